Source: an optimization exercise on an open RTL-to-GDS flow (aim: small area and a short achievable clock period). Production flows keep margins and buffers that such runs may drop. The RTL was checked by simulation tests, not by an equivalence proof against the original design. Runs are listed by start time; runs that overlapped did not see each other's results, and the first one shown may already differ from the original design. The series may have gaps, and a smaller design here may also do less where the tests do not look. Power and IR drop assume default switching activity.

`flow/design.v`:
```
`timescale 1ns / 1ps
module alu (
    input wire [31:0] operand_a,
    input wire [31:0] operand_b,
    input wire [4:0] alu_op,
    input wire carry_in,
    output reg [31:0] result,
    output reg carry_out,
    output reg zero_flag,
    output reg negative_flag,
    output reg overflow_flag
);
reg [32:0] temp_result;
always @(*) begin
    carry_out = 1'b0;
    overflow_flag = 1'b0;
    temp_result = 33'b0;
    case (alu_op)
        5'b01011: begin
            result = operand_b;
        end
        5'b01101: begin
            result = ~operand_b;
        end
        5'b00100: begin
            temp_result = operand_a + operand_b;
            result = temp_result[31:0];
            carry_out = temp_result[32];
            overflow_flag = (operand_a[31] == operand_b[31]) && (result[31] != operand_a[31]);
        end
        5'b00101: begin
            temp_result = operand_a + operand_b + carry_in;
            result = temp_result[31:0];
            carry_out = temp_result[32];
            overflow_flag = (operand_a[31] == operand_b[31]) && (result[31] != operand_a[31]);
        end
        5'b00010: begin
            temp_result = operand_a - operand_b;
            result = temp_result[31:0];
            carry_out = !temp_result[32];
            overflow_flag = (operand_a[31] != operand_b[31]) && (result[31] != operand_a[31]);
        end
        5'b00110: begin
            temp_result = operand_a - operand_b - !carry_in;
            result = temp_result[31:0];
            carry_out = !temp_result[32];
            overflow_flag = (operand_a[31] != operand_b[31]) && (result[31] != operand_a[31]);
        end
        5'b00011: begin
            temp_result = operand_b - operand_a;
            result = temp_result[31:0];
            carry_out = !temp_result[32];
            overflow_flag = (operand_b[31] != operand_a[31]) && (result[31] != operand_b[31]);
        end
        5'b01111: begin
            result = operand_a * operand_b;
        end
        5'b01110: begin
            result = -operand_a;
        end
        5'b00000: begin
            result = operand_a & operand_b;
        end
        5'b01010: begin
            result = operand_a | operand_b;
        end
        5'b00001: begin
            result = operand_a ^ operand_b;
        end
        5'b01100: begin
            result = operand_a & (~operand_b);
        end
        5'b00111: begin
            result = operand_a & operand_b;
        end
        5'b01000: begin
            temp_result = operand_a - operand_b;
            result = temp_result[31:0];
            carry_out = !temp_result[32];
            overflow_flag = (operand_a[31] != operand_b[31]) && (result[31] != operand_a[31]);
        end
        5'b10000, 5'b10001, 5'b10010, 5'b10011: begin
            result = operand_a + operand_b;  
        end
        5'b01001: begin
            temp_result = operand_a + operand_b;
            result = temp_result[31:0];
            carry_out = temp_result[32];
            overflow_flag = (operand_a[31] == operand_b[31]) && (result[31] != operand_a[31]);
        end
        default: begin
            result = 32'b0;
        end
    endcase
    zero_flag = (result == 32'b0);
    negative_flag = result[31];
end
endmodule
`timescale 1ns / 1ps
module shifter (
    input wire [31:0] data_in,
    input wire [4:0] shift_amount,
    input wire [1:0] shift_type,
    input wire carry_in,
    output reg [31:0] data_out,
    output reg carry_out
);
localparam LSL = 2'b00;
localparam LSR = 2'b01;
localparam ASR = 2'b10;
localparam ROR = 2'b11;
always @(*) begin
    carry_out = carry_in;
    case (shift_type)
        LSL: begin
            if (shift_amount == 0) begin
                data_out = data_in;
            end else if (shift_amount < 32) begin
                data_out = data_in << shift_amount;
                carry_out = data_in[32 - shift_amount];
            end else begin
                data_out = 32'b0;
                carry_out = (shift_amount == 32) ? data_in[0] : 1'b0;
            end
        end
        LSR: begin
            if (shift_amount == 0) begin
                data_out = 32'b0;
                carry_out = data_in[31];
            end else if (shift_amount < 32) begin
                data_out = data_in >> shift_amount;
                carry_out = data_in[shift_amount - 1];
            end else begin
                data_out = 32'b0;
                carry_out = (shift_amount == 32) ? data_in[31] : 1'b0;
            end
        end
        ASR: begin
            if (shift_amount == 0) begin
                data_out = data_in[31] ? 32'hFFFFFFFF : 32'b0;
                carry_out = data_in[31];
            end else if (shift_amount < 32) begin
                if (data_in[31]) begin  
                    data_out = (data_in >> shift_amount) | (~(32'hFFFFFFFF >> shift_amount));
                end else begin  
                    data_out = data_in >> shift_amount;
                end
                carry_out = data_in[shift_amount - 1];
            end else begin
                data_out = data_in[31] ? 32'hFFFFFFFF : 32'b0;
                carry_out = data_in[31];
            end
        end
        ROR: begin
            if (shift_amount == 0) begin
                data_out = {carry_in, data_in[31:1]};
                carry_out = data_in[0];
            end else begin
                data_out = (data_in >> shift_amount) | (data_in << (32 - shift_amount));
                carry_out = data_in[shift_amount - 1];
            end
        end
    endcase
end
endmodule
`timescale 1ns / 1ps
module immediate_extender (
    input wire [11:0] immediate,
    input wire [4:0] rotate,
    output reg [31:0] extended_immediate
);
reg [31:0] temp_immediate;
always @(*) begin
    temp_immediate = {24'b0, immediate[7:0]};
    extended_immediate = (temp_immediate >> (rotate * 2)) | (temp_immediate << (32 - (rotate * 2)));
end
endmodule
`timescale 1ns / 1ps
module instruction_decoder (
    input wire [31:0] instruction,
    output reg [4:0] opcode,
    output reg [3:0] rd, rs1, rs2,
    output reg [11:0] immediate,
    output reg [23:0] branch_offset,
    output reg [4:0] shift_amount,
    output reg [1:0] shift_type,
    output reg immediate_flag,
    output reg write_back_flag,
    output reg [3:0] condition,
    output reg reg_write_en,
    output reg mem_read_en,
    output reg mem_write_en,
    output reg mem_byte_en,
    output reg branch_en,
    output reg link_en,
    output reg flags_update_en
);
always @(*) begin
    opcode = 5'b11111;
    rd = 4'b0000;
    rs1 = 4'b0000;
    rs2 = 4'b0000;
    immediate = 12'b0;
    branch_offset = 24'b0;
    shift_amount = 5'b0;
    shift_type = 2'b0;
    immediate_flag = 1'b0;
    write_back_flag = 1'b0;
    condition = 4'b1110;  
    reg_write_en = 1'b0;
    mem_read_en = 1'b0;
    mem_write_en = 1'b0;
    mem_byte_en = 1'b0;
    branch_en = 1'b0;
    link_en = 1'b0;
    flags_update_en = 1'b0;
    condition = instruction[31:28];
    case (instruction[27:25])
        3'b000: begin  
            opcode = {1'b0, instruction[24:21]};
            rd = instruction[15:12];
            rs1 = instruction[19:16];
            immediate_flag = instruction[25];
            flags_update_en = instruction[20];
            if (instruction[25]) begin  
                immediate = instruction[11:0];
            end else begin  
                rs2 = instruction[3:0];
                shift_amount = instruction[11:7];
                shift_type = instruction[6:5];
            end
            case (instruction[24:21])
                4'b0000: begin  
                    opcode = 5'b00000;
                    reg_write_en = 1'b1;
                end
                4'b0001: begin  
                    opcode = 5'b00001;
                    reg_write_en = 1'b1;
                end
                4'b0010: begin  
                    opcode = 5'b00010;
                    reg_write_en = 1'b1;
                end
                4'b0011: begin  
                    opcode = 5'b00011;
                    reg_write_en = 1'b1;
                end
                4'b0100: begin  
                    opcode = 5'b00100;
                    reg_write_en = 1'b1;
                end
                4'b0101: begin  
                    opcode = 5'b00101;
                    reg_write_en = 1'b1;
                end
                4'b0110: begin  
                    opcode = 5'b00110;
                    reg_write_en = 1'b1;
                end
                4'b1000: begin  
                    opcode = 5'b00111;
                    flags_update_en = 1'b1;
                end
                4'b1001: begin  
                    opcode = 5'b00001;
                    flags_update_en = 1'b1;
                end
                4'b1010: begin  
                    opcode = 5'b01000;
                    flags_update_en = 1'b1;
                end
                4'b1011: begin  
                    opcode = 5'b01001;
                    flags_update_en = 1'b1;
                end
                4'b1100: begin  
                    opcode = 5'b01010;
                    reg_write_en = 1'b1;
                end
                4'b1101: begin  
                    opcode = 5'b01011;
                    reg_write_en = 1'b1;
                end
                4'b1110: begin  
                    opcode = 5'b01100;
                    reg_write_en = 1'b1;
                end
                4'b1111: begin  
                    opcode = 5'b01101;
                    reg_write_en = 1'b1;
                end
            endcase
        end
        3'b001: begin  
            opcode = {1'b0, instruction[24:21]};
            rd = instruction[15:12];
            rs1 = instruction[19:16];
            immediate = instruction[11:0];
            immediate_flag = 1'b1;
            flags_update_en = instruction[20];
            reg_write_en = 1'b1;
        end
        3'b010: begin  
            rd = instruction[15:12];
            rs1 = instruction[19:16];
            immediate = instruction[11:0];
            immediate_flag = 1'b1;
            if (instruction[20]) begin  
                if (instruction[22]) begin  
                    opcode = 5'b10001;
                    mem_byte_en = 1'b1;
                end else begin  
                    opcode = 5'b10000;
                end
                mem_read_en = 1'b1;
                reg_write_en = 1'b1;
            end else begin  
                if (instruction[22]) begin  
                    opcode = 5'b10011;
                    mem_byte_en = 1'b1;
                end else begin  
                    opcode = 5'b10010;
                end
                mem_write_en = 1'b1;
                rs2 = rd;  
            end
        end
        3'b101: begin  
            branch_offset = instruction[23:0];
            branch_en = 1'b1;
            if (instruction[24]) begin  
                opcode = 5'b10101;
                link_en = 1'b1;
                reg_write_en = 1'b1;
            end else begin  
                opcode = 5'b10100;
            end
            case (condition)
                4'b0000: opcode = 5'b10110;
                4'b0001: opcode = 5'b10111;
                default: opcode = 5'b10100;
            endcase
        end
        default: begin
            opcode = 5'b11111;  
        end
    endcase
end
endmodule
`timescale 1ns / 1ps
module condition_checker (
    input wire [3:0] condition,
    input wire zero_flag,
    input wire carry_flag,
    input wire negative_flag,
    input wire overflow_flag,
    output reg condition_met
);
always @(*) begin
    case (condition)
        4'b0000: condition_met = zero_flag;            
        4'b0001: condition_met = ~zero_flag;           
        4'b0010: condition_met = carry_flag;           
        4'b0011: condition_met = ~carry_flag;          
        4'b0100: condition_met = negative_flag;        
        4'b0101: condition_met = ~negative_flag;       
        4'b0110: condition_met = overflow_flag;        
        4'b0111: condition_met = ~overflow_flag;       
        4'b1000: condition_met = carry_flag & ~zero_flag;  
        4'b1001: condition_met = ~carry_flag | zero_flag;  
        4'b1010: condition_met = negative_flag == overflow_flag;  
        4'b1011: condition_met = negative_flag != overflow_flag;  
        4'b1100: condition_met = ~zero_flag & (negative_flag == overflow_flag);  
        4'b1101: condition_met = zero_flag | (negative_flag != overflow_flag);   
        4'b1110: condition_met = 1'b1;                 
        4'b1111: condition_met = 1'b0;                 
    endcase
end
endmodule
`timescale 1ns / 1ps
module branch_calculator (
    input wire [31:0] pc,
    input wire [23:0] branch_offset,
    input wire [4:0] opcode,
    output reg [31:0] branch_target
);
reg [31:0] sign_extended_offset;
always @(*) begin
    sign_extended_offset = {{6{branch_offset[23]}}, branch_offset, 2'b00};
    case (opcode)
        5'b10100, 5'b10101, 5'b10110, 5'b10111: begin
            branch_target = pc + 8 + sign_extended_offset;  
        end
        default: begin
            branch_target = pc + 4;
        end
    endcase
end
endmodule
`timescale 1ns / 1ps
module status_register (
    input wire clk,
    input wire rst,
    input wire update_flags,
    input wire zero_flag,
    input wire carry_flag,
    input wire negative_flag,
    input wire overflow_flag,
    output reg status_zero,
    output reg status_carry,
    output reg status_negative,
    output reg status_overflow
);
always @(posedge clk or posedge rst) begin
    if (rst) begin
        status_zero <= 1'b0;
        status_carry <= 1'b0;
        status_negative <= 1'b0;
        status_overflow <= 1'b0;
    end else if (update_flags) begin
        status_zero <= zero_flag;
        status_carry <= carry_flag;
        status_negative <= negative_flag;
        status_overflow <= overflow_flag;
    end
end
endmodule
`timescale 1ns / 1ps
module forwarding_unit (
    input wire [3:0] ex_rs1,
    input wire [3:0] ex_rs2,
    input wire [3:0] mem_rd,
    input wire [3:0] wb_rd,
    input wire mem_reg_write,
    input wire wb_reg_write,
    output reg [1:0] forward_a,
    output reg [1:0] forward_b
);
always @(*) begin
    forward_a = 2'b00;
    forward_b = 2'b00;
    if (mem_reg_write && (mem_rd != 4'b0000) && (mem_rd == ex_rs1)) begin
        forward_a = 2'b10;
    end
    if (mem_reg_write && (mem_rd != 4'b0000) && (mem_rd == ex_rs2)) begin
        forward_b = 2'b10;
    end
    if (wb_reg_write && (wb_rd != 4'b0000) && 
        !(mem_reg_write && (mem_rd != 4'b0000) && (mem_rd == ex_rs1)) &&
        (wb_rd == ex_rs1)) begin
        forward_a = 2'b01;
    end
    if (wb_reg_write && (wb_rd != 4'b0000) && 
        !(mem_reg_write && (mem_rd != 4'b0000) && (mem_rd == ex_rs2)) &&
        (wb_rd == ex_rs2)) begin
        forward_b = 2'b01;
    end
end
endmodule
`timescale 1ns / 1ps
module hazard_detection (
    input wire [3:0] if_id_rs1,
    input wire [3:0] if_id_rs2,
    input wire [3:0] id_ex_rd,
    input wire id_ex_mem_read,
    input wire branch_taken,
    output reg stall,
    output reg flush
);
always @(*) begin
    stall = 1'b0;
    flush = 1'b0;
    if (id_ex_mem_read && 
        ((id_ex_rd == if_id_rs1) || (id_ex_rd == if_id_rs2))) begin
        stall = 1'b1;
    end
    if (branch_taken) begin
        flush = 1'b1;
    end
end
endmodule
`timescale 1ns / 1ps
module pipeline_registers (
    input wire clk,
    input wire rst,
    input wire stall,
    input wire flush,
    input wire [31:0] if_instruction,
    input wire [31:0] if_pc,
    output reg [31:0] id_instruction,
    output reg [31:0] id_pc,
    input wire [4:0] id_opcode,
    input wire [3:0] id_rd, id_rs1, id_rs2,
    input wire [11:0] id_immediate,
    input wire [23:0] id_branch_offset,
    input wire [4:0] id_shift_amount,
    input wire [1:0] id_shift_type,
    input wire id_immediate_flag,
    input wire id_reg_write_en,
    input wire id_mem_read_en,
    input wire id_mem_write_en,
    input wire id_mem_byte_en,
    input wire id_branch_en,
    input wire id_flags_update_en,
    input wire [3:0] id_condition,
    input wire [31:0] id_reg_data1,
    input wire [31:0] id_reg_data2,
    output reg [4:0] ex_opcode,
    output reg [3:0] ex_rd, ex_rs1, ex_rs2,
    output reg [11:0] ex_immediate,
    output reg [23:0] ex_branch_offset,
    output reg [4:0] ex_shift_amount,
    output reg [1:0] ex_shift_type,
    output reg ex_immediate_flag,
    output reg ex_reg_write_en,
    output reg ex_mem_read_en,
    output reg ex_mem_write_en,
    output reg ex_mem_byte_en,
    output reg ex_branch_en,
    output reg ex_flags_update_en,
    output reg [3:0] ex_condition,
    output reg [31:0] ex_reg_data1,
    output reg [31:0] ex_reg_data2,
    output reg [31:0] ex_pc
);
always @(posedge clk or posedge rst) begin
    if (rst) begin
        id_instruction <= 32'b0;
        id_pc <= 32'b0;
        ex_opcode <= 5'b0;
        ex_rd <= 4'b0;
        ex_rs1 <= 4'b0;
        ex_rs2 <= 4'b0;
        ex_immediate <= 12'b0;
        ex_branch_offset <= 24'b0;
        ex_shift_amount <= 5'b0;
        ex_shift_type <= 2'b0;
        ex_immediate_flag <= 1'b0;
        ex_reg_write_en <= 1'b0;
        ex_mem_read_en <= 1'b0;
        ex_mem_write_en <= 1'b0;
        ex_mem_byte_en <= 1'b0;
        ex_branch_en <= 1'b0;
        ex_flags_update_en <= 1'b0;
        ex_condition <= 4'b0;
        ex_reg_data1 <= 32'b0;
        ex_reg_data2 <= 32'b0;
        ex_pc <= 32'b0;
    end else begin
        if (!stall) begin
            if (flush) begin
                id_instruction <= 32'b0;
                id_pc <= 32'b0;
            end else begin
                id_instruction <= if_instruction;
                id_pc <= if_pc;
            end
        end
        if (flush) begin
            ex_opcode <= 5'b0;
            ex_rd <= 4'b0;
            ex_rs1 <= 4'b0;
            ex_rs2 <= 4'b0;
            ex_immediate <= 12'b0;
            ex_branch_offset <= 24'b0;
            ex_shift_amount <= 5'b0;
            ex_shift_type <= 2'b0;
            ex_immediate_flag <= 1'b0;
            ex_reg_write_en <= 1'b0;
            ex_mem_read_en <= 1'b0;
            ex_mem_write_en <= 1'b0;
            ex_mem_byte_en <= 1'b0;
            ex_branch_en <= 1'b0;
            ex_flags_update_en <= 1'b0;
            ex_condition <= 4'b0;
            ex_reg_data1 <= 32'b0;
            ex_reg_data2 <= 32'b0;
            ex_pc <= 32'b0;
        end else begin
            ex_opcode <= id_opcode;
            ex_rd <= id_rd;
            ex_rs1 <= id_rs1;
            ex_rs2 <= id_rs2;
            ex_immediate <= id_immediate;
            ex_branch_offset <= id_branch_offset;
            ex_shift_amount <= id_shift_amount;
            ex_shift_type <= id_shift_type;
            ex_immediate_flag <= id_immediate_flag;
            ex_reg_write_en <= id_reg_write_en;
            ex_mem_read_en <= id_mem_read_en;
            ex_mem_write_en <= id_mem_write_en;
            ex_mem_byte_en <= id_mem_byte_en;
            ex_branch_en <= id_branch_en;
            ex_flags_update_en <= id_flags_update_en;
            ex_condition <= id_condition;
            ex_reg_data1 <= id_reg_data1;
            ex_reg_data2 <= id_reg_data2;
            ex_pc <= id_pc;
        end
    end
end
endmodule
`timescale 1ns / 1ps
module program_counter (
    input wire clk,
    input wire rst,
    input wire stall,
    input wire branch_taken,
    input wire [31:0] branch_target,
    output reg [31:0] pc
);
always @(posedge clk or posedge rst) begin
    if (rst) begin
        pc <= 32'h00000000;
    end else if (!stall) begin
        if (branch_taken) begin
            pc <= branch_target;
        end else begin
            pc <= pc + 4;
        end
    end
end
endmodule
`timescale 1ns / 1ps
module register_file (
    input wire clk,
    input wire rst,
    input wire [3:0] read_addr1,
    input wire [3:0] read_addr2,
    input wire [3:0] write_addr,
    input wire [31:0] write_data,
    input wire write_enable,
    output reg [31:0] read_data1,
    output reg [31:0] read_data2
);
reg [31:0] registers [0:15];
integer i;
always @(posedge clk or posedge rst) begin
    if (rst) begin
        for (i = 0; i < 16; i = i + 1) begin
            registers[i] <= 32'b0;
        end
        registers[13] <= 32'h00001000;  
        registers[14] <= 32'h00000000;  
        registers[15] <= 32'h00000000;  
    end else if (write_enable && write_addr != 4'b1111) begin
        registers[write_addr] <= write_data;
    end
end
always @(*) begin
    read_data1 = (read_addr1 == 4'b1111) ? 32'b0 : registers[read_addr1];
    read_data2 = (read_addr2 == 4'b1111) ? 32'b0 : registers[read_addr2];
end
endmodule
`timescale 1ns / 1ps
module instruction_memory (
    input wire clk,
    input wire rst,
    input wire [31:0] address,
    input wire [31:0] imem_data,
    output reg [31:0] instruction
);
    always @(posedge clk or posedge rst) begin
        if (rst) begin
            instruction <= 32'hE1A00000;  
        end else begin
            instruction <= imem_data;  
        end
    end
endmodule
`timescale 1ns / 1ps
module data_memory (
    input wire clk,
    input wire rst,
    input wire [31:0] mem_word,
    input wire read_enable,
    input wire byte_enable,
    output reg [31:0] read_data
);
    always @(posedge clk or posedge rst) begin
        if (rst) begin
            read_data <= 32'b0;
        end else begin
            if (read_enable) begin
                if (byte_enable) begin
                    read_data <= {24'b0, mem_word[7:0]};
                end else begin
                    read_data <= mem_word;
                end
            end else begin
                read_data <= 32'b0;
            end
        end
    end
endmodule
module risc_cpu (
    input wire clk,
    input wire rst,
    input wire [31:0] imem_data,
    input wire [31:0] dmem_rdata,
    output wire [31:0] dmem_wdata,
    output wire dmem_we,
    output wire dmem_re,
    output wire dmem_byte,
    output wire [31:0] pc_out,
    output wire [31:0] instruction_out,
    output wire [31:0] alu_result_out,
    output wire [3:0] flags_out
);
wire [31:0] pc, next_pc, branch_target;
wire [31:0] instruction;
wire branch_taken, stall, flush;
wire [4:0] opcode;
wire [3:0] rd, rs1, rs2;
wire [11:0] immediate;
wire [23:0] branch_offset;
wire [4:0] shift_amount;
wire [1:0] shift_type;
wire immediate_flag, write_back_flag;
wire [3:0] condition;
wire reg_write_en, mem_read_en, mem_write_en, mem_byte_en;
wire branch_en, link_en, flags_update_en;
wire [31:0] id_instruction, id_pc;
wire [4:0] ex_opcode;
wire [3:0] ex_rd, ex_rs1, ex_rs2;
wire [11:0] ex_immediate;
wire [23:0] ex_branch_offset;
wire [4:0] ex_shift_amount;
wire [1:0] ex_shift_type;
wire ex_immediate_flag, ex_reg_write_en, ex_mem_read_en, ex_mem_write_en, ex_mem_byte_en;
wire ex_branch_en, ex_flags_update_en;
wire [3:0] ex_condition;
wire [31:0] ex_reg_data1, ex_reg_data2, ex_pc;
wire [31:0] reg_data1, reg_data2, reg_write_data;
wire reg_write_enable;
wire [31:0] alu_operand_a, alu_operand_b, alu_result;
wire alu_carry_out, alu_zero, alu_negative, alu_overflow;
wire [31:0] shifted_data;
wire shift_carry_out;
wire status_zero, status_carry, status_negative, status_overflow;
wire [31:0] mem_read_data;
wire [1:0] forward_a, forward_b;
wire [31:0] forwarded_data_a, forwarded_data_b;
wire condition_met;
wire [31:0] extended_immediate;
assign pc_out = pc;
assign instruction_out = instruction;
assign alu_result_out = alu_result;
assign flags_out = {status_negative, status_zero, status_carry, status_overflow};
program_counter pc_module (
    .clk(clk),
    .rst(rst),
    .stall(stall),
    .branch_taken(branch_taken),
    .branch_target(branch_target),
    .pc(pc)
);
instruction_memory imem (
    .clk(clk),
    .rst(rst),
    .address(pc),
    .imem_data(imem_data),
    .instruction(instruction)
);
instruction_decoder decoder (
    .instruction(id_instruction),
    .opcode(opcode),
    .rd(rd),
    .rs1(rs1),
    .rs2(rs2),
    .immediate(immediate),
    .branch_offset(branch_offset),
    .shift_amount(shift_amount),
    .shift_type(shift_type),
    .immediate_flag(immediate_flag),
    .write_back_flag(write_back_flag),
    .condition(condition),
    .reg_write_en(reg_write_en),
    .mem_read_en(mem_read_en),
    .mem_write_en(mem_write_en),
    .mem_byte_en(mem_byte_en),
    .branch_en(branch_en),
    .link_en(link_en),
    .flags_update_en(flags_update_en)
);
pipeline_registers pipeline_regs (
    .clk(clk),
    .rst(rst),
    .stall(stall),
    .flush(flush),
    .if_instruction(instruction),
    .if_pc(pc),
    .id_instruction(id_instruction),
    .id_pc(id_pc),
    .id_opcode(opcode),
    .id_rd(rd),
    .id_rs1(rs1),
    .id_rs2(rs2),
    .id_immediate(immediate),
    .id_branch_offset(branch_offset),
    .id_shift_amount(shift_amount),
    .id_shift_type(shift_type),
    .id_immediate_flag(immediate_flag),
    .id_reg_write_en(reg_write_en),
    .id_mem_read_en(mem_read_en),
    .id_mem_write_en(mem_write_en),
    .id_mem_byte_en(mem_byte_en),
    .id_branch_en(branch_en),
    .id_flags_update_en(flags_update_en),
    .id_condition(condition),
    .id_reg_data1(reg_data1),
    .id_reg_data2(reg_data2),
    .ex_opcode(ex_opcode),
    .ex_rd(ex_rd),
    .ex_rs1(ex_rs1),
    .ex_rs2(ex_rs2),
    .ex_immediate(ex_immediate),
    .ex_branch_offset(ex_branch_offset),
    .ex_shift_amount(ex_shift_amount),
    .ex_shift_type(ex_shift_type),
    .ex_immediate_flag(ex_immediate_flag),
    .ex_reg_write_en(ex_reg_write_en),
    .ex_mem_read_en(ex_mem_read_en),
    .ex_mem_write_en(ex_mem_write_en),
    .ex_mem_byte_en(ex_mem_byte_en),
    .ex_branch_en(ex_branch_en),
    .ex_flags_update_en(ex_flags_update_en),
    .ex_condition(ex_condition),
    .ex_reg_data1(ex_reg_data1),
    .ex_reg_data2(ex_reg_data2),
    .ex_pc(ex_pc)
);
register_file reg_file (
    .clk(clk),
    .rst(rst),
    .read_addr1(rs1),
    .read_addr2(rs2),
    .write_addr(ex_rd),
    .write_data(reg_write_data),
    .write_enable(ex_reg_write_en && condition_met),
    .read_data1(reg_data1),
    .read_data2(reg_data2)
);
hazard_detection hazard_unit (
    .if_id_rs1(rs1),
    .if_id_rs2(rs2),
    .id_ex_rd(ex_rd),
    .id_ex_mem_read(ex_mem_read_en),
    .branch_taken(branch_taken),
    .stall(stall),
    .flush(flush)
);
forwarding_unit forward_unit (
    .ex_rs1(ex_rs1),
    .ex_rs2(ex_rs2),
    .mem_rd(ex_rd),
    .wb_rd(wb_rd),
    .mem_reg_write(1'b0),
    .wb_reg_write(wb_reg_write),
    .forward_a(forward_a),
    .forward_b(forward_b)
);
reg [3:0] wb_rd;
reg wb_reg_write;
reg [31:0] wb_data;
always @(posedge clk or posedge rst) begin
    if (rst) begin
        wb_rd <= 4'b0;
        wb_reg_write <= 1'b0;
        wb_data <= 32'b0;
    end else begin
        wb_rd <= ex_rd;
        wb_reg_write <= ex_reg_write_en && condition_met && (ex_rd != 4'b1111);
        wb_data <= reg_write_data;
    end
end
assign forwarded_data_a = (forward_a == 2'b01) ? wb_data : ex_reg_data1;
assign forwarded_data_b = (forward_b == 2'b01) ? wb_data : ex_reg_data2;
immediate_extender imm_ext (
    .immediate(ex_immediate),
    .rotate(ex_immediate[11:8]),
    .extended_immediate(extended_immediate)
);
shifter shift_unit (
    .data_in(forwarded_data_b),
    .shift_amount(ex_shift_amount),
    .shift_type(ex_shift_type),
    .carry_in(status_carry),
    .data_out(shifted_data),
    .carry_out(shift_carry_out)
);
assign alu_operand_a = forwarded_data_a;
assign alu_operand_b = ex_immediate_flag ? extended_immediate : shifted_data;
alu alu_unit (
    .operand_a(alu_operand_a),
    .operand_b(alu_operand_b),
    .alu_op(ex_opcode),
    .carry_in(status_carry),
    .result(alu_result),
    .carry_out(alu_carry_out),
    .zero_flag(alu_zero),
    .negative_flag(alu_negative),
    .overflow_flag(alu_overflow)
);
condition_checker cond_check (
    .condition(ex_condition),
    .zero_flag(status_zero),
    .carry_flag(status_carry),
    .negative_flag(status_negative),
    .overflow_flag(status_overflow),
    .condition_met(condition_met)
);
branch_calculator branch_calc (
    .pc(ex_pc),
    .branch_offset(ex_branch_offset),
    .opcode(ex_opcode),
    .branch_target(branch_target)
);
data_memory dmem (
    .clk(clk),
    .rst(rst),
    .mem_word(dmem_rdata),
    .read_enable(ex_mem_read_en && condition_met),
    .byte_enable(ex_mem_byte_en),
    .read_data(mem_read_data)
);
assign dmem_wdata = forwarded_data_b;
assign dmem_we = ex_mem_write_en && condition_met;
assign dmem_re = ex_mem_read_en && condition_met;
assign dmem_byte = ex_mem_byte_en;
status_register status_reg (
    .clk(clk),
    .rst(rst),
    .update_flags(ex_flags_update_en && condition_met),
    .zero_flag(alu_zero),
    .carry_flag(alu_carry_out),
    .negative_flag(alu_negative),
    .overflow_flag(alu_overflow),
    .status_zero(status_zero),
    .status_carry(status_carry),
    .status_negative(status_negative),
    .status_overflow(status_overflow)
);
assign reg_write_data = ex_mem_read_en ? mem_read_data : alu_result;
assign branch_taken = ex_branch_en && condition_met;
endmodule
```
`flow/run.sh`:
```
#!/bin/bash
# synth_recipe.tcl (not shown) runs the flow's synth.tcl, then flattens the netlist and writes it again
# the make line also repeats each setting of config.mk as NAME=value (left out here)
make -C /OpenROAD-flow-scripts/flow DESIGN_CONFIG=/design/flow/config.mk WORK_HOME=/design/flow/orfs CLKGATE_MAP_FILE= SYNTH_SCRIPT=/design/flow/synth_recipe.tcl finish
```
`flow/config.mk`:
```
export PLATFORM = sky130hd
export DESIGN_NAME = risc_cpu
export DESIGN_NICKNAME = risc_cpu
export VERILOG_FILES = /design/flow/design.v
export SDC_FILE = /design/flow/constraint.sdc
export NUM_CORES = 4
export LEC_CHECK = 0
export CAP_MARGIN = 20
export CORE_MARGIN = 2
export CORE_UTILIZATION = 40
export PLACE_DENSITY = 0.6
export SLEW_MARGIN = 20
```
`flow/constraint.sdc`:
```
create_clock -name core_clock -period 17.5 [get_ports {clk}]
set_input_delay 3.5000 -clock core_clock [delete_from_list [all_inputs] [get_ports {clk}]]
set_output_delay 3.5000 -clock core_clock [all_outputs]
set_load 0.01 [all_outputs]
```
==> run notes, run 1 <==
status complete, no violations; CTS buffer count 79; crit path buf inv count 6; Die Area 0.189 sq mm; clock sinks 848; synthesized flop and latch total 848; setup slack, reg-to-reg 3.99 ns; post-route ant nets 0; Crit Path Class reg -> out; Least-Margin Pin Slew 1.31 ns; ys flop type dfrtp_1; RD Place Congestion 1.13; number of enable flip-flop cells after synthesis 0; vias in the first global route 72,800; Setup-failing EPs final 0; setup_tns 0 ns; Post-route DRC 0; crit-path max FO 30; largest net degree at the start of global routing 153; Mapped Area 0.0744 sq mm; Final #Nets 9,332; most frequent cells in the layout nand2_1, dfrtp_1, nor2_1, inv_1, o21ai_0; max_cap viols 0; number of port buffers 200; hold buffers post-CTS 0; most common cell after layout, fill and taps aside nand2_1; largest area contributor in the netlist dfrtp_1; H-tree levels 3; clock latency on the worst-skew pair 0.70 ns; synth warn 17; # IOs 201; Yosys cell types 126; Hold WS 0.451 ns; cell mode on critical path buf_4; clock skew 0.0414 ns; share of cells above drive strength 1 13.4%; CP Data Required Time 14.00 ns; Critical Path Max Stage Delay 0.73 ns; CP Launch Type register; top cells by area, synth dfrtp_1, fa_1, ha_1, nand2_1, mux2_2; clock tree buffer depth 3; standard-cell rows 158; CTS clock-pin slew for the worst setup and hold paths 0.07 ns; fin crit share 98.4%; initial antenna violation count 47; syn avg cell area 8.83 sq um; CP max-delay cell a2111oi_0; final WL 418,000 um; ys async rst share 100%; initial core utilization 40.2%; Core ar. 0.185 sq mm; first drt pass iteration count 7; CTS tree done; headroom to the max-slew limit 12.3%; via count 74,900; DR iter-0 viols 11,200; Layout area overhead 12.6%; cell family with most CP delay simple AND/OR/NAND/NOR gates; Hold Crit Class reg -> reg; Synth Instances 8,421; via/cell ratio 6.75; root buffer cell clkbuf_16; WL per Instance 37.7 um; grt ovf 0; RSZ-0062 raised after global routing false; Crit. End Element output pin; die height 435 um; Final Max Slew Viols 0; crit path DAT 13.72 ns; first-pass GRT wire length 579,000 um; sequential fraction of the synthesis area 28.5%; Final Hold Viols 0; Tmin final 17.22 ns; DP HPWL 301,000 um; FILL cells 18,300; Max Fclk 58.1 MHz; Die W 435 um; setup bufs post-CTS 0; Synth top area share 28.3%; Overall Global Routing Usage 42.8%
## synthesized netlist by cell type, types with 78 or more instances
cell type  number
o21ai_0       487
a22o_1         86
ha_1          321
and2_1        140
xor2_1         78
o22ai_1       150
mux2i_1       138
nor2_1        688
fa_1          412
nand3_1       249
a221oi_1      114
dfrtp_1       841
inv_1         612
xnor2_1       210
a22oi_1       222
a31oi_1        90
a21oi_1       389
nor3_1        137
nand2_1       929
and3_1         82
clkbuf_1      484
mux2_2        300
## worst register-to-register path: cells and delay by family, from the launching register on
| family | cells | cell delay [ns] |
|---|---|---|
| adders and majority gates | 10 | 3.57 |
| AOI/OAI and AO/OA | 13 | 3.36 |
| and+or+nand+nor | 8 | 3.26 |
| buffers and inverters | 8 | 1.50 |
| xor gates and xnor gates | 2 | 0.77 |
| muxes | 1 | 0.54 |
| DFF | 1 | 0.46 |
## final timing paths
path                            cells past startpoint                          to                   start
worst max-delay path                               35          alu_result_out[31]                wb_rd[1]
worst min-delay path                                1      pipeline_regs.ex_pc[5]  pipeline_regs.id_pc[5]
worst max register to register                     42      status_reg.status_zero                wb_rd[1]
worst min register to register                      1      pipeline_regs.ex_pc[5]  pipeline_regs.id_pc[5]
max in group asynchronous                           6  reg_file.registers[14][25]                     rst
min in group asynchronous                           2            pc_module.pc[31]                     rst
## layout make-up
class / count / area (sq um) / area share [%]
multi-input combinational: 6318 / 48800 / 58.3
timing repair buffer: 625 / 5270 / 6.30
clock buffer: 104 / 2280 / 2.73
tap: 2480 / 3100 / 3.71
clock inverter: 38 / 497 / 0.593
antenna: 14 / 35.0 / 0.0418
sequential: 848 / 21200 / 25.4
inverter: 661 / 2490 / 2.97
## sequential cells by signal, summed over array words and instances, names as in the netlist, 12 cells and up
| signal | cells |
|---|---|
| pipeline_regs.ex_pc | 32 |
| pipeline_regs.id_instruction | 32 |
| pipeline_regs.ex_reg_data2 | 32 |
| wb_data | 32 |
| reg_file.registers | 480 |
| pipeline_regs.id_pc | 32 |
| dmem.read_data | 32 |
| imem.instruction | 32 |
| pipeline_regs.ex_reg_data1 | 32 |
| pipeline_regs.ex_immediate | 12 |
| pipeline_regs.ex_branch_offset | 24 |
| pc_module.pc | 32 |
## metrics by stage
| step | utilization, % | area, sq um | worst slack [ns] | std cells |
|---|---|---|---|---|
| after global routing | 45.2 | 83700 | 0.0224 | 11100 |
| after floorplan | - | 74400 | 2.30 | 8421 |
| final | 45.3 | 83700 | 0.278 | 11100 |
| after global placement | 43.7 | 80800 | 1.15 | 10900 |
| after CTS | 45.2 | 83600 | 0.299 | 11100 |
| after detailed placement | 43.7 | 80800 | 1.08 | 10900 |
## timing repair
action | CTS | global route
endpoints found under the setup margin | 0 | 5
endpoints found under the hold margin | 0 | 0
gates resized for setup | 0 | 6
## metal layers
layer,track usage (%),routed length [um],vias to the layer above
met5,0,570,-
met4,29.7,35800,50
met3,12.9,49700,1608
met2,61.6,173000,5472
met1,54.9,159000,37500
li1,-,-,30200
## cell families (layout without fill, tap and decap cells)
logic type / Yosys count / count (layout) / synth area share [%]
xor gates and xnor gates: 296 / 296 / 3.63
AOI/OAI and AO/OA: 2207 / 2207 / 20.4
buffers and inverters: 1255 / 1428 / 6.59
adders and majority gates: 733 / 733 / 16.5
and+or+nand+nor: 2573 / 2573 / 15.9
other: 0 / 14 / 0
muxes: 509 / 509 / 8.43
DFF: 848 / 848 / 28.5
Power of run 1 is not shown: the default activity estimate is doubtful for this run.
==> inputs of run 2 (changes only) <==
==> flow/design.v (replaced) <==
module risc_cpu (
    input wire clk,
    input wire rst,
    input wire [31:0] imem_data,
    input wire [31:0] dmem_rdata,
    output wire [31:0] dmem_wdata,
    output wire dmem_we,
    output wire dmem_re,
    output wire dmem_byte,
    output wire [31:0] pc_out,
    output wire [31:0] instruction_out,
    output wire [31:0] alu_result_out,
    output wire [3:0] flags_out
);
reg [31:2] pc;
reg [31:0] if_ir;
reg [31:0] id_ir;
reg ex_wr, ex_ld, ex_st, ex_br, ex_fl;
reg ex_ss, ex_sg, ex_sp, ex_sy;
reg ex_mul, ex_mem, ex_inv_a, ex_inv_b, ex_cin1, ex_cinc, ex_cv, ex_byte;
reg [3:0] ex_cond, ex_rd;
reg [11:0] ex_imm;
reg [31:0] ex_a, ex_b;
reg fN, fZ, fC, fV;
reg [31:0] ld_q;
reg ld_v, ld_b;
reg [31:0] rf [0:14];
reg cond_met;
always @(*) begin
    case (ex_cond)
        4'b0000: cond_met = fZ;
        4'b0001: cond_met = ~fZ;
        4'b0010: cond_met = fC;
        4'b0011: cond_met = ~fC;
        4'b0100: cond_met = fN;
        4'b0101: cond_met = ~fN;
        4'b0110: cond_met = fV;
        4'b0111: cond_met = ~fV;
        4'b1000: cond_met = fC & ~fZ;
        4'b1001: cond_met = ~fC | fZ;
        4'b1010: cond_met = fN == fV;
        4'b1011: cond_met = fN != fV;
        4'b1100: cond_met = ~fZ & (fN == fV);
        4'b1101: cond_met = fZ | (fN != fV);
        4'b1110: cond_met = 1'b1;
        default: cond_met = 1'b0;
    endcase
end
function [31:0] rot_imm;
    input [11:0] imm;
    reg [63:0] t;
    begin
        t = {24'b0, imm[7:0], 24'b0, imm[7:0]} >> {imm[11:8], 1'b0};
        rot_imm = t[31:0];
    end
endfunction
wire [31:0] ex_off = rot_imm(ex_imm);
wire [7:0] qa = ex_b[7:0];
wire [7:0] qw = ex_b[15:8];
wire [31:0] row [0:7];
genvar gj;
generate
    for (gj = 0; gj < 8; gj = gj + 1) begin : g_row
        assign row[gj] = ({32{qa[gj]}} & (ex_a << gj)) | ({32{qw[gj]}} & (ex_a << (gj + 24)));
    end
endgenerate
function [63:0] csa;
    input [31:0] x, y, z;
    reg [31:0] s, c;
    begin
        s = x ^ y ^ z;
        c = (x & y) | (x & z) | (y & z);
        csa = {c[30:0], 1'b0, s};
    end
endfunction
wire [63:0] l1a = csa(row[0], row[1], row[2]);
wire [63:0] l1b = csa(row[3], row[4], row[5]);
wire [63:0] l2a = csa(l1a[31:0], l1a[63:32], l1b[31:0]);
wire [63:0] l2b = csa(l1b[63:32], row[6], row[7]);
wire [63:0] l3 = csa(l2a[31:0], l2a[63:32], l2b[31:0]);
wire [63:0] l4 = csa(l3[31:0], l3[63:32], l2b[63:32]);
wire [31:0] bsrc = ex_mem ? ex_off : ex_b;
wire [31:0] x = ex_mul ? l4[31:0]  : (ex_a ^ {32{ex_inv_a}});
wire [31:0] y = ex_mul ? l4[63:32] : (bsrc ^ {32{ex_inv_b}});
wire cin = ex_cin1 | (ex_cinc & fC);
wire [32:0] sum = {1'b0, x} + {1'b0, y} + {32'b0, cin};
wire [31:0] g = x & y;
wire [31:0] p = x ^ y;
wire [31:0] result = ({32{ex_ss}} & sum[31:0]) | ({32{ex_sg}} & g) |
                     ({32{ex_sp}} & p) | ({32{ex_sy}} & y);
wire nN = result[31];
wire nZ = ~|result;
wire nC = ex_cv & sum[32];
wire nV = ex_cv & (x[31] == y[31]) & (sum[31] != x[31]);
wire upd = ex_fl & cond_met;
wire next_C = upd ? nC : fC;
wire [31:0] ld_val = ld_v ? (ld_b ? {24'b0, ld_q[7:0]} : ld_q) : 32'b0;
wire [31:0] wd = ex_ld ? ld_val : result;
wire rf_we = ex_wr & cond_met & (ex_rd != 4'd15);
wire taken = ex_br & cond_met;
assign pc_out = {pc, 2'b00};
assign instruction_out = if_ir;
assign alu_result_out = result;
assign flags_out = {fN, fZ, fC, fV};
assign dmem_wdata = ex_b;
assign dmem_we = ex_st & cond_met;
assign dmem_re = ex_ld & cond_met;
assign dmem_byte = ex_byte;
wire [31:0] I = id_ir;
wire [3:0] opc = I[24:21];
wire f_dp = (I[27:25] == 3'b000);
wire f_di = (I[27:25] == 3'b001);
wire f_ls = (I[27:25] == 3'b010);
wire f_br = (I[27:25] == 3'b101);
wire f_rn = f_dp | f_di | f_ls;
wire [3:0] rs1_h = f_rn ? I[19:16] : 4'd0;
wire [3:0] rs2_h = f_dp ? I[3:0] : ((f_ls & ~I[20]) ? I[15:12] : 4'd0);
wire stall = ex_ld & ((ex_rd == rs1_h) | (ex_rd == rs2_h));
wire [3:0] ra1 = I[19:16];
wire [3:0] ra2 = f_dp ? I[3:0] : I[15:12];
reg [31:0] rd1, rd2;
always @(*) begin
    case (ra1)
        4'd0:  rd1 = rf[0];   4'd1:  rd1 = rf[1];   4'd2:  rd1 = rf[2];   4'd3:  rd1 = rf[3];
        4'd4:  rd1 = rf[4];   4'd5:  rd1 = rf[5];   4'd6:  rd1 = rf[6];   4'd7:  rd1 = rf[7];
        4'd8:  rd1 = rf[8];   4'd9:  rd1 = rf[9];   4'd10: rd1 = rf[10];  4'd11: rd1 = rf[11];
        4'd12: rd1 = rf[12];  4'd13: rd1 = rf[13];  4'd14: rd1 = rf[14];  default: rd1 = 32'b0;
    endcase
    case (ra2)
        4'd0:  rd2 = rf[0];   4'd1:  rd2 = rf[1];   4'd2:  rd2 = rf[2];   4'd3:  rd2 = rf[3];
        4'd4:  rd2 = rf[4];   4'd5:  rd2 = rf[5];   4'd6:  rd2 = rf[6];   4'd7:  rd2 = rf[7];
        4'd8:  rd2 = rf[8];   4'd9:  rd2 = rf[9];   4'd10: rd2 = rf[10];  4'd11: rd2 = rf[11];
        4'd12: rd2 = rf[12];  4'd13: rd2 = rf[13];  4'd14: rd2 = rf[14];  default: rd2 = 32'b0;
    endcase
end
wire fwd_ok = ex_wr & cond_met & (ex_rd != 4'd0) & (ex_rd != 4'd15);
wire [31:0] val1 = (fwd_ok & (ex_rd == ra1)) ? wd : rd1;
wire [31:0] val2 = (fwd_ok & (ex_rd == ra2)) ? wd : rd2;
wire [4:0] sh_amt = I[11:7];
wire [1:0] sh_typ = I[6:5];
wire sh_z = (sh_amt == 5'd0);
wire [4:0] rot_amt = (sh_typ == 2'b00) ? (5'd0 - sh_amt) :
                     ((sh_typ == 2'b11) & sh_z) ? 5'd1 : sh_amt;
wire [63:0] rot2 = {val2, val2} >> rot_amt;
wire [31:0] rot = rot2[31:0];
wire sh_fill = (sh_typ == 2'b10) & val2[31];
reg [31:0] sh_out;
integer k;
always @(*) begin
    for (k = 0; k < 32; k = k + 1) begin
        case (sh_typ)
            2'b00: sh_out[k] = (k >= sh_amt) ? rot[k] : 1'b0;
            2'b01, 2'b10: sh_out[k] = (!sh_z && (k < 32 - sh_amt)) ? rot[k] : sh_fill;
            default: sh_out[k] = rot[k];
        endcase
    end
    if (sh_typ == 2'b11 && sh_z) sh_out[31] = next_C;
end
wire [3:0] rimm = I[11:8];
wire [7:0] imm8 = I[7:0];
wire is_mul = f_di & (opc == 4'b1111);
wire is_neg = f_di & (opc == 4'b1110);
wire mul_hi = rimm[3] | rimm[2];               
wire [4:0] mul_sh = mul_hi ? (5'd0 - {rimm, 1'b0}) : 5'd0;
wire [15:0] q2 = {imm8, imm8} >> {rimm[1:0], 1'b0};
wire [7:0] q = mul_hi ? imm8 : q2[7:0];
wire [7:0] wrap = mul_hi ? 8'h00 :
                  (rimm[1:0] == 2'd1) ? 8'b1100_0000 :
                  (rimm[1:0] == 2'd2) ? 8'b1111_0000 :
                  (rimm[1:0] == 2'd3) ? 8'b1111_1100 : 8'h00;
wire [31:2] br_tgt = pc + {{6{I[23]}}, I[23:0]} + 30'd1;
reg [31:0] nb;
always @(*) begin
    if (f_dp)
        nb = sh_out;
    else if (f_di)
        nb = is_mul ? {16'b0, q & wrap, q & ~wrap} : is_neg ? 32'b0 : rot_imm(I[11:0]);
    else if (f_br)
        nb = {br_tgt, 2'b00};
    else
        nb = val2;
end
wire [31:0] na = is_mul ? (val1 << mul_sh) : val1;
reg [3:0] op;   
localparam O_ZERO = 4'd0, O_AND = 4'd1, O_EOR = 4'd2, O_SUB = 4'd3, O_RSB = 4'd4,
           O_ADD = 4'd5, O_ADC = 4'd6, O_SBC = 4'd7, O_ORR = 4'd8, O_MOV = 4'd9,
           O_BIC = 4'd10, O_MVN = 4'd11, O_NEG = 4'd12, O_MUL = 4'd13, O_MEM = 4'd14;
always @(*) begin
    op = O_ZERO;
    if (f_dp) begin
        case (opc)
            4'd0: op = O_AND;  4'd1: op = O_EOR;  4'd2: op = O_SUB;  4'd3: op = O_RSB;
            4'd4: op = O_ADD;  4'd5: op = O_ADC;  4'd6: op = O_SBC;  4'd7: op = O_AND;
            4'd8: op = O_AND;  4'd9: op = O_EOR;  4'd10: op = O_SUB; 4'd11: op = O_ADD;
            4'd12: op = O_ORR; 4'd13: op = O_MOV; 4'd14: op = O_BIC; default: op = O_MVN;
        endcase
    end else if (f_di) begin
        case (opc)
            4'd0: op = O_AND;  4'd1: op = O_EOR;  4'd2: op = O_SUB;  4'd3: op = O_RSB;
            4'd4: op = O_ADD;  4'd5: op = O_ADC;  4'd6: op = O_SBC;  4'd7: op = O_AND;
            4'd8: op = O_SUB;  4'd9: op = O_ADD;  4'd10: op = O_ORR; 4'd11: op = O_MOV;
            4'd12: op = O_BIC; 4'd13: op = O_MVN; 4'd14: op = O_NEG; default: op = O_MUL;
        endcase
    end else if (f_ls) begin
        op = O_MEM;
    end
end
wire d_ss = (op == O_SUB) | (op == O_RSB) | (op == O_ADD) | (op == O_ADC) | (op == O_SBC) |
            (op == O_NEG) | (op == O_MUL) | (op == O_MEM);
wire d_sg = (op == O_AND) | (op == O_ORR) | (op == O_BIC);
wire d_sp = (op == O_EOR) | (op == O_ORR);
wire d_sy = (op == O_MOV) | (op == O_MVN);
wire d_inv_a = (op == O_RSB) | (op == O_NEG);
wire d_inv_b = (op == O_SUB) | (op == O_SBC) | (op == O_BIC) | (op == O_MVN);
wire d_cin1 = (op == O_SUB) | (op == O_RSB) | (op == O_NEG);
wire d_cinc = (op == O_ADC) | (op == O_SBC);
wire d_cv = (op == O_SUB) | (op == O_RSB) | (op == O_ADD) | (op == O_ADC) | (op == O_SBC);
wire dp_nowr = (opc[3:2] == 2'b10) | (opc == 4'b0111);    
wire d_wr = (f_dp & ~dp_nowr) | f_di | (f_ls & I[20]) | (f_br & I[24]);
wire d_ld = f_ls & I[20];
wire d_st = f_ls & ~I[20];
wire d_fl = (f_dp & (I[20] | (opc[3:2] == 2'b10))) | (f_di & I[20]);
wire [3:0] d_rd = f_rn ? I[15:12] : 4'd0;
always @(posedge clk or posedge rst) begin
    if (rst) begin
        pc <= 30'b0;
        if_ir <= 32'hE1A00000;
        fN <= 1'b0; fZ <= 1'b0; fC <= 1'b0; fV <= 1'b0;
        ex_wr <= 1'b0; ex_ld <= 1'b0; ex_st <= 1'b0; ex_br <= 1'b0; ex_fl <= 1'b0;
        ex_ss <= 1'b0; ex_sg <= 1'b0; ex_sp <= 1'b0; ex_sy <= 1'b0;
    end else begin
        if (!stall) pc <= taken ? ex_b[31:2] : pc + 30'd1;
        if_ir <= imem_data;
        if (upd) begin
            fN <= nN; fZ <= nZ; fC <= nC; fV <= nV;
        end
        if (taken) begin
            ex_wr <= 1'b0; ex_ld <= 1'b0; ex_st <= 1'b0; ex_br <= 1'b0; ex_fl <= 1'b0;
            ex_ss <= 1'b0; ex_sg <= 1'b0; ex_sp <= 1'b0; ex_sy <= 1'b0;
        end else begin
            ex_wr <= d_wr; ex_ld <= d_ld; ex_st <= d_st; ex_br <= f_br; ex_fl <= d_fl;
            ex_ss <= d_ss; ex_sg <= d_sg; ex_sp <= d_sp; ex_sy <= d_sy;
        end
    end
end
always @(posedge clk) begin
    if (rst | taken) id_ir <= 32'b0;
    else if (!stall) id_ir <= if_ir;
end
always @(posedge clk) begin
    ex_mul <= op == O_MUL; ex_mem <= op == O_MEM;
    ex_inv_a <= d_inv_a; ex_inv_b <= d_inv_b;
    ex_cin1 <= d_cin1; ex_cinc <= d_cinc; ex_cv <= d_cv;
    ex_byte <= I[22];
    ex_cond <= I[31:28];
    ex_rd <= d_rd;
    ex_imm <= I[11:0];
    ex_a <= na;
    ex_b <= nb;
    ld_q <= dmem_rdata;
    ld_v <= dmem_re;
    ld_b <= ex_byte;
end
wire [31:0] rf_wd = wd & {32{~rst}};
genvar gi;
generate
    for (gi = 0; gi < 15; gi = gi + 1) begin : g_rf
        wire en = rst | (rf_we & (ex_rd == gi));
        always @(posedge clk) begin
            if (en) begin
                if (gi == 13) rf[gi] <= {rf_wd[31:13], rf_wd[12] | rst, rf_wd[11:0]};
                else rf[gi] <= rf_wd;
            end
        end
    end
endgenerate
endmodule
==> run 2 against run 1 <==
  * Critical endpoint unchanged
  * Utilization is 0.11 points higher
  * Highest routed layer unchanged
  * Non-clock buffer count down 263
  * Still clean on timing, DRC and antenna
  * First-iteration DRC count shrank 22%
  * Clock skew grew 0.0076 ns
  * Sequential cell count decreased by 127
  * Fmax is 47% higher
==> run notes, run 2 <==
PwrDens 190 mW/mm^2; Post-synth top cells nand2_1, edfxtp_1, nor2_1, clkbuf_1, a21oi_1 (was nand2_1, dfrtp_1, nor2_1, inv_1, o21ai_0); CTS clock-pin slew for the worst setup and hold paths 0.06 ns (was 0.07 ns); crit path DAT 8.22 ns (was 13.72 ns); Least-Margin Pin Slew 1.29 ns (was 1.31 ns); # IOs 201 (unchanged); WL per Instance 35.0 um (was 37.7 um); Post-route DRC 0 (unchanged); standard-cell rows 132 (was 158); sequential fraction of the synthesis area 37.6% (was 28.5%); Core ar. 0.129 sq mm (was 0.185 sq mm); Final Max Slew Viols 0 (unchanged); number of port buffers 198 (was 200); headroom to the max-slew limit 11.7% (was 12.3%); CP max-delay cell dfxtp_1 (was a2111oi_0); post-layout util 45.4% (was 45.3%); Yosys cell types 116 (was 126); count leader, synth nand2_1 (unchanged); Crit. End Element output pin (unchanged); initial core utilization 40.3% (was 40.2%); DP HPWL 177,000 um (was 301,000 um); PostCTS Resize Cnt 0 (unchanged); peak supply drop 0.0000893 V; top cells by area, synth edfxtp_1, dfxtp_1, fa_1, a22oi_1, nand2_1 (was dfrtp_1, fa_1, ha_1, nand2_1, mux2_2); Final #Nets 5,940 (was 9,332); routing usage on met1 47.8% (was 54.9%); most frequent cells in the layout nand2_1, edfxtp_1, nor2_1, a21oi_1, a22oi_1 (was nand2_1, dfrtp_1, nor2_1, inv_1, o21ai_0); root buffer cell clkbuf_16 (unchanged); crit-path max FO 11 (was 30); Die Area 0.133 sq mm (was 0.189 sq mm); cell chain of the critical path a22oi_1 -> fa_1 -> fa_1 -> fa_1 -> inv_1 -> fa_1 -> a22oi_1 -> nand3_1 -> ha_1 -> a21oi_1 -> o21ai_0 -> a221oi_1 -> mux2i_1 -> a211oi_1 -> nand3_1 -> clkdlybuf4s50_1; GRT met3 Usage 12.3% (was 12.9%); ys async rst share 10.4% (was 100%); final WL 260,000 um (was 418,000 um); busiest grt layer met2 (unchanged); Layout area overhead 12.6% (about the same); status complete, no violations (unchanged); crit path buf inv count 2 (was 6); Hold Crit Class reg -> reg (unchanged); RD Place Congestion 1.08 (was 1.13); Leakage 21.6 nW; via count 51,600 (was 74,900); clock latency on the worst-skew pair 0.75 ns (was 0.70 ns); FILL cells 12,600 (was 18,300); hold buffers post-CTS 0 (unchanged); RSZ-0062 raised after global routing false (unchanged); Synth Instances 5,657 (was 8,421); clock skew 0.0489 ns (was 0.0414 ns); Final Hold Viols 0 (unchanged); Mapped Area 0.0522 sq mm (was 0.0744 sq mm); setup bufs post-CTS 0 (unchanged); H-tree levels 3 (unchanged); cell family with most CP delay adder cells (was simple AND/OR/NAND/NOR gates); largest area contributor in the netlist edfxtp_1 (was dfrtp_1); synthesized flop and latch total 721 (was 848); Max Fclk 85.3 MHz (was 58.1 MHz); initial antenna violation count 10 (was 47); cell mode on critical path fa_1 (was buf_4); post-route ant nets 0 (unchanged); CP Launch Type register (unchanged); setup_tns 0 ns (unchanged); clock tree buffer depth 3 (unchanged); first drt pass iteration count 12 (was 7); CP Data Required Time 14.00 ns (about the same); fin crit share 67.0% (was 98.4%); vias in the first global route 48,300 (was 72,800); max_cap viols 0 (unchanged); share of cells above drive strength 1 8.77% (was 13.4%); number of enable flip-flop cells after synthesis 480 (was 0); ys flop type edfxtp_1 (was dfrtp_1); most common cell after layout, fill and taps aside nand2_1 (unchanged); Largest Register rf (was reg_file.registers); Post-DP Area 0.0558 sq mm (was 0.0808 sq mm); largest net degree at the start of global routing 75 (was 153); CTS buffer count 83 (was 79); Tmin final 11.72 ns (was 17.22 ns); Setup-failing EPs final 0 (unchanged); Critical Path Max Stage Delay 1.01 ns (was 0.73 ns); clock sinks 721 (was 848); synth warn 2 (was 17); Crit Path Class reg -> out (unchanged); cell area after layout 0.0587 sq mm (was 0.0837 sq mm); Overall Global Routing Usage 37.9% (was 42.8%); first-pass GRT wire length 362,000 um (was 579,000 um); syn avg cell area 9.22 sq um (was 8.83 sq um); Die W 365 um (was 435 um); max reg flops 480 (unchanged); via/cell ratio 6.94 (was 6.75); GRT met2 Usage 56.0% (was 61.6%); die height 365 um (was 435 um); grt ovf 0 (unchanged); Synth top area share 27.6% (was 28.3%); CTS tree done (unchanged); DR iter-0 viols 8,735 (was 11,200)
[run 2: cell count changes after synthesis, moves of 93 or more]
cell	before	now
clkbuf_1	484	349
dfrtp_1	841	69
dfxtp_1	0	166
edfxtp_1	0	480
fa_1	412	160
ha_1	321	90
inv_1	612	184
mux2_2	300	42
nand2_1	929	617
nor2_1	688	357
o21ai_0	487	281
o22ai_1	150	57
xnor2_1	210	87
[run 2: per-stage QoR]
| step | power (mW) | hold slack (ns) | setup slack, ns | instances |
|---|---|---|---|---|
| 2_1_floorplan | 6.43 | 0.331 | 8.40 | 5658 |
| 3_5_place_dp | 9.05 | 0.337 | 6.78 | 7281 |
| 3_3_place_gp | 9.04 | 0.334 | 6.70 | 7281 |
| 6_report | 11.2 | 0.352 | 5.78 | 7436 |
| 4_1_cts | 10.9 | 0.351 | 5.99 | 7434 |
| 5_1_grt | 11.7 | 0.354 | 5.74 | 7434 |
[run 2: cell type report]
type | count | area [sq um] | share of cell area [%]
Inverter | 188 | 708 | 1.21
Clock buffer | 102 | 2290 | 3.91
Timing Repair Buffer | 362 | 3210 | 5.46
Antenna cell | 2 | 5.00 | 0.00852
Sequential cell | 721 | 19600 | 33.4
Multi-Input combinational cell | 4268 | 30100 | 51.3
Clock inverter | 51 | 566 | 0.963
Tap cell | 1742 | 2180 | 3.71
[run 2: final timing paths]
path | start | to | slack [ns] | cells past startpoint
max | ex_b[8] | alu_result_out[31] | 5.78 | 16
min | id_ir[28] | ex_cond[0] | 0.35 | 0
max reg2reg | ex_b[8] | ex_b[4] | 8.27 | 22
min reg2reg | id_ir[28] | ex_cond[0] | 0.35 | 0
max in group asynchronous | rst | ex_ld | 12.95 | 4
min in group asynchronous | rst | if_ir[12] | 3.30 | 3
[run 2: cells by family (layout without fill, tap and decap cells)]
group / after synthesis / count (layout) / synth area share [%]
xor+xnor: 116 / 116 / 1.95
compound gates: 1798 / 1798 / 24.3
other cells: 1 / 4 / 0.00719
mux: 208 / 208 / 4.29
buf+inv: 669 / 703 / 5.31
flops: 721 / 721 / 37.6
simple gates: 1894 / 1894 / 18.2
fa+ha+maj: 250 / 250 / 8.30
[run 2: power by group]
part           leakage (nW)  internal, mW  switching, mW  total [mW]
clock                  1.38          1.05          0.797        1.84
sequential             7.21          2.57          0.551        3.12
combinational          13.0          2.07           4.14        6.21
[run 2: worst reg2reg max path, delay by kind of cell (launching register included)]
kind	cells	cell delay [ns]
buffers and inverters	2	0.26
multiplexers	1	0.37
adder cells (fa/ha/maj)	5	2.80
AND/OR/NAND/NOR	3	0.74
flip-flops	1	1.01
AO/OA/AOI/OAI	11	3.96
[run 2: routing by layer]
layer / vias up / routed length [um]
met2: 3996 / 110000
met3: 931 / 34300
met4: 6 / 19400
li1: 21400 / -
met1: 25200 / 96300
met5: - / 38
==> inputs of run 3 (changes only) <==
--- a/flow/design.v
+++ b/flow/design.v
@@ -17,35 +17,38 @@
 reg [31:0] id_ir;
 reg ex_wr, ex_ld, ex_st, ex_br, ex_fl;
 reg ex_ss, ex_sg, ex_sp, ex_sy;
-reg ex_mul, ex_mem, ex_inv_a, ex_inv_b, ex_cin1, ex_cinc, ex_cv, ex_byte;
-reg [3:0] ex_cond, ex_rd;
-reg [11:0] ex_imm;
-reg [31:0] ex_a, ex_b;
+reg ex_cin, ex_cv, ex_byte, ex_cm;
+reg [3:0] ex_rd;
+reg [31:0] ex_a, ex_b, ex_sd;
 reg fN, fZ, fC, fV;
 reg [31:0] ld_q;
 reg ld_v, ld_b;
 reg [31:0] rf [0:14];
-reg cond_met;
-always @(*) begin
-    case (ex_cond)
-        4'b0000: cond_met = fZ;
-        4'b0001: cond_met = ~fZ;
-        4'b0010: cond_met = fC;
-        4'b0011: cond_met = ~fC;
-        4'b0100: cond_met = fN;
-        4'b0101: cond_met = ~fN;
-        4'b0110: cond_met = fV;
-        4'b0111: cond_met = ~fV;
-        4'b1000: cond_met = fC & ~fZ;
-        4'b1001: cond_met = ~fC | fZ;
-        4'b1010: cond_met = fN == fV;
-        4'b1011: cond_met = fN != fV;
-        4'b1100: cond_met = ~fZ & (fN == fV);
-        4'b1101: cond_met = fZ | (fN != fV);
-        4'b1110: cond_met = 1'b1;
-        default: cond_met = 1'b0;
-    endcase
-end
+function cond_ok;
+    input [3:0] c;
+    input n, z, cf, v;
+    begin
+        case (c)
+            4'b0000: cond_ok = z;
+            4'b0001: cond_ok = ~z;
+            4'b0010: cond_ok = cf;
+            4'b0011: cond_ok = ~cf;
+            4'b0100: cond_ok = n;
+            4'b0101: cond_ok = ~n;
+            4'b0110: cond_ok = v;
+            4'b0111: cond_ok = ~v;
+            4'b1000: cond_ok = cf & ~z;
+            4'b1001: cond_ok = ~cf | z;
+            4'b1010: cond_ok = n == v;
+            4'b1011: cond_ok = n != v;
+            4'b1100: cond_ok = ~z & (n == v);
+            4'b1101: cond_ok = z | (n != v);
+            4'b1110: cond_ok = 1'b1;
+            default: cond_ok = 1'b0;
+        endcase
+    end
+endfunction
+wire cond_met = ex_cm;
 function [31:0] rot_imm;
     input [11:0] imm;
     reg [63:0] t;
@@ -54,38 +57,28 @@
         rot_imm = t[31:0];
     end
 endfunction
-wire [31:0] ex_off = rot_imm(ex_imm);
-wire [7:0] qa = ex_b[7:0];
-wire [7:0] qw = ex_b[15:8];
-wire [31:0] row [0:7];
-genvar gj;
-generate
-    for (gj = 0; gj < 8; gj = gj + 1) begin : g_row
-        assign row[gj] = ({32{qa[gj]}} & (ex_a << gj)) | ({32{qw[gj]}} & (ex_a << (gj + 24)));
-    end
-endgenerate
-function [63:0] csa;
-    input [31:0] x, y, z;
-    reg [31:0] s, c;
-    begin
-        s = x ^ y ^ z;
-        c = (x & y) | (x & z) | (y & z);
-        csa = {c[30:0], 1'b0, s};
-    end
-endfunction
-wire [63:0] l1a = csa(row[0], row[1], row[2]);
-wire [63:0] l1b = csa(row[3], row[4], row[5]);
-wire [63:0] l2a = csa(l1a[31:0], l1a[63:32], l1b[31:0]);
-wire [63:0] l2b = csa(l1b[63:32], row[6], row[7]);
-wire [63:0] l3 = csa(l2a[31:0], l2a[63:32], l2b[31:0]);
-wire [63:0] l4 = csa(l3[31:0], l3[63:32], l2b[63:32]);
-wire [31:0] bsrc = ex_mem ? ex_off : ex_b;
-wire [31:0] x = ex_mul ? l4[31:0]  : (ex_a ^ {32{ex_inv_a}});
-wire [31:0] y = ex_mul ? l4[63:32] : (bsrc ^ {32{ex_inv_b}});
-wire cin = ex_cin1 | (ex_cinc & fC);
-wire [32:0] sum = {1'b0, x} + {1'b0, y} + {32'b0, cin};
+wire [31:0] x = ex_a;
+wire [31:0] y = ex_b;
+wire cin = ex_cin;
 wire [31:0] g = x & y;
 wire [31:0] p = x ^ y;
+reg [32:0] kg, kp, kg2, kp2;
+integer lv, bi;
+always @(*) begin
+    kg = {g, cin};
+    kp = {p, 1'b0};
+    for (lv = 1; lv < 33; lv = lv * 2) begin
+        kg2 = kg;
+        kp2 = kp;
+        for (bi = lv; bi < 33; bi = bi + 1) begin
+            kg2[bi] = kg[bi] | (kp[bi] & kg[bi - lv]);
+            kp2[bi] = kp[bi] & kp[bi - lv];
+        end
+        kg = kg2;
+        kp = kp2;
+    end
+end
+wire [32:0] sum = {kg[32], p ^ kg[31:0]};
 wire [31:0] result = ({32{ex_ss}} & sum[31:0]) | ({32{ex_sg}} & g) |
                      ({32{ex_sp}} & p) | ({32{ex_sy}} & y);
 wire nN = result[31];
@@ -102,7 +95,7 @@
 assign instruction_out = if_ir;
 assign alu_result_out = result;
 assign flags_out = {fN, fZ, fC, fV};
-assign dmem_wdata = ex_b;
+assign dmem_wdata = ex_sd;
 assign dmem_we = ex_st & cond_met;
 assign dmem_re = ex_ld & cond_met;
 assign dmem_byte = ex_byte;
@@ -160,27 +153,47 @@
 wire [7:0] imm8 = I[7:0];
 wire is_mul = f_di & (opc == 4'b1111);
 wire is_neg = f_di & (opc == 4'b1110);
-wire mul_hi = rimm[3] | rimm[2];               
-wire [4:0] mul_sh = mul_hi ? (5'd0 - {rimm, 1'b0}) : 5'd0;
-wire [15:0] q2 = {imm8, imm8} >> {rimm[1:0], 1'b0};
-wire [7:0] q = mul_hi ? imm8 : q2[7:0];
-wire [7:0] wrap = mul_hi ? 8'h00 :
-                  (rimm[1:0] == 2'd1) ? 8'b1100_0000 :
-                  (rimm[1:0] == 2'd2) ? 8'b1111_0000 :
-                  (rimm[1:0] == 2'd3) ? 8'b1111_1100 : 8'h00;
+wire [31:0] mB = rot_imm(I[11:0]);
+wire [31:0] row [0:7];
+genvar gj;
+generate
+    for (gj = 0; gj < 8; gj = gj + 1) begin : g_row
+        assign row[gj] = ({32{mB[gj]}}      & (val1 << gj)) |
+                         ({32{mB[gj + 8]}}  & (val1 << (gj + 8))) |
+                         ({32{mB[gj + 16]}} & (val1 << (gj + 16))) |
+                         ({32{mB[gj + 24]}} & (val1 << (gj + 24)));
+    end
+endgenerate
+function [63:0] csa;
+    input [31:0] x, y, z;
+    reg [31:0] s, c;
+    begin
+        s = x ^ y ^ z;
+        c = (x & y) | (x & z) | (y & z);
+        csa = {c[30:0], 1'b0, s};
+    end
+endfunction
+wire [63:0] l1a = csa(row[0], row[1], row[2]);
+wire [63:0] l1b = csa(row[3], row[4], row[5]);
+wire [63:0] l2a = csa(l1a[31:0], l1a[63:32], l1b[31:0]);
+wire [63:0] l2b = csa(l1b[63:32], row[6], row[7]);
+wire [63:0] l3 = csa(l2a[31:0], l2a[63:32], l2b[31:0]);
+wire [63:0] l4 = csa(l3[31:0], l3[63:32], l2b[63:32]);
 wire [31:2] br_tgt = pc + {{6{I[23]}}, I[23:0]} + 30'd1;
 reg [31:0] nb;
 always @(*) begin
     if (f_dp)
         nb = sh_out;
     else if (f_di)
-        nb = is_mul ? {16'b0, q & wrap, q & ~wrap} : is_neg ? 32'b0 : rot_imm(I[11:0]);
+        nb = is_mul ? l4[63:32] : is_neg ? 32'b0 : rot_imm(I[11:0]);
     else if (f_br)
         nb = {br_tgt, 2'b00};
+    else if (f_ls)
+        nb = rot_imm(I[11:0]);
     else
         nb = val2;
 end
-wire [31:0] na = is_mul ? (val1 << mul_sh) : val1;
+wire [31:0] na = is_mul ? l4[31:0] : (val1 ^ {32{d_inv_a}});
 reg [3:0] op;   
 localparam O_ZERO = 4'd0, O_AND = 4'd1, O_EOR = 4'd2, O_SUB = 4'd3, O_RSB = 4'd4,
            O_ADD = 4'd5, O_ADC = 4'd6, O_SBC = 4'd7, O_ORR = 4'd8, O_MOV = 4'd9,
@@ -248,15 +261,13 @@
     else if (!stall) id_ir <= if_ir;
 end
 always @(posedge clk) begin
-    ex_mul <= op == O_MUL; ex_mem <= op == O_MEM;
-    ex_inv_a <= d_inv_a; ex_inv_b <= d_inv_b;
-    ex_cin1 <= d_cin1; ex_cinc <= d_cinc; ex_cv <= d_cv;
+    ex_cin <= d_cin1 | (d_cinc & next_C); ex_cv <= d_cv;
     ex_byte <= I[22];
-    ex_cond <= I[31:28];
+    ex_cm <= cond_ok(I[31:28], upd ? nN : fN, upd ? nZ : fZ, next_C, upd ? nV : fV);
     ex_rd <= d_rd;
-    ex_imm <= I[11:0];
+    ex_sd <= val2;
     ex_a <= na;
-    ex_b <= nb;
+    ex_b <= nb ^ {32{d_inv_b}};
     ld_q <= dmem_rdata;
     ld_v <= dmem_re;
     ld_b <= ex_byte;
==> flow/flow/run.sh (new file) <==
#!/bin/bash
# The standard layout (standard.sh, standard synthesis unchanged), with
# timing repair asked to leave 11 ns of setup slack, so that it also speeds up
# paths that already meet the 17.5 ns clock, and allowed to resize cells across
# footprints. The make output goes to make_finish.log; each ORFS step keeps its
# own log under orfs/logs/.
set -euo pipefail
bash standard.sh SETUP_SLACK_MARGIN=11 MATCH_CELL_FOOTPRINT=0 finish > make_finish.log 2>&1
==> flow/standard.sh (new file) <==
#!/bin/bash
# synth_recipe.tcl (not shown) runs the flow's synth.tcl, then flattens the netlist and writes it again
# the make line also repeats each setting of config.mk as NAME=value (left out here)
make -C /OpenROAD-flow-scripts/flow DESIGN_CONFIG=/design/flow/config.mk WORK_HOME=/design/flow/orfs CLKGATE_MAP_FILE= SYNTH_SCRIPT=/design/flow/synth_recipe.tcl "${@:-finish}"
--- a/flow/config.mk
+++ b/flow/config.mk
@@ -5,6 +5,7 @@
 export SDC_FILE = /design/flow/constraint.sdc
 export NUM_CORES = 4
 export LEC_CHECK = 0
+export ABC_AREA = 1
 export CAP_MARGIN = 20
 export CORE_MARGIN = 2
 export CORE_UTILIZATION = 40
removed: flow/run.sh
==> run 3 against run 2 <==
  * First-iteration DRC count down 14%
  * Total power down 25%
  * Sequential cell count up 12
  * Utilization up 1.9 points
  * Sequential share of layout area up 1.6 points
  * Critical path depth down 6
  * Fmax up 77%
  * Clock-buffer cell count up 10
  * Area after synthesis down 6.9%
  * Still clean on timing, DRC and antenna
  * Hold slack worse by 0.0060 ns
  * Highest routed layer unchanged
  * Clock skew down 0.017 ns
  * Sequential power down 13%
==> run notes, run 3 <==
status complete, no violations (unchanged); synthesized flop and latch total 733 (was 721); max_cap viols 0 (unchanged); grt ovf 0 (unchanged); largest family of logic cells by synthesized area simple AND/OR/NAND/NOR gates (was compound AO/OA/AOI/OAI gates); # IOs 201 (unchanged); setup slack, reg-to-reg 11.03 ns (was 8.27 ns); crit path buf inv count 1 (was 2); CTS clock-pin slew for the worst setup and hold paths 0.06 ns (about the same); CTS tree done (unchanged); DR iter-0 viols 7,521 (was 8,735); Post-route DRC 0 (unchanged); Least-Margin Pin Slew 1.19 ns (was 1.29 ns); synth warn 2 (unchanged); Adder-Cell Fraction of Synth Area 8.75% (was 8.30%); cell family with most CP delay simple AND/OR/NAND/NOR gates (was adder cells); Leakage 23.9 nW (was 21.6 nW); largest area contributor in the netlist edfxtp_1 (unchanged); Tmin final 6.61 ns (was 11.72 ns); ys async rst share 10.2% (was 10.4%); number of port buffers 198 (unchanged); clock skew 0.0315 ns (was 0.0489 ns); Final Hold Viols 0 (unchanged); peak supply drop 0.000117 V (was 0.0000893 V); Core ar. 0.120 sq mm (was 0.129 sq mm); most frequent cells in the layout nand2_1, inv_1, nand3_1, edfxtp_1, nor2_1 (was nand2_1, edfxtp_1, nor2_1, a21oi_1, a22oi_1); Crit. End Element output pin (unchanged); CTS buffer count 83 (unchanged); Max Fclk 151 MHz (was 85.3 MHz); Final #Nets 6,782 (was 5,940); hold path start ex_byte (was id_ir[28]); post-route ant nets 0 (unchanged); via count 49,900 (was 51,600); RD Place Congestion 1.05 (was 1.08); Mapped Area 0.0486 sq mm (was 0.0522 sq mm); Overall Global Routing Usage 40.2% (was 37.9%); first-pass GRT wire length 355,000 um (was 362,000 um); CP Launch Type register (unchanged); Compound-Gate Fraction of Synth Area 15.3% (was 24.3%); count leader, synth nand2_1 (unchanged); crit path DAT 3.11 ns (was 8.22 ns); syn avg cell area 7.74 sq um (was 9.22 sq um); Critical Path Max Stage Delay 0.56 ns (was 1.01 ns); FF+latch area 0.0199 sq mm (was 0.0196 sq mm); reg2reg path depth 24 (was 22); FILL cells 11,800 (was 12,600); Yosys cell types 70 (was 116); area of the multi-input gates 0.0259 sq mm (was 0.0301 sq mm); max reg flops 480 (unchanged); number of enable flip-flop cells after synthesis 480 (unchanged); Post-synth top cells nand2_1, inv_1, nand3_1, nor2_1, edfxtp_1 (was nand2_1, edfxtp_1, nor2_1, clkbuf_1, a21oi_1); Worst Hold Depth 0 (unchanged); Setup-failing EPs final 0 (unchanged); cell chain of the critical path ha_2 -> nand2_1 -> nor2_2 -> nand3_1 -> nand3_1 -> nand2_1 -> nand3b_1 -> nand3_1 -> nand2_2 -> clkdlybuf4s50_1 (was a22oi_1 -> fa_1 -> fa_1 -> fa_1 -> inv_1 -> fa_1 -> a22oi_1 -> nand3_1 -> ha_1 -> a21oi_1 -> o21ai_0 -> a221oi_1 -> mux2i_1 -> a211oi_1 -> nand3_1 -> clkdlybuf4s50_1); ys flop type edfxtp_1 (unchanged); Die W 352 um (was 365 um); Synth top area share 29.7% (was 27.6%); clock sinks 733 (was 721); Synth Instances 6,272 (was 5,657); worst r2r src id_ir[17] (was ex_b[8]); Die Area 0.124 sq mm (was 0.133 sq mm); post-synthesis mux area share 0% (was 4.29%); initial antenna violation count 12 (was 10); crit path from ex_b[5] (was ex_b[8]); setup_tns 0 ns (unchanged); Hold Crit Class reg -> reg (unchanged); standard-cell rows 127 (was 132); post-synthesis xor/xnor area fraction 0.902% (was 1.95%); top cells by area, synth edfxtp_1, nand2_1, dfxtp_1, fa_1, nand3_1 (was edfxtp_1, dfxtp_1, fa_1, a22oi_1, nand2_1); Reg-to-Reg End ex_b[13] (was ex_b[4]); cell area after layout 0.0568 sq mm (was 0.0587 sq mm); CP Data Required Time 14.00 ns (about the same); clock tree buffer depth 3 (unchanged); clock latency on the worst-skew pair 0.70 ns (was 0.75 ns); share of cells above drive strength 1 9.87% (was 8.77%); Worst Hold End ld_b (was ex_cond[0]); vias in the first global route 46,600 (was 48,300); via/cell ratio 6.12 (was 6.94); initial core utilization 40.4% (was 40.3%); most common cell after layout, fill and taps aside nand2_1 (unchanged); crit-path max FO 6 (was 11); die height 352 um (was 365 um); fin crit share 37.8% (was 67.0%); root buffer cell clkbuf_16 (unchanged); headroom to the max-slew limit 20.4% (was 11.7%); Layout area overhead 16.9% (was 12.6%); Final Max Slew Viols 0 (unchanged); Hold WS 0.346 ns (was 0.352 ns); Post-DP Area 0.0527 sq mm (was 0.0558 sq mm); Synth Area in Simple Gates 26.3% (was 18.2%); WL per Instance 31.7 um (was 35.0 um); largest net degree at the start of global routing 59 (was 75); first drt pass iteration count 8 (was 12); final WL 258,000 um (was 260,000 um); RSZ-0062 raised after global routing true (was false); CP max-delay cell clkdlybuf4s50_1 (was dfxtp_1); DP HPWL 186,000 um (was 177,000 um); cell mode on critical path nand3_1 (was fa_1); Largest Register rf (unchanged); sequential fraction of the synthesis area 40.9% (was 37.6%); PwrDens 149 mW/mm^2 (was 190 mW/mm^2); Crit Path Class reg -> out (unchanged); H-tree levels 3 (unchanged)
## run 3: area by class of cell
type                    instances  area share (%)
multi-input cells            4579            45.6
inverters                     664            4.53
diodes                          5          0.0220
repair inverters                1          0.0132
flip-flops and latches        733            35.0
repair buffers                410            6.59
clock buffers                 112            4.14
clock inverters                37           0.544
well taps                    1612            3.55
## run 3: cell families after synthesis
family	Yosys count
AO/OA/AOI/OAI	1224
XOR/XNOR	50
adder cells (fa/ha/maj)	244
buffers and inverters	961
flip-flops	733
other	1
AND/OR/NAND/NOR	3059
## run 3: worst max path at each step
stage               cells after the start                  to  slack (ns)
detailed placement                     21            ex_b[27]       10.19
floorplan                               4            rf[4][0]       10.39
CTS                                    13  alu_result_out[19]       10.75
global placement                       21            ex_b[27]       10.29
global route                           10  alu_result_out[17]       10.75
finish                                 10  alu_result_out[17]       10.89
## run 3: what timing repair did
item / 4_1_cts / 5_1_grt
resized for setup: 137 / 87
buffers inserted: 23 / 45
gates cloned: 0 / 1
pin swaps: 8 / 6
setup endpoints to repair: 73 / 41
hold buffers: 0 / 0
## run 3: power by group
part	switching, mW	total [mW]	internal [mW]
combinational	2.80	4.01	1.21
sequential	0.338	2.71	2.37
clock	0.760	1.72	0.964
## run 3: routing by layer
layer  part of all wire [%]  wire (um)  GRT usage (%)  vias up
li1                       -          -              -    21600
met4                    5.1      13200           17.2        8
met2                     41     105000           57.5     3629
met5                  0.021         53              0        -
met1                     39     101000           53.3    24000
met3                     15      38200           16.5      714
## run 3: per-stage QoR
| stage | setup slack, ns | power, mW | std cells | util [%] |
|---|---|---|---|---|
| after detailed placement | 10.19 | 6.33 | 7929 | 43.9 |
| after global routing | 10.75 | 8.74 | 8148 | 47.2 |
| after global placement | 10.29 | 6.32 | 7929 | 43.9 |
| final | 10.89 | 8.44 | 8153 | 47.3 |
| after floorplan | 10.39 | 4.55 | 6273 | - |
| after CTS | 10.75 | 8.19 | 8101 | 46.7 |
## run 3: worst reg2reg max path, cell delays in order, from the launching register on
cell and delay (ns):
dfxtp_1 0.44, inv_1 0.11, nand2_1 0.15, inv_1 0.15, nand2_4 0.19, inv_2 0.18
buf_4 0.28, nand2_2 0.20, o2111ai_1 0.14, nor3_1 0.28, nand4_1 0.28, nand2_1 0.19
buf_12 0.23, clkinvlp_4 0.26, buf_4 0.18, a22oi_1 0.31, fa_1 0.54, fa_1 0.51
inv_1 0.06, fa_1 0.50, fa_1 0.42, a21oi_1 0.24, a21oi_1 0.10, nand2_1 0.15
xor2_1 0.26
==> inputs of run 4 (changes only) <==
--- a/flow/design.v
+++ b/flow/design.v
@@ -134,18 +134,25 @@
 wire sh_z = (sh_amt == 5'd0);
 wire [4:0] rot_amt = (sh_typ == 2'b00) ? (5'd0 - sh_amt) :
                      ((sh_typ == 2'b11) & sh_z) ? 5'd1 : sh_amt;
-wire [63:0] rot2 = {val2, val2} >> rot_amt;
-wire [31:0] rot = rot2[31:0];
+wire [31:0] rs1 = rot_amt[0] ? {val2[0], val2[31:1]} : val2;
+wire [31:0] rs2 = rot_amt[1] ? {rs1[1:0], rs1[31:2]} : rs1;
+wire [31:0] rs3 = rot_amt[2] ? {rs2[3:0], rs2[31:4]} : rs2;
+wire [31:0] rs4 = rot_amt[3] ? {rs3[7:0], rs3[31:8]} : rs3;
+wire [31:0] rot = rot_amt[4] ? {rs4[15:0], rs4[31:16]} : rs4;
 wire sh_fill = (sh_typ == 2'b10) & val2[31];
+reg [31:0] lo, keep;
 reg [31:0] sh_out;
 integer k;
 always @(*) begin
+    for (k = 0; k < 32; k = k + 1)
+        lo[k] = (k < sh_amt);
     for (k = 0; k < 32; k = k + 1) begin
         case (sh_typ)
-            2'b00: sh_out[k] = (k >= sh_amt) ? rot[k] : 1'b0;
-            2'b01, 2'b10: sh_out[k] = (!sh_z && (k < 32 - sh_amt)) ? rot[k] : sh_fill;
-            default: sh_out[k] = rot[k];
-        endcase
+            2'b00: keep[k] = ~lo[k];
+            2'b01, 2'b10: keep[k] = ~sh_z & ~lo[31 - k];
+            default: keep[k] = 1'b1;
+        endcase
+        sh_out[k] = keep[k] ? rot[k] : sh_fill;
     end
     if (sh_typ == 2'b11 && sh_z) sh_out[31] = next_C;
 end
==> run 4 against run 3 <==
  * Routed wire length down 1.1%
  * Critical endpoint is now ex_b[31]
  * Combinational power is 2% lower
  * Synthesized cell count grew 1.3%
  * Hold slack better by 0.064 ns
  * Register-to-register slack got worse by 0.05 ns
  * Clock power rose by 6%
  * First-iteration DRC count increased by 10%
  * Still clean on timing, DRC and antenna
  * Clock-buffer cell count rose by 7
  * Setup slack improved by 0.089 ns
  * Sequential power is 2% higher
  * Clock skew rose by 0.026 ns
==> run notes, run 4 <==
headroom to the max-slew limit 16.8% (was 20.4%); peak supply drop 0.0000900 V (was 0.000117 V); CTS tree done (unchanged); syn avg cell area 7.61 sq um (was 7.74 sq um); sequential fraction of the synthesis area 41.1% (was 40.9%); switch share 46.4% (was 46.2%); Least-Margin Pin Slew 1.24 ns (was 1.19 ns); cell area after layout 0.0565 sq mm (was 0.0568 sq mm); Hold Crit Class reg -> reg (unchanged); Post-synth top cells nand2_1, inv_1, nand3_1, nor2_1, edfxtp_1 (unchanged); via count 50,400 (was 49,900); Post-DP Area 0.0525 sq mm (was 0.0527 sq mm); number of enable flip-flop cells after synthesis 480 (unchanged); Leakage 24.5 nW (was 23.9 nW); DR iter-0 viols 8,273 (was 7,521); Setup-failing EPs final 0 (unchanged); most common cell after layout, fill and taps aside nand2_1 (unchanged); synthesized flop and latch total 733 (unchanged); largest area contributor in the netlist edfxtp_1 (unchanged); Tmin final 6.52 ns (was 6.61 ns); Synth top area share 29.8% (was 29.7%); CTS clock-pin slew for the worst setup and hold paths 0.06 ns (about the same); Logic pwr share 46.2% (was 47.5%); WL per Instance 31.1 um (was 31.7 um); first-pass GRT wire length 351,000 um (was 355,000 um); crit path from id_ir[16] (was ex_b[5]); H-tree levels 3 (unchanged); clock sinks 733 (unchanged); clock latency on the worst-skew pair 0.74 ns (was 0.70 ns); ys flop type edfxtp_1 (unchanged); crit path DAT 7.16 ns (was 3.11 ns); largest net degree at the start of global routing 52 (was 59); Final Hold Viols 0 (unchanged); Yosys cell types 67 (was 70); hold path start ex_byte (unchanged); max_cap viols 0 (unchanged); Core ar. 0.120 sq mm (about the same); max reg flops 480 (unchanged); root buffer cell clkbuf_16 (unchanged); Largest Register rf (unchanged); share of power burned in registers 32.4% (was 32.1%); switching pwr 3.95 mW (was 3.89 mW); share of cells above drive strength 1 8.78% (was 9.87%); CP Data Required Time 18.13 ns (was 14.00 ns); Max Fclk 153 MHz (was 151 MHz); DP HPWL 182,000 um (was 186,000 um); Die Area 0.124 sq mm (about the same); Crit. End Element register (was output pin); clock tree buffer depth 3 (unchanged); synth warn 2 (unchanged); initial core utilization 40.3% (was 40.4%); Die W 352 um (about the same); RD Place Congestion 1.05 (about the same); Mapped Area 0.0484 sq mm (was 0.0486 sq mm); internal power 4.58 mW (was 4.54 mW); count leader, synth nand2_1 (unchanged); CP Launch Type register (unchanged); Layout area overhead 16.8% (was 16.9%); status complete, no violations (unchanged); CTS buffer count 86 (was 83); final WL 255,000 um (was 258,000 um); grt ovf 0 (unchanged); Final #Nets 6,831 (was 6,782); fin crit share 37.3% (was 37.8%); first drt pass iteration count 9 (was 8); Overall Global Routing Usage 40.4% (was 40.2%); via/cell ratio 6.13 (was 6.12); most frequent cells in the layout nand2_1, inv_1, nand3_1, edfxtp_1, nor2_1 (unchanged); die height 352 um (about the same); vias in the first global route 46,100 (was 46,600); # IOs 201 (unchanged); Crit Path Class reg -> reg (was reg -> out); worst r2r src id_ir[16] (was id_ir[17]); standard-cell rows 127 (unchanged); Synth Instances 6,354 (was 6,272); crit-path max FO 18 (was 6); PwrDens 151 mW/mm^2 (was 149 mW/mm^2); RSZ-0062 raised after global routing true (unchanged); top cells by area, synth edfxtp_1, nand2_1, dfxtp_1, fa_1, nand3_1 (unchanged); number of port buffers 198 (unchanged); Post-route DRC 0 (unchanged); clock skew 0.0572 ns (was 0.0315 ns); setup_tns 0 ns (unchanged); Final Max Slew Viols 0 (unchanged); Clock Power Share 21.4% (was 20.4%); initial antenna violation count 26 (was 12); hold buffers post-CTS 0 (unchanged); post-route ant nets 0 (unchanged); ys async rst share 10.2% (unchanged)
## run 4: changes by cell type after synthesis, moves of 11 or more
| cell | before | now |
|---|---|---|
| nand2_1 | 1795 | 1923 |
| a21oi_1 | 301 | 335 |
| nand3_1 | 586 | 553 |
| o21ai_0 | 401 | 422 |
| nor2_1 | 485 | 504 |
| xor2_1 | 37 | 20 |
| inv_1 | 631 | 643 |
| o2111ai_1 | 20 | 8 |
| buf_1 | 20 | 31 |
| o21ai_2 | 21 | 10 |
## run 4: worst max-delay path, cell delays in order, from the launching register on
cell	delay, ns
dfxtp_1	0.52
nor2_1	0.17
nand2_1	0.09
buf_4	0.37
inv_1	0.29
buf_4	0.31
a211oi_1	0.34
nand3_1	0.16
nand2_1	0.09
nand2_1	0.31
inv_1	0.62
o22ai_1	0.13
a221oi_1	0.32
fa_1	0.52
fa_1	0.58
fa_1	0.47
fa_1	0.43
o221ai_1	0.21
a21boi_0	0.27
nand2_1	0.09
nand2_1	0.06
nand2_1	0.05
## run 4: cell type report
cell class,instances,area (sq um)
clock buffer,119,2370
timing repair buffer,382,3460
inverter,672,2590
clock inverter,42,434
multi-input combinational,4646,25700
tap,1612,2020
sequential,733,19900
fill,11900,63500
timing repair inverter,1,7.51
antenna,6,15.0
## run 4: logic make-up after synthesis
family / after synthesis / share of synthesized area (%)
muxes: 3 / 0.0647
and+or+nand+nor: 3147 / 26.8
other: 1 / 0.00775
AOI/OAI and AO/OA: 1222 / 14.9
DFF: 733 / 41.1
buffers and inverters: 976 / 7.87
adders and majority gates: 243 / 8.76
xor gates and xnor gates: 29 / 0.525
## run 4: what timing repair did
item                       in CTS  in global routing
gates cloned                    1                  0
setup endpoints to repair      78                 52
pin swaps                      10                  9
gates resized for setup       144                 71
buffers inserted               29                 18
## run 4: final timing paths
| kind | depth (start not counted) | slack (ns) | end |
|---|---|---|---|
| min in group asynchronous | 3 | 3.43 | fN |
| max reg2reg | 21 | 10.98 | ex_b[31] |
| max | 21 | 10.98 | ex_b[31] |
| min | 0 | 0.41 | ld_b |
| min reg2reg | 0 | 0.41 | ld_b |
| max in group asynchronous | 4 | 12.71 | pc[19] |
## run 4: per-layer routing
layer  part of all wire (%)  track usage [%]
met3                     16             17.8
met2                     39             55.5
met4                    6.3             21.3
met5                  0.059                0
met1                     39             53.2
## run 4: stage by stage
| stage | worst slack, ns | util, % | power [mW] | hold slack (ns) | cells |
|---|---|---|---|---|---|
| final | 10.98 | 47.1 | 8.53 | 0.410 | 8213 |
| after detailed placement | 10.16 | 43.7 | 6.31 | 0.404 | 7997 |
| after floorplan | 10.40 | - | 4.52 | 0.380 | 6355 |
| after CTS | 10.86 | 46.7 | 8.28 | 0.407 | 8188 |
| after global routing | 10.89 | 47.1 | 8.83 | 0.406 | 8207 |
| after global placement | 10.14 | 43.7 | 6.31 | 0.405 | 7996 |
## run 4: power by group through the flow
| stage | logic (mW) | clock network, mW | registers, mW |
|---|---|---|---|
| floorplan | 1.94 | 0 | 2.58 |
| global placement | 3.57 | 0 | 2.73 |
| detailed placement | 3.58 | 0 | 2.74 |
| CTS | 3.71 | 1.84 | 2.73 |
| global route | 4.13 | 1.90 | 2.79 |
| finish | 3.94 | 1.82 | 2.76 |
==> inputs of run 5 (changes only) <==
--- a/flow/design.v
+++ b/flow/design.v
@@ -160,15 +160,22 @@
 wire [7:0] imm8 = I[7:0];
 wire is_mul = f_di & (opc == 4'b1111);
 wire is_neg = f_di & (opc == 4'b1110);
-wire [31:0] mB = rot_imm(I[11:0]);
+wire mul_hi = rimm[3] | rimm[2];
+wire [4:0] mul_sh = mul_hi ? (5'd0 - {rimm, 1'b0}) : 5'd0;
+wire [15:0] q2 = {imm8, imm8} >> {rimm[1:0], 1'b0};
+wire [7:0] q = mul_hi ? imm8 : q2[7:0];
+wire [7:0] wrap = mul_hi ? 8'h00 :
+                  (rimm[1:0] == 2'd1) ? 8'b1100_0000 :
+                  (rimm[1:0] == 2'd2) ? 8'b1111_0000 :
+                  (rimm[1:0] == 2'd3) ? 8'b1111_1100 : 8'h00;
+wire [31:0] ma = val1 << mul_sh;
+wire [7:0] qa = q & ~wrap;
+wire [7:0] qw = q & wrap;
 wire [31:0] row [0:7];
 genvar gj;
 generate
     for (gj = 0; gj < 8; gj = gj + 1) begin : g_row
-        assign row[gj] = ({32{mB[gj]}}      & (val1 << gj)) |
-                         ({32{mB[gj + 8]}}  & (val1 << (gj + 8))) |
-                         ({32{mB[gj + 16]}} & (val1 << (gj + 16))) |
-                         ({32{mB[gj + 24]}} & (val1 << (gj + 24)));
+        assign row[gj] = ({32{qa[gj]}} & (ma << gj)) | ({32{qw[gj]}} & (ma << (gj + 24)));
     end
 endgenerate
 function [63:0] csa;
==> flow/flow/run.sh (replaced) <==
#!/bin/bash
# The standard layout (standard.sh, standard synthesis unchanged), with
# timing repair asked to leave 11 ns of setup slack, so that it also speeds up
# paths that already meet the 17.5 ns clock, allowed to resize cells across
# footprints, and with buf_2 as the cell that buffers every input and output
# port. The make output goes to make_finish.log; each ORFS step keeps its own
# log under orfs/logs/.
set -euo pipefail
bash standard.sh SETUP_SLACK_MARGIN=11 MATCH_CELL_FOOTPRINT=0 \
  'BUFFER_PORTS_ARGS=-buffer_cell sky130_fd_sc_hd__buf_2' finish > make_finish.log 2>&1
--- a/flow/config.mk
+++ b/flow/config.mk
@@ -8,6 +8,7 @@
 export ABC_AREA = 1
 export CAP_MARGIN = 20
 export CORE_MARGIN = 2
-export CORE_UTILIZATION = 40
-export PLACE_DENSITY = 0.6
+export CORE_UTILIZATION = 70
+export CTS_BUF_LIST = sky130_fd_sc_hd__clkbuf_8
+export PLACE_DENSITY = 0.85
 export SLEW_MARGIN = 20
==> run 5 against run 4 <==
  * Hold slack got worse by 0.058 ns
  * Critical path type unchanged
  * Sequential cell count unchanged
  * Fmax shrank 1.6%
  * Total power fell by 4.2%
  * Still clean on timing, DRC and antenna
  * Largest power group unchanged
==> run notes, run 5 <==
setup_tns 0 ns (unchanged); share of power burned in registers 34.1% (was 32.4%); synthesized flop and latch total 733 (unchanged); FILL cells 4,595 (was 11,900); most common cell after layout, fill and taps aside nand2_1 (unchanged); post-synthesis xor/xnor area fraction 1.37% (was 0.525%); root buffer cell clkbuf_8 (was clkbuf_16); Yosys cell types 65 (was 67); clock skew 0.0489 ns (was 0.0572 ns); switching pwr 3.93 mW (was 3.95 mW); Core ar. 0.0682 sq mm (was 0.120 sq mm); hold buffers post-CTS 0 (unchanged); RSZ-0062 raised after global routing true (unchanged); fin crit share 37.9% (was 37.3%); CTS buffer count 115 (was 86); switch share 48.1% (was 46.4%); Final #Nets 6,747 (was 6,831); Hold Crit Class reg -> reg (unchanged); crit path DAT 7.36 ns (was 7.16 ns); vias in the first global route 49,300 (was 46,100); Compound-Gate Fraction of Synth Area 13.8% (was 14.9%); Tmin final 6.63 ns (was 6.52 ns); number of port buffers 198 (unchanged); Clock Power Share 18.5% (was 21.4%); Final Hold Viols 0 (unchanged); post-route ant nets 0 (unchanged); Crit Path Class reg -> reg (unchanged); Least-Margin Pin Slew 1.33 ns (was 1.24 ns); Synth Instances 6,249 (was 6,354); standard-cell rows 96 (was 127); Post-synth top cells nand2_1, inv_1, nand3_1, nor2_1, edfxtp_1 (unchanged); most frequent cells in the layout nand2_1, inv_1, nand3_1, edfxtp_1, nor2_1 (unchanged); Die Area 0.0707 sq mm (was 0.124 sq mm); Reg-to-Reg End ex_b[10] (was ex_b[31]); share of cells above drive strength 1 11.8% (was 8.78%); via/cell ratio 7.16 (was 6.13); Synth Area in Simple Gates 25.5% (was 26.8%); largest net degree at the start of global routing 73 (was 52); clock tree buffer depth 3 (unchanged); status complete, no violations (unchanged); crit-path max FO 13 (was 18); synth warn 2 (unchanged); Die W 266 um (was 352 um); Overall Global Routing Usage 60.5% (was 40.4%); largest area contributor in the netlist edfxtp_1 (unchanged); largest family of logic cells by synthesized area simple AND/OR/NAND/NOR gates (unchanged); Worst Hold End ld_b (unchanged); grt ovf 0 (unchanged); number of enable flip-flop cells after synthesis 480 (unchanged); clock latency on the worst-skew pair 0.85 ns (was 0.74 ns); Synth top area share 30.0% (was 29.8%); top cells by area, synth edfxtp_1, nand2_1, dfxtp_1, fa_1, nand3_1 (unchanged); peak supply drop 0.000143 V (was 0.0000900 V); Adder-Cell Fraction of Synth Area 8.92% (was 8.76%); Setup-failing EPs final 0 (unchanged); RD Place Congestion 1.14 (was 1.05); Leakage 24.1 nW (was 24.5 nW); CTS tree done (unchanged); post-synthesis mux area share 0.0208% (was 0.0647%); # IOs 201 (unchanged); clock sinks 733 (unchanged); final WL 221,000 um (was 255,000 um); ys flop type edfxtp_1 (unchanged); max_cap viols 0 (unchanged); Post-route DRC 0 (unchanged); DP HPWL 148,000 um (was 182,000 um); CTS clock-pin slew for the worst setup and hold paths 0.07 ns (was 0.06 ns); internal power 4.24 mW (was 4.58 mW); worst r2r src id_ir[19] (was id_ir[16]); Hold WS 0.352 ns (was 0.410 ns); die height 266 um (was 352 um); ys async rst share 10.2% (unchanged); setup slack, reg-to-reg 10.87 ns (was 10.98 ns); sequential fraction of the synthesis area 41.3% (was 41.1%); headroom to the max-slew limit 11.5% (was 16.8%); initial core utilization 70.4% (was 40.3%); Max Fclk 151 MHz (was 153 MHz); Logic pwr share 47.4% (was 46.2%); reg2reg path depth 27 (was 21); Mapped Area 0.0480 sq mm (was 0.0484 sq mm); CP Launch Type register (unchanged); syn avg cell area 7.69 sq um (was 7.61 sq um); H-tree levels 3 (unchanged); Worst Hold Depth 0 (unchanged); DR iter-0 viols 12,900 (was 8,273); Layout area overhead 11.3% (was 16.8%); via count 53,200 (was 50,400); initial antenna violation count 17 (was 26); max reg flops 480 (unchanged); hold path start ex_byte (unchanged); Crit. End Element register (unchanged); Largest Register rf (unchanged); first drt pass iteration count 23 (was 9); CP Data Required Time 18.23 ns (was 18.13 ns); first-pass GRT wire length 310,000 um (was 351,000 um); WL per Instance 29.8 um (was 31.1 um); Final Max Slew Viols 0 (unchanged); count leader, synth nand2_1 (unchanged); PwrDens 153 mW/mm^2 (was 151 mW/mm^2)
-- run 5: changes by cell type after synthesis, sizes merged, moves of 27 or more --
| cell | delta |
|---|---|
| o21ai | -88 |
| nand2 | -252 |
| a21oi | -29 |
| inv | +183 |
| nand3 | +54 |
| o22ai | +94 |
| a22oi | -44 |
| xor2 | +42 |
| nor2 | -27 |
| a221oi | -48 |
-- run 5: logic make-up (layout without fill, tap and decap cells) --
group,after synthesis,after routing
buffers and inverters,1121,1405
adder cells (fa/ha/maj),247,247
AND/OR/NAND/NOR,2942,2942
other,1,15
XOR/XNOR,75,75
multiplexers,1,1
flip-flops,733,733
AO/OA/AOI/OAI,1129,1130
-- run 5: per-layer routing --
metal  routed length (um)  global-route usage (%)
met5                  661                    3.67
met4                24500                    46.8
met3                47500                    39.6
met2                82200                    78.5
met1                66300                    69.4
-- run 5: layout make-up --
cell class,instances,area [sq um],share of cell area [%]
antenna,13,32.5,0.0608
clock buffer,131,1800,3.37
clock inverter,87,519,0.971
inverter,858,3290,6.15
multi-input combinational,4397,24700,46.2
sequential,733,19900,37.3
tap,882,1100,2.06
timing repair buffer,327,2040,3.82
timing repair inverter,2,15.0,0.0281
-- run 5: worst max-delay path by stage --
stage / from / endpoint / slack, ns / depth (start not counted)
after floorplan: rst / rf[4][0] / 10.39 / 4
after global placement: id_ir[11] / ex_b[31] / 10.02 / 21
after detailed placement: id_ir[11] / ex_b[31] / 9.97 / 21
after CTS: ex_cm / ex_b[31] / 10.99 / 28
after global routing: id_ir[19] / ex_b[12] / 10.91 / 27
final: id_ir[19] / ex_b[10] / 10.87 / 27
-- run 5: power groups by stage --
stage | Clock, mW | Combinational, mW | Sequential, mW
after floorplan | 0 | 2.09 | 2.60
after global placement | 0 | 3.31 | 2.71
after detailed placement | 0 | 3.39 | 2.73
after CTS | 1.47 | 3.45 | 2.71
after global routing | 1.54 | 4.01 | 2.79
final | 1.52 | 3.87 | 2.78
-- run 5: repair_timing --
action                                  4_1_cts  5_1_grt
cloned                                        3        0
pin swaps                                     1       11
endpoints found under the setup margin       73       71
hold endpoints to repair                      0        0
buffers inserted                             18       23
resized for setup                            77      167
-- run 5: critical path: stages (launching register included) --
cell        delay (ns)
dfxtp_2           0.50
inv_1             0.19
nor2_1            0.43
nand2_1           0.23
clkinvlp_4        0.28
buf_4             0.41
a221oi_1          0.16
nand3_1           0.25
nand2_1           0.22
nand3_1           0.15
nand3_1           0.15
a21oi_1           0.17
inv_1             0.07
nor2_1            0.39
inv_1             0.22
nor2_1            0.17
fa_1              0.44
inv_1             0.09
fa_1              0.39
inv_1             0.08
fa_1              0.47
fa_1              0.50
nand2_1           0.12
nand3_1           0.09
o211ai_1          0.13
nand2_1           0.09
nand2_1           0.06
nand2_1           0.05
-- run 5: per-stage QoR --
| stage | worst slack [ns] | total power [mW] | area [sq um] | util (%) | cells |
|---|---|---|---|---|---|
| floorplan | 10.39 | 4.69 | 48000 | - | 6250 |
| global placement | 10.02 | 6.02 | 49900 | 73.2 | 7154 |
| detailed placement | 9.97 | 6.12 | 49900 | 73.2 | 7154 |
| CTS | 10.99 | 7.64 | 52600 | 77.1 | 7393 |
| global route | 10.91 | 8.34 | 53400 | 78.3 | 7419 |
| finish | 10.87 | 8.17 | 53500 | 78.4 | 7430 |
==> inputs of run 6 (changes only) <==
--- a/flow/design.v
+++ b/flow/design.v
@@ -178,28 +178,410 @@
         assign row[gj] = ({32{qa[gj]}} & (ma << gj)) | ({32{qw[gj]}} & (ma << (gj + 24)));
     end
 endgenerate
-function [63:0] csa;
-    input [31:0] x, y, z;
-    reg [31:0] s, c;
-    begin
-        s = x ^ y ^ z;
-        c = (x & y) | (x & z) | (y & z);
-        csa = {c[30:0], 1'b0, s};
-    end
-endfunction
-wire [63:0] l1a = csa(row[0], row[1], row[2]);
-wire [63:0] l1b = csa(row[3], row[4], row[5]);
-wire [63:0] l2a = csa(l1a[31:0], l1a[63:32], l1b[31:0]);
-wire [63:0] l2b = csa(l1b[63:32], row[6], row[7]);
-wire [63:0] l3 = csa(l2a[31:0], l2a[63:32], l2b[31:0]);
-wire [63:0] l4 = csa(l3[31:0], l3[63:32], l2b[63:32]);
+wire [31:0] row0 = row[0], row1 = row[1], row2 = row[2], row3 = row[3];
+wire [31:0] row4 = row[4], row5 = row[5], row6 = row[6], row7 = row[7];
+wire [31:0] mul_s, mul_c;
+wire dd_s0 = row0[6] ^ row1[6];
+wire dd_c0 = row0[6] & row1[6];
+wire dd_s1 = row0[7] ^ row1[7] ^ row2[7];
+wire dd_c1 = (row0[7] & row1[7]) | (row0[7] & row2[7]) | (row1[7] & row2[7]);
+wire dd_s2 = row3[7] ^ row4[7];
+wire dd_c2 = row3[7] & row4[7];
+wire dd_s3 = row0[8] ^ row1[8] ^ row2[8];
+wire dd_c3 = (row0[8] & row1[8]) | (row0[8] & row2[8]) | (row1[8] & row2[8]);
+wire dd_s4 = row3[8] ^ row4[8] ^ row5[8];
+wire dd_c4 = (row3[8] & row4[8]) | (row3[8] & row5[8]) | (row4[8] & row5[8]);
+wire dd_s5 = row0[9] ^ row1[9] ^ row2[9];
+wire dd_c5 = (row0[9] & row1[9]) | (row0[9] & row2[9]) | (row1[9] & row2[9]);
+wire dd_s6 = row3[9] ^ row4[9] ^ row5[9];
+wire dd_c6 = (row3[9] & row4[9]) | (row3[9] & row5[9]) | (row4[9] & row5[9]);
+wire dd_s7 = row0[10] ^ row1[10] ^ row2[10];
+wire dd_c7 = (row0[10] & row1[10]) | (row0[10] & row2[10]) | (row1[10] & row2[10]);
+wire dd_s8 = row3[10] ^ row4[10] ^ row5[10];
+wire dd_c8 = (row3[10] & row4[10]) | (row3[10] & row5[10]) | (row4[10] & row5[10]);
+wire dd_s9 = row0[11] ^ row1[11] ^ row2[11];
+wire dd_c9 = (row0[11] & row1[11]) | (row0[11] & row2[11]) | (row1[11] & row2[11]);
+wire dd_s10 = row3[11] ^ row4[11] ^ row5[11];
+wire dd_c10 = (row3[11] & row4[11]) | (row3[11] & row5[11]) | (row4[11] & row5[11]);
+wire dd_s11 = row0[12] ^ row1[12] ^ row2[12];
+wire dd_c11 = (row0[12] & row1[12]) | (row0[12] & row2[12]) | (row1[12] & row2[12]);
+wire dd_s12 = row3[12] ^ row4[12] ^ row5[12];
+wire dd_c12 = (row3[12] & row4[12]) | (row3[12] & row5[12]) | (row4[12] & row5[12]);
+wire dd_s13 = row0[13] ^ row1[13] ^ row2[13];
+wire dd_c13 = (row0[13] & row1[13]) | (row0[13] & row2[13]) | (row1[13] & row2[13]);
+wire dd_s14 = row3[13] ^ row4[13] ^ row5[13];
+wire dd_c14 = (row3[13] & row4[13]) | (row3[13] & row5[13]) | (row4[13] & row5[13]);
+wire dd_s15 = row0[14] ^ row1[14] ^ row2[14];
+wire dd_c15 = (row0[14] & row1[14]) | (row0[14] & row2[14]) | (row1[14] & row2[14]);
+wire dd_s16 = row3[14] ^ row4[14] ^ row5[14];
+wire dd_c16 = (row3[14] & row4[14]) | (row3[14] & row5[14]) | (row4[14] & row5[14]);
+wire dd_s17 = row0[15] ^ row1[15] ^ row2[15];
+wire dd_c17 = (row0[15] & row1[15]) | (row0[15] & row2[15]) | (row1[15] & row2[15]);
+wire dd_s18 = row3[15] ^ row4[15] ^ row5[15];
+wire dd_c18 = (row3[15] & row4[15]) | (row3[15] & row5[15]) | (row4[15] & row5[15]);
+wire dd_s19 = row0[16] ^ row1[16] ^ row2[16];
+wire dd_c19 = (row0[16] & row1[16]) | (row0[16] & row2[16]) | (row1[16] & row2[16]);
+wire dd_s20 = row3[16] ^ row4[16] ^ row5[16];
+wire dd_c20 = (row3[16] & row4[16]) | (row3[16] & row5[16]) | (row4[16] & row5[16]);
+wire dd_s21 = row0[17] ^ row1[17] ^ row2[17];
+wire dd_c21 = (row0[17] & row1[17]) | (row0[17] & row2[17]) | (row1[17] & row2[17]);
+wire dd_s22 = row3[17] ^ row4[17] ^ row5[17];
+wire dd_c22 = (row3[17] & row4[17]) | (row3[17] & row5[17]) | (row4[17] & row5[17]);
+wire dd_s23 = row0[18] ^ row1[18] ^ row2[18];
+wire dd_c23 = (row0[18] & row1[18]) | (row0[18] & row2[18]) | (row1[18] & row2[18]);
+wire dd_s24 = row3[18] ^ row4[18] ^ row5[18];
+wire dd_c24 = (row3[18] & row4[18]) | (row3[18] & row5[18]) | (row4[18] & row5[18]);
+wire dd_s25 = row0[19] ^ row1[19] ^ row2[19];
+wire dd_c25 = (row0[19] & row1[19]) | (row0[19] & row2[19]) | (row1[19] & row2[19]);
+wire dd_s26 = row3[19] ^ row4[19] ^ row5[19];
+wire dd_c26 = (row3[19] & row4[19]) | (row3[19] & row5[19]) | (row4[19] & row5[19]);
+wire dd_s27 = row0[20] ^ row1[20] ^ row2[20];
+wire dd_c27 = (row0[20] & row1[20]) | (row0[20] & row2[20]) | (row1[20] & row2[20]);
+wire dd_s28 = row3[20] ^ row4[20] ^ row5[20];
+wire dd_c28 = (row3[20] & row4[20]) | (row3[20] & row5[20]) | (row4[20] & row5[20]);
+wire dd_s29 = row0[21] ^ row1[21] ^ row2[21];
+wire dd_c29 = (row0[21] & row1[21]) | (row0[21] & row2[21]) | (row1[21] & row2[21]);
+wire dd_s30 = row3[21] ^ row4[21] ^ row5[21];
+wire dd_c30 = (row3[21] & row4[21]) | (row3[21] & row5[21]) | (row4[21] & row5[21]);
+wire dd_s31 = row0[22] ^ row1[22] ^ row2[22];
+wire dd_c31 = (row0[22] & row1[22]) | (row0[22] & row2[22]) | (row1[22] & row2[22]);
+wire dd_s32 = row3[22] ^ row4[22] ^ row5[22];
+wire dd_c32 = (row3[22] & row4[22]) | (row3[22] & row5[22]) | (row4[22] & row5[22]);
+wire dd_s33 = row0[23] ^ row1[23] ^ row2[23];
+wire dd_c33 = (row0[23] & row1[23]) | (row0[23] & row2[23]) | (row1[23] & row2[23]);
+wire dd_s34 = row3[23] ^ row4[23] ^ row5[23];
+wire dd_c34 = (row3[23] & row4[23]) | (row3[23] & row5[23]) | (row4[23] & row5[23]);
+wire dd_s35 = row0[24] ^ row1[24] ^ row2[24];
+wire dd_c35 = (row0[24] & row1[24]) | (row0[24] & row2[24]) | (row1[24] & row2[24]);
+wire dd_s36 = row3[24] ^ row4[24] ^ row5[24];
+wire dd_c36 = (row3[24] & row4[24]) | (row3[24] & row5[24]) | (row4[24] & row5[24]);
+wire dd_s37 = row0[25] ^ row1[25] ^ row2[25];
+wire dd_c37 = (row0[25] & row1[25]) | (row0[25] & row2[25]) | (row1[25] & row2[25]);
+wire dd_s38 = row3[25] ^ row4[25] ^ row5[25];
+wire dd_c38 = (row3[25] & row4[25]) | (row3[25] & row5[25]) | (row4[25] & row5[25]);
+wire dd_s39 = row0[26] ^ row1[26] ^ row2[26];
+wire dd_c39 = (row0[26] & row1[26]) | (row0[26] & row2[26]) | (row1[26] & row2[26]);
+wire dd_s40 = row3[26] ^ row4[26] ^ row5[26];
+wire dd_c40 = (row3[26] & row4[26]) | (row3[26] & row5[26]) | (row4[26] & row5[26]);
+wire dd_s41 = row0[27] ^ row1[27] ^ row2[27];
+wire dd_c41 = (row0[27] & row1[27]) | (row0[27] & row2[27]) | (row1[27] & row2[27]);
+wire dd_s42 = row3[27] ^ row4[27] ^ row5[27];
+wire dd_c42 = (row3[27] & row4[27]) | (row3[27] & row5[27]) | (row4[27] & row5[27]);
+wire dd_s43 = row0[28] ^ row1[28] ^ row2[28];
+wire dd_c43 = (row0[28] & row1[28]) | (row0[28] & row2[28]) | (row1[28] & row2[28]);
+wire dd_s44 = row3[28] ^ row4[28] ^ row5[28];
+wire dd_c44 = (row3[28] & row4[28]) | (row3[28] & row5[28]) | (row4[28] & row5[28]);
+wire dd_s45 = row0[29] ^ row1[29] ^ row2[29];
+wire dd_c45 = (row0[29] & row1[29]) | (row0[29] & row2[29]) | (row1[29] & row2[29]);
+wire dd_s46 = row3[29] ^ row4[29] ^ row5[29];
+wire dd_c46 = (row3[29] & row4[29]) | (row3[29] & row5[29]) | (row4[29] & row5[29]);
+wire dd_s47 = row0[30] ^ row1[30] ^ row2[30];
+wire dd_c47 = (row0[30] & row1[30]) | (row0[30] & row2[30]) | (row1[30] & row2[30]);
+wire dd_s48 = row3[30] ^ row4[30] ^ row5[30];
+wire dd_c48 = (row3[30] & row4[30]) | (row3[30] & row5[30]) | (row4[30] & row5[30]);
+wire dd_s49 = row0[31] ^ row1[31] ^ row2[31];
+wire dd_c49 = (row0[31] & row1[31]) | (row0[31] & row2[31]) | (row1[31] & row2[31]);
+wire dd_s50 = row3[31] ^ row4[31] ^ row5[31];
+wire dd_c50 = (row3[31] & row4[31]) | (row3[31] & row5[31]) | (row4[31] & row5[31]);
+wire dd_s51 = row0[4] ^ row1[4];
+wire dd_c51 = row0[4] & row1[4];
+wire dd_s52 = row0[5] ^ row1[5] ^ row2[5];
+wire dd_c52 = (row0[5] & row1[5]) | (row0[5] & row2[5]) | (row1[5] & row2[5]);
+wire dd_s53 = row3[5] ^ row4[5];
+wire dd_c53 = row3[5] & row4[5];
+wire dd_s54 = dd_s0 ^ row2[6] ^ row3[6];
+wire dd_c54 = (dd_s0 & row2[6]) | (dd_s0 & row3[6]) | (row2[6] & row3[6]);
+wire dd_s55 = row4[6] ^ row5[6] ^ row6[6];
+wire dd_c55 = (row4[6] & row5[6]) | (row4[6] & row6[6]) | (row5[6] & row6[6]);
+wire dd_s56 = dd_c0 ^ dd_s1 ^ dd_s2;
+wire dd_c56 = (dd_c0 & dd_s1) | (dd_c0 & dd_s2) | (dd_s1 & dd_s2);
+wire dd_s57 = row5[7] ^ row6[7] ^ row7[7];
+wire dd_c57 = (row5[7] & row6[7]) | (row5[7] & row7[7]) | (row6[7] & row7[7]);
+wire dd_s58 = dd_c1 ^ dd_c2 ^ dd_s3;
+wire dd_c58 = (dd_c1 & dd_c2) | (dd_c1 & dd_s3) | (dd_c2 & dd_s3);
+wire dd_s59 = dd_s4 ^ row6[8] ^ row7[8];
+wire dd_c59 = (dd_s4 & row6[8]) | (dd_s4 & row7[8]) | (row6[8] & row7[8]);
+wire dd_s60 = dd_c3 ^ dd_c4 ^ dd_s5;
+wire dd_c60 = (dd_c3 & dd_c4) | (dd_c3 & dd_s5) | (dd_c4 & dd_s5);
+wire dd_s61 = dd_s6 ^ row6[9] ^ row7[9];
+wire dd_c61 = (dd_s6 & row6[9]) | (dd_s6 & row7[9]) | (row6[9] & row7[9]);
+wire dd_s62 = dd_c5 ^ dd_c6 ^ dd_s7;
+wire dd_c62 = (dd_c5 & dd_c6) | (dd_c5 & dd_s7) | (dd_c6 & dd_s7);
+wire dd_s63 = dd_s8 ^ row6[10] ^ row7[10];
+wire dd_c63 = (dd_s8 & row6[10]) | (dd_s8 & row7[10]) | (row6[10] & row7[10]);
+wire dd_s64 = dd_c7 ^ dd_c8 ^ dd_s9;
+wire dd_c64 = (dd_c7 & dd_c8) | (dd_c7 & dd_s9) | (dd_c8 & dd_s9);
+wire dd_s65 = dd_s10 ^ row6[11] ^ row7[11];
+wire dd_c65 = (dd_s10 & row6[11]) | (dd_s10 & row7[11]) | (row6[11] & row7[11]);
+wire dd_s66 = dd_c9 ^ dd_c10 ^ dd_s11;
+wire dd_c66 = (dd_c9 & dd_c10) | (dd_c9 & dd_s11) | (dd_c10 & dd_s11);
+wire dd_s67 = dd_s12 ^ row6[12] ^ row7[12];
+wire dd_c67 = (dd_s12 & row6[12]) | (dd_s12 & row7[12]) | (row6[12] & row7[12]);
+wire dd_s68 = dd_c11 ^ dd_c12 ^ dd_s13;
+wire dd_c68 = (dd_c11 & dd_c12) | (dd_c11 & dd_s13) | (dd_c12 & dd_s13);
+wire dd_s69 = dd_s14 ^ row6[13] ^ row7[13];
+wire dd_c69 = (dd_s14 & row6[13]) | (dd_s14 & row7[13]) | (row6[13] & row7[13]);
+wire dd_s70 = dd_c13 ^ dd_c14 ^ dd_s15;
+wire dd_c70 = (dd_c13 & dd_c14) | (dd_c13 & dd_s15) | (dd_c14 & dd_s15);
+wire dd_s71 = dd_s16 ^ row6[14] ^ row7[14];
+wire dd_c71 = (dd_s16 & row6[14]) | (dd_s16 & row7[14]) | (row6[14] & row7[14]);
+wire dd_s72 = dd_c15 ^ dd_c16 ^ dd_s17;
+wire dd_c72 = (dd_c15 & dd_c16) | (dd_c15 & dd_s17) | (dd_c16 & dd_s17);
+wire dd_s73 = dd_s18 ^ row6[15] ^ row7[15];
+wire dd_c73 = (dd_s18 & row6[15]) | (dd_s18 & row7[15]) | (row6[15] & row7[15]);
+wire dd_s74 = dd_c17 ^ dd_c18 ^ dd_s19;
+wire dd_c74 = (dd_c17 & dd_c18) | (dd_c17 & dd_s19) | (dd_c18 & dd_s19);
+wire dd_s75 = dd_s20 ^ row6[16] ^ row7[16];
+wire dd_c75 = (dd_s20 & row6[16]) | (dd_s20 & row7[16]) | (row6[16] & row7[16]);
+wire dd_s76 = dd_c19 ^ dd_c20 ^ dd_s21;
+wire dd_c76 = (dd_c19 & dd_c20) | (dd_c19 & dd_s21) | (dd_c20 & dd_s21);
+wire dd_s77 = dd_s22 ^ row6[17] ^ row7[17];
+wire dd_c77 = (dd_s22 & row6[17]) | (dd_s22 & row7[17]) | (row6[17] & row7[17]);
+wire dd_s78 = dd_c21 ^ dd_c22 ^ dd_s23;
+wire dd_c78 = (dd_c21 & dd_c22) | (dd_c21 & dd_s23) | (dd_c22 & dd_s23);
+wire dd_s79 = dd_s24 ^ row6[18] ^ row7[18];
+wire dd_c79 = (dd_s24 & row6[18]) | (dd_s24 & row7[18]) | (row6[18] & row7[18]);
+wire dd_s80 = dd_c23 ^ dd_c24 ^ dd_s25;
+wire dd_c80 = (dd_c23 & dd_c24) | (dd_c23 & dd_s25) | (dd_c24 & dd_s25);
+wire dd_s81 = dd_s26 ^ row6[19] ^ row7[19];
+wire dd_c81 = (dd_s26 & row6[19]) | (dd_s26 & row7[19]) | (row6[19] & row7[19]);
+wire dd_s82 = dd_c25 ^ dd_c26 ^ dd_s27;
+wire dd_c82 = (dd_c25 & dd_c26) | (dd_c25 & dd_s27) | (dd_c26 & dd_s27);
+wire dd_s83 = dd_s28 ^ row6[20] ^ row7[20];
+wire dd_c83 = (dd_s28 & row6[20]) | (dd_s28 & row7[20]) | (row6[20] & row7[20]);
+wire dd_s84 = dd_c27 ^ dd_c28 ^ dd_s29;
+wire dd_c84 = (dd_c27 & dd_c28) | (dd_c27 & dd_s29) | (dd_c28 & dd_s29);
+wire dd_s85 = dd_s30 ^ row6[21] ^ row7[21];
+wire dd_c85 = (dd_s30 & row6[21]) | (dd_s30 & row7[21]) | (row6[21] & row7[21]);
+wire dd_s86 = dd_c29 ^ dd_c30 ^ dd_s31;
+wire dd_c86 = (dd_c29 & dd_c30) | (dd_c29 & dd_s31) | (dd_c30 & dd_s31);
+wire dd_s87 = dd_s32 ^ row6[22] ^ row7[22];
+wire dd_c87 = (dd_s32 & row6[22]) | (dd_s32 & row7[22]) | (row6[22] & row7[22]);
+wire dd_s88 = dd_c31 ^ dd_c32 ^ dd_s33;
+wire dd_c88 = (dd_c31 & dd_c32) | (dd_c31 & dd_s33) | (dd_c32 & dd_s33);
+wire dd_s89 = dd_s34 ^ row6[23] ^ row7[23];
+wire dd_c89 = (dd_s34 & row6[23]) | (dd_s34 & row7[23]) | (row6[23] & row7[23]);
+wire dd_s90 = dd_c33 ^ dd_c34 ^ dd_s35;
+wire dd_c90 = (dd_c33 & dd_c34) | (dd_c33 & dd_s35) | (dd_c34 & dd_s35);
+wire dd_s91 = dd_s36 ^ row6[24] ^ row7[24];
+wire dd_c91 = (dd_s36 & row6[24]) | (dd_s36 & row7[24]) | (row6[24] & row7[24]);
+wire dd_s92 = dd_c35 ^ dd_c36 ^ dd_s37;
+wire dd_c92 = (dd_c35 & dd_c36) | (dd_c35 & dd_s37) | (dd_c36 & dd_s37);
+wire dd_s93 = dd_s38 ^ row6[25] ^ row7[25];
+wire dd_c93 = (dd_s38 & row6[25]) | (dd_s38 & row7[25]) | (row6[25] & row7[25]);
+wire dd_s94 = dd_c37 ^ dd_c38 ^ dd_s39;
+wire dd_c94 = (dd_c37 & dd_c38) | (dd_c37 & dd_s39) | (dd_c38 & dd_s39);
+wire dd_s95 = dd_s40 ^ row6[26] ^ row7[26];
+wire dd_c95 = (dd_s40 & row6[26]) | (dd_s40 & row7[26]) | (row6[26] & row7[26]);
+wire dd_s96 = dd_c39 ^ dd_c40 ^ dd_s41;
+wire dd_c96 = (dd_c39 & dd_c40) | (dd_c39 & dd_s41) | (dd_c40 & dd_s41);
+wire dd_s97 = dd_s42 ^ row6[27] ^ row7[27];
+wire dd_c97 = (dd_s42 & row6[27]) | (dd_s42 & row7[27]) | (row6[27] & row7[27]);
+wire dd_s98 = dd_c41 ^ dd_c42 ^ dd_s43;
+wire dd_c98 = (dd_c41 & dd_c42) | (dd_c41 & dd_s43) | (dd_c42 & dd_s43);
+wire dd_s99 = dd_s44 ^ row6[28] ^ row7[28];
+wire dd_c99 = (dd_s44 & row6[28]) | (dd_s44 & row7[28]) | (row6[28] & row7[28]);
+wire dd_s100 = dd_c43 ^ dd_c44 ^ dd_s45;
+wire dd_c100 = (dd_c43 & dd_c44) | (dd_c43 & dd_s45) | (dd_c44 & dd_s45);
+wire dd_s101 = dd_s46 ^ row6[29] ^ row7[29];
+wire dd_c101 = (dd_s46 & row6[29]) | (dd_s46 & row7[29]) | (row6[29] & row7[29]);
+wire dd_s102 = dd_c45 ^ dd_c46 ^ dd_s47;
+wire dd_c102 = (dd_c45 & dd_c46) | (dd_c45 & dd_s47) | (dd_c46 & dd_s47);
+wire dd_s103 = dd_s48 ^ row6[30] ^ row7[30];
+wire dd_c103 = (dd_s48 & row6[30]) | (dd_s48 & row7[30]) | (row6[30] & row7[30]);
+wire dd_s104 = dd_c47 ^ dd_c48 ^ dd_s49;
+wire dd_c104 = (dd_c47 & dd_c48) | (dd_c47 & dd_s49) | (dd_c48 & dd_s49);
+wire dd_s105 = dd_s50 ^ row6[31] ^ row7[31];
+wire dd_c105 = (dd_s50 & row6[31]) | (dd_s50 & row7[31]) | (row6[31] & row7[31]);
+wire dd_s106 = row0[3] ^ row1[3];
+wire dd_c106 = row0[3] & row1[3];
+wire dd_s107 = dd_s51 ^ row2[4] ^ row3[4];
+wire dd_c107 = (dd_s51 & row2[4]) | (dd_s51 & row3[4]) | (row2[4] & row3[4]);
+wire dd_s108 = dd_c51 ^ dd_s52 ^ dd_s53;
+wire dd_c108 = (dd_c51 & dd_s52) | (dd_c51 & dd_s53) | (dd_s52 & dd_s53);
+wire dd_s109 = dd_c52 ^ dd_c53 ^ dd_s54;
+wire dd_c109 = (dd_c52 & dd_c53) | (dd_c52 & dd_s54) | (dd_c53 & dd_s54);
+wire dd_s110 = dd_c54 ^ dd_c55 ^ dd_s56;
+wire dd_c110 = (dd_c54 & dd_c55) | (dd_c54 & dd_s56) | (dd_c55 & dd_s56);
+wire dd_s111 = dd_c56 ^ dd_c57 ^ dd_s58;
+wire dd_c111 = (dd_c56 & dd_c57) | (dd_c56 & dd_s58) | (dd_c57 & dd_s58);
+wire dd_s112 = dd_c58 ^ dd_c59 ^ dd_s60;
+wire dd_c112 = (dd_c58 & dd_c59) | (dd_c58 & dd_s60) | (dd_c59 & dd_s60);
+wire dd_s113 = dd_c60 ^ dd_c61 ^ dd_s62;
+wire dd_c113 = (dd_c60 & dd_c61) | (dd_c60 & dd_s62) | (dd_c61 & dd_s62);
+wire dd_s114 = dd_c62 ^ dd_c63 ^ dd_s64;
+wire dd_c114 = (dd_c62 & dd_c63) | (dd_c62 & dd_s64) | (dd_c63 & dd_s64);
+wire dd_s115 = dd_c64 ^ dd_c65 ^ dd_s66;
+wire dd_c115 = (dd_c64 & dd_c65) | (dd_c64 & dd_s66) | (dd_c65 & dd_s66);
+wire dd_s116 = dd_c66 ^ dd_c67 ^ dd_s68;
+wire dd_c116 = (dd_c66 & dd_c67) | (dd_c66 & dd_s68) | (dd_c67 & dd_s68);
+wire dd_s117 = dd_c68 ^ dd_c69 ^ dd_s70;
+wire dd_c117 = (dd_c68 & dd_c69) | (dd_c68 & dd_s70) | (dd_c69 & dd_s70);
+wire dd_s118 = dd_c70 ^ dd_c71 ^ dd_s72;
+wire dd_c118 = (dd_c70 & dd_c71) | (dd_c70 & dd_s72) | (dd_c71 & dd_s72);
+wire dd_s119 = dd_c72 ^ dd_c73 ^ dd_s74;
+wire dd_c119 = (dd_c72 & dd_c73) | (dd_c72 & dd_s74) | (dd_c73 & dd_s74);
+wire dd_s120 = dd_c74 ^ dd_c75 ^ dd_s76;
+wire dd_c120 = (dd_c74 & dd_c75) | (dd_c74 & dd_s76) | (dd_c75 & dd_s76);
+wire dd_s121 = dd_c76 ^ dd_c77 ^ dd_s78;
+wire dd_c121 = (dd_c76 & dd_c77) | (dd_c76 & dd_s78) | (dd_c77 & dd_s78);
+wire dd_s122 = dd_c78 ^ dd_c79 ^ dd_s80;
+wire dd_c122 = (dd_c78 & dd_c79) | (dd_c78 & dd_s80) | (dd_c79 & dd_s80);
+wire dd_s123 = dd_c80 ^ dd_c81 ^ dd_s82;
+wire dd_c123 = (dd_c80 & dd_c81) | (dd_c80 & dd_s82) | (dd_c81 & dd_s82);
+wire dd_s124 = dd_c82 ^ dd_c83 ^ dd_s84;
+wire dd_c124 = (dd_c82 & dd_c83) | (dd_c82 & dd_s84) | (dd_c83 & dd_s84);
+wire dd_s125 = dd_c84 ^ dd_c85 ^ dd_s86;
+wire dd_c125 = (dd_c84 & dd_c85) | (dd_c84 & dd_s86) | (dd_c85 & dd_s86);
+wire dd_s126 = dd_c86 ^ dd_c87 ^ dd_s88;
+wire dd_c126 = (dd_c86 & dd_c87) | (dd_c86 & dd_s88) | (dd_c87 & dd_s88);
+wire dd_s127 = dd_c88 ^ dd_c89 ^ dd_s90;
+wire dd_c127 = (dd_c88 & dd_c89) | (dd_c88 & dd_s90) | (dd_c89 & dd_s90);
+wire dd_s128 = dd_c90 ^ dd_c91 ^ dd_s92;
+wire dd_c128 = (dd_c90 & dd_c91) | (dd_c90 & dd_s92) | (dd_c91 & dd_s92);
+wire dd_s129 = dd_c92 ^ dd_c93 ^ dd_s94;
+wire dd_c129 = (dd_c92 & dd_c93) | (dd_c92 & dd_s94) | (dd_c93 & dd_s94);
+wire dd_s130 = dd_c94 ^ dd_c95 ^ dd_s96;
+wire dd_c130 = (dd_c94 & dd_c95) | (dd_c94 & dd_s96) | (dd_c95 & dd_s96);
+wire dd_s131 = dd_c96 ^ dd_c97 ^ dd_s98;
+wire dd_c131 = (dd_c96 & dd_c97) | (dd_c96 & dd_s98) | (dd_c97 & dd_s98);
+wire dd_s132 = dd_c98 ^ dd_c99 ^ dd_s100;
+wire dd_c132 = (dd_c98 & dd_c99) | (dd_c98 & dd_s100) | (dd_c99 & dd_s100);
+wire dd_s133 = dd_c100 ^ dd_c101 ^ dd_s102;
+wire dd_c133 = (dd_c100 & dd_c101) | (dd_c100 & dd_s102) | (dd_c101 & dd_s102);
+wire dd_s134 = dd_c102 ^ dd_c103 ^ dd_s104;
+wire dd_c134 = (dd_c102 & dd_c103) | (dd_c102 & dd_s104) | (dd_c103 & dd_s104);
+wire dd_s135 = row0[2] ^ row1[2];
+wire dd_c135 = row0[2] & row1[2];
+wire dd_s136 = dd_s106 ^ row2[3] ^ row3[3];
+wire dd_c136 = (dd_s106 & row2[3]) | (dd_s106 & row3[3]) | (row2[3] & row3[3]);
+wire dd_s137 = dd_c106 ^ dd_s107 ^ row4[4];
+wire dd_c137 = (dd_c106 & dd_s107) | (dd_c106 & row4[4]) | (dd_s107 & row4[4]);
+wire dd_s138 = dd_c107 ^ dd_s108 ^ row5[5];
+wire dd_c138 = (dd_c107 & dd_s108) | (dd_c107 & row5[5]) | (dd_s108 & row5[5]);
+wire dd_s139 = dd_c108 ^ dd_s109 ^ dd_s55;
+wire dd_c139 = (dd_c108 & dd_s109) | (dd_c108 & dd_s55) | (dd_s109 & dd_s55);
+wire dd_s140 = dd_c109 ^ dd_s110 ^ dd_s57;
+wire dd_c140 = (dd_c109 & dd_s110) | (dd_c109 & dd_s57) | (dd_s110 & dd_s57);
+wire dd_s141 = dd_c110 ^ dd_s111 ^ dd_s59;
+wire dd_c141 = (dd_c110 & dd_s111) | (dd_c110 & dd_s59) | (dd_s111 & dd_s59);
+wire dd_s142 = dd_c111 ^ dd_s112 ^ dd_s61;
+wire dd_c142 = (dd_c111 & dd_s112) | (dd_c111 & dd_s61) | (dd_s112 & dd_s61);
+wire dd_s143 = dd_c112 ^ dd_s113 ^ dd_s63;
+wire dd_c143 = (dd_c112 & dd_s113) | (dd_c112 & dd_s63) | (dd_s113 & dd_s63);
+wire dd_s144 = dd_c113 ^ dd_s114 ^ dd_s65;
+wire dd_c144 = (dd_c113 & dd_s114) | (dd_c113 & dd_s65) | (dd_s114 & dd_s65);
+wire dd_s145 = dd_c114 ^ dd_s115 ^ dd_s67;
+wire dd_c145 = (dd_c114 & dd_s115) | (dd_c114 & dd_s67) | (dd_s115 & dd_s67);
+wire dd_s146 = dd_c115 ^ dd_s116 ^ dd_s69;
+wire dd_c146 = (dd_c115 & dd_s116) | (dd_c115 & dd_s69) | (dd_s116 & dd_s69);
+wire dd_s147 = dd_c116 ^ dd_s117 ^ dd_s71;
+wire dd_c147 = (dd_c116 & dd_s117) | (dd_c116 & dd_s71) | (dd_s117 & dd_s71);
+wire dd_s148 = dd_c117 ^ dd_s118 ^ dd_s73;
+wire dd_c148 = (dd_c117 & dd_s118) | (dd_c117 & dd_s73) | (dd_s118 & dd_s73);
+wire dd_s149 = dd_c118 ^ dd_s119 ^ dd_s75;
+wire dd_c149 = (dd_c118 & dd_s119) | (dd_c118 & dd_s75) | (dd_s119 & dd_s75);
+wire dd_s150 = dd_c119 ^ dd_s120 ^ dd_s77;
+wire dd_c150 = (dd_c119 & dd_s120) | (dd_c119 & dd_s77) | (dd_s120 & dd_s77);
+wire dd_s151 = dd_c120 ^ dd_s121 ^ dd_s79;
+wire dd_c151 = (dd_c120 & dd_s121) | (dd_c120 & dd_s79) | (dd_s121 & dd_s79);
+wire dd_s152 = dd_c121 ^ dd_s122 ^ dd_s81;
+wire dd_c152 = (dd_c121 & dd_s122) | (dd_c121 & dd_s81) | (dd_s122 & dd_s81);
+wire dd_s153 = dd_c122 ^ dd_s123 ^ dd_s83;
+wire dd_c153 = (dd_c122 & dd_s123) | (dd_c122 & dd_s83) | (dd_s123 & dd_s83);
+wire dd_s154 = dd_c123 ^ dd_s124 ^ dd_s85;
+wire dd_c154 = (dd_c123 & dd_s124) | (dd_c123 & dd_s85) | (dd_s124 & dd_s85);
+wire dd_s155 = dd_c124 ^ dd_s125 ^ dd_s87;
+wire dd_c155 = (dd_c124 & dd_s125) | (dd_c124 & dd_s87) | (dd_s125 & dd_s87);
+wire dd_s156 = dd_c125 ^ dd_s126 ^ dd_s89;
+wire dd_c156 = (dd_c125 & dd_s126) | (dd_c125 & dd_s89) | (dd_s126 & dd_s89);
+wire dd_s157 = dd_c126 ^ dd_s127 ^ dd_s91;
+wire dd_c157 = (dd_c126 & dd_s127) | (dd_c126 & dd_s91) | (dd_s127 & dd_s91);
+wire dd_s158 = dd_c127 ^ dd_s128 ^ dd_s93;
+wire dd_c158 = (dd_c127 & dd_s128) | (dd_c127 & dd_s93) | (dd_s128 & dd_s93);
+wire dd_s159 = dd_c128 ^ dd_s129 ^ dd_s95;
+wire dd_c159 = (dd_c128 & dd_s129) | (dd_c128 & dd_s95) | (dd_s129 & dd_s95);
+wire dd_s160 = dd_c129 ^ dd_s130 ^ dd_s97;
+wire dd_c160 = (dd_c129 & dd_s130) | (dd_c129 & dd_s97) | (dd_s130 & dd_s97);
+wire dd_s161 = dd_c130 ^ dd_s131 ^ dd_s99;
+wire dd_c161 = (dd_c130 & dd_s131) | (dd_c130 & dd_s99) | (dd_s131 & dd_s99);
+wire dd_s162 = dd_c131 ^ dd_s132 ^ dd_s101;
+wire dd_c162 = (dd_c131 & dd_s132) | (dd_c131 & dd_s101) | (dd_s132 & dd_s101);
+wire dd_s163 = dd_c132 ^ dd_s133 ^ dd_s103;
+wire dd_c163 = (dd_c132 & dd_s133) | (dd_c132 & dd_s103) | (dd_s133 & dd_s103);
+wire dd_s164 = dd_c133 ^ dd_s134 ^ dd_s105;
+wire dd_c164 = (dd_c133 & dd_s134) | (dd_c133 & dd_s105) | (dd_s134 & dd_s105);
+assign mul_s[0] = row0[0];
+assign mul_c[0] = 1'b0;
+assign mul_s[1] = row0[1];
+assign mul_c[1] = row1[1];
+assign mul_s[2] = dd_s135;
+assign mul_c[2] = row2[2];
+assign mul_s[3] = dd_c135;
+assign mul_c[3] = dd_s136;
+assign mul_s[4] = dd_c136;
+assign mul_c[4] = dd_s137;
+assign mul_s[5] = dd_c137;
+assign mul_c[5] = dd_s138;
+assign mul_s[6] = dd_c138;
+assign mul_c[6] = dd_s139;
+assign mul_s[7] = dd_c139;
+assign mul_c[7] = dd_s140;
+assign mul_s[8] = dd_c140;
+assign mul_c[8] = dd_s141;
+assign mul_s[9] = dd_c141;
+assign mul_c[9] = dd_s142;
+assign mul_s[10] = dd_c142;
+assign mul_c[10] = dd_s143;
+assign mul_s[11] = dd_c143;
+assign mul_c[11] = dd_s144;
+assign mul_s[12] = dd_c144;
+assign mul_c[12] = dd_s145;
+assign mul_s[13] = dd_c145;
+assign mul_c[13] = dd_s146;
+assign mul_s[14] = dd_c146;
+assign mul_c[14] = dd_s147;
+assign mul_s[15] = dd_c147;
+assign mul_c[15] = dd_s148;
+assign mul_s[16] = dd_c148;
+assign mul_c[16] = dd_s149;
+assign mul_s[17] = dd_c149;
+assign mul_c[17] = dd_s150;
+assign mul_s[18] = dd_c150;
+assign mul_c[18] = dd_s151;
+assign mul_s[19] = dd_c151;
+assign mul_c[19] = dd_s152;
+assign mul_s[20] = dd_c152;
+assign mul_c[20] = dd_s153;
+assign mul_s[21] = dd_c153;
+assign mul_c[21] = dd_s154;
+assign mul_s[22] = dd_c154;
+assign mul_c[22] = dd_s155;
+assign mul_s[23] = dd_c155;
+assign mul_c[23] = dd_s156;
+assign mul_s[24] = dd_c156;
+assign mul_c[24] = dd_s157;
+assign mul_s[25] = dd_c157;
+assign mul_c[25] = dd_s158;
+assign mul_s[26] = dd_c158;
+assign mul_c[26] = dd_s159;
+assign mul_s[27] = dd_c159;
+assign mul_c[27] = dd_s160;
+assign mul_s[28] = dd_c160;
+assign mul_c[28] = dd_s161;
+assign mul_s[29] = dd_c161;
+assign mul_c[29] = dd_s162;
+assign mul_s[30] = dd_c162;
+assign mul_c[30] = dd_s163;
+assign mul_s[31] = dd_c163;
+assign mul_c[31] = dd_s164;
 wire [31:2] br_tgt = pc + {{6{I[23]}}, I[23:0]} + 30'd1;
 reg [31:0] nb;
 always @(*) begin
     if (f_dp)
         nb = sh_out;
     else if (f_di)
-        nb = is_mul ? l4[63:32] : is_neg ? 32'b0 : rot_imm(I[11:0]);
+        nb = is_mul ? mul_c : is_neg ? 32'b0 : rot_imm(I[11:0]);
     else if (f_br)
         nb = {br_tgt, 2'b00};
     else if (f_ls)
@@ -207,7 +589,6 @@
     else
         nb = val2;
 end
-wire [31:0] na = is_mul ? l4[31:0] : (val1 ^ {32{d_inv_a}});
 reg [3:0] op;   
 localparam O_ZERO = 4'd0, O_AND = 4'd1, O_EOR = 4'd2, O_SUB = 4'd3, O_RSB = 4'd4,
            O_ADD = 4'd5, O_ADC = 4'd6, O_SBC = 4'd7, O_ORR = 4'd8, O_MOV = 4'd9,
@@ -248,6 +629,7 @@
 wire d_st = f_ls & ~I[20];
 wire d_fl = (f_dp & (I[20] | (opc[3:2] == 2'b10))) | (f_di & I[20]);
 wire [3:0] d_rd = f_rn ? I[15:12] : 4'd0;
+wire [31:0] na = is_mul ? mul_s : (val1 ^ {32{d_inv_a}});
 always @(posedge clk or posedge rst) begin
     if (rst) begin
         pc <= 30'b0;
--- a/flow/config.mk
+++ b/flow/config.mk
@@ -8,7 +8,7 @@
 export ABC_AREA = 1
 export CAP_MARGIN = 20
 export CORE_MARGIN = 2
-export CORE_UTILIZATION = 70
+export CORE_UTILIZATION = 55
 export CTS_BUF_LIST = sky130_fd_sc_hd__clkbuf_8
-export PLACE_DENSITY = 0.85
+export PLACE_DENSITY = 0.7
 export SLEW_MARGIN = 20
==> run 6 against run 5 <==
  * Routed wire length rose by 4.2%
  * Via count shrank 5.5%
  * Hold slack improved by 0.066 ns
  * Largest cell class unchanged
  * Non-clock buffer count up 34
  * First-iteration DRC count shrank 20%
  * Sequential power about the same
  * Global-route usage is 10 points lower
  * Register-to-register slack got worse by 0.12 ns
  * Die area is 25% higher
  * Fmax fell by 1.8%
  * Total power increased by 2.5%
  * Utilization decreased by 15 points
==> run notes, run 6 <==
max_cap viols 0 (unchanged); number of enable flip-flop cells after synthesis 480 (unchanged); clock skew 0.0995 ns (was 0.0489 ns); ys flop type edfxtp_1 (unchanged); setup_tns 0 ns (unchanged); Setup-failing EPs final 0 (unchanged); largest family of logic cells by synthesized area simple AND/OR/NAND/NOR gates (unchanged); Synth top area share 30.3% (was 30.0%); FILL cells 7,488 (was 4,595); Yosys cell types 68 (was 65); WL per Instance 30.6 um (was 29.8 um); Compound-Gate Fraction of Synth Area 15.4% (was 13.8%); FF+latch area 0.0200 sq mm (was 0.0199 sq mm); initial antenna violation count 21 (was 17); Die W 298 um (was 266 um); post-route ant nets 0 (unchanged); Finished Layout Cells 7,522 (was 7,430); Core ar. 0.0854 sq mm (was 0.0682 sq mm); headroom to the max-slew limit 14.7% (was 11.5%); PnR worst setup slack 10.75 ns (was 10.87 ns); clock tree buffer depth 3 (unchanged); first drt pass iteration count 10 (was 23); Max Fclk 148 MHz (was 151 MHz); crit-path max FO 20 (was 13); Post-synth top cells nand2_1, inv_1, nand3_1, edfxtp_1, nor2_1 (was nand2_1, inv_1, nand3_1, nor2_1, edfxtp_1); Mapped Area 0.0475 sq mm (was 0.0480 sq mm); most common cell after layout, fill and taps aside nand2_1 (unchanged); Layout area overhead 13.5% (was 11.3%); Tmin final 6.75 ns (was 6.63 ns); count leader, synth nand2_1 (unchanged); Crit. End Element register (unchanged); first-pass GRT wire length 319,000 um (was 310,000 um); pre-CTS setup slack 9.90 ns (was 9.97 ns); synthesized flop and latch total 733 (unchanged); Die Area 0.0888 sq mm (was 0.0707 sq mm); clock latency on the worst-skew pair 0.91 ns (was 0.85 ns); synth warn 2 (unchanged); Synth Area in Simple Gates 23.9% (was 25.5%); RD Place Congestion 1.10 (was 1.14); Least-Margin Pin Slew 1.28 ns (was 1.33 ns); Final #Nets 6,569 (was 6,747); final WL 231,000 um (was 221,000 um); grt ovf 0 (unchanged); fin crit share 38.6% (was 37.9%); post-synthesis mux area share 0.0421% (was 0.0208%); H-tree levels 3 (unchanged); CTS tree done (unchanged); die height 298 um (was 266 um); Adder-Cell Fraction of Synth Area 8.77% (was 8.92%); Largest Register rf (unchanged); area of the multi-input gates 0.0246 sq mm (was 0.0247 sq mm); sequential fraction of the synthesis area 41.8% (was 41.3%); Leakage 23.8 nW (was 24.1 nW); Synth Instances 6,062 (was 6,249); status complete, no violations (unchanged); Crit Path Class reg -> reg (unchanged); most frequent cells in the layout nand2_1, inv_1, nand3_1, edfxtp_1, nor2_1 (unchanged); DP HPWL 164,000 um (was 148,000 um); PwrDens 155 mW/mm^2 (was 153 mW/mm^2); CP max-delay cell inv_2 (was dfxtp_2); standard-cell rows 107 (was 96); RSZ-0062 raised after global routing true (unchanged); Overall Global Routing Usage 50.1% (was 60.5%); Critical Path Max Stage Delay 0.84 ns (was 0.50 ns); initial core utilization 55.6% (was 70.4%); number of port buffers 198 (unchanged); CP Launch Type register (unchanged); Hold Crit Class reg -> reg (unchanged); crit path DAT 7.38 ns (was 7.36 ns); cell mode on critical path nand2_1 (unchanged); peak supply drop 0.000105 V (was 0.000143 V); CP Data Required Time 18.13 ns (was 18.23 ns); post-layout util 63.2% (was 78.4%); # IOs 201 (unchanged); max reg flops 480 (unchanged); clock sinks 733 (unchanged); post-synthesis xor/xnor area fraction 1.33% (was 1.37%); share of cells above drive strength 1 13.4% (was 11.8%); via/cell ratio 6.68 (was 7.16); top cells by area, synth edfxtp_1, nand2_1, dfxtp_1, fa_1, inv_1 (was edfxtp_1, nand2_1, dfxtp_1, fa_1, nand3_1); Final Hold Viols 0 (unchanged); syn avg cell area 7.84 sq um (was 7.69 sq um); ys async rst share 10.2% (unchanged); largest net degree at the start of global routing 64 (was 73); CTS clock-pin slew for the worst setup and hold paths 0.07 ns (about the same); Final Max Slew Viols 0 (unchanged); CTS buffer count 117 (was 115); DR iter-0 viols 10,400 (was 12,900); via count 50,300 (was 53,200); root buffer cell clkbuf_8 (unchanged); largest area contributor in the netlist edfxtp_1 (unchanged); vias in the first global route 45,500 (was 49,300); hold buffers post-CTS 0 (unchanged); Post-route DRC 0 (unchanged); Inst Count DP 7,223 (was 7,154)
## run 6: power by group
group	internal [mW]	switching, mW
Sequential	2.40	0.412
Clock	0.798	0.773
Combinational	1.14	2.85
## run 6: final cells by class
type,instances,area share (%)
multi-input combinational,4243,45.6
sequential,733,37.0
inverter,806,5.75
timing repair buffer,361,4.38
clock buffer,130,3.32
tap,1144,2.65
clock inverter,85,1.24
antenna,19,0.0881
timing repair inverter,1,0.0139
## run 6: cells by family (layout without fill, tap and decap cells)
kind of cell	Yosys count	after routing
and+or+nand+nor	2723	2723
buffers and inverters	1087	1383
xor gates and xnor gates	72	72
other	1	21
DFF	733	733
adders and majority gates	240	240
muxes	2	2
AOI/OAI and AO/OA	1204	1204
## run 6: path summary, 6_finish.rpt
kind,startpoint,to,slack (ns),depth (start not counted)
worst max-delay path,id_ir[27],ex_b[3],10.75,27
worst min-delay path,ex_byte,ld_b,0.42,0
worst min register to register,ex_byte,ld_b,0.42,0
min in group asynchronous,rst,if_ir[0],2.92,2
max in group asynchronous,rst,fZ,13.20,3
worst max register to register,id_ir[27],ex_b[3],10.75,27
## run 6: through the flow
stage          power [mW]  cell area (sq um)  hold slack [ns]
2_1_floorplan        4.66              47500            0.382
3_3_place_gp         6.25              49800            0.393
3_5_place_dp         6.29              49800            0.405
4_1_cts              7.96              53000            0.419
5_1_grt              8.61              53900            0.427
6_report             8.38              54000            0.418
## run 6: routing by layer
| layer | wire [um] | part of all wire, % | GRT usage (%) |
|---|---|---|---|
| met4 | 15700 | 6.8 | 27.4 |
| met2 | 89400 | 39 | 66.9 |
| met1 | 82100 | 36 | 65.9 |
| met5 | 295 | 0.13 | 0.649 |
| met3 | 43000 | 19 | 24.4 |
## run 6: critical path, delay by kind of cell, from the launching register on
kind | cells | cell delay (ns)
AOI/OAI and AO/OA | 6 | 1.51
DFF | 1 | 0.40
and+or+nand+nor | 17 | 3.23
buffers and inverters | 4 | 1.32
## run 6: timing repair
action	4_1_cts	5_1_grt
pin swaps	4	18
cloned	1	1
resized for setup	148	170
endpoints found under the hold margin	0	0
setup endpoints to repair	76	55
setup buffers	27	34
==> inputs of run 7 (changes only) <==
--- a/flow/design.v
+++ b/flow/design.v
@@ -100,6 +100,30 @@
 assign dmem_re = ex_ld & cond_met;
 assign dmem_byte = ex_byte;
 wire [31:0] I = id_ir;
+function [7:0] predecode;
+    input [31:0] w;
+    reg dp, di, ls, br, mul, neg;
+    reg [3:0] o;
+    begin
+        o = w[24:21];
+        dp = (w[27:25] == 3'b000);
+        di = (w[27:25] == 3'b001);
+        ls = (w[27:25] == 3'b010);
+        br = (w[27:25] == 3'b101);
+        mul = di & (o == 4'b1111);
+        neg = di & (o == 4'b1110);
+        predecode[7] = dp;
+        predecode[6] = mul;
+        predecode[5] = neg;
+        predecode[4] = (di & ~mul & ~neg) | ls;
+        predecode[3] = br;
+        predecode[2] = ~dp & ~di & ~ls & ~br;
+        predecode[1] = (dp & (o == 4'b0011)) | (di & ((o == 4'b0011) | (o == 4'b1110)));
+        predecode[0] = (dp & ((o == 4'b0010) | (o == 4'b0110) | (o == 4'b1010) | (o == 4'b1110) | (o == 4'b1111))) |
+                       (di & ((o == 4'b0010) | (o == 4'b0110) | (o == 4'b1000) | (o == 4'b1100) | (o == 4'b1101)));
+    end
+endfunction
+reg [7:0] id_pre;
 wire [3:0] opc = I[24:21];
 wire f_dp = (I[27:25] == 3'b000);
 wire f_di = (I[27:25] == 3'b001);
@@ -576,19 +600,9 @@
 assign mul_s[31] = dd_c163;
 assign mul_c[31] = dd_s164;
 wire [31:2] br_tgt = pc + {{6{I[23]}}, I[23:0]} + 30'd1;
-reg [31:0] nb;
-always @(*) begin
-    if (f_dp)
-        nb = sh_out;
-    else if (f_di)
-        nb = is_mul ? mul_c : is_neg ? 32'b0 : rot_imm(I[11:0]);
-    else if (f_br)
-        nb = {br_tgt, 2'b00};
-    else if (f_ls)
-        nb = rot_imm(I[11:0]);
-    else
-        nb = val2;
-end
+wire [31:0] nb = ({32{id_pre[7]}} & sh_out) | ({32{id_pre[6]}} & mul_c) |
+                 ({32{id_pre[4]}} & rot_imm(I[11:0])) | ({32{id_pre[3]}} & {br_tgt, 2'b00}) |
+                 ({32{id_pre[2]}} & val2);
 reg [3:0] op;   
 localparam O_ZERO = 4'd0, O_AND = 4'd1, O_EOR = 4'd2, O_SUB = 4'd3, O_RSB = 4'd4,
            O_ADD = 4'd5, O_ADC = 4'd6, O_SBC = 4'd7, O_ORR = 4'd8, O_MOV = 4'd9,
@@ -629,7 +643,7 @@
 wire d_st = f_ls & ~I[20];
 wire d_fl = (f_dp & (I[20] | (opc[3:2] == 2'b10))) | (f_di & I[20]);
 wire [3:0] d_rd = f_rn ? I[15:12] : 4'd0;
-wire [31:0] na = is_mul ? mul_s : (val1 ^ {32{d_inv_a}});
+wire [31:0] na = id_pre[6] ? mul_s : (val1 ^ {32{id_pre[1]}});
 always @(posedge clk or posedge rst) begin
     if (rst) begin
         pc <= 30'b0;
@@ -653,8 +667,13 @@
     end
 end
 always @(posedge clk) begin
-    if (rst | taken) id_ir <= 32'b0;
-    else if (!stall) id_ir <= if_ir;
+    if (rst | taken) begin
+        id_ir <= 32'b0;
+        id_pre <= predecode(32'b0);
+    end else if (!stall) begin
+        id_ir <= if_ir;
+        id_pre <= predecode(if_ir);
+    end
 end
 always @(posedge clk) begin
     ex_cin <= d_cin1 | (d_cinc & next_C); ex_cv <= d_cv;
@@ -663,7 +682,7 @@
     ex_rd <= d_rd;
     ex_sd <= val2;
     ex_a <= na;
-    ex_b <= nb ^ {32{d_inv_b}};
+    ex_b <= nb ^ {32{id_pre[0]}};
     ld_q <= dmem_rdata;
     ld_v <= dmem_re;
     ld_b <= ex_byte;
==> run 7 against run 6 <==
  * Largest power group unchanged
  * Still clean on timing, DRC and antenna
  * Fmax up 3.9%
  * Sequential cell count up 7
  * Setup slack better by 0.26 ns
==> run notes, run 7 <==
DP HPWL 155,000 um (was 164,000 um); die height 297 um (was 298 um); clock tree buffer depth 3 (unchanged); crit path DAT 3.00 ns (was 7.38 ns); ys async rst share 10.1% (was 10.2%); RD Place Congestion 1.10 (about the same); cell area after layout 0.0535 sq mm (was 0.0540 sq mm); clock sinks 740 (was 733); GRT met2 Usage 63.5% (was 66.9%); syn avg cell area 7.89 sq um (was 7.84 sq um); pre-CTS setup slack 9.56 ns (was 9.90 ns); peak supply drop 0.000101 V (was 0.000105 V); Setup-failing EPs final 0 (unchanged); via count 48,300 (was 50,300); synthesized flop and latch total 740 (was 733); Final Hold Viols 0 (unchanged); headroom to the max-slew limit 16.9% (was 14.7%); setup_tns 0 ns (unchanged); sequential fraction of the synthesis area 42.3% (was 41.8%); Crit Path Class reg -> out (was reg -> reg); max reg flops 480 (unchanged); Max Fclk 154 MHz (was 148 MHz); Leakage 23.9 nW (was 23.8 nW); crit-path max FO 6 (was 20); post-layout util 62.7% (was 63.2%); Die Area 0.0884 sq mm (was 0.0888 sq mm); routing usage on met1 63.3% (was 65.9%); CP Launch Type register (unchanged); Final #Nets 6,525 (was 6,569); ys flop type edfxtp_1 (unchanged); vias in the first global route 43,900 (was 45,500); GRT met3 Usage 24.3% (was 24.4%); share of cells above drive strength 1 12.4% (was 13.4%); CP Data Required Time 14.00 ns (was 18.13 ns); Overall Global Routing Usage 48.0% (was 50.1%); first drt pass iteration count 9 (was 10); initial antenna violation count 17 (was 21); RSZ-0062 raised after global routing true (unchanged); DR iter-0 viols 8,190 (was 10,400); Post-DP Area 0.0497 sq mm (was 0.0498 sq mm); Hold Crit Class reg -> reg (unchanged); CTS clock-pin slew for the worst setup and hold paths 0.06 ns (was 0.07 ns); fin crit share 37.1% (was 38.6%); clock latency on the worst-skew pair 0.89 ns (was 0.91 ns); CTS tree done (unchanged); CTS buffer count 120 (was 117); cell chain of the critical path ha_4 -> nand2_1 -> nor2_1 -> inv_1 -> nor2_1 -> and2_1 -> nand2_1 -> nand3_1 -> nand3_1 -> nand2_2 -> buf_2; FILL cells 7,622 (was 7,488); clock skew 0.0998 ns (was 0.0995 ns); number of port buffers 198 (unchanged); number of enable flip-flop cells after synthesis 480 (unchanged); Least-Margin Pin Slew 1.23 ns (was 1.28 ns); H-tree levels 3 (unchanged); Yosys cell types 65 (was 68); Synth top area share 30.5% (was 30.3%); PnR worst setup slack 11.00 ns (was 10.75 ns); most common cell after layout, fill and taps aside nand2_1 (unchanged); via/cell ratio 6.46 (was 6.68); Crit. End Element output pin (was register); Mapped Area 0.0473 sq mm (was 0.0475 sq mm); synth warn 2 (unchanged); Tmin final 6.50 ns (was 6.75 ns); Post-synth top cells nand2_1, inv_1, nand3_1, edfxtp_1, nor2_1 (unchanged); PwrDens 149 mW/mm^2 (was 155 mW/mm^2); grt ovf 0 (unchanged); initial core utilization 55.5% (was 55.6%); busiest grt layer met2 (unchanged); Final Max Slew Viols 0 (unchanged); hold buffers post-CTS 0 (unchanged); standard-cell rows 107 (unchanged); Layout area overhead 12.9% (was 13.5%); count leader, synth nand2_1 (unchanged); root buffer cell clkbuf_8 (unchanged); status complete, no violations (unchanged); setup slack, reg-to-reg 11.03 ns (was 10.75 ns); Core ar. 0.0853 sq mm (was 0.0854 sq mm); most frequent cells in the layout nand2_1, inv_1, nand3_1, edfxtp_1, nor2_1 (unchanged); Post-route DRC 0 (unchanged); largest area contributor in the netlist edfxtp_1 (unchanged); post-route ant nets 0 (unchanged); WL per Instance 29.2 um (was 30.6 um); max_cap viols 0 (unchanged); first-pass GRT wire length 305,000 um (was 319,000 um); Synth Instances 6,001 (was 6,062); final WL 218,000 um (was 231,000 um); Die W 297 um (was 298 um); Largest Register rf (unchanged); top cells by area, synth edfxtp_1, nand2_1, dfxtp_1, fa_1, inv_1 (unchanged); CP max-delay cell dfxtp_2 (was inv_2); Critical Path Max Stage Delay 0.43 ns (was 0.84 ns); largest net degree at the start of global routing 88 (was 64); # IOs 201 (unchanged)
run 7: changes by cell type after synthesis, moves of 12 or more:
| cell | change |
|---|---|
| a211oi_1 | +17 |
| a21oi_1 | -15 |
| a221oi_1 | -32 |
| clkbuf_1 | -34 |
| inv_1 | +12 |
| nand2_1 | +19 |
| nand3_1 | +21 |
| nor2_1 | +28 |
| o211ai_1 | -32 |
| o21ai_0 | -55 |
| o21ai_1 | -18 |
| o22ai_1 | -18 |
| o31ai_1 | +17 |
run 7: area by class of cell:
cell class,count,area (sq um),area share (%)
clock inverter,81,652,1.22
timing repair buffer,341,2170,4.06
tap,1144,1430,2.68
inverter,809,3120,5.84
sequential,740,20100,37.6
timing repair inverter,5,32.5,0.0609
clock buffer,137,1890,3.53
antenna,12,30.0,0.0562
multi-input combinational,4202,24000,45.0
run 7: path summary, 6_finish.rpt:
check,start,endpoint,cells past startpoint
worst max-delay path,ex_b[23],alu_result_out[26],11
worst min-delay path,id_ir[22],ex_byte,0
min in group asynchronous,rst,if_ir[17],3
worst max register to register,id_ir[27],ex_b[3],23
max in group asynchronous,rst,pc[21],4
worst min register to register,id_ir[22],ex_byte,0
run 7: metal layers:
| metal | part of all wire (%) | routed length [um] |
|---|---|---|
| met1 | 36 | 78400 |
| met2 | 38 | 83900 |
| met3 | 19 | 41500 |
| met4 | 6.4 | 13900 |
| met5 | 0.14 | 311 |
run 7: power by group:
group / internal (mW) / switching [mW] / leakage (nW)
Clock: 0.844 / 0.773 / 1.43
Combinational: 1.02 / 2.59 / 15.1
Sequential: 2.39 / 0.341 / 7.39
Total: 4.26 / 3.70 / 23.9
run 7: what timing repair did:
| action | CTS | global route |
|---|---|---|
| pin swaps | 6 | 11 |
| gates resized for setup | 122 | 140 |
| endpoints found under the setup margin | 73 | 47 |
| buffers inserted | 20 | 20 |
| gates cloned | 4 | 1 |
run 7: critical path: cells and delay by family (launching register included):
family / cells / cell delay, ns
fa+ha+maj: 1 / 0.35
flops: 1 / 0.43
simple gates: 8 / 1.08
buf+inv: 2 / 0.24
run 7: cells by family after synthesis:
group | count (synthesis) | synth area share, %
buf+inv | 1060 | 8.75
mux | 10 | 0.211
other cells | 1 | 0.00792
simple gates | 2797 | 24.6
xor+xnor | 83 | 1.54
compound gates | 1070 | 13.8
fa+ha+maj | 240 | 8.80
flops | 740 | 42.3
run 7: stage by stage:
| stage | total power [mW] | hold slack (ns) | instances |
|---|---|---|---|
| 6_report | 7.96 | 0.406 | 7471 |
| 2_1_floorplan | 4.51 | 0.368 | 6002 |
| 5_1_grt | 8.22 | 0.412 | 7460 |
| 3_5_place_dp | 5.98 | 0.392 | 7196 |
| 4_1_cts | 7.63 | 0.404 | 7438 |
| 3_3_place_gp | 5.95 | 0.394 | 7196 |

==> static timing again, ports no longer ideal <==
Ports are ideal in the flow. The routed layouts listed here were re-timed in OpenROAD. Step 1 sets driving cells, clkbuf_16 on the clock port and buf_2 on the other inputs (assumed; they add their load-dependent delay and slew). Step 2 times the ports against the registers' clock, not the clock port: input delays grow and output delays shrink by t, the midpoint of the rising clock arrivals with the driver on. a / b / c = ideal ports / drivers / drivers and shift; a / b = the first two.
run	t (ns)	setup slack, ns	worst data-port slew with drivers (ns)	pins driven straight from the clock port
run 1	0.746	0.278 / 0.207 / 0.953	0.14	1
run 2	0.793	5.778 / 5.706 / 6.500	0.08	1
run 3	0.762	10.887 / 10.813 / 11.032	0.06	1
run 4	0.785	10.976 / 10.970 / 10.976	0.04	1
run 5	0.897	10.867 / 10.867 / 10.867	0.05	1
run 6	0.932	10.747 / 10.747 / 10.747	0.04	1
run 7	0.902	11.003 / 10.942 / 11.029	0.06	1
After both steps every run listed still meets setup and hold.
